What follows belongs to an exercise in optimizing a design on an open flow for small area; a production flow would make more cautious choices. Where RTL was checked, it was by simulation tests only, not by an equivalence proof against the original. The runs stand in the order in which they began. Some may have run side by side, so a run need not build on the results above it, and the first need not be the original design. Some runs may be left out. An edit can pass the tests and still lose a function that they never use. For runs 4, 5 and 13 to 16, only the layout was checked, not whether the RTL still works. No activity file was given, so power comes from the tool's default toggle rates.

`flow/config.mk`:
```
export PLATFORM = sky130hd
export DESIGN_NAME = dvs_ravens
export DESIGN_NICKNAME = dvs_ravens
export VERILOG_FILES = /design/flow/design.v
export SDC_FILE = /design/flow/constraint.sdc
export NUM_CORES = 4
export LEC_CHECK = 0
export CAP_MARGIN = 20
export CORE_MARGIN = 2
export CORE_UTILIZATION = 45
export PLACE_DENSITY = 0.6
export SLEW_MARGIN = 20
```
`flow/constraint.sdc`:
```
create_clock -name core_clock -period 24.0 [get_ports {clk}]
set_input_delay 4.8000 -clock core_clock [delete_from_list [all_inputs] [get_ports {clk}]]
set_output_delay 4.8000 -clock core_clock [all_outputs]
set_load 0.01 [all_outputs]
```
`flow/design.v`:
```
    package dvs_ravens_pkg;
        localparam DVS_WIDTH_PXLS = 346;
        localparam DVS_HEIGHT_PXLS = 260;
        localparam DVS_X_ADDR_BITS = $clog2(DVS_WIDTH_PXLS);
        localparam DVS_Y_ADDR_BITS = $clog2(DVS_HEIGHT_PXLS);
        localparam CLK_PERIOD_NS = 50;
        localparam CLK_PERIOD_US_DIVISOR = 1000 / CLK_PERIOD_NS;
        localparam TIMESTAMP_US_BITS = 16;
        localparam TIMESTAMP_CLK_CYCLE_BITS = TIMESTAMP_US_BITS + $clog2(CLK_PERIOD_US_DIVISOR);
        localparam EVENT_BITS = DVS_X_ADDR_BITS + DVS_Y_ADDR_BITS + 1 + TIMESTAMP_US_BITS;
        localparam RAVENS_PKT_BITS = 32;
        localparam EVENT_QUEUE_DEPTH = 4;
    endpackage: dvs_ravens_pkg
`timescale 1ns/1ps
import dvs_ravens_pkg::*;
module dummy_sram
    (
        input logic clk,
        input logic [$clog2(EVENT_QUEUE_DEPTH)-1:0] addr,
        input logic [EVENT_BITS-1:0] din,
        input logic wr_en,
        input logic sense_en,
        output logic [EVENT_BITS-1:0] dout
    );
    logic [EVENT_BITS-1:0] sram [EVENT_QUEUE_DEPTH-1:0];
    always_ff @(posedge clk) begin: dummy_sram_mem
        if(wr_en) begin
            sram[addr] <= din;
        end
        else if(sense_en) begin
            dout <= sram[addr];
        end
    end
endmodule
`timescale 1ns/1ps
import dvs_ravens_pkg::*;
module dvs_aer_receiver
    (
        input logic clk,
        input logic rst_n,
        input logic [9:0] aer,
        input logic xsel,
        input logic req,
        input logic [TIMESTAMP_US_BITS-1:0] time_us,
        output logic ack,
        output logic [DVS_X_ADDR_BITS-1:0] event_x,
        output logic [DVS_Y_ADDR_BITS-1:0] event_y,
        output logic [TIMESTAMP_US_BITS-1:0] event_timestamp,
        output logic event_polarity,
        output logic new_event
    );
    enum bit[1:0] {WAIT_FOR_REQ_ASSERT, DELAY_50NS, RECEIVE_DATA, WAIT_FOR_REQ_DEASSERT} cur_fsm_state, next_fsm_state;
    localparam CLK_CYCLES_50NS = (50/CLK_PERIOD_NS);
    localparam REQ_COUNT_50NS = (CLK_CYCLES_50NS > 2) ? CLK_CYCLES_50NS - 2 : 0;
    logic [DVS_Y_ADDR_BITS-1:0] y_addr;
    logic [TIMESTAMP_US_BITS-1:0] timestamp_us;
    logic [$clog2(REQ_COUNT_50NS):0] req_count;
    logic [9:0] aer_mid_sync, aer_synced;
    logic xsel_mid_sync, xsel_synced;
    logic req_mid_sync, req_synced;
    always_ff @(posedge clk, negedge rst_n) begin: rec_double_ff_sync
        if(!rst_n) begin
            aer_mid_sync <= 0;
            xsel_mid_sync <= 0;
            req_mid_sync <= 0;
            aer_synced <= 0;
            xsel_synced <= 0;
            req_synced <= 0;
        end
        else begin
            aer_mid_sync <= aer;
            xsel_mid_sync <= xsel;
            req_mid_sync <= req;
            aer_synced <= aer_mid_sync;
            xsel_synced <= xsel_mid_sync;
            req_synced <= req_mid_sync;
        end
    end
    always_ff @(posedge clk, negedge rst_n) begin: rec_fsm_mem
        if(!rst_n) begin
            cur_fsm_state <= WAIT_FOR_REQ_ASSERT;
        end
        else begin
            cur_fsm_state <= next_fsm_state;
        end
    end
    always_ff @(posedge clk, negedge rst_n) begin: rec_req_delay_counter
        if(!rst_n) begin
            req_count <= REQ_COUNT_50NS;
        end
        else begin
            if(cur_fsm_state != DELAY_50NS) begin
                req_count <= REQ_COUNT_50NS;
            end
            else begin
                req_count <= req_count - 1;
            end
        end
    end
    always_ff @(posedge clk, negedge rst_n) begin: rec_sample_aer_event_data
        if(!rst_n) begin
            y_addr <= 0;
            timestamp_us <= 0;
            event_x <= 0;
            event_y <= 0;
            event_timestamp <= 0;
            event_polarity <= 0;
            new_event <= 0;
        end
        else begin
            if(next_fsm_state == RECEIVE_DATA) begin
                if(xsel_synced == 0) begin
                    y_addr <= aer_synced[DVS_Y_ADDR_BITS-1:0];
                    timestamp_us <= time_us;
                    new_event <= 0;
                end
                else begin
                    event_x <= aer_synced[DVS_X_ADDR_BITS:1];
                    event_y <= y_addr;
                    event_timestamp <= timestamp_us;
                    event_polarity <= aer_synced[0];
                    new_event <= 1;
                end
            end
            else begin
                new_event <= 0;
            end
        end
    end
    always_comb begin: rec_fsm_next_state
        unique case(cur_fsm_state)
            WAIT_FOR_REQ_ASSERT: begin
                if(req_synced) begin
                    if(xsel_synced == 0) begin
                        next_fsm_state = DELAY_50NS;
                    end
                    else begin
                        next_fsm_state = RECEIVE_DATA;
                    end
                end
                else begin
                    next_fsm_state = WAIT_FOR_REQ_ASSERT;
                end
            end
            DELAY_50NS: begin
                if(req_count > 1) begin
                    next_fsm_state = DELAY_50NS;
                end
                else begin
                    next_fsm_state = RECEIVE_DATA;
                end
            end
            RECEIVE_DATA: begin
                next_fsm_state = WAIT_FOR_REQ_DEASSERT;
            end
            WAIT_FOR_REQ_DEASSERT: begin
                if(!req_synced) begin
                    next_fsm_state = WAIT_FOR_REQ_ASSERT;
                end
                else begin
                    next_fsm_state = WAIT_FOR_REQ_DEASSERT;
                end
            end
            default: begin
                next_fsm_state = WAIT_FOR_REQ_ASSERT;
            end
        endcase
    end
    assign ack = (cur_fsm_state == WAIT_FOR_REQ_DEASSERT || cur_fsm_state == RECEIVE_DATA) ? 1 : 0;
endmodule
`timescale 1ns/1ps
import dvs_ravens_pkg::*;
module dvs_event_crop_filter #(parameter CROP_WIDTH = 100, CROP_HEIGHT = 100, CROP_CORNER_X = 0, CROP_CORNER_Y = 0)
    (
        input logic [DVS_X_ADDR_BITS-1:0] event_x,
        input logic [DVS_Y_ADDR_BITS-1:0] event_y,
        output logic crop_filter
    );
    always_comb begin: crop_filter_comb
        if(event_x < CROP_CORNER_X || event_x >= CROP_CORNER_X + CROP_WIDTH || event_y < CROP_CORNER_Y || event_y >= CROP_CORNER_Y + CROP_HEIGHT) begin
            crop_filter = 1;
        end
        else begin
            crop_filter = 0;
        end    
    end
endmodule
`timescale 1ns/1ps
import dvs_ravens_pkg::*;
module dvs_event_polarity_filter #(parameter POS_FILTER = 1)
    (
        input logic event_polarity,
        output logic polarity_filter
    );
    always_comb begin: polarity_filter_comb
        if(POS_FILTER) begin
            if(event_polarity == 0) begin
                polarity_filter = 1;
            end
            else begin
                polarity_filter = 0;
            end
        end
        else begin
            if(event_polarity == 0) begin
                polarity_filter = 0;
            end
            else begin
                polarity_filter = 1;
            end
        end
    end
endmodule
`timescale 1ns/1ps
import dvs_ravens_pkg::*;
module dvs_event_preprocessor
    (
        input logic clk,
        input logic rst_n,
        input logic [DVS_X_ADDR_BITS-1:0] event_x,
        input logic [DVS_Y_ADDR_BITS-1:0] event_y,
        input logic [TIMESTAMP_US_BITS-1:0] event_timestamp,
        input logic event_polarity,
        output logic [EVENT_BITS-1:0] preprocessed_event,
        output logic event_filtered
    );
    logic polarity_filter;
    logic crop_filter;
    dvs_event_polarity_filter #(.POS_FILTER(1)) DVS_EVENT_POLARITY_FILTER_INST (
        .event_polarity(event_polarity),
        .polarity_filter(polarity_filter)
    );
    dvs_event_crop_filter #(.CROP_WIDTH(100), .CROP_HEIGHT(100), .CROP_CORNER_X(0), .CROP_CORNER_Y(0)) DVS_EVENT_CROP_FILTER_INST (
        .event_x(event_x),
        .event_y(event_y),
        .crop_filter(crop_filter)
    );
    assign preprocessed_event = (event_filtered == 0) ? {event_x, event_y, event_polarity, event_timestamp} : 0;
    assign event_filtered = polarity_filter | crop_filter;
endmodule
`timescale 1ns/1ps
import dvs_ravens_pkg::*;
module dvs_aer_to_event_interface
    (
        input logic clk,
        input logic rst_n,
        input logic [9:0] aer,
        input logic xsel,
        input logic req,
        input logic fifo_grant,
        input logic [TIMESTAMP_US_BITS-1:0] time_us,
        output logic ack,
        output logic fifo_req,
        output logic fifo_wr_en,
        output logic [EVENT_BITS-1:0] fifo_event
    );
    logic [DVS_X_ADDR_BITS-1:0] event_x;
    logic [DVS_Y_ADDR_BITS-1:0] event_y;
    logic [TIMESTAMP_US_BITS-1:0] event_timestamp;
    logic event_polarity;
    logic new_event;
    logic [EVENT_BITS-1:0] dvs_event;
    logic event_filtered;
    logic event_written;
    dvs_aer_receiver DVS_AER_RECEIVER_INST (
        .clk(clk),
        .rst_n(rst_n),
        .aer(aer),
        .xsel(xsel),
        .req(req),
        .time_us(time_us),
        .ack(ack),
        .event_x(event_x),
        .event_y(event_y),
        .event_timestamp(event_timestamp),
        .event_polarity(event_polarity),
        .new_event(new_event)
    );
    dvs_event_preprocessor DVS_EVENT_PREPROCESSOR_INST (
        .clk(clk),
        .rst_n(rst_n),
        .event_x(event_x),
        .event_y(event_y),
        .event_timestamp(event_timestamp),
        .event_polarity(event_polarity),
        .preprocessed_event(dvs_event),
        .event_filtered(event_filtered)
    );
    always_ff @(posedge clk, negedge rst_n) begin: aer_event_interface_event_written
        if(!rst_n) begin
            event_written <= 1;
        end
        else begin
            if(new_event) begin
                event_written <= 0;
            end
            else if(fifo_grant) begin
                event_written <= 1;
            end
        end
    end
    always_ff @(posedge clk, negedge rst_n) begin: aer_event_interface_fifo_bus_event
        if(!rst_n) begin
            fifo_event <= 0;
            fifo_wr_en <= 0;
        end
        else begin
            if(fifo_grant) begin
                fifo_event <= dvs_event;
                fifo_wr_en <= 1;
            end
            else begin
                fifo_event <= fifo_event;
                fifo_wr_en <= 0;
            end
        end
    end
    assign fifo_req = ~(event_written | event_filtered);
endmodule
`timescale 1ns/1ps
import dvs_ravens_pkg::*;
module timer_us
    (
        input logic clk,
        input logic rst_n,
        output logic [TIMESTAMP_US_BITS-1:0] time_us
    );
    logic [TIMESTAMP_CLK_CYCLE_BITS-1:0] timestamp_clk_cycles;
    always_ff @(posedge clk, negedge rst_n) begin: timestamp_clk_cycles_counter
        if(!rst_n) begin
            timestamp_clk_cycles <= 0;
        end
        else begin
            timestamp_clk_cycles <= timestamp_clk_cycles + 1;
        end
    end
    assign time_us = timestamp_clk_cycles / CLK_PERIOD_US_DIVISOR;
endmodule
`timescale 1ns/1ps
import dvs_ravens_pkg::*;
module dvs_ravens_arbiter
    (
        input logic req_m1,
        input logic req_m2,
        input logic fifo_empty,
        input logic fifo_full,
        output logic grant_m1,
        output logic grant_m2
    );
    assign grant_m1 = req_m1 & ~fifo_full;
    assign grant_m2 = req_m2 & ~req_m1 & ~fifo_empty;
endmodule
`timescale 1ns/1ps
import dvs_ravens_pkg::*;
module dvs_fifo_event_queue
    (
        input logic clk,
        input logic rst_n,
        input logic [EVENT_BITS-1:0] event_in,
        input logic wr_en,
        input logic rd_en,
        output logic [EVENT_BITS-1:0] event_out,
        output logic empty,
        output logic full
    );
    logic [$clog2(EVENT_QUEUE_DEPTH)-1:0] read_ptr;
    logic [$clog2(EVENT_QUEUE_DEPTH)-1:0] write_ptr;
    logic [$clog2(EVENT_QUEUE_DEPTH)-1:0] next_write_ptr;
    logic [$clog2(EVENT_QUEUE_DEPTH)-1:0] next_read_ptr;
    logic [$clog2(EVENT_QUEUE_DEPTH)-1:0] addr;
    dummy_sram DUMMY_SRAM_INST  (
        .clk(clk),
        .addr(addr),
        .din(event_in),
        .wr_en(wr_en),
        .sense_en(rd_en),
        .dout(event_out)
    );
    always_ff @(posedge clk, negedge rst_n) begin: fifo_queue_update_pointer_mem
        if(!rst_n) begin
            read_ptr <= 0;
            write_ptr <= 0;
        end
        else begin
            read_ptr <= next_read_ptr;
            write_ptr <= next_write_ptr;
        end
    end
    always_comb begin: fifo_queue_next_pointer_logic
        next_read_ptr = read_ptr;
        next_write_ptr = write_ptr;
        if(wr_en && !full) begin
            next_write_ptr = (write_ptr + 1) % EVENT_QUEUE_DEPTH;
        end
        if(rd_en && !empty) begin
            next_read_ptr = (read_ptr + 1) % EVENT_QUEUE_DEPTH;
        end
    end
    assign addr = (wr_en == 1) ? write_ptr : read_ptr;
    assign empty = (read_ptr == write_ptr);
    assign full = ((write_ptr + 1) % EVENT_QUEUE_DEPTH == read_ptr);
endmodule
`timescale 1ns/1ps
import dvs_ravens_pkg::*;
module dvs_event_to_ravens_spike
    (
        input logic [EVENT_BITS-1:0] dvs_event,
        output logic [RAVENS_PKT_BITS-1:0] ravens_spike
    );
    logic [$clog2(DVS_WIDTH_PXLS*DVS_HEIGHT_PXLS)-1:0] flat_pxl_ind;
    logic [7:0] flat_pxl_ind_8_bits;
    assign flat_pxl_ind = dvs_event[EVENT_BITS-1 -: DVS_X_ADDR_BITS] + dvs_event[EVENT_BITS-DVS_X_ADDR_BITS-1 -: DVS_Y_ADDR_BITS] * DVS_WIDTH_PXLS;
    assign flat_pxl_ind_8_bits = flat_pxl_ind % 256;
    assign ravens_spike = {3'b0, 16'b0, flat_pxl_ind_8_bits[7:4], flat_pxl_ind_8_bits[3:0], 5'b0};
endmodule
`timescale 1ns/1ps
import dvs_ravens_pkg::*;
module dvs_ravens_transmitter #(parameter SEGMENT_LENGTH_US = 25, NUM_SEGMENTS_PER_SIM_TIME = 10, SIM_TIME = 15)
    (
        input logic clk,
        input logic rst_n,
        input logic new_spike,
        input logic [TIMESTAMP_US_BITS-1:0] ravens_spike_timestamp_us,
        input logic [RAVENS_PKT_BITS-1:0] ravens_spike,
        input logic [TIMESTAMP_US_BITS-1:0] time_us,
        output logic sent_spike,
        output logic rdy_for_next_spike,
        output logic [RAVENS_PKT_BITS-1:0] ravens_pkt
    );
    enum bit[2:0] {WAIT_FOR_SPIKE_NEW_SIM_TIME, WAIT_FOR_NEXT_SPIKE_IN_SIM_TIME, START_NEW_SIM_TIME, RUN, TRANSMIT_SPIKE} cur_fsm_state, next_fsm_state;
    logic [TIMESTAMP_US_BITS-1:0] time_us_start_looking_for_new_sim_time;
    logic [TIMESTAMP_US_BITS-1:0] segment_last_timestamp_us;
    logic [$clog2(SIM_TIME)-1:0] cur_sim_time_timestep;
    logic [$clog2((1<<TIMESTAMP_US_BITS) / SEGMENT_LENGTH_US + 1) - 1 : 0] num_timesteps_to_run;
    logic is_new_sim_time;
    always_ff @(posedge clk, negedge rst_n) begin: ravens_trasmitter_fsm_mem
        if(!rst_n) begin
            cur_fsm_state <= WAIT_FOR_SPIKE_NEW_SIM_TIME;
        end
        else begin
            cur_fsm_state <= next_fsm_state;
        end
    end
    always_ff @(posedge clk, negedge rst_n) begin: ravens_trasmitter_last_timestamp_us_mem
        if(!rst_n) begin
            segment_last_timestamp_us <= 0;
        end
        else begin
            if(cur_fsm_state == RUN) begin
                segment_last_timestamp_us <= segment_last_timestamp_us + num_timesteps_to_run * SEGMENT_LENGTH_US;
            end
            else if(cur_fsm_state == START_NEW_SIM_TIME) begin
                segment_last_timestamp_us <= ravens_spike_timestamp_us;
            end
        end
    end
    always_ff @(posedge clk, negedge rst_n) begin: ravens_trasmitter_sim_time_timestep_mem
        if(!rst_n) begin
            cur_sim_time_timestep <= 0;
        end
        else begin
            if(cur_fsm_state == RUN) begin
                cur_sim_time_timestep <= cur_sim_time_timestep + num_timesteps_to_run;
            end
            else if(cur_fsm_state == START_NEW_SIM_TIME) begin
                cur_sim_time_timestep <= 0;
            end
        end
    end
    always_ff @(posedge clk, negedge rst_n) begin: ravens_trasmitter_ravens_pkt_mem
        if(!rst_n) begin
            ravens_pkt <= 0;
        end
        else begin
            unique case(cur_fsm_state)
                TRANSMIT_SPIKE: ravens_pkt <= ravens_spike;
                RUN: ravens_pkt <= {3'b001, 29'b0};
                START_NEW_SIM_TIME: ravens_pkt <= {3'b010, 29'b0};
                default: ravens_pkt <= ravens_pkt;
            endcase
        end
    end
    always_ff @(posedge clk, negedge rst_n) begin: ravens_trasmitter_time_us_start_looking_for_new_sim_time_mem
        if(!rst_n) begin
            time_us_start_looking_for_new_sim_time <= 0;
        end
        else begin
            if(next_fsm_state == WAIT_FOR_SPIKE_NEW_SIM_TIME) begin
                time_us_start_looking_for_new_sim_time <= time_us;
            end
        end
    end
    always_comb begin: ravens_transmitter_fsm_next_state
        unique case(cur_fsm_state)
            WAIT_FOR_SPIKE_NEW_SIM_TIME: begin
                if(new_spike == 1 && (time_us_start_looking_for_new_sim_time < ravens_spike_timestamp_us || time_us_start_looking_for_new_sim_time - ravens_spike_timestamp_us < SEGMENT_LENGTH_US*NUM_SEGMENTS_PER_SIM_TIME)) begin
                    next_fsm_state = START_NEW_SIM_TIME;
                end
                else begin
                    next_fsm_state = WAIT_FOR_SPIKE_NEW_SIM_TIME;
                end
            end
            WAIT_FOR_NEXT_SPIKE_IN_SIM_TIME: begin
                if(new_spike == 1) begin
                    if(num_timesteps_to_run > 0) begin
                        next_fsm_state = RUN;
                    end
                    else begin
                        next_fsm_state = TRANSMIT_SPIKE;    
                    end
                end
                else begin
                    next_fsm_state = WAIT_FOR_NEXT_SPIKE_IN_SIM_TIME;
                end
            end
            START_NEW_SIM_TIME: next_fsm_state = TRANSMIT_SPIKE;
            RUN: begin
                if(is_new_sim_time) begin
                    next_fsm_state = WAIT_FOR_SPIKE_NEW_SIM_TIME;
                end
                else begin
                    next_fsm_state = TRANSMIT_SPIKE;
                end
            end
            TRANSMIT_SPIKE: next_fsm_state = WAIT_FOR_NEXT_SPIKE_IN_SIM_TIME;
            default: next_fsm_state = WAIT_FOR_SPIKE_NEW_SIM_TIME;
        endcase
    end
    always_comb begin: ravens_transmitter_num_timesteps_to_run
        if(ravens_spike_timestamp_us > segment_last_timestamp_us) begin
            num_timesteps_to_run = (ravens_spike_timestamp_us - segment_last_timestamp_us - 1) / SEGMENT_LENGTH_US + 1;
            if(cur_sim_time_timestep + num_timesteps_to_run >= NUM_SEGMENTS_PER_SIM_TIME) begin
                num_timesteps_to_run = SIM_TIME - cur_sim_time_timestep;
            end
        end
        else begin
            num_timesteps_to_run = 0;
        end
    end
    assign is_new_sim_time = (num_timesteps_to_run == SIM_TIME - cur_sim_time_timestep) ? 1 : 0;
    assign sent_spike = (cur_fsm_state == TRANSMIT_SPIKE) ? 1 : 0;
    assign rdy_for_next_spike = (cur_fsm_state == WAIT_FOR_SPIKE_NEW_SIM_TIME || cur_fsm_state == WAIT_FOR_NEXT_SPIKE_IN_SIM_TIME) ? 1 : 0;
endmodule
`timescale 1ns/1ps
import dvs_ravens_pkg::*;
module dvs_event_to_ravens
    (
        input logic clk,
        input logic rst_n,
        input logic fifo_grant,
        input logic [EVENT_BITS-1:0] fifo_event,
        input logic [TIMESTAMP_US_BITS-1:0] time_us,
        output logic fifo_req,
        output logic fifo_rd_en,
        output logic [RAVENS_PKT_BITS-1:0] ravens_pkt
    );
    enum bit[1:0] {WAIT_FOR_GRANT, READ_CTRL, READ} cur_fsm_state, next_fsm_state;
    logic new_spike;
    logic sent_spike;
    logic [EVENT_BITS-1:0] dvs_event;
    logic [RAVENS_PKT_BITS-1:0] ravens_spike;
    dvs_event_to_ravens_spike DVS_EVENT_TO_RAVENS_SPIKE_INST (
        .dvs_event(dvs_event),
        .ravens_spike(ravens_spike)
    );
    dvs_ravens_transmitter DVS_RAVENS_TRANSMITTER_INST (
        .clk(clk),
        .rst_n(rst_n),
        .new_spike(new_spike),
        .ravens_spike_timestamp_us(dvs_event[TIMESTAMP_US_BITS-1:0]),
        .ravens_spike(ravens_spike),
        .time_us(time_us),
        .sent_spike(sent_spike),
        .rdy_for_next_spike(fifo_req),
        .ravens_pkt(ravens_pkt)
    );
    always_ff @(posedge clk, negedge rst_n) begin: event_ravens_interface_fsm_mem
        if(!rst_n) begin
            cur_fsm_state <= WAIT_FOR_GRANT;
        end
        else begin
            cur_fsm_state <= next_fsm_state;
        end
    end
    always_ff @(posedge clk, negedge rst_n) begin: event_ravens_interface_fifo_bus_read_event
        if(!rst_n) begin
            dvs_event <= 0;
        end
        else begin
            if(cur_fsm_state == READ) begin
                dvs_event <= fifo_event;
            end
        end
    end
    always_ff @(posedge clk, negedge rst_n) begin: event_ravens_interface_new_spike
        if(!rst_n) begin
            new_spike <= 0;
        end
        else begin
            if(cur_fsm_state == READ) begin
                new_spike <= 1;
            end
            else if(sent_spike == 1) begin
                new_spike <= 0;
            end
        end
    end
    always_comb begin: event_ravens_interface_fsm_next_state
        unique case(cur_fsm_state)
            WAIT_FOR_GRANT: next_fsm_state = (fifo_grant == 1) ? READ_CTRL : WAIT_FOR_GRANT;
            READ_CTRL: next_fsm_state = READ;
            READ: next_fsm_state = WAIT_FOR_GRANT;
            default: next_fsm_state = WAIT_FOR_GRANT;
        endcase
    end
    assign fifo_rd_en = (cur_fsm_state == READ_CTRL) ? 1 : 0;
endmodule
`timescale 1ns/1ps
import dvs_ravens_pkg::*;
module dvs_ravens
    (
        input logic clk,
        input logic rst_n,
        input logic [9:0] aer,
        input logic xsel,
        input logic req,
        output logic ack,
        output logic [RAVENS_PKT_BITS-1:0] ravens_pkt
    );
    logic [TIMESTAMP_US_BITS-1:0] time_us;
    logic fifo_req_write;
    logic fifo_req_read;
    logic fifo_grant_write;
    logic fifo_grant_read;
    logic fifo_wr_en;
    logic fifo_rd_en;
    logic fifo_empty;
    logic fifo_full;
    logic [EVENT_BITS-1:0] fifo_write_event;
    logic [EVENT_BITS-1:0] fifo_read_event;
    dvs_aer_to_event_interface  DVS_AER_TO_EVENT_INTERFACE_INST (
        .clk(clk),
        .rst_n(rst_n),
        .aer(aer),
        .xsel(xsel),
        .req(req),
        .fifo_grant(fifo_grant_write),
        .time_us(time_us),
        .ack(ack),
        .fifo_req(fifo_req_write),
        .fifo_wr_en(fifo_wr_en),
        .fifo_event(fifo_write_event)
    );
    timer_us TIMER_US_INST (
        .clk(clk),
        .rst_n(rst_n),
        .time_us(time_us)
    );
    dvs_ravens_arbiter DVS_RAVENS_ARBITER_INST (
        .req_m1(fifo_req_write),
        .req_m2(fifo_req_read),
        .fifo_empty(fifo_empty),
        .fifo_full(fifo_full),
        .grant_m1(fifo_grant_write),
        .grant_m2(fifo_grant_read)
    );
    dvs_fifo_event_queue DVS_FIFO_EVENT_QUEUE_INST (
        .clk(clk),
        .rst_n(rst_n),
        .event_in(fifo_write_event),
        .wr_en(fifo_wr_en),
        .rd_en(fifo_rd_en),
        .event_out(fifo_read_event),
        .empty(fifo_empty),
        .full(fifo_full)
    );
    dvs_event_to_ravens DVS_EVENT_TO_RAVENS_INST (
        .clk(clk),
        .rst_n(rst_n),
        .fifo_grant(fifo_grant_read),
        .fifo_event(fifo_read_event),
        .time_us(time_us),
        .fifo_req(fifo_req_read),
        .fifo_rd_en(fifo_rd_en),
        .ravens_pkt(ravens_pkt)
    );
endmodule
```
`flow/run.sh`:
```
#!/bin/bash
# synth_recipe.tcl (not shown) runs the flow's synth.tcl, then flattens the netlist and writes it again
# the make line also repeats each setting of config.mk as NAME=value (left out here)
make -C /OpenROAD-flow-scripts/flow DESIGN_CONFIG=/design/flow/config.mk WORK_HOME=/design/flow/orfs CLKGATE_MAP_FILE= SYNTH_SCRIPT=/design/flow/synth_recipe.tcl finish
```
==> impl_results.md, run 1 <==
- Reg2reg start: DVS_EVENT_TO_RAVENS_INST.dvs_event[0]
- H-tree depth: 2
- Clock latency (worst-skew pair): 0.56 ns
- Mean Syn Cell Area: about 10 um2
- CTS tree: built
- R2R depth: 73
- Pin count of the biggest net entering global routing: 114
- Fill cell count: 4797
- Ys flop type: dfrtp_1
- Yosys reg bits: 383
- Pre-CTS setup slack: approximately 4 ns
- Slew headroom: 0.348
- Ranking of synthesized cells by area: dfrtp_1, edfxtp_1, ha_1
- Num rows: 84
- R2R Setup Slk: 3.86 ns
- Fraction of the mapped netlist area in simple logic gates: 0.135
- Post-Syn Area: about 24000 um2
- Core footprint: 52600 um2
- Status: finished clean
- Synth Area in Compound Gates: 0.173
- Area grow syn2layout: 9.24%
- Clk buf depth: 3
- Detailed Routing Iterations Pass 1: 5
- Worst-Margin Slew: between 0.9 and 1 ns
- Library cells used by synthesis: 131
- Final hold violations: 0
- Synth area leader: dfrtp_1
- Critical path class: register to register
- Final WS setup: 3.86 ns
- Synth Area in Adders: 0.0818
- RSZ-0062 raised after global routing: false
- Fmax: 49.7 MHz
- Antenna-violating nets left: 0
- Share of cells above drive strength 1: 0.115
- Tcrit/Tclk final: 0.839
- Slowest CP cell: nor3b_1
- Die area: 55000 um2
- Detailed-route wire length per cell: 18.3 um
- First-pass GRT wire length: roughly 90 mm
- DRC violations left: 0
- CP arrival: 20.61 ns
- Commonest cells after routing, fill and taps aside: nand2_1, dfrtp_1, edfxtp_1, inv_1, o21ai_0
- Starting density of the core: 0.455
- Initial antenna violation count: 0
- Post-synth EDFFs: between 150 and 200
- Number of global-route vias before repair: between 15000 and 20000
- Die outline height: 234 um
- Sequential area share after synthesis: 0.433
- Clock Pin Slew Worst Setup and Hold Paths: 0.06 ns
- Max FO, Critical Path: 16
- Fin crit period: 20.14 ns
- Asr flop ratio synth: 0.595
- Routed via count: 17370
- Num CTS Buffers: 40
- Post-synthesis mux area share: 0.0834
- Gr usage total: 0.205
- Post-Synth XOR/XNOR Area: 0.0460
- Hold Path Stages: 0
- Hold/Removal Path Class: register to register
- Worst Skew: 0.0295 ns
- GPL Wtd Cong: a little under 0.9
- Number of DRC markers in iteration 0: 935
- Vias per cell: 5.70
- Count of hold-fix buffers inserted at cts: 0
- Critical path data required time: approximately 24 ns
- Max Transition Viols Final: 0
- Largest family of logic cells by synthesized area: compound AO/OA/AOI/OAI gates
- Commonest non-fill, non-tap cell in the layout: nand2_1
- Final Setup Violations: 0
- CP endpoint kind: register
- Routed Wire Length: 55.8 mm
- Max-Cap Viols: 0
- Hold WS: 0.348 ns
- Critical Path Source Type: register
- Setup tns final: 0 ns
- Post-synth top area share: 0.238
- Die X: 234 um
- CP dominant cell by count: a21oi_1
- Post-cts sizing count: 0
- Remaining global-route overflow: 0
- Final nets: 2479
- Post-DP HPWL: 39.9 mm
- Mapped Cells: 2312
- Clock sink total: 383
- Port bufs: 24
- Ports: 47
- Postcts setup bufs: 0
- Root Buffer: clkbuf_16
- CP peak stage delay: about 0.7 ns
- Synth warn: 9
-- worst max-delay path by stage --
stage	start	depth (start not counted)	slack, ns	to
6_report	DVS_EVENT_TO_RAVENS_INST.dvs_event[0]	73	3.86	register
5_1_grt	DVS_EVENT_TO_RAVENS_INST.dvs_event[0]	73	2.05	register
4_1_cts	DVS_EVENT_TO_RAVENS_INST.dvs_event[0]	72	3.93	register
3_5_place_dp	DVS_EVENT_TO_RAVENS_INST.dvs_event[0]	72	3.99	register
3_3_place_gp	DVS_EVENT_TO_RAVENS_INST.dvs_event[0]	72	4.56	register
2_1_floorplan	register	72	7.03	register
-- stage by stage --
step                 util  instance area [um2]  std cells
floorplan               -                24100       2359
global placement    0.474                24900       2975
detailed placement  0.474                24900       2975
CTS                 0.497                26100       3048
global route        0.497                26100       3048
finish              0.497                26100       3049
-- worst max-delay path: cells and delay by family (launching register included) --
family,cells,cell delay [ns]
xor gates and xnor gates,6,2.19
adders and majority gates,9,3.13
AOI/OAI and AO/OA,36,9.10
buffers and inverters,4,0.29
and+or+nand+nor,15,4.02
muxes,3,0.91
DFF,1,0.38
-- per-layer routing --
metal | GRT usage | share of wire | vias to the layer above
met5 | 0 | 0 | -
met4 | 0.0609 | 0.027 | 0
met3 | 0.0206 | 0.029 | 99
met2 | 0.365 | 0.51 | 338
met1 | 0.264 | 0.43 | 8502
li1 | - | - | 8431
-- Yosys cell counts (8+ instances only) --
library cell	count
nand2_1	276
mux2i_1	46
a21oi_1	78
nand2b_1	18
o21ai_1	13
nand4_1	17
clkbuf_1	81
xor2_1	32
nor4_1	16
a21o_1	29
mux4_2	31
o21a_1	27
o31ai_1	9
nor2b_1	14
nor2_1	133
buf_2	12
a22oi_1	14
and2_1	13
fa_1	27
or3_1	9
a211oi_1	16
xnor2_1	88
nand3_1	54
a31oi_1	21
nor3_1	59
a211o_1	10
a31o_2	8
o22ai_1	11
dfrtp_1	227
o211ai_1	30
ha_1	109
o2111ai_1	14
o21ai_0	142
o21bai_1	11
buf_4	22
mux2_2	63
inv_1	142
edfxtp_1	155
and3_1	23
-- logic make-up (layout without fill, tap and decap cells) --
| kind of cell | count (synthesis) | in the layout |
|---|---|---|
| buffers and inverters | 270 | 271 |
| flip-flops | 383 | 383 |
| AND/OR/NAND/NOR | 678 | 678 |
| other | 2 | 50 |
| multiplexers | 150 | 150 |
| XOR/XNOR | 123 | 123 |
| AO/OA/AOI/OAI | 565 | 565 |
| adder cells (fa/ha/maj) | 141 | 141 |
-- area by class of cell --
| type | count | area (um2) | share of cell area |
|---|---|---|---|
| Multi-Input combinational cell | 1706 | 12700 | 0.485 |
| Antenna cell | 1 | 2.50 | 0.0000958 |
| Inverter | 146 | 548 | 0.0210 |
| Tap cell | 688 | 861 | 0.0330 |
| Clock inverter | 19 | 166 | 0.00637 |
| Clock buffer | 54 | 1050 | 0.0403 |
| Sequential cell | 383 | 10400 | 0.397 |
| Timing Repair Buffer | 52 | 455 | 0.0174 |
Power of run 1 is not shown: default switching activity piles up to over one toggle a cycle in this logic, so the estimate is an artifact.
==> run 2, diff against run 1 <==
==> flow/design.v (replaced) <==
`timescale 1ns/1ps
module timer_us
    (
        input  logic        clk,
        input  logic        rst_n,
        output logic [15:0] time_prev
    );
    logic [4:0]  tm_pre;
    logic [16:0] tm_us;
    wire tm_wrap = tm_us[16] & tm_us[15] & tm_us[12] & tm_us[11] & tm_us[8] &
                   tm_us[7] & tm_us[4] & tm_us[3] & tm_us[0] &
                   tm_pre[3] & ~tm_pre[2] & tm_pre[1] & tm_pre[0];
    wire tm_tick = tm_pre[4] & tm_pre[1] & tm_pre[0];
    always_ff @(posedge clk, negedge rst_n) begin
        if (!rst_n) begin
            tm_pre <= 5'd11;
            tm_us  <= 17'd104857;
        end
        else if (tm_wrap) begin
            tm_pre <= 5'd0;
            tm_us  <= 17'd0;
        end
        else if (tm_tick) begin
            tm_pre <= 5'd0;
            tm_us  <= tm_us + 17'd1;
        end
        else begin
            tm_pre <= tm_pre + 5'd1;
        end
    end
    assign time_prev = tm_us[15:0];
endmodule
`timescale 1ns/1ps
module dvs_ravens
    (
        input  logic        clk,
        input  logic        rst_n,
        input  logic [9:0]  aer,
        input  logic        xsel,
        input  logic        req,
        output logic        ack,
        output logic [31:0] ravens_pkt
    );
    logic [15:0] time_prev;
    timer_us TIMER (
        .clk(clk),
        .rst_n(rst_n),
        .time_prev(time_prev)
    );
    logic       req_m, req_s;
    logic       xsel_m, xsel_s;
    logic [9:0] aer_m, aer_s;
    always_ff @(posedge clk, negedge rst_n) begin
        if (!rst_n) begin
            req_m <= 1'b0;
            req_s <= 1'b0;
        end
        else begin
            req_m <= req;
            req_s <= req_m;
        end
    end
    always_ff @(posedge clk) begin
        xsel_m <= xsel;
        xsel_s <= xsel_m;
        aer_m  <= aer;
        aer_s  <= aer_m;
    end
    logic [1:0] rx_st;
    wire rx_samp = (rx_st == 2'd1) | ((rx_st == 2'd0) & req_s & xsel_s);
    always_ff @(posedge clk, negedge rst_n) begin
        if (!rst_n) begin
            rx_st <= 2'd0;
        end
        else begin
            case (rx_st)
                2'd0: rx_st <= req_s ? (xsel_s ? 2'd2 : 2'd1) : 2'd0;
                2'd1: rx_st <= 2'd2;
                2'd2: rx_st <= 2'd3;
                2'd3: rx_st <= req_s ? 2'd3 : 2'd0;
            endcase
        end
    end
    assign ack = rx_st[1];
    logic       row_yok;
    logic [6:0] row_y;
    logic       row_tcap;
    logic [15:0] row_ts;
    always_ff @(posedge clk, negedge rst_n) begin
        if (!rst_n) begin
            row_yok  <= 1'b1;
            row_y    <= 7'd0;
            row_tcap <= 1'b0;
        end
        else begin
            row_tcap <= rx_samp & ~xsel_s;
            if (rx_samp & ~xsel_s) begin
                row_yok <= (aer_s[8:0] < 9'd100);
                row_y   <= aer_s[6:0];
            end
        end
    end
    always_ff @(posedge clk, negedge rst_n) begin
        if (!rst_n) begin
            row_ts <= 16'd0;
        end
        else if (row_tcap) begin
            row_ts <= time_prev;
        end
    end
    wire       ev_ok  = aer_s[0] & (aer_s[9:1] < 9'd100) & row_yok;
    wire [7:0] ev_idx = aer_s[8:1] + {row_y, 1'b0} * 8'd45;
    logic [7:0]  ev_idx_q;
    logic [15:0] ev_ts_q;
    logic        ev_unf;
    always_ff @(posedge clk) begin
        if (rx_samp & xsel_s) begin
            ev_idx_q <= ev_idx;
            ev_ts_q  <= row_ts;
        end
    end
    logic ev_new, ev_done, wr_en;
    logic [1:0]  wp, rp;
    logic [23:0] slot [0:3];         
    logic [23:0] cur_ev;             
    logic [1:0] rd_st;
    logic       new_spike;
    logic [2:0] tx_st;
    wire full     = (wp + 2'd1 == rp);
    wire empty    = (wp == rp);
    wire wr_req   = ev_unf & ~ev_done;
    wire wr_grant = wr_req & ~full;
    wire rdy      = (tx_st == 3'd0) | (tx_st == 3'd1);
    wire rd_grant = rdy & ~wr_req & ~empty;
    wire [1:0] wr_slot = wp + {1'b0, wr_en & ~full};
    always_ff @(posedge clk, negedge rst_n) begin
        if (!rst_n) begin
            ev_new  <= 1'b0;
            ev_unf  <= 1'b0;
            ev_done <= 1'b1;
            wr_en   <= 1'b0;
            wp      <= 2'd0;
            rp      <= 2'd0;
            rd_st   <= 2'd0;
        end
        else begin
            ev_new <= rx_samp & xsel_s;
            if (rx_samp & xsel_s) ev_unf <= ev_ok;
            if (ev_new) ev_done <= 1'b0;
            else if (wr_grant) ev_done <= 1'b1;
            wr_en <= wr_grant;
            if (wr_en & ~full) wp <= wp + 2'd1;
            if (rd_st == 2'd1 && !empty) rp <= rp + 2'd1;
            case (rd_st)
                2'd0: rd_st <= rd_grant ? 2'd1 : 2'd0;
                2'd1: rd_st <= 2'd2;
                default: rd_st <= 2'd0;
            endcase
        end
    end
    always_ff @(posedge clk) begin
        if (wr_grant) slot[wr_slot] <= {ev_idx_q, ev_ts_q};
        if (rd_st == 2'd2) cur_ev <= slot[rp - 2'd1];
    end
    wire [15:0] sp_ts  = cur_ev[15:0];
    wire [7:0]  sp_idx = cur_ev[23:16];
    localparam TX_WAIT_NEW = 3'd0, TX_WAIT_NEXT = 3'd1, TX_START = 3'd2, TX_RUN = 3'd3, TX_SPIKE = 3'd4;
    logic [15:0] seg_last;
    logic [3:0]  step;
    wire [16:0] dsum = {1'b0, sp_ts} + {1'b0, ~seg_last};
    wire        later = dsum[16];
    wire [15:0] d = dsum[15:0];
    logic [3:0] q;
    always_comb begin
        if (d[15:8] != 8'd0 || d[7:0] >= 8'd225) q = 4'd9;
        else if (d[7:0] >= 8'd200) q = 4'd8;
        else if (d[7:0] >= 8'd175) q = 4'd7;
        else if (d[7:0] >= 8'd150) q = 4'd6;
        else if (d[7:0] >= 8'd125) q = 4'd5;
        else if (d[7:0] >= 8'd100) q = 4'd4;
        else if (d[7:0] >= 8'd75)  q = 4'd3;
        else if (d[7:0] >= 8'd50)  q = 4'd2;
        else if (d[7:0] >= 8'd25)  q = 4'd1;
        else q = 4'd0;
    end
    wire [4:0] cq     = {1'b0, step} + {1'b0, q};
    wire       capped = (cq >= 5'd9);
    wire [3:0] nrun   = ~later ? 4'd0 : (capped ? (4'd15 - step) : (q + 4'd1));
    wire [4:0] nsum   = {1'b0, nrun} + {1'b0, step};
    wire       new_sim = (nsum == 5'd15);
    wire [16:0] ts_lim  = {1'b0, sp_ts} + 17'd250;
    wire        ts_near = (ts_lim > {1'b0, time_prev});
    always_ff @(posedge clk, negedge rst_n) begin
        if (!rst_n) begin
            tx_st <= TX_WAIT_NEW;
        end
        else begin
            case (tx_st)
                TX_WAIT_NEW:  tx_st <= (new_spike & ts_near) ? TX_START : TX_WAIT_NEW;
                TX_WAIT_NEXT: tx_st <= new_spike ? (later ? TX_RUN : TX_SPIKE) : TX_WAIT_NEXT;
                TX_START:     tx_st <= TX_SPIKE;
                TX_RUN:       tx_st <= new_sim ? TX_WAIT_NEW : TX_SPIKE;
                TX_SPIKE:     tx_st <= TX_WAIT_NEXT;
                default:      tx_st <= TX_WAIT_NEW;
            endcase
        end
    end
    always_ff @(posedge clk, negedge rst_n) begin
        if (!rst_n) begin
            new_spike <= 1'b0;
        end
        else if (rd_st == 2'd2) begin
            new_spike <= 1'b1;
        end
        else if (tx_st == TX_SPIKE) begin
            new_spike <= 1'b0;
        end
    end
    always_ff @(posedge clk, negedge rst_n) begin
        if (!rst_n) begin
            seg_last <= 16'd0;
            step     <= 4'd0;
        end
        else if (tx_st == TX_RUN) begin
            seg_last <= seg_last + nrun * 16'd25;
            step     <= step + nrun;
        end
        else if (tx_st == TX_START) begin
            seg_last <= sp_ts;
            step     <= 4'd0;
        end
    end
    logic [1:0] pkt_hdr;
    logic [7:0] pkt_idx;
    always_ff @(posedge clk, negedge rst_n) begin
        if (!rst_n) begin
            pkt_hdr <= 2'b00;
            pkt_idx <= 8'd0;
        end
        else begin
            case (tx_st)
                TX_SPIKE: begin pkt_hdr <= 2'b00; pkt_idx <= sp_idx; end
                TX_RUN:   begin pkt_hdr <= 2'b01; pkt_idx <= 8'd0; end
                TX_START: begin pkt_hdr <= 2'b10; pkt_idx <= 8'd0; end
                default: ;
            endcase
        end
    end
    assign ravens_pkt = {1'b0, pkt_hdr, 16'd0, pkt_idx, 5'd0};
endmodule
==> run 2 against run 1 <==
Net effect: still clean; fmax increased to 2.5 times the previous value; register-to-register slack better by 12 ns; setup slack better by 12 ns; via count shrank 54%; critical path depth decreased by 47; global-route usage down 2.7 points; die area fell by 45%; utilization grew 0.83 points.
==> impl_results.md, run 2 <==
- Routed via count: 7984 (-54%)
- Die area: 30400 um2 (-45%)
- Root Buffer: clkbuf_16
- Commonest non-fill, non-tap cell in the layout: edfxtp_1
- Critical path data required time: 24.38 ns (-0.09 ns)
- Max FO, Critical Path: 12 (-4)
- Share of cells above drive strength 1: 0.123 (+0.00736)
- Antenna-violating nets left: 0 (unchanged)
- DP Area: 13600 um2 (-45%)
- Hold/Removal Path Class: register to register
- Fin crit period: 7.93 ns (-12.21 ns)
- Die outline height: 174 um (-26%)
- Final Core Density: 0.505 (+0.00831)
- Postcts setup bufs: 0 (unchanged)
- Vias per cell: 5.38 (-5.6%)
- CP endpoint kind: register
- Ys flop type: edfxtp_1
- Yosys reg bits: 261 (-32%)
- Count of hold-fix buffers inserted at cts: 0 (unchanged)
- Clock latency (worst-skew pair): 0.54 ns (-0.02 ns)
- Detailed-route wire length per cell: 17.9 um (-2.1%)
- Final Setup Violations: 0 (unchanged)
- Die X: 174 um (-26%)
- Fmax: 126 MHz (+150%)
- Tcrit/Tclk final: 0.330 (-0.509)
- Reg2reg start: cur_ev[4]
- RSZ-0062 raised after global routing: false
- Remaining global-route overflow: 0 (unchanged)
- Area of the multi-input gates: 5400 um2 (-57%)
- Max-Cap Viols: 0 (unchanged)
- Final hold violations: 0 (unchanged)
- Synth warn: 2 (-7)
- GPL Wtd Cong: 0.803 (-7.5%)
- Clock sink total: 261 (-32%)
- Commonest cells after routing, fill and taps aside: edfxtp_1, ha_1, dfrtp_1, inv_1, nand2_1
- Final nets: 1186 (-52%)
- H-tree depth: 1 (-1)
- Most flops, register: slot
- Synth area leader: edfxtp_1
- Ports: 47 (unchanged)
- Number of flip-flops in the largest register: 96
- Final WS setup: 16.07 ns (+12.21 ns)
- Largest registers: slot: 96 flops, cur_ev: 24 flops, TIMER.tm_us: 17 flops
- Pin count of the biggest net entering global routing: 53 (-54%)
- Worst-Margin Slew: 0.970 ns (-0.00431 ns)
- Post-Syn Area: 13000 um2 (-45%)
- Mean Syn Cell Area: 12.3 um2 (+19%)
- Sequential area share after synthesis: 0.549 (+0.116)
- Pre-CTS setup slack: 16.17 ns (+12.18 ns)
- Num rows: 62 (-26%)
- Mapped Cells: 1057 (-54%)
- Slew headroom: 0.354 (+0.00573)
- Routed Wire Length: 26.6 mm (-52%)
- Post-route cell area: 14500 um2 (-45%)
- Fill cell count: 2461 (-49%)
- Antenna diode count: 0 (-1)
- First-pass GRT wire length: 43.0 mm (-52%)
- Starting density of the core: 0.456 (+0.000575)
- Clock Pin Slew Worst Setup and Hold Paths: 0.07 ns (about the same)
- Clk buf depth: 3 (unchanged)
- HP Start: aer_m[7]
- Library cells used by synthesis: 79 (-40%)
- Critical path class: register to register
- CP arrival: 8.31 ns (-12.30 ns)
- Worst Skew: 0.0121 ns (-0.0174 ns)
- CTS tree: built
- Setup tns final: 0 ns (unchanged)
- Port bufs: 24 (unchanged)
- DRC violations left: 0 (unchanged)
- Number of DRC markers in iteration 0: 410 (-56%)
- Most frequent cell after synthesis: edfxtp_1
- Post-synth EDFFs: 144 (-7.1%)
- Number of global-route vias before repair: 7932 (-53%)
- Area grow syn2layout: 10.9%
- CP Launch Point: cur_ev[4]
- Core footprint: 28600 um2 (-46%)
- Asr flop ratio synth: 0.364 (-0.231)
- Post-cts sizing count: 0 (unchanged)
- Gr usage total: 0.178 (-0.0265)
- Num CTS Buffers: 26 (-35%)
- Initial antenna violation count: 0 (unchanged)
- Critical Path Source Type: register
- Status: finished clean
- Post-synth top area share: 0.332 (+0.0940)
- Detailed Routing Iterations Pass 1: 5 (unchanged)
- Register area: 7160 um2 (-31%)
- Max Transition Viols Final: 0 (unchanged)
- Top cells by count, synth: edfxtp_1, dfrtp_1, ha_1
- Post-DP HPWL: 18.7 mm (-53%)
- Ranking of synthesized cells by area: edfxtp_1, dfrtp_1, ha_1
==> run 2: changes by cell type after synthesis, sizes merged, moves of 46 or more <==
cell and change:
clkbuf -60, mux2 -46, nand2 -212, dfrtp -146, nor2 -75, o21ai -102, inv -69
==> run 2: routing by layer <==
metal,track usage,vias to the layer above,wire (um)
li1,-,3865,-
met1,0.256,3944,12700
met2,0.291,140,12600
met3,0.0199,35,760
met4,0.0455,0,524
met5,0,-,0
==> run 2: final cells by class <==
type,count,share of cell area
well taps,384,0.0332
multi-input cells,685,0.373
clock buffers,31,0.0463
flip-flops and latches,261,0.495
repair buffers,32,0.0206
clock inverters,17,0.0119
inverters,75,0.0195
==> run 2: cells by family (layout without fill, tap and decap cells) <==
group | after synthesis | in the layout | synth area share
flip-flops | 261 | 261 | 0.549
XOR/XNOR | 68 | 68 | 0.0463
buffers and inverters | 132 | 155 | 0.0453
other | 1 | 22 | 0.000288
adder cells (fa/ha/maj) | 91 | 91 | 0.0931
multiplexers | 62 | 62 | 0.0733
AND/OR/NAND/NOR | 238 | 238 | 0.0895
AO/OA/AOI/OAI | 204 | 204 | 0.103
==> run 2: path summary, 6_finish.rpt <==
| path | slack, ns | depth (start not counted) | end |
|---|---|---|---|
| setup / recovery | 16.07 | 26 | seg_last[12] |
| setup reg to reg | 16.07 | 26 | seg_last[12] |
| hold / removal | 0.33 | 0 | aer_s[7] |
| hold reg to reg | 0.33 | 0 | aer_s[7] |
| min in group asynchronous | 4.30 | 1 | row_y[5] |
| max in group asynchronous | 18.66 | 2 | TIMER.tm_us[15] |
==> run 2: worst max-delay path: stages (launching register included) <==
cell and delay [ns]:
edfxtp_1 0.51, ha_1 0.51, nand2_1 0.09, o31a_2 0.35, xor2_1 0.67, a311oi_1 0.30, a311oi_1 0.36, o2111ai_2 0.24
xnor2_1 0.20, ha_1 0.30, nor2_1 0.15, nand3_1 0.12, a22oi_1 0.20, a21oi_1 0.08, mux2_4 0.32, o31ai_1 0.57
ha_1 0.36, fa_1 0.46, ha_1 0.31, inv_1 0.08, o21ai_0 0.11, a2111oi_0 0.44, nor3_1 0.16, a311oi_1 0.45
nor3_1 0.16, mux2i_1 0.19, a21oi_1 0.08
==> run 2: through the flow <==
step / instances / hold slack (ns)
2_1_floorplan: 1078 / 0.310
3_3_place_gp: 1437 / 0.311
3_5_place_dp: 1437 / 0.313
4_1_cts: 1485 / 0.329
5_1_grt: 1485 / 0.332
6_report: 1485 / 0.326
Power of run 2 is not shown: the default activity estimate is doubtful for this run.
==> run 3, diff against run 2 <==
--- a/flow/design.v
+++ b/flow/design.v
@@ -120,9 +120,8 @@
         end
     end
     logic ev_new, ev_done, wr_en;
-    logic [1:0]  wp, rp;
+    logic [1:0]  wp, rp, cur_ptr;
     logic [23:0] slot [0:3];         
-    logic [23:0] cur_ev;             
     logic [1:0] rd_st;
     logic       new_spike;
     logic [2:0] tx_st;
@@ -158,10 +157,13 @@
             endcase
         end
     end
-    always_ff @(posedge clk) begin
-        if (wr_grant) slot[wr_slot] <= {ev_idx_q, ev_ts_q};
-        if (rd_st == 2'd2) cur_ev <= slot[rp - 2'd1];
-    end
+    wire [1:0] rp_next  = rp + {1'b0, rd_st == 2'd1 && !empty};
+    wire       wr_keep  = (wr_slot + 2'd1 != rp_next);
+    always_ff @(posedge clk) begin
+        if (wr_grant & wr_keep) slot[wr_slot] <= {ev_idx_q, ev_ts_q};
+        if (rd_st == 2'd2) cur_ptr <= rp - 2'd1;
+    end
+    wire [23:0] cur_ev = slot[cur_ptr];
     wire [15:0] sp_ts  = cur_ev[15:0];
     wire [7:0]  sp_idx = cur_ev[23:16];
     localparam TX_WAIT_NEW = 3'd0, TX_WAIT_NEXT = 3'd1, TX_START = 3'd2, TX_RUN = 3'd3, TX_SPIKE = 3'd4;
@@ -216,12 +218,8 @@
             new_spike <= 1'b0;
         end
     end
-    always_ff @(posedge clk, negedge rst_n) begin
-        if (!rst_n) begin
-            seg_last <= 16'd0;
-            step     <= 4'd0;
-        end
-        else if (tx_st == TX_RUN) begin
+    always_ff @(posedge clk) begin
+        if (tx_st == TX_RUN) begin
             seg_last <= seg_last + nrun * 16'd25;
             step     <= step + nrun;
         end
--- a/flow/config.mk
+++ b/flow/config.mk
@@ -5,8 +5,9 @@
 export SDC_FILE = /design/flow/constraint.sdc
 export NUM_CORES = 4
 export LEC_CHECK = 0
+export ABC_AREA = 1
 export CAP_MARGIN = 20
 export CORE_MARGIN = 2
-export CORE_UTILIZATION = 45
-export PLACE_DENSITY = 0.6
+export CORE_UTILIZATION = 60
+export PLACE_DENSITY = 0.75
 export SLEW_MARGIN = 20
==> run 3 against run 2 <==
Net effect: still clean on timing, DRC and antenna; routed wire length fell by 4.8%; non-clock buffer count did not move; register-to-register slack got worse by 0.84 ns; via count rose by 11%; first-iteration DRC count rose by 49%; clock skew fell by 0.0047 ns; fmax fell by 9.5%; final cell count rose by 10%; utilization rose by 17 points; critical path type unchanged; critical endpoint is now seg_last[13].
==> impl_results.md, run 3 <==
- Post-synth top area share: 0.341 (+0.00937)
- Number of flip-flops in the largest register: 96 (unchanged)
- Slew headroom: 0.356 (+0.00276)
- Initial antenna violation count: 1 (+1)
- Clock latency (worst-skew pair): 0.51 ns (-0.03 ns)
- Detailed Routing Iterations Pass 1: 5 (unchanged)
- Hold/Removal Path Class: register to register
- Num CTS Buffers: 25 (-3.8%)
- Ports: 47 (unchanged)
- Die area: 22000 um2 (-27%)
- CTS tree: built
- R2R Path End: seg_last[13]
- WHS Endpoint: aer_s[4]
- GPL Wtd Cong: 0.991 (+23%)
- Asr flop ratio synth: 0.311 (-0.0528)
- Clock Pin Slew Worst Setup and Hold Paths: 0.06 ns (about the same)
- DRC violations left: 0 (unchanged)
- Ys flop type: edfxtp_1
- Num rows: 52 (-16%)
- Max-Cap Viols: 0 (unchanged)
- Routed Wire Length: 25.3 mm (-4.8%)
- Worst Skew: 0.00738 ns (-0.00470 ns)
- Worst Path Buf+Inv: 7 (+6)
- Setup tns final: 0 ns (unchanged)
- Area grow syn2layout: 10.6%
- Clock sink total: 241 (-7.7%)
- Most frequent cell after synthesis: nand2_1
- Number of global-route vias before repair: 8655 (+9.1%)
- Post-cts sizing count: 0 (unchanged)
- RSZ-0062 raised after global routing: false
- Top delay family on crit path: simple AND/OR/NAND/NOR gates
- Gr usage total: 0.236 (+0.0575)
- Ranking of synthesized cells by area: edfxtp_1, dfrtp_1, ha_1
- CP peak stage delay: 0.92 ns (+0.25 ns)
- Mean Syn Cell Area: 9.55 um2 (-23%)
- Worst path depth: 44 (+69%)
- Remaining global-route overflow: 0 (unchanged)
- R2R Setup Slk: 15.24 ns (-0.84 ns)
- Synth area leader: edfxtp_1
- Clk buf depth: 3 (unchanged)
- Commonest cells after routing, fill and taps aside: nand2_1, inv_1, edfxtp_1, nor2_1, ha_1
- Antenna-violating nets left: 0 (unchanged)
- Count of hold-fix buffers inserted at cts: 0 (unchanged)
- Final nets: 1454 (+23%)
- CP endpoint kind: register
- Die X: 148 um (-15%)
- Pin count of the biggest net entering global routing: 51 (-3.8%)
- Top cells by count, synth: nand2_1, inv_1, edfxtp_1
- Slowest CP cell: dfxtp_1
- Fmax: 114 MHz (-9.5%)
- Area of the multi-input gates: 5040 um2 (-6.7%)
- Critical path data required time: 24.23 ns (-0.15 ns)
- Critical path class: register to register
- Vias per cell: 5.45 (+1.3%)
- Max Transition Viols Final: 0 (unchanged)
- Fill cell count: 1504 (-39%)
- Number of DRC markers in iteration 0: 612 (+49%)
- HP Start: aer_m[4]
- Max FO, Critical Path: 25 (+13)
- Synth warn: 2 (unchanged)
- First-pass GRT wire length: 42.0 mm (-2.4%)
- Tcrit/Tclk final: 0.365 (+0.0348)
- Root Buffer: clkbuf_16
- Post-synth EDFFs: 142 (-1.4%)
- Yosys reg bits: 241 (-7.7%)
- Post-DP HPWL: 17.9 mm (-4.3%)
- Die outline height: 148 um (-15%)
- Worst-Margin Slew: 0.965 ns (-0.00415 ns)
- H-tree depth: 1 (unchanged)
- Status: finished clean
- Most flops, register: slot
- CP dominant cell by count: nand2_1
- Library cells used by synthesis: 51 (-35%)
- Detailed-route wire length per cell: 15.5 um (-13%)
- Starting density of the core: 0.614 (+0.159)
- CP arrival: 8.99 ns (+0.68 ns)
- Fin crit period: 8.76 ns (+0.836 ns)
- Postcts setup bufs: 0 (unchanged)
- Share of cells above drive strength 1: 0.0690 (-0.0536)
- Port bufs: 24 (unchanged)
- Largest registers: slot: 96 flops, TIMER.tm_us: 17 flops
- Hold Path Stages: 0 (unchanged)
- Final Setup Violations: 0 (unchanged)
- Sequential area share after synthesis: 0.531 (-0.0182)
- Commonest non-fill, non-tap cell in the layout: nand2_1
- Critical Path Source Type: register
- Mapped Cells: 1309 (+24%)
- R2R depth: 44 (+69%)
- Routed via count: 8895 (+11%)
- Post-Syn Area: 12500 um2 (-4.1%)
- Register area: 6640 um2 (-7.3%)
- Core footprint: 20400 um2 (-29%)
- Final hold violations: 0 (unchanged)
## run 3: cell count changes after synthesis, moves of 24 or more
cell     change
nand2_1    +201
inv_1      +100
nand3_1     +66
nor2_1      +55
xnor2_1     -28
mux4_2      -24
## run 3: logic make-up after synthesis
group	count (synthesis)	share of synthesized area
compound gates	172	0.0764
xor+xnor	59	0.0413
fa+ha+maj	96	0.103
buf+inv	223	0.0743
flops	241	0.531
other cells	1	0.000300
simple gates	517	0.174
## run 3: per-layer routing
layer  part of all wire  global-route usage
met5                  0                   0
met4              0.026              0.0676
met3              0.057              0.0273
met2               0.46               0.388
met1               0.45               0.336
## run 3: layout make-up
| cell class | count | area share |
|---|---|---|
| flip-flops and latches | 241 | 0.480 |
| inverters | 178 | 0.0483 |
| diodes | 1 | 0.000181 |
| multi-input cells | 866 | 0.364 |
| well taps | 270 | 0.0244 |
| repair buffers | 32 | 0.0215 |
| clock inverters | 14 | 0.0115 |
| clock buffers | 31 | 0.0498 |
## run 3: how the worst max path moves through the flow
stage	slack (ns)	startpoint	to
after floorplan	16.96	register	seg_last[13]
after global placement	15.68	register	seg_last[13]
after detailed placement	15.32	register	seg_last[13]
final	15.24	register	seg_last[13]
after global routing	14.47	register	seg_last[13]
after CTS	15.31	register	seg_last[13]
## run 3: worst register-to-register path: cells and delay by family, from the launching register on
family / cells / cell delay (ns)
DFF: 1 / 0.92
buffers and inverters: 7 / 1.24
adders and majority gates: 6 / 2.18
xor gates and xnor gates: 3 / 0.40
and+or+nand+nor: 22 / 2.50
AOI/OAI and AO/OA: 6 / 1.24
## run 3: stage by stage
step	setup slack, ns	util	instances	hold WS (ns)	instance area, um2
3_5_place_dp	15.32	0.637	1587	0.313	13000
3_3_place_gp	15.68	0.637	1587	0.311	13000
5_1_grt	14.47	0.679	1632	0.333	13800
2_1_floorplan	16.96	-	1330	0.310	12600
6_report	15.24	0.679	1633	0.323	13800
4_1_cts	15.31	0.679	1632	0.327	13800
Power of run 3 is not shown: the default activity estimate is doubtful for this run.
==> run 4, diff against run 3 <==
--- a/flow/design.v
+++ b/flow/design.v
@@ -167,29 +167,40 @@
     wire [15:0] sp_ts  = cur_ev[15:0];
     wire [7:0]  sp_idx = cur_ev[23:16];
     localparam TX_WAIT_NEW = 3'd0, TX_WAIT_NEXT = 3'd1, TX_START = 3'd2, TX_RUN = 3'd3, TX_SPIKE = 3'd4;
-    logic [15:0] seg_last;
+    logic [15:0] base;
     logic [3:0]  step;
-    wire [16:0] dsum = {1'b0, sp_ts} + {1'b0, ~seg_last};
-    wire        later = dsum[16];
-    wire [15:0] d = dsum[15:0];
-    logic [3:0] q;
+    logic [8:0] step25;
     always_comb begin
-        if (d[15:8] != 8'd0 || d[7:0] >= 8'd225) q = 4'd9;
-        else if (d[7:0] >= 8'd200) q = 4'd8;
-        else if (d[7:0] >= 8'd175) q = 4'd7;
-        else if (d[7:0] >= 8'd150) q = 4'd6;
-        else if (d[7:0] >= 8'd125) q = 4'd5;
-        else if (d[7:0] >= 8'd100) q = 4'd4;
-        else if (d[7:0] >= 8'd75)  q = 4'd3;
-        else if (d[7:0] >= 8'd50)  q = 4'd2;
-        else if (d[7:0] >= 8'd25)  q = 4'd1;
-        else q = 4'd0;
-    end
-    wire [4:0] cq     = {1'b0, step} + {1'b0, q};
-    wire       capped = (cq >= 5'd9);
-    wire [3:0] nrun   = ~later ? 4'd0 : (capped ? (4'd15 - step) : (q + 4'd1));
-    wire [4:0] nsum   = {1'b0, nrun} + {1'b0, step};
-    wire       new_sim = (nsum == 5'd15);
+        case (step)
+            4'd0: step25 = 9'd0;    4'd1: step25 = 9'd25;   4'd2: step25 = 9'd50;
+            4'd3: step25 = 9'd75;   4'd4: step25 = 9'd100;  4'd5: step25 = 9'd125;
+            4'd6: step25 = 9'd150;  4'd7: step25 = 9'd175;  4'd8: step25 = 9'd200;
+            4'd9: step25 = 9'd225;  4'd10: step25 = 9'd250; 4'd11: step25 = 9'd275;
+            4'd12: step25 = 9'd300; 4'd13: step25 = 9'd325; 4'd14: step25 = 9'd350;
+            default: step25 = 9'd375;
+        endcase
+    end
+    wire [9:0] seg_lo = {1'b0, base[8:0]} + {1'b0, step25};
+    wire       seg_wrap = (&base[15:9]) & seg_lo[9];
+    wire [16:0] f = {1'b0, sp_ts} + {1'b0, ~base};
+    wire        e_pos = seg_wrap | f[16];
+    wire        e_big = (seg_wrap & f[16]) | (f[15:8] != 8'd0);
+    logic [3:0] qe;
+    always_comb begin
+        if (e_big || f[7:0] >= 8'd225) qe = 4'd9;
+        else if (f[7:0] >= 8'd200) qe = 4'd8;
+        else if (f[7:0] >= 8'd175) qe = 4'd7;
+        else if (f[7:0] >= 8'd150) qe = 4'd6;
+        else if (f[7:0] >= 8'd125) qe = 4'd5;
+        else if (f[7:0] >= 8'd100) qe = 4'd4;
+        else if (f[7:0] >= 8'd75)  qe = 4'd3;
+        else if (f[7:0] >= 8'd50)  qe = 4'd2;
+        else if (f[7:0] >= 8'd25)  qe = 4'd1;
+        else qe = 4'd0;
+    end
+    wire later   = e_pos & (qe >= step);
+    wire capped  = (qe == 4'd9);
+    wire new_sim = later & capped;
     wire [16:0] ts_lim  = {1'b0, sp_ts} + 17'd250;
     wire        ts_near = (ts_lim > {1'b0, time_prev});
     always_ff @(posedge clk, negedge rst_n) begin
@@ -220,12 +231,11 @@
     end
     always_ff @(posedge clk) begin
         if (tx_st == TX_RUN) begin
-            seg_last <= seg_last + nrun * 16'd25;
-            step     <= step + nrun;
+            if (later) step <= capped ? 4'd15 : qe + 4'd1;
         end
         else if (tx_st == TX_START) begin
-            seg_last <= sp_ts;
-            step     <= 4'd0;
+            base <= sp_ts;
+            step <= 4'd0;
         end
     end
     logic [1:0] pkt_hdr;
--- a/flow/config.mk
+++ b/flow/config.mk
@@ -5,9 +5,10 @@
 export SDC_FILE = /design/flow/constraint.sdc
 export NUM_CORES = 4
 export LEC_CHECK = 0
-export ABC_AREA = 1
 export CAP_MARGIN = 20
 export CORE_MARGIN = 2
 export CORE_UTILIZATION = 60
+export CTS_BUF_LIST = sky130_fd_sc_hd__clkbuf_8
+export CTS_CLUSTER_SIZE = 30
 export PLACE_DENSITY = 0.75
 export SLEW_MARGIN = 20
==> run 4 against run 3 <==
Net effect: first-iteration DRC count decreased by 21%; non-clock buffer count grew 1; still clean on timing, DRC and antenna; critical endpoint is now step25[5]; critical path depth decreased by 19; via count is 18% lower; final area is 3.8% lower.
==> impl_results.md, run 4 <==
- Status: finished clean
- WL met2: 10.3 mm (-13%)
- Max-Cap Viols: 0 (unchanged)
- Met3 wire len: 948 um (-35%)
- DRC violations left: 0 (unchanged)
- Detailed-route wire length per cell: 17.0 um (+9.6%)
- Synth warn: 2 (unchanged)
- Routed Wire Length: 22.2 mm (-12%)
- Max FO, Critical Path: 24 (-4.0%)
- Post-synth EDFFs: 142 (unchanged)
- Worst-Margin Slew: 0.890 ns (-0.0755 ns)
- Library cells used by synthesis: 76 (+49%)
- Tcrit/Tclk final: 0.308 (-0.0567)
- Root Buffer: clkbuf_8
- DP Area: 12600 um2 (-3.3%)
- Vias per cell: 5.60 (+2.8%)
- Clock latency (worst-skew pair): 0.55 ns (+0.04 ns)
- Fin crit period: 7.40 ns (-1.36 ns)
- Asr flop ratio synth: 0.300 (-0.0112)
- Final WS setup: 16.60 ns (+1.36 ns)
- Most flops, register: slot
- Leak: around 5.4 nW
- Critical path class: register to register
- Critical Path Source Type: register
- Initial antenna violation count: 0 (-1)
- Slew headroom: 0.406 (+0.0497)
- Clk buf depth: 3 (unchanged)
- Die area: 21300 um2 (-3.4%)
- Post-DP HPWL: 15.8 mm (-12%)
- Yosys reg bits: 250 (+3.7%)
- Post-Syn Area: 12100 um2 (-3.5%)
- Final Setup Violations: 0 (unchanged)
- CP arrival: 7.88 ns (-1.11 ns)
- CP endpoint kind: register
- Final nets: 1108 (-24%)
- Pre-CTS setup slack: 16.60 ns (+1.27 ns)
- Hold/Removal Path Class: register to register
- Fmax: 135 MHz (+18%)
- Pwr Total: 1.73 mW
- Die outline height: 146 um (-1.7%)
- Num rows: 51 (-1.9%)
- Post-route cell area: 13300 um2 (-3.8%)
- PwrDens: ~130 nW/um2
- Gr usage total: 0.216 (-0.0194)
- Largest registers: slot: 96 flops, TIMER.tm_us: 17 flops
- Remaining global-route overflow: 0 (unchanged)
- Mapped Cells: 958 (-27%)
- Port bufs: 24 (unchanged)
- Ys flop type: edfxtp_1
- Share of cells above drive strength 1: 0.139 (+0.0700)
- Max Transition Viols Final: 0 (unchanged)
- Starting density of the core: 0.616 (+0.00205)
- Setup tns final: 0 ns (unchanged)
- CTS tree: built
- Post-synth top area share: 0.353 (+0.0123)
- Most frequent cell after synthesis: edfxtp_1
- Top cells by count, synth: edfxtp_1, ha_1, inv_1
- Antenna diode count: 0 (-1)
- Hold WS: 0.323 ns (-0.0000700 ns)
- GPL Wtd Cong: 0.897 (-9.5%)
- Commonest non-fill, non-tap cell in the layout: edfxtp_1
- Routed via count: 7321 (-18%)
- Clock Pin Slew Worst Setup and Hold Paths: 0.06 ns (about the same)
- Ranking of synthesized cells by area: edfxtp_1, dfrtp_1, ha_1
- Mean Syn Cell Area: 12.6 um2 (+32%)
- Area grow syn2layout: 10.2%
- Worst Skew: 0.0306 ns (+0.0232 ns)
- RSZ-0062 raised after global routing: false
- Count of hold-fix buffers inserted at cts: 0 (unchanged)
- Die X: 146 um (-1.7%)
- Final hold violations: 0 (unchanged)
- Peak supply drop: 0.110 mV
- First-pass GRT wire length: 37.2 mm (-11%)
- Sequential area share after synthesis: 0.565 (+0.0341)
- Detailed Routing Iterations Pass 1: 5 (unchanged)
- DR top layer: met4
- Num CTS Buffers: 40 (+60%)
- Antenna-violating nets left: 0 (unchanged)
- H-tree depth: 2 (+1)
- Pin count of the biggest net entering global routing: 65 (+27%)
- Number of flip-flops in the largest register: 96 (unchanged)
- Wl on met1: 10.4 mm (-9.7%)
- Commonest cells after routing, fill and taps aside: edfxtp_1, inv_1, ha_1, dfrtp_1, nand2_1
- Number of global-route vias before repair: 7518 (-13%)
- Core footprint: 19600 um2 (-3.8%)
- Ports: 47 (unchanged)
- Number of DRC markers in iteration 0: 484 (-21%)
- Postcts setup bufs: 0 (unchanged)
- Post-cts sizing count: 0 (unchanged)
- Critical path data required time: 24.48 ns (+0.25 ns)
- Clock sink total: 250 (+3.7%)
- Synth area leader: edfxtp_1
[run 4: cell types whose count changed in the layout (fill, tap and decap cells not counted), sizes merged, moves of 29 or more]
cell   previous run  this run
a21oi            70        41
inv             179        89
nand2           275        56
nand3            87        21
nor2            117        54
o21ai            68        38
[run 4: final timing paths]
kind	slack, ns	endpoint	cells after the start	startpoint
max	16.60	step25[5]	25	register
min	0.32	aer_s[4]	0	aer_m[4]
max reg2reg	16.60	step25[5]	25	register
min reg2reg	0.32	aer_s[4]	0	aer_m[4]
max in group asynchronous	18.84	row_ts[6]	2	rst_n
min in group asynchronous	4.08	wp[1]	1	rst_n
[run 4: final cells by class]
type / count / area [um2]
Inverter: 76 / 285
Tap cell: 265 / 332
Multi-Input combinational cell: 611 / 4810
Clock inverter: 28 / 130
Sequential cell: 250 / 6820
Timing Repair Buffer: 33 / 305
Clock buffer: 45 / 619
Fill cell: 1425 / 6290
[run 4: critical path, cell delays in order (launching register included)]
cell and delay [ns]:
dfxtp_1 0.31, buf_4 0.40, mux4_2 0.65, ha_1 0.32, a211oi_1 0.40, o21a_2 0.27
o31a_1 0.20, mux2_4 0.31, or4_4 0.54, or4_4 0.55, or3_4 0.43, inv_1 0.07
ha_1 0.21, nand2b_1 0.14, a21o_1 0.18, a21oi_1 0.13, nor2b_1 0.07, o22ai_1 0.26
a21o_1 0.24, inv_1 0.16, mux2i_2 0.36, ha_1 0.32, ha_1 0.28, a21boi_0 0.13
a41oi_1 0.18, a21boi_1 0.17
[run 4: cells by family (layout without fill, tap and decap cells)]
family                   count (synthesis)  in the layout  share of synthesized area
flip-flops                             250            250                      0.565
adder cells (fa/ha/maj)                 82             82                     0.0881
multiplexers                            54             54                     0.0730
AND/OR/NAND/NOR                        230            230                     0.0971
buffers and inverters                  118            182                     0.0435
XOR/XNOR                                61             61                     0.0443
other                                    1             22                   0.000311
AO/OA/AOI/OAI                          162            162                     0.0886
[run 4: where the power goes]
part	total [mW]	switching (mW)	leakage, nW	internal (mW)
Combinational	0.805	0.448	2.45	0.357
Sequential	0.594	0.0491	2.50	0.545
Clock	0.333	0.161	0.428	0.173
[run 4: routing by layer]
layer | GRT usage | vias to the layer above
met2 | 0.338 | 165
met5 | 0 | -
met3 | 0.0335 | 44
met4 | 0.0873 | 0
met1 | 0.308 | 3527
li1 | - | 3585
[run 4: per-stage QoR]
stage	utilization	cells
final	0.679	1308
after global routing	0.679	1308
after CTS	0.679	1308
after detailed placement	0.641	1235
after global placement	0.641	1235
after floorplan	-	979
==> run 5, diff against run 4 <==
--- a/flow/config.mk
+++ b/flow/config.mk
@@ -8,7 +8,6 @@
 export CAP_MARGIN = 20
 export CORE_MARGIN = 2
 export CORE_UTILIZATION = 60
-export CTS_BUF_LIST = sky130_fd_sc_hd__clkbuf_8
-export CTS_CLUSTER_SIZE = 30
+export CTS_BUF_LIST = sky130_fd_sc_hd__clkbuf_4
 export PLACE_DENSITY = 0.75
 export SLEW_MARGIN = 20
==> run 5 against run 4 <==
Net effect: die area unchanged; first-iteration DRC count down 2.5%; utilization up 0.75 points; count of clock-buffer cells in the layout up 55; total power up 2.8%; sequential power about the same; fmax up 0.50%.
==> impl_results.md, run 5 <==
- Status: finished clean
- Die area: 21300 um2 (unchanged)
- Gr usage total: 0.220 (+0.00356)
- Port bufs: 24 (unchanged)
- Worst-Margin Slew: 0.891 ns (+0.00144 ns)
- Number of DRC markers in iteration 0: 472 (-2.5%)
- Critical path data required time: 24.58 ns (+0.10 ns)
- Num rows: 51 (unchanged)
- Worst Path Buf+Inv: 3 (unchanged)
- Peak supply drop: 0.108 mV (-2.3%)
- WHS Endpoint: aer_s[8]
- Initial antenna violation count: 1 (+1)
- Core footprint: 19600 um2 (unchanged)
- Ys flop type: edfxtp_1
- Clock sink total: 250 (unchanged)
- Layout Cells excl Fill: 1356 (+3.7%)
- Leak: 5.48 nW (+1.8%)
- Hold/Removal Path Class: register to register
- R2R depth: 25 (unchanged)
- Detailed Routing Iterations Pass 1: 5 (unchanged)
- Asr flop ratio synth: 0.300 (unchanged)
- Vias per cell: 5.58 (-0.36%)
- DP Area: 12600 um2 (unchanged)
- Slowest CP cell: mux4_2
- Post-synth top area share: 0.353 (unchanged)
- Clk buf depth: 3 (unchanged)
- Final nets: 1134 (+2.3%)
- Top delay family on crit path: compound AO/OA/AOI/OAI gates
- Routed Wire Length: 22.5 mm (+1.3%)
- Final hold violations: 0 (unchanged)
- CP arrival: 7.94 ns (+0.06 ns)
- RSZ-0062 raised after global routing: false
- Ranking of synthesized cells by area: edfxtp_1, dfrtp_1, ha_1
- CP peak stage delay: 0.65 ns (about the same)
- Critical Path Source Type: register
- Hold WS: 0.327 ns (+0.00365 ns)
- Critical path class: register to register
- Num CTS Buffers: 66 (+65%)
- Share of cells above drive strength 1: 0.184 (+0.0454)
- Synth warn: 2 (unchanged)
- Sequential area share after synthesis: 0.565 (unchanged)
- Mapped Cells: 958 (unchanged)
- Post-DP HPWL: 15.8 mm (unchanged)
- Post-cts sizing count: 0 (unchanged)
- H-tree depth: 3 (+1)
- Die outline height: 146 um (unchanged)
- First-pass GRT wire length: 37.7 mm (+1.4%)
- CTS tree: built
- Slew headroom: 0.405 (-0.000960)
- Ports: 47 (unchanged)
- Top cells by count, synth: edfxtp_1, ha_1, inv_1
- Most flops, register: slot
- GPL Wtd Cong: 0.897 (unchanged)
- Tcrit/Tclk final: 0.307 (-0.00152)
- Largest registers: slot: 96 flops, TIMER.tm_us: 17 flops
- Pin count of the biggest net entering global routing: 65 (unchanged)
- Post-Syn Area: 12100 um2 (unchanged)
- Count of hold-fix buffers inserted at cts: 0 (unchanged)
- Fin crit period: 7.37 ns (-0.0365 ns)
- HP Start: aer_m[8]
- Clock latency (worst-skew pair): 0.66 ns (+0.11 ns)
- Area grow syn2layout: 11.4%
- Max Transition Viols Final: 0 (unchanged)
- Most frequent cell after synthesis: edfxtp_1
- Fmax: 136 MHz (+0.50%)
- Commonest non-fill, non-tap cell in the layout: edfxtp_1
- Detailed-route wire length per cell: 16.6 um (-2.3%)
- Setup tns final: 0 ns (unchanged)
- Remaining global-route overflow: 0 (unchanged)
- Routed via count: 7562 (+3.3%)
- Postcts setup bufs: 0 (unchanged)
- R2R Setup Slk: 16.63 ns (+0.04 ns)
- Hold Path Stages: 0 (unchanged)
- Pre-CTS setup slack: 16.60 ns (unchanged)
- Post-Place Cells: 1235 (unchanged)
- R2R Path End: step25[5]
- PwrDens: 132 nW/um2 (+1.7%)
- Number of global-route vias before repair: 7773 (+3.4%)
- Worst Skew: 0.0416 ns (+0.0110 ns)
- Final WS setup: 16.63 ns (+0.0365 ns)
- Commonest cells after routing, fill and taps aside: edfxtp_1, clkbuf_4, ha_1, inv_1, dfrtp_1
- Post-synth EDFFs: 142 (unchanged)
- Library cells used by synthesis: 76 (unchanged)
- Clock Pin Slew Worst Setup and Hold Paths: 0.06 ns (about the same)
- Max FO, Critical Path: 24 (unchanged)
- Antenna-violating nets left: 0 (unchanged)
- Mean Syn Cell Area: 12.6 um2 (unchanged)
- DRC violations left: 0 (unchanged)
- Root Buffer: clkbuf_4
- Number of flip-flops in the largest register: 96 (unchanged)
- Yosys reg bits: 250 (unchanged)
- Max-Cap Viols: 0 (unchanged)
- Post-route cell area: 13400 um2 (+1.1%)
- CP dominant cell by count: ha_1
- CP endpoint kind: register
- Starting density of the core: 0.616 (unchanged)
- Die X: 146 um (unchanged)
- Final Setup Violations: 0 (unchanged)
- Synth area leader: edfxtp_1
## run 5: cell types whose count changed in the layout (fill, tap and decap cells not counted), sizes merged
cell | before | now
clkbuf | 45 | 100
inv | 89 | 78
bufinv | 0 | 2
clkinv | 13 | 14
diode | 0 | 1
## run 5: layout make-up
| class | instances | area (um2) |
|---|---|---|
| clock inverters | 20 | 143 |
| inverters | 76 | 285 |
| fillers | 1427 | 6140 |
| diodes | 1 | 2.50 |
| multi-input cells | 611 | 4810 |
| well taps | 265 | 332 |
| repair buffers | 33 | 305 |
| flip-flops and latches | 250 | 6820 |
| clock buffers | 100 | 751 |
## run 5: logic make-up (layout without fill, tap and decap cells)
family,after synthesis,in the layout,share of synthesized area
flip-flops,250,250,0.565
AND/OR/NAND/NOR,230,230,0.0971
AO/OA/AOI/OAI,162,162,0.0886
buffers and inverters,118,229,0.0435
adder cells (fa/ha/maj),82,82,0.0881
XOR/XNOR,61,61,0.0443
multiplexers,54,54,0.0730
other,1,23,0.000311
## run 5: worst max-delay path by stage
stage,from,endpoint,slack [ns],cells after the start
3_3_place_gp,register,step25[5],16.79,25
5_1_grt,register,step25[5],15.98,25
3_5_place_dp,register,step25[5],16.60,25
4_1_cts,register,step25[5],16.61,25
6_report,register,step25[5],16.63,25
2_1_floorplan,register,step25[5],16.13,28
## run 5: where the power goes
part	leakage (nW)	total (mW)	switching [mW]	internal (mW)
clock	0.524	0.380	0.167	0.213
combinational	2.45	0.807	0.450	0.358
sequential	2.50	0.594	0.0495	0.544
total	5.48	1.78	0.666	1.12
## run 5: metrics by stage
step	utilization	power, mW
6_report	0.687	1.78
5_1_grt	0.687	1.92
4_1_cts	0.686	1.79
3_5_place_dp	0.641	1.40
3_3_place_gp	0.641	1.38
2_1_floorplan	-	1.22
## run 5: layer usage
metal  up-vias  track usage  wire, um
met4         0       0.0956       665
met1      3630        0.304     10200
met5         -            0         0
met2       204        0.342     10600
li1       3677            -         -
met3        51       0.0455      1100
==> run 6, diff against run 5 <==
--- a/flow/design.v
+++ b/flow/design.v
@@ -169,20 +169,11 @@
     localparam TX_WAIT_NEW = 3'd0, TX_WAIT_NEXT = 3'd1, TX_START = 3'd2, TX_RUN = 3'd3, TX_SPIKE = 3'd4;
     logic [15:0] base;
     logic [3:0]  step;
-    logic [8:0] step25;
-    always_comb begin
-        case (step)
-            4'd0: step25 = 9'd0;    4'd1: step25 = 9'd25;   4'd2: step25 = 9'd50;
-            4'd3: step25 = 9'd75;   4'd4: step25 = 9'd100;  4'd5: step25 = 9'd125;
-            4'd6: step25 = 9'd150;  4'd7: step25 = 9'd175;  4'd8: step25 = 9'd200;
-            4'd9: step25 = 9'd225;  4'd10: step25 = 9'd250; 4'd11: step25 = 9'd275;
-            4'd12: step25 = 9'd300; 4'd13: step25 = 9'd325; 4'd14: step25 = 9'd350;
-            default: step25 = 9'd375;
-        endcase
-    end
+    wire [8:0] step25 = {1'b0, step, 4'b0} + {2'b0, step, 3'b0} + {5'b0, step};
     wire [9:0] seg_lo = {1'b0, base[8:0]} + {1'b0, step25};
     wire       seg_wrap = (&base[15:9]) & seg_lo[9];
-    wire [16:0] f = {1'b0, sp_ts} + {1'b0, ~base};
+    wire [15:0] f_x = (tx_st == TX_WAIT_NEW) ? time_prev : base;
+    wire [16:0] f = {1'b0, sp_ts} + {1'b0, ~f_x};
     wire        e_pos = seg_wrap | f[16];
     wire        e_big = (seg_wrap & f[16]) | (f[15:8] != 8'd0);
     logic [3:0] qe;
@@ -201,8 +192,7 @@
     wire later   = e_pos & (qe >= step);
     wire capped  = (qe == 4'd9);
     wire new_sim = later & capped;
-    wire [16:0] ts_lim  = {1'b0, sp_ts} + 17'd250;
-    wire        ts_near = (ts_lim > {1'b0, time_prev});
+    wire        ts_near = f[16] | (f[15:0] >= 16'd65286);
     always_ff @(posedge clk, negedge rst_n) begin
         if (!rst_n) begin
             tx_st <= TX_WAIT_NEW;
--- a/flow/config.mk
+++ b/flow/config.mk
@@ -8,6 +8,8 @@
 export CAP_MARGIN = 20
 export CORE_MARGIN = 2
 export CORE_UTILIZATION = 60
-export CTS_BUF_LIST = sky130_fd_sc_hd__clkbuf_4
+export CTS_BUF_LIST = sky130_fd_sc_hd__clkbuf_8
+export CTS_CLUSTER_DIAMETER = 100
+export CTS_CLUSTER_SIZE = 20
 export PLACE_DENSITY = 0.75
 export SLEW_MARGIN = 20
==> run 6 against run 5 <==
Net effect: still clean on timing, DRC and antenna; first-iteration DRC count grew 9.7%; fmax grew 16%; sequential share of layout area increased by 4.5 points; non-clock buffer count rose by 3; utilization is 3.9 points lower; final cell count fell by 19%; clock skew decreased by 0.011 ns; synthesized area shrank 6.7%; via count fell by 12%; synthesized cell count down 13%; routed wire length down 2.1%; sequential cell count is 9 lower; highest routed layer unchanged.
==> impl_results.md, run 6 <==
- Most flops, register: slot
- Clock latency (worst-skew pair): 0.53 ns (-0.13 ns)
- Library cells used by synthesis: 75 (-1.3%)
- Detailed-route wire length per cell: 19.9 um (+20%)
- Initial antenna violation count: 0 (-1)
- Die outline height: 141 um (-3.3%)
- Synth Area in Compound Gates: 0.0851 (-0.00355)
- Routed via count: 6691 (-12%)
- Final WS setup: 17.66 ns (+1.02 ns)
- Mean Syn Cell Area: 13.5 um2 (+7.1%)
- Core footprint: 18600 um2 (-5.2%)
- Yosys reg bits: 241 (-3.6%)
- Area grow syn2layout: 6.75%
- Antenna diode count: 0 (-1)
- Mapped Cells: 835 (-13%)
- Ys flop type: edfxtp_1
- Max Transition Viols Final: 0 (unchanged)
- Synth Area in Adders: 0.0780 (-0.0101)
- Clock Pin Slew Worst Setup and Hold Paths: 0.12 ns (+0.06 ns)
- Worst Path Buf+Inv: 1 (-2)
- Post-DP HPWL: 15.5 mm (-1.9%)
- CP arrival: 1.54 ns (-6.40 ns)
- Pin count of the biggest net entering global routing: 76 (+17%)
- GPL Wtd Cong: 0.854 (-4.8%)
- Setup tns final: 0 ns (unchanged)
- Number of flip-flops in the largest register: 96 (unchanged)
- Final hold violations: 0 (unchanged)
- Commonest cells after routing, fill and taps aside: edfxtp_1, dfrtp_1, nor2_1, ha_1, inv_1
- Count of hold-fix buffers inserted at cts: 0 (unchanged)
- Final Setup Violations: 0 (unchanged)
- Asr flop ratio synth: 0.311 (+0.0112)
- Largest registers: slot: 96 flops, TIMER.tm_us: 17 flops
- Final nets: 939 (-17%)
- Synth area leader: edfxtp_1
- Post-synth top area share: 0.379 (+0.0253)
- Root Buffer: clkbuf_8
- Num rows: 50 (-2.0%)
- H-tree depth: 1 (-2)
- Critical path class: register to primary output
- Post-Syn Area: 11300 um2 (-6.7%)
- Ports: 47 (unchanged)
- Status: finished clean
- CP peak stage delay: 0.57 ns (-0.08 ns)
- Gr usage total: 0.226 (+0.00579)
- Hold/Removal Path Class: register to register
- Fmax: 158 MHz (+16%)
- Post-synthesis mux area share: 0.0870 (+0.0140)
- Die area: 19900 um2 (-6.5%)
- Post-Synth XOR/XNOR Area: 0.0389 (-0.00539)
- Worst-path cell chain: clkdlybuf4s50_1
- CP endpoint kind: primary output
- Port bufs: 24 (unchanged)
- Max FO, Critical Path: 6 (-75%)
- Critical path data required time: 19.20 ns (-5.38 ns)
- First-pass GRT wire length: 35.2 mm (-6.5%)
- Post-synth EDFFs: 142 (unchanged)
- Remaining global-route overflow: 0 (unchanged)
- Ranking of synthesized cells by area: edfxtp_1, dfrtp_1, ha_1
- CTS tree: built
- Most frequent cell after synthesis: edfxtp_1
- Hold WS: 0.336 ns (+0.00927 ns)
- Fin crit period: 6.34 ns (-1.02 ns)
- Tcrit/Tclk final: 0.264 (-0.0427)
- Starting density of the core: 0.606 (-0.00989)
- Clock sink total: 241 (-3.6%)
- Slowest CP cell: clkdlybuf4s50_1
- Antenna-violating nets left: 0 (unchanged)
- DP Area: 11700 um2 (-6.9%)
- Pre-CTS setup slack: 18.13 ns (+1.53 ns)
- Share of cells above drive strength 1: 0.124 (-0.0604)
- Routed Wire Length: 22.0 mm (-2.1%)
- Detailed Routing Iterations Pass 1: 6 (+1)
- Post-route cell area: 12000 um2 (-11%)
- Number of DRC markers in iteration 0: 518 (+9.7%)
- Sequential area share after synthesis: 0.589 (+0.0244)
- Top delay family on crit path: buffers and inverters
- Max-Cap Viols: 0 (unchanged)
- RSZ-0062 raised after global routing: false
- Postcts setup bufs: 0 (unchanged)
- DRC violations left: 0 (unchanged)
- Clk buf depth: 3 (unchanged)
- Worst-Margin Slew: 0.799 ns (-0.0927 ns)
- Critical Path Source Type: register
- Vias per cell: 6.06 (+8.6%)
- Die X: 141 um (-3.3%)
- Slew headroom: 0.468 (+0.0625)
- Number of global-route vias before repair: 6687 (-14%)
- Worst Skew: 0.0307 ns (-0.0110 ns)
- Synth warn: 2 (unchanged)
- Top cells by count, synth: edfxtp_1, dfrtp_1, ha_1, nor2_1, nand2_1
- Post-cts sizing count: 0 (unchanged)
- Num CTS Buffers: 16 (-76%)
- Commonest non-fill, non-tap cell in the layout: edfxtp_1
- Fraction of the mapped netlist area in simple logic gates: 0.0854 (-0.0117)
- Largest family of logic cells by synthesized area: multiplexers
-- run 6: path summary, 6_finish.rpt --
kind	start	to	slack, ns	cells after the start
worst max-delay path	rx_st[1]	ack	17.66	1
worst min-delay path	xsel_m	xsel_s	0.34	0
worst max register to register	register	step[0]	18.13	20
worst min register to register	xsel_m	xsel_s	0.34	0
max in group asynchronous	rst_n	TIMER.tm_us[11]	19.13	2
min in group asynchronous	rst_n	pkt_idx[6]	4.20	1
-- run 6: stage by stage --
stage	std cells	util
final	1105	0.647
after global routing	1105	0.647
after CTS	1104	0.646
after detailed placement	1076	0.629
after global placement	1076	0.629
after floorplan	856	-
-- run 6: kinds of logic (layout without fill, tap and decap cells) --
family	count (synthesis)	in the layout
AOI/OAI and AO/OA	140	140
and+or+nand+nor	189	189
DFF	241	241
xor gates and xnor gates	50	50
muxes	65	65
other	1	22
adders and majority gates	65	65
buffers and inverters	84	99
-- run 6: area by class of cell --
class	count	area [um2]
Sequential cell	241	6640
Timing Repair Buffer	36	348
Clock inverter	12	88.8
Inverter	35	131
Clock buffer	16	220
Fill cell	1329	6560
Tap cell	234	293
Multi-Input combinational cell	531	4300
-- run 6: metal layers --
metal	GRT usage	part of all wire	up-vias
met1	0.306	0.42	3356
met4	0.0632	0.023	0
li1	-	-	3093
met2	0.397	0.50	211
met5	0	0	-
met3	0.0194	0.052	31
Power of run 6 is not shown: the default activity estimate is doubtful for this run.
==> run 7, diff against run 6 <==
--- a/flow/config.mk
+++ b/flow/config.mk
@@ -8,8 +8,8 @@
 export CAP_MARGIN = 20
 export CORE_MARGIN = 2
 export CORE_UTILIZATION = 60
-export CTS_BUF_LIST = sky130_fd_sc_hd__clkbuf_8
+export CTS_BUF_LIST = sky130_fd_sc_hd__clkbuf_16
 export CTS_CLUSTER_DIAMETER = 100
-export CTS_CLUSTER_SIZE = 20
+export CTS_CLUSTER_SIZE = 25
 export PLACE_DENSITY = 0.75
 export SLEW_MARGIN = 20
==> run 7 against run 6 <==
Net effect: critical path depth is the same; synthesized area is the same; fmax grew 1.0%; sequential share of layout area shrank 0.56 points; critical path type unchanged.
==> impl_results.md, run 7 <==
- Worst-Margin Slew: 0.816 ns (+0.0176 ns)
- Die area: 19900 um2 (unchanged)
- CTS tree: built
- Antenna-violating nets left: 0 (unchanged)
- Remaining global-route overflow: 0 (unchanged)
- Critical path data required time: 19.20 ns (about the same)
- Hold/Removal Path Class: register to register
- Worst Path Buf+Inv: 1 (unchanged)
- Fill cell count: 1318 (-0.83%)
- Clock Pin Slew Worst Setup and Hold Paths: 0.09 ns (-0.03 ns)
- Ranking of synthesized cells by area: edfxtp_1, dfrtp_1, ha_1
- CP peak stage delay: 0.57 ns (about the same)
- Top cells by count, synth: edfxtp_1, dfrtp_1, ha_1, nor2_1, nand2_1
- Num CTS Buffers: 14 (-2)
- Number of global-route vias before repair: 6751 (+0.96%)
- Synth area leader: edfxtp_1
- Worst-path cell chain: clkdlybuf4s50_1
- Worst Skew: 0.0208 ns (-0.00988 ns)
- Slowest CP cell: clkdlybuf4s50_1
- Sequential area share after synthesis: 0.589 (unchanged)
- Ports: 47 (unchanged)
- DRC violations left: 0 (unchanged)
- Commonest cells after routing, fill and taps aside: edfxtp_1, dfrtp_1, nor2_1, ha_1, inv_1
- Post-DP HPWL: 15.5 mm (unchanged)
- First-pass GRT wire length: 35.5 mm (+0.74%)
- Status: finished clean
- Detailed-route wire length per cell: 20.1 um (+0.59%)
- Largest registers: slot: 96 flops, TIMER.tm_us: 17 flops
- Critical Path Source Type: register
- Vias per cell: 6.04 (-0.21%)
- CP arrival: 1.48 ns (-0.06 ns)
- Post-Syn Area: 11300 um2 (unchanged)
- Critical path class: register to primary output
- Area grow syn2layout: 7.85%
- Post-cts sizing count: 0 (unchanged)
- Largest family of logic cells by synthesized area: multiplexers
- Core footprint: 18600 um2 (unchanged)
- Fin crit period: 6.28 ns (-0.0632 ns)
- Register area: 6640 um2 (unchanged)
- CP endpoint kind: primary output
- Tcrit/Tclk final: 0.262 (-0.00263)
- Postcts setup bufs: 0 (unchanged)
- Routed Wire Length: 22.1 mm (+0.32%)
- Final Setup Violations: 0 (unchanged)
- Port bufs: 24 (unchanged)
- Setup tns final: 0 ns (unchanged)
- Commonest non-fill, non-tap cell in the layout: edfxtp_1
- Area of the multi-input gates: 4300 um2 (unchanged)
- Number of flip-flops in the largest register: 96 (unchanged)
- Post-Synth XOR/XNOR Area: 0.0389 (unchanged)
- Max-Cap Viols: 0 (unchanged)
- RSZ-0062 raised after global routing: false
- Gr usage total: 0.228 (+0.00220)
- Asr flop ratio synth: 0.311 (unchanged)
- Post-synth EDFFs: 142 (unchanged)
- Final hold violations: 0 (unchanged)
- Final nets: 937 (-0.21%)
- Slew headroom: 0.456 (-0.0118)
- Die X: 141 um (unchanged)
- Detailed Routing Iterations Pass 1: 5 (-1)
- Starting density of the core: 0.606 (unchanged)
- Most frequent cell after synthesis: edfxtp_1
- Initial antenna violation count: 1 (+1)
- Clock latency (worst-skew pair): 0.48 ns (-0.05 ns)
- Clk buf depth: 3 (unchanged)
- Fmax: 159 MHz (+1.0%)
- Post-synthesis mux area share: 0.0870 (unchanged)
- Clock sink total: 241 (unchanged)
- GPL Wtd Cong: 0.854 (unchanged)
- Met2 usage: 0.401 (+0.00385)
- Post-synth top area share: 0.379 (unchanged)
- Synth warn: 2 (unchanged)
- Share of cells above drive strength 1: 0.122 (-0.00173)
- Fraction of the mapped netlist area in simple logic gates: 0.0854 (unchanged)
- Number of DRC markers in iteration 0: 511 (-1.4%)
- M3 GR Usage: 0.0272 (+0.00781)
- Max Transition Viols Final: 0 (unchanged)
- Pin count of the biggest net entering global routing: 76 (unchanged)
- Num rows: 50 (unchanged)
- Yosys reg bits: 241 (unchanged)
- Mean Syn Cell Area: 13.5 um2 (unchanged)
- H-tree depth: 1 (unchanged)
- Mapped Cells: 835 (unchanged)
- Grt peak-use layer: met2
- Ys flop type: edfxtp_1
- Die outline height: 141 um (unchanged)
- Count of hold-fix buffers inserted at cts: 0 (unchanged)
- Routed via count: 6659 (-0.48%)
- Top delay family on crit path: buffers and inverters
- Root Buffer: clkbuf_16
- GR Util met1: 0.300 (-0.00575)
- Most flops, register: slot
- Synth Area in Adders: 0.0780 (unchanged)
- Max FO, Critical Path: 6 (unchanged)
- Synth Area in Compound Gates: 0.0851 (unchanged)
- Library cells used by synthesis: 75 (unchanged)
[run 7: final timing paths]
path | startpoint | to | slack [ns] | cells after the start
worst max-delay path | rx_st[1] | ack | 17.72 | 1
worst min-delay path | aer_m[2] | aer_s[2] | 0.32 | 0
worst max register to register | register | step[1] | 18.15 | 20
worst min register to register | aer_m[2] | aer_s[2] | 0.32 | 0
max in group asynchronous | rst_n | row_yok | 19.03 | 2
min in group asynchronous | rst_n | row_y[3] | 4.30 | 1
[run 7: layout make-up]
class / count / share of cell area
inverter: 35 / 0.0108
clock buffer: 15 / 0.0309
clock inverter: 9 / 0.00515
antenna: 1 / 0.000206
sequential: 241 / 0.547
multi-input combinational: 531 / 0.354
timing repair buffer: 36 / 0.0280
tap: 234 / 0.0241
[run 7: metal layers]
layer / routed length, um / vias up
met5: 0 / -
met3: 1190 / 32
met2: 11300 / 200
met4: 617 / 0
met1: 9050 / 3334
li1: - / 3093
[run 7: logic make-up (layout without fill, tap and decap cells)]
kind of cell / after synthesis / count (layout)
AND/OR/NAND/NOR: 189 / 189
other: 1 / 23
XOR/XNOR: 50 / 50
buffers and inverters: 84 / 95
flip-flops: 241 / 241
AO/OA/AOI/OAI: 140 / 140
adder cells (fa/ha/maj): 65 / 65
multiplexers: 65 / 65
[run 7: stage by stage]
stage | hold WS [ns] | worst slack, ns | std cells | util | cell area (um2)
after floorplan | 0.310 | 17.67 | 856 | - | 11300
after global placement | 0.310 | 18.24 | 1076 | 0.629 | 11700
after detailed placement | 0.312 | 18.13 | 1076 | 0.629 | 11700
after CTS | 0.321 | 17.69 | 1100 | 0.653 | 12100
after global routing | 0.320 | 17.66 | 1101 | 0.654 | 12100
final | 0.317 | 17.72 | 1102 | 0.654 | 12100
Power of run 7 is not shown: the default activity estimate is doubtful for this run.
==> run 8, diff against run 7 <==
==> flow/flow/run.sh (new file) <==
#!/bin/bash
# Standard ORFS layout (standard.sh), with two changes to how it is
# made: CTS without dummy loads, and the smallest buffer on the ports.
set -euo pipefail
CTS="-sink_clustering_enable -repair_clock_nets -dont_use_dummy_load -buf_list sky130_fd_sc_hd__clkbuf_16 -sink_clustering_size 25 -sink_clustering_max_diameter 100"
bash standard.sh finish "CTS_ARGS=$CTS" "BUFFER_PORTS_ARGS=-buffer_cell sky130_fd_sc_hd__buf_1" > standard.log 2>&1
==> flow/standard.sh (new file) <==
#!/bin/bash
# synth_recipe.tcl (not shown) runs the flow's synth.tcl, then flattens the netlist and writes it again
# the make line also repeats each setting of config.mk as NAME=value (left out here)
make -C /OpenROAD-flow-scripts/flow DESIGN_CONFIG=/design/flow/config.mk WORK_HOME=/design/flow/orfs CLKGATE_MAP_FILE= SYNTH_SCRIPT=/design/flow/synth_recipe.tcl "${@:-finish}"
removed: flow/run.sh
==> run 8 against run 7 <==
Net effect: register-to-register slack got worse by 0.02 ns; largest cell class unchanged; global-route usage decreased by 0.27 points; clock skew decreased by 0.0017 ns.
==> impl_results.md, run 8 <==
- Asr flop ratio synth: 0.311 (unchanged)
- CP arrival: 1.10 ns (-0.38 ns)
- Number of global-route vias before repair: 6686 (-0.96%)
- Post-route cell area: 11900 um2 (-2.3%)
- Die area: 19900 um2 (unchanged)
- Critical path data required time: 19.20 ns (about the same)
- Detailed-route wire length per cell: 20.1 um (about the same)
- H-tree depth: 1 (unchanged)
- Number of DRC markers in iteration 0: 605 (+18%)
- DRC violations left: 0 (unchanged)
- Commonest non-fill, non-tap cell in the layout: edfxtp_1
- Num rows: 50 (unchanged)
- Final Setup Violations: 0 (unchanged)
- Clk buf depth: 3 (unchanged)
- Clock Pin Slew Worst Setup and Hold Paths: 0.09 ns (about the same)
- Starting density of the core: 0.606 (unchanged)
- Synth warn: 2 (unchanged)
- Commonest cells after routing, fill and taps aside: edfxtp_1, dfrtp_1, nor2_1, ha_1, nand2_1
- Fmax: 170 MHz (+6.4%)
- Max FO, Critical Path: 6 (unchanged)
- Most flops, register: slot
- Critical path class: register to primary output
- Post-synth EDFFs: 142 (unchanged)
- Antenna diode count: 0 (-1)
- Final nets: 934 (-0.32%)
- Die outline height: 141 um (unchanged)
- Initial antenna violation count: 0 (-1)
- Postcts setup bufs: 0 (unchanged)
- DP Area: 11500 um2 (-1.3%)
- Final hold violations: 0 (unchanged)
- Setup tns final: 0 ns (unchanged)
- Antenna-violating nets left: 0 (unchanged)
- Post-Syn Area: 11300 um2 (unchanged)
- Hold/Removal Path Class: register to register
- Top delay family on crit path: flip-flops
- Routed Wire Length: 21.8 mm (-1.2%)
- Worst-Margin Slew: 0.810 ns (-0.00602 ns)
- Count of hold-fix buffers inserted at cts: 0 (unchanged)
- Largest registers: slot: 96 flops, TIMER.tm_us: 17 flops
- Worst-path cell chain: buf_1
- First-pass GRT wire length: 34.9 mm (-1.6%)
- Clock latency (worst-skew pair): 0.47 ns (about the same)
- Die X: 141 um (unchanged)
- Worst Path Buf+Inv: 1 (unchanged)
- Tcrit/Tclk final: 0.246 (-0.0158)
- CP peak stage delay: 0.44 ns (-0.13 ns)
- Vias per cell: 6.17 (+2.1%)
- Sequential area share after synthesis: 0.589 (unchanged)
- Critical Path Source Type: register
- Synth area leader: edfxtp_1
- CP endpoint kind: primary output
- Post-DP HPWL: 15.5 mm (-0.11%)
- Port bufs: 24 (unchanged)
- Ys flop type: edfxtp_1
- Number of flip-flops in the largest register: 96 (unchanged)
- GPL Wtd Cong: 0.873 (+2.3%)
- Top cells by count, synth: edfxtp_1, dfrtp_1, ha_1, nor2_1, nand2_1
- Core footprint: 18600 um2 (unchanged)
- Ranking of synthesized cells by area: edfxtp_1, dfrtp_1, ha_1
- Mapped Cells: 835 (unchanged)
- Remaining global-route overflow: 0 (unchanged)
- Ports: 47 (unchanged)
- CTS tree: built
- Post-synth top area share: 0.379 (unchanged)
- Pin count of the biggest net entering global routing: 76 (unchanged)
- Status: finished clean
- Register area: 6640 um2 (about the same)
- Library cells used by synthesis: 75 (unchanged)
- Fill cell count: 1327 (+0.68%)
- RSZ-0062 raised after global routing: false
- Share of cells above drive strength 1: 0.119 (-0.00282)
- Max Transition Viols Final: 0 (unchanged)
- Worst Skew: 0.0191 ns (-0.00169 ns)
- Num CTS Buffers: 13 (-1)
- Routed via count: 6713 (+0.81%)
- Root Buffer: clkbuf_16
- Most frequent cell after synthesis: edfxtp_1
- Slew headroom: 0.460 (+0.00401)
- Mean Syn Cell Area: 13.5 um2 (unchanged)
- Post-cts sizing count: 0 (unchanged)
- Clock sink total: 241 (unchanged)
- Slowest CP cell: dfrtp_1
- Gr usage total: 0.225 (-0.00268)
- Detailed Routing Iterations Pass 1: 5 (unchanged)
- Max-Cap Viols: 0 (unchanged)
- Fin crit period: 5.90 ns (-0.379 ns)
- Area grow syn2layout: 5.35%
- Yosys reg bits: 241 (unchanged)
- Area of the multi-input gates: 4300 um2 (unchanged)
run 8: cell counts after synthesis:
Identical to the previous run, type by type.
run 8: final timing paths:
| path | from | endpoint | slack (ns) | depth (start not counted) |
|---|---|---|---|---|
| setup / recovery | rx_st[1] | ack | 18.10 | 1 |
| hold / removal | xsel_m | xsel_s | 0.33 | 0 |
| setup reg to reg | register | step[3] | 18.13 | 20 |
| hold reg to reg | xsel_m | xsel_s | 0.33 | 0 |
| max in group asynchronous | rst_n | TIMER.tm_us[10] | 19.02 | 2 |
| min in group asynchronous | rst_n | pkt_idx[2] | 4.47 | 2 |
run 8: kinds of logic after synthesis:
kind of cell / after synthesis / synth area share
AO/OA/AOI/OAI: 140 / 0.0851
XOR/XNOR: 50 / 0.0389
adder cells (fa/ha/maj): 65 / 0.0780
buffers and inverters: 84 / 0.0359
flip-flops: 241 / 0.589
multiplexers: 65 / 0.0870
other: 1 / 0.000333
AND/OR/NAND/NOR: 189 / 0.0854
run 8: routing by layer:
layer | share of wire | global-route usage | routed length (um) | up-vias
met5 | 0 | 0 | 0 | -
met4 | 0.030 | 0.0753 | 648 | 0
met3 | 0.053 | 0.0238 | 1150 | 39
met2 | 0.50 | 0.390 | 10800 | 208
met1 | 0.42 | 0.302 | 9230 | 3390
li1 | - | - | - | 3076
run 8: layout make-up:
class,count,share of cell area
flip-flops and latches,241,0.560
multi-input cells,531,0.363
clock buffers,13,0.0274
well taps,234,0.0247
repair buffers,34,0.0146
inverters,35,0.0111
run 8: through the flow:
step / setup slack [ns] / utilization / instances / hold WS, ns
final: 18.10 / 0.639 / 1088 / 0.328
after global routing: 17.77 / 0.639 / 1088 / 0.338
after floorplan: 17.67 / - / 856 / 0.310
after global placement: 18.06 / 0.621 / 1075 / 0.311
after detailed placement: 18.17 / 0.621 / 1075 / 0.312
after CTS: 18.08 / 0.638 / 1088 / 0.333
Power of run 8 is not shown: the default activity estimate is doubtful for this run.
==> run 9, diff against run 8 <==
==> flow/flow/run.sh (replaced) <==
#!/bin/bash
# Standard ORFS layout (standard.sh), with changes to how it is
# made: CTS without dummy loads, the smallest buffer on the ports, and one
# tie cell for the constant outputs.
set -euo pipefail
CTS="-sink_clustering_enable -repair_clock_nets -dont_use_dummy_load -buf_list sky130_fd_sc_hd__clkbuf_16 -sink_clustering_size 30 -sink_clustering_max_diameter 120"
bash standard.sh finish "CTS_ARGS=$CTS" "BUFFER_PORTS_ARGS=-buffer_cell sky130_fd_sc_hd__buf_1" "SKIP_REPAIR_TIE_FANOUT=1" > standard.log 2>&1
==> run 9 against run 8 <==
Net effect: via count down 1.7%; critical path depth unchanged; clock skew up 0.044 ns; die area unchanged; largest cell class unchanged; register-to-register slack better by 0.04 ns; first-iteration DRC count down 20%; worst hold slack worse by 0.070 ns; non-clock buffer count unchanged.
==> impl_results.md, run 9 <==
- Status: finished clean
- Yosys reg bits: 241 (unchanged)
- Die X: 141 um (unchanged)
- Detailed Routing Iterations Pass 1: 4 (-1)
- Vias per cell: 6.19 (+0.38%)
- Final hold violations: 0 (unchanged)
- Final WS setup: 18.11 ns (+0.0122 ns)
- Tcrit/Tclk final: 0.245 (-0.000508)
- Top delay family on crit path: flip-flops
- Clk buf depth: 3 (unchanged)
- Count of hold-fix buffers inserted at cts: 0 (unchanged)
- Commonest non-fill, non-tap cell in the layout: edfxtp_1
- Postcts setup bufs: 0 (unchanged)
- Fin crit period: 5.89 ns (-0.0122 ns)
- CP endpoint kind: primary output
- RSZ-0062 raised after global routing: false
- Area of the multi-input gates: 4230 um2 (-1.8%)
- Ys flop type: edfxtp_1
- Register area: 6640 um2 (about the same)
- Post-Syn Area: 11300 um2 (unchanged)
- Slew headroom: 0.338 (-0.122)
- Clock sink total: 241 (unchanged)
- Mean Syn Cell Area: 13.5 um2 (unchanged)
- R2R Setup Slk: 18.17 ns (+0.04 ns)
- Die area: 19900 um2 (unchanged)
- Clock latency (worst-skew pair): 0.47 ns (about the same)
- First-pass GRT wire length: 34.5 mm (-1.2%)
- R2R Path End: step[1]
- Commonest cells after routing, fill and taps aside: edfxtp_1, dfrtp_1, nor2_1, ha_1, nand2_1
- Num CTS Buffers: 12 (-1)
- Number of global-route vias before repair: 6684 (-0.030%)
- Most frequent cell after synthesis: edfxtp_1
- CP Launch Point: rx_st[1]
- Worst path depth: 1 (unchanged)
- Gr usage total: 0.220 (-0.00554)
- Clock Pin Slew Worst Setup and Hold Paths: 0.10 ns (about the same)
- Worst-Margin Slew: 0.993 ns (+0.182 ns)
- Post-cts sizing count: 0 (unchanged)
- Starting density of the core: 0.606 (unchanged)
- Max-Cap Viols: 0 (unchanged)
- Synth area leader: edfxtp_1
- Ports: 47 (unchanged)
- Share of cells above drive strength 1: 0.120 (+0.000754)
- Detailed-route wire length per cell: 20.1 um (+0.11%)
- Post-DP HPWL: 14.9 mm (-4.2%)
- Routed Wire Length: 21.4 mm (-1.9%)
- Num rows: 50 (unchanged)
- Final Setup Violations: 0 (unchanged)
- Critical path data required time: 19.20 ns (about the same)
- Number of flip-flops in the largest register: 96 (unchanged)
- Ranking of synthesized cells by area: edfxtp_1, dfrtp_1, ha_1
- Pre-CTS setup slack: 18.16 ns (-0.00810 ns)
- Worst Path Buf+Inv: 1 (unchanged)
- Fmax: 170 MHz (+0.21%)
- Largest registers: slot: 96 flops, TIMER.tm_us: 17 flops
- Routed via count: 6602 (-1.7%)
- Max FO, Critical Path: 6 (unchanged)
- Core footprint: 18600 um2 (unchanged)
- Die outline height: 141 um (unchanged)
- Slowest CP cell: dfrtp_1
- H-tree depth: 1 (unchanged)
- Post-synth EDFFs: 142 (unchanged)
- Fill cell count: 1356 (+2.2%)
- Setup tns final: 0 ns (unchanged)
- CP peak stage delay: 0.46 ns (+0.02 ns)
- Final Core Density: 0.633 (-0.00586)
- CTS tree: built
- DRC violations left: 0 (unchanged)
- Final nets: 912 (-2.4%)
- Top cells by count, synth: edfxtp_1, dfrtp_1, ha_1, nor2_1, nand2_1
- Mapped Cells: 835 (unchanged)
- CP arrival: 1.09 ns (about the same)
- Sequential area share after synthesis: 0.589 (unchanged)
- Critical Path Source Type: register
- Most flops, register: slot
- Antenna diode count: 0 (unchanged)
- Number of DRC markers in iteration 0: 481 (-20%)
- Port bufs: 24 (unchanged)
- Hold/Removal Path Class: register to register
- Asr flop ratio synth: 0.311 (unchanged)
- Critical path class: register to primary output
- Max Transition Viols Final: 0 (unchanged)
- Pin count of the biggest net entering global routing: 76 (unchanged)
- Post-synth top area share: 0.379 (unchanged)
- Worst Skew: 0.0628 ns (+0.0437 ns)
- Remaining global-route overflow: 0 (unchanged)
- Library cells used by synthesis: 75 (unchanged)
- Root Buffer: clkbuf_16
- Area grow syn2layout: 4.39%
- Critical path capture point: ack
- Antenna-violating nets left: 0 (unchanged)
- Initial antenna violation count: 0 (unchanged)
- Worst-path cell chain: buf_1
- R2R depth: 20 (unchanged)
- Synth warn: 2 (unchanged)
- GPL Wtd Cong: 0.896 (+2.6%)
[run 9: cell counts after synthesis]
Identical to the previous run, type by type.
[run 9: layout make-up]
class / instances / share of cell area
multi-input cells: 510 / 0.359
clock buffers: 12 / 0.0255
flip-flops and latches: 241 / 0.565
well taps: 234 / 0.0249
repair buffers: 34 / 0.0144
inverters: 35 / 0.0112
[run 9: worst min path at each step]
stage / startpoint / to / slack, ns / cells past startpoint
CTS: aer_m[5] / aer_s[5] / 0.26 / 0
detailed placement: aer_m[2] / aer_s[2] / 0.31 / 0
global route: aer_m[5] / aer_s[5] / 0.25 / 0
finish: aer_m[5] / aer_s[5] / 0.26 / 0
global placement: aer_m[8] / aer_s[8] / 0.31 / 0
floorplan: aer_m[0] / aer_s[0] / 0.31 / 0
[run 9: cells by family after synthesis]
group / count (synthesis) / share of synthesized area
flops: 241 / 0.589
xor+xnor: 50 / 0.0389
compound gates: 140 / 0.0851
buf+inv: 84 / 0.0359
simple gates: 189 / 0.0854
fa+ha+maj: 65 / 0.0780
mux: 65 / 0.0870
other cells: 1 / 0.000333
[run 9: per-layer routing]
metal	vias to the layer above	share of wire	GRT usage
met5	-	0	0
met4	0	0.019	0.0505
met3	27	0.048	0.0207
met2	170	0.51	0.383
met1	3352	0.43	0.305
li1	3053	-	-
[run 9: metrics by stage]
stage	hold WS [ns]	instance area [um2]	std cells
floorplan	0.310	11300	835
global placement	0.310	11500	1054
detailed placement	0.312	11500	1054
CTS	0.262	11800	1066
global route	0.251	11800	1066
finish	0.259	11800	1066
Power of run 9 is not shown: the default activity estimate is doubtful for this run.
==> run 10, diff against run 9 <==
--- a/flow/design.v
+++ b/flow/design.v
@@ -5,27 +5,29 @@
         input  logic        rst_n,
         output logic [15:0] time_prev
     );
+    localparam logic [4:0] PRE_FIRST = 5'b01100;    
+    localparam logic [4:0] PRE_WRAP  = 5'b00110;    
     logic [4:0]  tm_pre;
     logic [16:0] tm_us;
-    wire tm_wrap = tm_us[16] & tm_us[15] & tm_us[12] & tm_us[11] & tm_us[8] &
-                   tm_us[7] & tm_us[4] & tm_us[3] & tm_us[0] &
-                   tm_pre[3] & ~tm_pre[2] & tm_pre[1] & tm_pre[0];
-    wire tm_tick = tm_pre[4] & tm_pre[1] & tm_pre[0];
-    always_ff @(posedge clk, negedge rst_n) begin
-        if (!rst_n) begin
-            tm_pre <= 5'd11;
+    wire pre_last = ~tm_pre[4] & ~tm_pre[2] & ~tm_pre[0];
+    wire pre_wrap = ~tm_pre[3] & ~tm_pre[0];
+    wire tm_wrap  = tm_us[16] & tm_us[15] & tm_us[12] & tm_us[11] & tm_us[8] &
+                    tm_us[7] & tm_us[4] & tm_us[3] & tm_us[0] & pre_wrap;
+    always_ff @(posedge clk, negedge rst_n) begin
+        if (!rst_n) begin
+            tm_pre <= PRE_WRAP;
             tm_us  <= 17'd104857;
         end
         else if (tm_wrap) begin
-            tm_pre <= 5'd0;
+            tm_pre <= PRE_FIRST;
             tm_us  <= 17'd0;
         end
-        else if (tm_tick) begin
-            tm_pre <= 5'd0;
+        else if (pre_last) begin
+            tm_pre <= PRE_FIRST;
             tm_us  <= tm_us + 17'd1;
         end
         else begin
-            tm_pre <= tm_pre + 5'd1;
+            tm_pre <= {tm_pre[3:0], tm_pre[4] ^ tm_pre[2]};
         end
     end
     assign time_prev = tm_us[15:0];
@@ -96,7 +98,7 @@
             row_tcap <= rx_samp & ~xsel_s;
             if (rx_samp & ~xsel_s) begin
                 row_yok <= (aer_s[8:0] < 9'd100);
-                row_y   <= aer_s[6:0];
+                row_y   <= aer_s[6:0] * 7'd45;
             end
         end
     end
@@ -109,7 +111,7 @@
         end
     end
     wire       ev_ok  = aer_s[0] & (aer_s[9:1] < 9'd100) & row_yok;
-    wire [7:0] ev_idx = aer_s[8:1] + {row_y, 1'b0} * 8'd45;
+    wire [7:0] ev_idx = {aer_s[8:2] + row_y, aer_s[1]};
     logic [7:0]  ev_idx_q;
     logic [15:0] ev_ts_q;
     logic        ev_unf;
==> run 10 against run 9 <==
Net effect: fmax is 0.45% lower; synthesized cell count fell by 1.9%; non-clock buffer count stayed put; count of clock-buffer cells in the layout did not move; die area down 0.89%; still clean; sequential share of layout area increased by 0.41 points; synthesized area decreased by 0.92%; register-to-register slack better by 0.04 ns; clock skew grew 0.0036 ns; routed wire length decreased by 3.4%; first-iteration DRC count shrank 2.9%; critical path depth unchanged.
==> impl_results.md, run 10 <==
- Status: finished clean
- R2R Setup Slk: 18.21 ns (+0.04 ns)
- Mean Syn Cell Area: 13.6 um2 (+1.0%)
- Max FO, Critical Path: 6 (unchanged)
- Wl on met1: 9.23 mm (+0.70%)
- HP Start: aer_m[7]
- CP peak stage delay: 0.45 ns (about the same)
- Critical Path Source Type: register
- Postcts setup bufs: 0 (unchanged)
- Ranking of synthesized cells by area: edfxtp_1, dfrtp_1, ha_1
- Final hold violations: 0 (unchanged)
- Number of DRC markers in iteration 0: 467 (-2.9%)
- Max-Cap Viols: 0 (unchanged)
- R2R depth: 18 (-10%)
- Commonest cells after routing, fill and taps aside: edfxtp_1, dfrtp_1, ha_1, nand2_1, nor2_1
- Post-route cell area: 11700 um2 (-0.73%)
- Core footprint: 18100 um2 (-2.7%)
- Post-synth top area share: 0.382 (+0.00352)
- Post-synth EDFFs: 142 (unchanged)
- Detailed-route wire length per cell: 19.7 um (-1.9%)
- Top delay family on crit path: flip-flops
- CP arrival: 1.11 ns (+0.02 ns)
- Most frequent cell after synthesis: edfxtp_1
- Root Buffer: clkbuf_16
- Yosys reg bits: 241 (unchanged)
- CTS tree: built
- Sequential Power Share: 0.385
- Slew headroom: 0.360 (+0.0213)
- Post-Synth XOR/XNOR Area: 0.0368 (-0.00210)
- Most flops, register: slot
- Die X: 140 um (-0.45%)
- Count of hold-fix buffers inserted at cts: 0 (unchanged)
- Final nets: 901 (-1.2%)
- Clk buf depth: 3 (unchanged)
- Worst Path Buf+Inv: 1 (unchanged)
- Top cells by count, synth: edfxtp_1, dfrtp_1, ha_1
- Synth Area in Adders: 0.0778 (-0.000171)
- Sw Share: 0.391
- First-pass GRT wire length: 33.1 mm (-4.0%)
- Sequential area share after synthesis: 0.595 (+0.00537)
- Post-synthesis mux area share: 0.0836 (-0.00334)
- Post-Syn Area: 11200 um2 (-0.92%)
- Net Switching: 558 uW
- Num rows: 49 (-2.0%)
- Worst Skew: 0.0664 ns (+0.00362 ns)
- Worst-path cell chain: buf_1
- Routed via count: 6401 (-3.0%)
- Post-DP HPWL: 15.2 mm (+2.0%)
- Number of flip-flops in the largest register: 96 (unchanged)
- Antenna-violating nets left: 0 (unchanged)
- Critical path class: register to primary output
- DP Area: 11400 um2 (-0.75%)
- Library cells used by synthesis: 70 (-6.7%)
- Leak: 4.57 nW
- Logic pwr share: 0.472
- Post-cts sizing count: 0 (unchanged)
- CP endpoint kind: primary output
- WHS Endpoint: aer_s[7]
- Detailed Routing Iterations Pass 1: 5 (+1)
- RSZ-0062 raised after global routing: false
- Share of cells above drive strength 1: 0.117 (-0.00326)
- P_int: 870 uW
- R2R Path End: step[2]
- Commonest non-fill, non-tap cell in the layout: edfxtp_1
- Ys flop type: edfxtp_1
- Tcrit/Tclk final: 0.246 (+0.00110)
- Port bufs: 24 (unchanged)
- DR top layer: met4
- Pre-CTS setup slack: 18.24 ns (+0.0768 ns)
- Gr usage total: 0.214 (-0.00570)
- Antenna diode count: 0 (unchanged)
- GPL Wtd Cong: 0.860 (-4.0%)
- Final Setup Violations: 0 (unchanged)
- Post-Place Cells: 1038 (-1.5%)
- H-tree depth: 1 (unchanged)
- Clock power frac: 0.143
- Fraction of the mapped netlist area in simple logic gates: 0.0869 (+0.00147)
- Clock sink total: 241 (unchanged)
- Clock latency (worst-skew pair): 0.48 ns (about the same)
- Mapped Cells: 819 (-1.9%)
- Slowest CP cell: dfrtp_1
- Asr flop ratio synth: 0.311 (unchanged)
- Starting density of the core: 0.617 (+0.0108)
- Area grow syn2layout: 4.59%
- DRC violations left: 0 (unchanged)
- Ports: 47 (unchanged)
- Clock Pin Slew Worst Setup and Hold Paths: 0.10 ns (about the same)
- Fin crit period: 5.91 ns (+0.0265 ns)
- Routed Wire Length: 20.7 mm (-3.4%)
- Largest family of logic cells by synthesized area: simple AND/OR/NAND/NOR gates
- Met3 wire len: 774 um (-24%)
- Hold Path Stages: 0 (unchanged)
- Die area: 19700 um2 (-0.89%)
- Layout Cells excl Fill: 1050 (-1.5%)
- WL met2: 10.1 mm (-6.8%)
- Peak supply drop: roughly 0.090 mV
- Num CTS Buffers: 12 (unchanged)
- Vias per cell: 6.10 (-1.6%)
- Largest registers: slot: 96 flops, TIMER.tm_us: 17 flops
- PwrDens: 122 nW/um2
- Setup tns final: 0 ns (unchanged)
- Initial antenna violation count: 0 (unchanged)
- Max Transition Viols Final: 0 (unchanged)
- Number of global-route vias before repair: 6409 (-4.1%)
- Hold/Removal Path Class: register to register
- Critical path data required time: 19.20 ns (about the same)
- Remaining global-route overflow: 0 (unchanged)
- CP Launch Point: rx_st[1]
- Synth area leader: edfxtp_1
- Pin count of the biggest net entering global routing: 76 (unchanged)
- Final WS setup: 18.09 ns (-0.0265 ns)
- Die outline height: 140 um (-0.45%)
- Synth Area in Compound Gates: 0.0857 (+0.000568)
- Fmax: 169 MHz (-0.45%)
- Worst-Margin Slew: 0.961 ns (-0.0319 ns)
- Synth warn: 2 (unchanged)
## run 10: cell types whose count changed in the layout (fill, tap and decap cells not counted), moves of 6 or more
cell	change
nand2_1	+12
o21ai_0	-12
a22o_1	+14
nor3_1	+9
a22oi_1	-9
nor2_1	-6
## run 10: cell families after synthesis
family,after synthesis
AOI/OAI and AO/OA,132
xor gates and xnor gates,46
adders and majority gates,64
buffers and inverters,79
DFF,241
muxes,61
other,1
and+or+nand+nor,195
## run 10: per-stage QoR
stage          power [mW]  hold slack (ns)  utilization
2_1_floorplan        1.07            0.310            -
3_3_place_gp         1.20            0.310        0.629
3_5_place_dp         1.23            0.312        0.629
4_1_cts              1.43            0.336        0.645
5_1_grt              1.52            0.343        0.645
6_report             1.43            0.335        0.645
## run 10: worst reg2reg max path, stage by stage (launching register included)
cell       delay [ns]
dfxtp_1          0.32
buf_4            0.42
mux4_2           0.60
ha_1             0.26
fa_1             0.44
a211oi_2         0.38
nor2_1           0.10
xor2_1           0.23
nor2_1           0.25
a2111oi_0        0.16
nor4_2           0.38
or4b_1           0.63
a211oi_4         0.28
ha_1             0.29
a21o_1           0.16
a21o_1           0.16
a21oi_1          0.18
a21o_1           0.15
a21oi_1          0.15
## run 10: worst max path at each step
| stage | to | slack, ns | cells past startpoint |
|---|---|---|---|
| after floorplan | step[0] | 17.77 | 21 |
| after global placement | pkt_idx[0] | 18.29 | 1 |
| after detailed placement | pkt_idx[6] | 18.24 | 1 |
| after CTS | ack | 18.06 | 1 |
| after global routing | tx_st[2] | 17.88 | 22 |
| final | ack | 18.09 | 1 |
## run 10: cell type report
class	instances	area [um2]
Fill cell	1286	6410
Inverter	35	131
Clock buffer	12	300
Multi-Input combinational cell	499	4150
Tap cell	229	287
Sequential cell	241	6640
Timing Repair Buffer	34	169
## run 10: per-layer routing
| metal | vias up | GRT usage |
|---|---|---|
| met2 | 161 | 0.368 |
| li1 | 3000 | - |
| met3 | 39 | 0.0212 |
| met4 | 0 | 0.0611 |
| met1 | 3201 | 0.295 |
| met5 | - | 0 |
## run 10: power by group through the flow
stage | Clock [mW] | Combinational, mW | Sequential [mW]
global route | 0.222 | 0.741 | 0.557
CTS | 0.210 | 0.670 | 0.549
finish | 0.204 | 0.674 | 0.550
global placement | 0 | 0.642 | 0.554
detailed placement | 0 | 0.668 | 0.558
floorplan | 0 | 0.529 | 0.543
==> run 11, diff against run 10 <==
==> flow/flow/run.sh (replaced) <==
#!/bin/bash
# Standard ORFS layout (standard.sh), with changes to how it is
# made: CTS without dummy loads, the smallest buffer on the ports, and one
# tie cell for the constant outputs.
set -euo pipefail
CTS="-sink_clustering_enable -repair_clock_nets -dont_use_dummy_load -buf_list {sky130_fd_sc_hd__clkbuf_8 sky130_fd_sc_hd__clkbuf_16} -sink_clustering_size 30 -sink_clustering_max_diameter 120"
bash standard.sh finish "CTS_ARGS=$CTS" "BUFFER_PORTS_ARGS=-buffer_cell sky130_fd_sc_hd__buf_1" "SKIP_REPAIR_TIE_FANOUT=1" > standard.log 2>&1
==> run 11 against run 10 <==
Net effect: largest cell class unchanged; global-route usage unchanged; clock power is essentially flat; routed wire length did not move; synthesized cell count is the same; count of clock-buffer cells in the layout did not move; utilization stayed put; worst hold slack is the same; register-to-register slack barely moved.
==> impl_results.md, run 11 <==
- GR Util met1: 0.295 (unchanged)
- GPL Wtd Cong: 0.860 (unchanged)
- Peak supply drop: 0.0902 mV (unchanged)
- First-pass GRT wire length: 33.1 mm (unchanged)
- Ports: 47 (unchanged)
- CP peak stage delay: 0.45 ns (about the same)
- Antenna-violating nets left: 0 (unchanged)
- Fill cell count: 1286 (unchanged)
- Leak: 4.57 nW (unchanged)
- Post-DP HPWL: 15.2 mm (unchanged)
- Postcts setup bufs: 0 (unchanged)
- Most flops, register: slot
- Post-route cell area: 11700 um2 (unchanged)
- Count of hold-fix buffers inserted at cts: 0 (unchanged)
- Hold Path Stages: 0 (unchanged)
- Die X: 140 um (unchanged)
- Pin count of the biggest net entering global routing: 76 (unchanged)
- Share of cells above drive strength 1: 0.117 (unchanged)
- Die outline height: 140 um (unchanged)
- Hold/Removal Path Class: register to register
- PwrDens: 122 nW/um2 (unchanged)
- Grt peak-use layer: met2
- Detailed Routing Iterations Pass 1: 5 (unchanged)
- R2R Setup Slk: 18.21 ns (about the same)
- Core footprint: 18100 um2 (unchanged)
- Post-cts sizing count: 0 (unchanged)
- Final nets: 901 (unchanged)
- Library cells used by synthesis: 70 (unchanged)
- Top delay family on crit path: flip-flops
- Commonest non-fill, non-tap cell in the layout: edfxtp_1
- Port bufs: 24 (unchanged)
- Final WS setup: 18.09 ns (unchanged)
- DP Area: 11400 um2 (unchanged)
- Starting density of the core: 0.617 (unchanged)
- Top cells by count, synth: edfxtp_1, dfrtp_1, ha_1
- Fmax: 169 MHz (unchanged)
- Post-Syn Area: 11200 um2 (unchanged)
- Remaining global-route overflow: 0 (unchanged)
- Num rows: 49 (unchanged)
- Pre-CTS setup slack: 18.24 ns (unchanged)
- Final hold violations: 0 (unchanged)
- WHS Endpoint: aer_s[7]
- Hold WS: 0.335 ns (unchanged)
- Clock Pin Slew Worst Setup and Hold Paths: 0.10 ns (about the same)
- Fin crit period: 5.91 ns (unchanged)
- Tcrit/Tclk final: 0.246 (unchanged)
- Gr usage total: 0.214 (unchanged)
- Worst Path Buf+Inv: 1 (unchanged)
- Number of flip-flops in the largest register: 96 (unchanged)
- H-tree depth: 1 (unchanged)
- Layout Cells excl Fill: 1050 (unchanged)
- Register area: 6640 um2 (unchanged)
- Clock sink total: 241 (unchanged)
- Post-Place Cells: 1038 (unchanged)
- Final Setup Violations: 0 (unchanged)
- Slew headroom: 0.360 (unchanged)
- HP Start: aer_m[7]
- Worst-path cell chain: buf_1
- Critical path data required time: 19.20 ns (about the same)
- RSZ-0062 raised after global routing: false
- CP arrival: 1.11 ns (about the same)
- Die area: 19700 um2 (unchanged)
- Vias per cell: 6.10 (unchanged)
- Sequential area share after synthesis: 0.595 (unchanged)
- Area grow syn2layout: 4.59% (unchanged)
- Max-Cap Viols: 0 (unchanged)
- Mapped Cells: 819 (unchanged)
- Max Transition Viols Final: 0 (unchanged)
- Max FO, Critical Path: 6 (unchanged)
- Met2 usage: 0.368 (unchanged)
- Initial antenna violation count: 0 (unchanged)
- Worst-Margin Slew: 0.961 ns (unchanged)
- Slowest CP cell: dfrtp_1
- Setup tns final: 0 ns (unchanged)
- R2R Path End: step[2]
- Number of DRC markers in iteration 0: 467 (unchanged)
- Num CTS Buffers: 12 (unchanged)
- R2R depth: 18 (unchanged)
- M3 GR Usage: 0.0212 (unchanged)
- Detailed-route wire length per cell: 19.7 um (unchanged)
- Yosys reg bits: 241 (unchanged)
- Largest registers: slot: 96 flops, TIMER.tm_us: 17 flops
- Pwr Total: 1.43 mW (unchanged)
- Asr flop ratio synth: 0.311 (unchanged)
- Status: finished clean
- Synth warn: 2 (unchanged)
- Post-synth EDFFs: 142 (unchanged)
- Clk buf depth: 3 (unchanged)
- Root Buffer: clkbuf_16
- Post-synth top area share: 0.382 (unchanged)
- Synth area leader: edfxtp_1
- Most frequent cell after synthesis: edfxtp_1
- Critical Path Source Type: register
- Clock latency (worst-skew pair): 0.48 ns (about the same)
- Worst Skew: 0.0664 ns (unchanged)
- Mean Syn Cell Area: 13.6 um2 (unchanged)
- CP endpoint kind: primary output
- Routed Wire Length: 20.7 mm (unchanged)
- Final Core Density: 0.645 (unchanged)
- Antenna diode count: 0 (unchanged)
- Critical path class: register to primary output
- Commonest cells after routing, fill and taps aside: edfxtp_1, dfrtp_1, ha_1, nand2_1, nor2_1
- Ys flop type: edfxtp_1
- Area of the multi-input gates: 4150 um2 (unchanged)
- DRC violations left: 0 (unchanged)
- CTS tree: built
- Ranking of synthesized cells by area: edfxtp_1, dfrtp_1, ha_1
- Routed via count: 6401 (unchanged)
- Number of global-route vias before repair: 6409 (unchanged)
-- run 11: cell counts after synthesis --
No cell type changed its count.
-- run 11: worst max path at each step --
stage / from / endpoint / slack [ns] / cells after the start
6_report: rx_st[1] / ack / 18.09 / 1
5_1_grt: register / tx_st[2] / 17.88 / 22
2_1_floorplan: register / step[0] / 17.77 / 21
4_1_cts: rx_st[1] / ack / 18.06 / 1
3_3_place_gp: rst_n / pkt_idx[0] / 18.29 / 1
3_5_place_dp: rst_n / pkt_idx[6] / 18.24 / 1
-- run 11: logic make-up (layout without fill, tap and decap cells) --
family | count (synthesis) | count (layout) | synth area share
muxes | 61 | 61 | 0.0836
adders and majority gates | 64 | 64 | 0.0778
DFF | 241 | 241 | 0.595
other | 1 | 1 | 0.000336
AOI/OAI and AO/OA | 132 | 132 | 0.0857
xor gates and xnor gates | 46 | 46 | 0.0368
and+or+nand+nor | 195 | 195 | 0.0869
buffers and inverters | 79 | 81 | 0.0341
-- run 11: per-layer routing --
metal  vias to the layer above  part of all wire
met5                         -                 0
met1                      3201              0.45
li1                       3000                 -
met3                        39             0.037
met2                       161              0.49
met4                         0             0.029
-- run 11: layout make-up --
type,instances,share of cell area
inverter,35,0.0113
multi-input combinational,499,0.355
sequential,241,0.569
clock buffer,12,0.0257
tap,229,0.0245
timing repair buffer,34,0.0145
-- run 11: where the power goes --
group          internal [mW]  total [mW]  switching [mW]
clock                 0.0901       0.204           0.114
sequential             0.505       0.550          0.0441
combinational          0.275       0.674           0.399
==> run 12, diff against run 11 <==
==> flow/flow/run.sh (replaced) <==
#!/bin/bash
# Standard ORFS layout (standard.sh), with changes to how it is
# made: CTS without dummy loads, the smallest buffer on the ports, and one
# tie cell for the constant outputs.
set -euo pipefail
CTS="-sink_clustering_enable -repair_clock_nets -dont_use_dummy_load -buf_list sky130_fd_sc_hd__clkbuf_16 -sink_clustering_size 36 -sink_clustering_max_diameter 150"
bash standard.sh finish "CTS_ARGS=$CTS" "BUFFER_PORTS_ARGS=-buffer_cell sky130_fd_sc_hd__buf_1" "SKIP_REPAIR_TIE_FANOUT=1" > standard.log 2>&1
==> run 12 against run 11 <==
Net effect: total power shrank 1.2%; largest cell class unchanged; sequential power barely moved; final area shrank 0.43%; sequential share of layout area increased by 0.25 points; highest routed layer unchanged; clock power shrank 8%; worst hold slack got worse by 0.034 ns; setup slack improved by 0.040 ns; largest power group unchanged.
==> impl_results.md, run 12 <==
- Commonest non-fill, non-tap cell in the layout: edfxtp_1
- Worst path depth: 1 (unchanged)
- Antenna-violating nets left: 0 (unchanged)
- Worst-Margin Slew: 0.950 ns (-0.0106 ns)
- Number of global-route vias before repair: 6399 (-0.16%)
- Die outline height: 140 um (unchanged)
- Sequential area share after synthesis: 0.595 (unchanged)
- Largest family of logic cells by synthesized area: simple AND/OR/NAND/NOR gates
- Largest registers: slot: 96 flops, TIMER.tm_us: 17 flops
- CP peak stage delay: 0.45 ns (about the same)
- Synth Area in Adders: 0.0778 (unchanged)
- Number of flip-flops in the largest register: 96 (unchanged)
- Routed via count: 6414 (+0.20%)
- R2R depth: 18 (unchanged)
- Post-synth EDFFs: 142 (unchanged)
- Num rows: 49 (unchanged)
- Post-synth top area share: 0.382 (unchanged)
- Fill cell count: 1296 (+0.78%)
- Detailed Routing Iterations Pass 1: 5 (unchanged)
- Ports: 47 (unchanged)
- Tcrit/Tclk final: 0.245 (-0.00169)
- Remaining global-route overflow: 0 (unchanged)
- Root Buffer: clkbuf_16
- Detailed-route wire length per cell: 19.9 um (+0.79%)
- Clock latency (worst-skew pair): 0.48 ns (about the same)
- Area grow syn2layout: 4.14%
- Core footprint: 18100 um2 (unchanged)
- Fin crit period: 5.87 ns (-0.0405 ns)
- Most flops, register: slot
- CTS tree: built
- Ranking of synthesized cells by area: edfxtp_1, dfrtp_1, ha_1
- Post-cts sizing count: 0 (unchanged)
- Critical path capture point: ack
- Worst-path cell chain: buf_1
- Pin count of the biggest net entering global routing: 76 (unchanged)
- Synth Area in Compound Gates: 0.0857 (unchanged)
- Max FO, Critical Path: 6 (unchanged)
- Initial antenna violation count: 0 (unchanged)
- RSZ-0062 raised after global routing: false
- Final hold violations: 0 (unchanged)
- Clk buf depth: 3 (unchanged)
- H-tree depth: 1 (unchanged)
- PwrDens: 121 nW/um2 (-0.74%)
- Routed Wire Length: 20.8 mm (+0.59%)
- Ys flop type: edfxtp_1
- Final nets: 899 (-0.22%)
- GPL Wtd Cong: 0.860 (unchanged)
- CP endpoint kind: primary output
- Most frequent cell after synthesis: edfxtp_1
- Critical path class: register to primary output
- Critical Path Source Type: register
- Asr flop ratio synth: 0.311 (unchanged)
- Worst Path Buf+Inv: 1 (unchanged)
- Die X: 140 um (unchanged)
- Post-Syn Area: 11200 um2 (unchanged)
- R2R Setup Slk: 18.20 ns (about the same)
- Synth warn: 2 (unchanged)
- Gr usage total: 0.215 (+0.000922)
- Worst Skew: 0.0361 ns (-0.0303 ns)
- Mean Syn Cell Area: 13.6 um2 (unchanged)
- Max-Cap Viols: 0 (unchanged)
- Slowest CP cell: dfrtp_1
- Setup tns final: 0 ns (unchanged)
- Fraction of the mapped netlist area in simple logic gates: 0.0869 (unchanged)
- Yosys reg bits: 241 (unchanged)
- Share of cells above drive strength 1: 0.115 (-0.00216)
- Peak supply drop: 0.0788 mV (-13%)
- DRC violations left: 0 (unchanged)
- Commonest cells after routing, fill and taps aside: edfxtp_1, dfrtp_1, ha_1, nand2_1, nor2_1
- Post-route cell area: 11600 um2 (-0.43%)
- Number of DRC markers in iteration 0: 426 (-8.8%)
- Clock Pin Slew Worst Setup and Hold Paths: 0.12 ns (+0.02 ns)
- Slew headroom: 0.367 (+0.00707)
- Port bufs: 24 (unchanged)
- Synth area leader: edfxtp_1
- Hold/Removal Path Class: register to register
- Status: finished clean
- Post-Synth XOR/XNOR Area: 0.0368 (unchanged)
- Clock sink total: 241 (unchanged)
- Top cells by count, synth: edfxtp_1, dfrtp_1, ha_1
- CP arrival: 1.07 ns (-0.04 ns)
- R2R Path End: step[0]
- First-pass GRT wire length: 33.4 mm (+0.75%)
- DP Area: 11400 um2 (unchanged)
- Critical path data required time: 19.20 ns (about the same)
- Antenna diode count: 0 (unchanged)
- Max Transition Viols Final: 0 (unchanged)
- Postcts setup bufs: 0 (unchanged)
- Vias per cell: 6.12 (+0.39%)
- Starting density of the core: 0.617 (unchanged)
- Library cells used by synthesis: 70 (unchanged)
- Post-DP HPWL: 15.2 mm (unchanged)
- Count of hold-fix buffers inserted at cts: 0 (unchanged)
- Post-synthesis mux area share: 0.0836 (unchanged)
- Fmax: 170 MHz (+0.69%)
- Hold WS: 0.301 ns (-0.0342 ns)
- Top delay family on crit path: flip-flops
- Leak: 4.54 nW (-0.54%)
- CP Launch Point: rx_st[1]
- Die area: 19700 um2 (unchanged)
- Num CTS Buffers: 10 (-2)
- Mapped Cells: 819 (unchanged)
- Final Setup Violations: 0 (unchanged)
[run 12: cell families after synthesis]
group                      after synthesis
DFF                                    241
and+or+nand+nor                        195
AOI/OAI and AO/OA                      132
buffers and inverters                   79
adders and majority gates               64
muxes                                   61
xor gates and xnor gates                46
other                                    1
[run 12: worst min-delay path by stage]
stage | startpoint | endpoint | cells past startpoint
floorplan | aer_m[0] | aer_s[0] | 0
global route | aer_m[5] | aer_s[5] | 0
CTS | aer_m[5] | aer_s[5] | 0
detailed placement | aer_m[7] | aer_s[7] | 0
global placement | aer_m[3] | aer_s[3] | 0
finish | aer_m[5] | aer_s[5] | 0
[run 12: area by class of cell]
type                       count  area (um2)  share of cell area
multi-input combinational    499        4150               0.357
sequential                   241        6640               0.571
clock buffer                  10         250              0.0215
timing repair buffer          34         169              0.0145
tap                          229         287              0.0247
inverter                      35         131              0.0113
[run 12: power by group]
group,internal [mW],switching (mW)
combinational,0.275,0.400
sequential,0.505,0.0441
clock,0.0760,0.111
[run 12: layer usage]
metal	wire length, um	GRT usage	vias up	share of wire
met5	0	0	-	0
met4	454	0.0468	0	0.022
met3	900	0.0222	30	0.043
met2	10300	0.371	158	0.49
met1	9180	0.300	3235	0.44
li1	-	-	2991	-
[run 12: metrics by stage]
stage	instances	power, mW	setup slack [ns]	util
2_1_floorplan	819	1.07	17.77	-
3_3_place_gp	1038	1.20	18.29	0.629
3_5_place_dp	1038	1.23	18.24	0.629
4_1_cts	1048	1.41	18.10	0.643
5_1_grt	1048	1.50	17.85	0.643
6_report	1048	1.41	18.13	0.643
==> run 13, diff against run 12 <==
--- a/flow/design.v
+++ b/flow/design.v
@@ -123,7 +123,7 @@
     end
     logic ev_new, ev_done, wr_en;
     logic [1:0]  wp, rp, cur_ptr;
-    logic [23:0] slot [0:3];         
+    logic [23:0] slot0, slot1, slot2, slot3;    
     logic [1:0] rd_st;
     logic       new_spike;
     logic [2:0] tx_st;
@@ -161,11 +161,23 @@
     end
     wire [1:0] rp_next  = rp + {1'b0, rd_st == 2'd1 && !empty};
     wire       wr_keep  = (wr_slot + 2'd1 != rp_next);
-    always_ff @(posedge clk) begin
-        if (wr_grant & wr_keep) slot[wr_slot] <= {ev_idx_q, ev_ts_q};
+    wire slot_we = wr_grant & wr_keep;
+    always_ff @(posedge clk) begin
+        if (slot_we && wr_slot == 2'd0) slot0 <= {ev_idx_q, ev_ts_q};
+        if (slot_we && wr_slot == 2'd1) slot1 <= {ev_idx_q, ev_ts_q};
+        if (slot_we && wr_slot == 2'd2) slot2 <= {ev_idx_q, ev_ts_q};
+        if (slot_we && wr_slot == 2'd3) slot3 <= {ev_idx_q, ev_ts_q};
         if (rd_st == 2'd2) cur_ptr <= rp - 2'd1;
     end
-    wire [23:0] cur_ev = slot[cur_ptr];
+    logic [23:0] cur_ev;
+    always_comb begin
+        case (cur_ptr)
+            2'd0: cur_ev = slot0;
+            2'd1: cur_ev = slot1;
+            2'd2: cur_ev = slot2;
+            default: cur_ev = slot3;
+        endcase
+    end
     wire [15:0] sp_ts  = cur_ev[15:0];
     wire [7:0]  sp_idx = cur_ev[23:16];
     localparam TX_WAIT_NEW = 3'd0, TX_WAIT_NEXT = 3'd1, TX_START = 3'd2, TX_RUN = 3'd3, TX_SPIKE = 3'd4;
==> flow/flow/run.sh (replaced) <==
#!/bin/bash
# Standard ORFS layout (standard.sh), with changes to how it is
# made: CTS without dummy loads, the smallest buffer on the ports, and one
# tie cell for the constant outputs.
set -euo pipefail
CTS="-sink_clustering_enable -repair_clock_nets -dont_use_dummy_load -buf_list sky130_fd_sc_hd__clkbuf_16 -sink_clustering_size 30 -sink_clustering_max_diameter 120"
bash standard.sh finish "CTS_ARGS=$CTS" "BUFFER_PORTS_ARGS=-buffer_cell sky130_fd_sc_hd__buf_1" "SKIP_REPAIR_TIE_FANOUT=1" "REMOVE_ABC_BUFFERS=1" "RECOVER_POWER=100" > standard.log 2>&1
==> run 13 against run 12 <==
Net effect: the layout now fails its checks (capacitance limit, slew limit); synthesized cell count increased by 0.85%; critical path depth increased by 1; final area decreased by 0.69%; combinational power decreased by 24%; synthesized area decreased by 0.11%; sequential cell count decreased by 2; global-route usage increased by 0.56 points; critical endpoint is now rp[0].
==> impl_results.md, run 13 <==
- Slew headroom: -1.77 (-2.13)
- Post-Syn Area: 11100 um2 (-0.11%)
- Final hold violations: 0 (unchanged)
- Fmax: 122 MHz (-29%)
- Pwr Total: 1.26 mW (-10%)
- Max FO, Critical Path: 75 (+69)
- Antenna diode count: 0 (unchanged)
- CTS tree: built
- Routed via count: 6496 (+1.3%)
- Synth warn: 2 (unchanged)
- Mapped Cells: 826 (+0.85%)
- Wl on met1: 9.56 mm (+4.1%)
- Area of the multi-input gates: 4130 um2 (-0.30%)
- Clock Pin Slew Worst Setup and Hold Paths: 0.10 ns (-0.02 ns)
- PwrDens: 109 nW/um2 (-9.9%)
- DRC violations left: 0 (unchanged)
- Leak: 4.39 nW (-3.4%)
- Die area: 19700 um2 (-0.11%)
- GPL Wtd Cong: 0.930 (+8.1%)
- Critical path class: input port to asynchronous set/reset pin
- Detailed-route wire length per cell: 20.4 um (+2.6%)
- Vias per cell: 6.18 (+0.99%)
- Clock sink total: 239 (-0.83%)
- DP Area: 11300 um2 (-0.43%)
- Register area: 6600 um2 (-0.60%)
- Ys flop type: edfxtp_1
- Pre-CTS setup slack: 17.83 ns (-0.411 ns)
- Gr usage total: 0.221 (+0.00560)
- Top cells by count, synth: edfxtp_1, dfrtp_1, nand2_1
- Final nets: 902 (+0.33%)
- Most frequent cell after synthesis: edfxtp_1
- Fin crit period: 8.23 ns (+2.35 ns)
- Routed Wire Length: 21.4 mm (+2.9%)
- Met3 wire len: 896 um (-0.44%)
- Ranking of synthesized cells by area: edfxtp_1, dfrtp_1, ha_1
- CP arrival: 7.85 ns (+6.78 ns)
- Critical path data required time: 23.62 ns (+4.42 ns)
- Number of DRC markers in iteration 0: 626 (+47%)
- Root Buffer: clkbuf_16
- Synth area leader: edfxtp_1
- Area grow syn2layout: 3.54%
- Final Setup Violations: 0 (unchanged)
- Pin count of the biggest net entering global routing: 76 (unchanged)
- Tcrit/Tclk final: 0.343 (+0.0981)
- Num CTS Buffers: 11 (+1)
- Starting density of the core: 0.616 (-0.000692)
- Detailed Routing Iterations Pass 1: 5 (unchanged)
- CP endpoint kind: asynchronous set/reset pin
- Fill cell count: 1321 (+1.9%)
- Port bufs: 24 (unchanged)
- Count of hold-fix buffers inserted at cts: 0 (unchanged)
- Worst-path cell chain: clkbuf_4 -> clkbuf_1
- Antenna-violating nets left: 0 (unchanged)
- Worst-Margin Slew: 4.15 ns (+3.20 ns)
- RSZ-0062 raised after global routing: false
- Critical Path Source Type: input port
- H-tree depth: 1 (unchanged)
- Final WS setup: 15.77 ns (-2.35 ns)
- Max Transition Viols Final: 151 (+151)
- Hold/Removal Path Class: register to register
- Peak supply drop: 0.0528 mV (-33%)
- Library cells used by synthesis: 71 (+1.4%)
- First-pass GRT wire length: 34.2 mm (+2.5%)
- Num rows: 49 (unchanged)
- Mean Syn Cell Area: 13.5 um2 (-0.96%)
- WL met2: 10.6 mm (+2.7%)
- Remaining global-route overflow: 0 (unchanged)
- Yosys reg bits: 239 (-0.83%)
- Share of cells above drive strength 1: 0.0912 (-0.0235)
- Final Core Density: 0.638 (-0.00443)
- Clk buf depth: 3 (unchanged)
- Top delay family on crit path: buffers and inverters
- Die X: 140 um (about the same)
- Post-cts sizing count: 0 (unchanged)
- Postcts setup bufs: 0 (unchanged)
- Clock latency (worst-skew pair): 0.47 ns (about the same)
- Commonest non-fill, non-tap cell in the layout: edfxtp_1
- SO Faults: capacitance limit, slew limit
- CP peak stage delay: 2.91 ns (+2.46 ns)
- Initial antenna violation count: 0 (unchanged)
- DR top layer: met4
- Die outline height: 140 um (about the same)
- Post-DP HPWL: 15.2 mm (+0.18%)
- Slowest CP cell: clkbuf_1
- Worst Path Buf+Inv: 2 (+1)
- Commonest cells after routing, fill and taps aside: edfxtp_1, dfrtp_1, nand2_1, ha_1, a21oi_1
- Post-synth EDFFs: 142 (unchanged)
- Status: finished with violations
- Worst Skew: 0.0125 ns (-0.0236 ns)
- Setup tns final: 0 ns (unchanged)
- Number of global-route vias before repair: 6472 (+1.1%)
- Sequential area share after synthesis: 0.592 (-0.00292)
- Core footprint: 18100 um2 (unchanged)
- Post-route cell area: 11500 um2 (-0.69%)
- Post-synth top area share: 0.383 (+0.000429)
- Asr flop ratio synth: 0.314 (+0.00260)
- Max-Cap Viols: 4 (+4)
- Ports: 47 (unchanged)
[run 13: final timing paths]
path                            start         endpoint  slack [ns]  cells past startpoint
setup / recovery                rst_n            rp[0]       15.77                      2
hold / removal               aer_m[4]         aer_s[4]        0.33                      0
setup reg to reg           cur_ptr[0]          step[3]       16.17                     19
hold reg to reg              aer_m[4]         aer_s[4]        0.33                      0
max in group core_clock    cur_ptr[0]          step[3]       16.17                     19
min in group asynchronous       rst_n  TIMER.tm_pre[0]        5.92                      2
[run 13: routing by layer]
layer / track usage / up-vias
li1: - / 3005
met1: 0.307 / 3284
met2: 0.383 / 171
met3: 0.0243 / 36
met4: 0.0447 / 0
met5: 0 / -
[run 13: where the power goes]
part	internal (mW)	switching (mW)	total, mW
clock network	0.0832	0.113	0.197
logic	0.210	0.305	0.516
registers	0.499	0.0519	0.551
[run 13: kinds of logic (layout without fill, tap and decap cells)]
| kind of cell | Yosys count | after routing | synth area share |
|---|---|---|---|
| and+or+nand+nor | 191 | 191 | 0.0880 |
| adders and majority gates | 64 | 64 | 0.0779 |
| muxes | 58 | 58 | 0.0808 |
| buffers and inverters | 79 | 75 | 0.0359 |
| xor gates and xnor gates | 48 | 48 | 0.0377 |
| other | 1 | 1 | 0.000336 |
| AOI/OAI and AO/OA | 146 | 146 | 0.0874 |
| DFF | 239 | 239 | 0.592 |
[run 13: through the flow]
stage	hold slack, ns	instances
2_1_floorplan	0.310	778
3_3_place_gp	0.310	1040
3_5_place_dp	0.312	1040
4_1_cts	0.336	1051
5_1_grt	0.340	1051
6_report	0.333	1051
[run 13: layout make-up]
class	count	share of cell area
Sequential cell	239	0.572
Multi-Input combinational cell	508	0.358
Tap cell	229	0.0248
Clock buffer	11	0.0239
Timing Repair Buffer	33	0.0114
Inverter	31	0.0101
==> run 14, diff against run 13 <==
==> flow/flow/run.sh (replaced) <==
#!/bin/bash
# Standard ORFS layout (standard.sh), with changes to how it is
# made: CTS without dummy loads, the smallest buffer on the ports, and one
# tie cell for the constant outputs.
set -euo pipefail
CTS="-sink_clustering_enable -repair_clock_nets -dont_use_dummy_load -buf_list sky130_fd_sc_hd__clkbuf_8 -sink_clustering_size 16 -sink_clustering_max_diameter 80"
bash standard.sh finish "CTS_ARGS=$CTS" "BUFFER_PORTS_ARGS=-buffer_cell sky130_fd_sc_hd__buf_1" "SKIP_REPAIR_TIE_FANOUT=1" > standard.log 2>&1
==> run 14 against run 13 <==
Net effect: now clean on timing, DRC and antenna; total power is 0.42% lower; combinational power rose by 2%; register-to-register slack better by 2.0 ns; sequential share of layout area shrank 0.28 points; setup slack better by 2.3 ns; die area did not move; non-clock buffer count rose by 1; clock power down 6%; count of clock-buffer cells in the layout grew 8; via count hardly changed; synthesized area stayed put; critical endpoint is now ravens_pkt[12]; highest routed layer unchanged.
==> impl_results.md, run 14 <==
- Tcrit/Tclk final: 0.247 (-0.0961)
- Remaining global-route overflow: 0 (unchanged)
- Most frequent cell after synthesis: edfxtp_1
- Critical path class: register to primary output
- WHS Endpoint: aer_s[2]
- Routed Wire Length: 21.3 mm (-0.52%)
- Routed via count: 6497 (+0.015%)
- Die outline height: 140 um (unchanged)
- Root Buffer: clkbuf_8
- First-pass GRT wire length: 34.2 mm (-0.22%)
- Ranking of synthesized cells by area: edfxtp_1, dfrtp_1, ha_1
- CP arrival: 1.12 ns (-6.73 ns)
- Fin crit period: 5.92 ns (-2.31 ns)
- Top cells by count, synth: edfxtp_1, dfrtp_1, nand2_1
- RSZ-0062 raised after global routing: false
- Port bufs: 24 (unchanged)
- Peak supply drop: 0.0758 mV (+44%)
- Final nets: 911 (+1.0%)
- Layout Cells excl Fill: 1060 (+0.86%)
- Post-DP HPWL: 15.1 mm (-0.59%)
- Worst Skew: 0.0513 ns (+0.0387 ns)
- Worst-Margin Slew: 0.974 ns (-3.18 ns)
- Commonest non-fill, non-tap cell in the layout: edfxtp_1
- Hold/Removal Path Class: register to register
- Final Core Density: 0.641 (+0.00318)
- Status: finished clean
- R2R Path End: step[3]
- PwrDens: 108 nW/um2 (-0.91%)
- Post-Syn Area: 11100 um2 (unchanged)
- CTS tree: built
- Post-Place Cells: 1040 (unchanged)
- Max Transition Viols Final: 0 (-100%)
- Clock Pin Slew Worst Setup and Hold Paths: 0.11 ns (about the same)
- Antenna diode count: 0 (unchanged)
- Ys flop type: edfxtp_1
- Num rows: 49 (unchanged)
- Starting density of the core: 0.616 (unchanged)
- CP endpoint kind: primary output
- Vias per cell: 6.13 (-0.83%)
- Synth area leader: edfxtp_1
- Worst Path Buf+Inv: 1 (-1)
- Critical path data required time: 19.20 ns (-4.42 ns)
- Commonest cells after routing, fill and taps aside: edfxtp_1, dfrtp_1, nand2_1, ha_1, a21oi_1
- R2R Setup Slk: 18.18 ns (+2.01 ns)
- Core footprint: 18100 um2 (unchanged)
- Clk buf depth: 3 (unchanged)
- Final Setup Violations: 0 (unchanged)
- DP Area: 11300 um2 (unchanged)
- Critical Path Source Type: register
- Area grow syn2layout: 4.05%
- GPL Wtd Cong: 0.909 (-2.3%)
- Leak: 4.44 nW (+1.1%)
- H-tree depth: 1 (unchanged)
- Synth warn: 2 (unchanged)
- Mapped Cells: 826 (unchanged)
- CP Launch Point: pkt_idx[7]
- Die X: 140 um (unchanged)
- Share of cells above drive strength 1: 0.117 (+0.0255)
- Max-Cap Viols: 0 (-4)
- Post-synth top area share: 0.383 (unchanged)
- Area of the multi-input gates: 4160 um2 (+0.64%)
- Post-cts sizing count: 0 (unchanged)
- Final hold violations: 0 (unchanged)
- Antenna-violating nets left: 0 (unchanged)
- Number of global-route vias before repair: 6651 (+2.8%)
- Max FO, Critical Path: 3 (-96%)
- Fmax: 169 MHz (+39%)
- Die area: 19700 um2 (unchanged)
- Fill cell count: 1298 (-1.7%)
- Number of DRC markers in iteration 0: 529 (-15%)
- Initial antenna violation count: 0 (unchanged)
- Top delay family on crit path: flip-flops
- Post-synth EDFFs: 142 (unchanged)
- Pin count of the biggest net entering global routing: 76 (unchanged)
- Register area: 6600 um2 (unchanged)
- Reg2reg start: cur_ptr[0]
- HP Start: aer_m[2]
- Hold Path Stages: 0 (unchanged)
- Setup tns final: 0 ns (unchanged)
- DRC violations left: 0 (unchanged)
- R2R depth: 19 (unchanged)
- Gr usage total: 0.220 (about the same)
- Ports: 47 (unchanged)
- Worst-path cell chain: buf_1
- Count of hold-fix buffers inserted at cts: 0 (unchanged)
- Yosys reg bits: 239 (unchanged)
- Slew headroom: 0.351 (+2.12)
- Post-route cell area: 11600 um2 (+0.50%)
- Clock sink total: 239 (unchanged)
- Detailed Routing Iterations Pass 1: 5 (unchanged)
- Postcts setup bufs: 0 (unchanged)
- Library cells used by synthesis: 71 (unchanged)
- CP peak stage delay: 0.39 ns (-2.52 ns)
- Clock latency (worst-skew pair): 0.53 ns (+0.06 ns)
- Slowest CP cell: dfrtp_1
- Asr flop ratio synth: 0.314 (unchanged)
- Detailed-route wire length per cell: 20.1 um (-1.4%)
- Sequential area share after synthesis: 0.592 (unchanged)
- Num CTS Buffers: 19 (+8)
- Mean Syn Cell Area: 13.5 um2 (unchanged)
-- run 14: area by class of cell --
class                      instances  share of cell area
timing repair buffer              34              0.0152
inverter                          31              0.0100
tap                              229              0.0247
sequential                       239               0.569
multi-input combinational        508               0.359
clock buffer                      19              0.0225
-- run 14: cell families after synthesis --
kind of cell	Yosys count	share of synthesized area
and+or+nand+nor	191	0.0880
other	1	0.000336
xor gates and xnor gates	48	0.0377
adders and majority gates	64	0.0779
DFF	239	0.592
AOI/OAI and AO/OA	146	0.0874
muxes	58	0.0808
buffers and inverters	79	0.0359
-- run 14: where the power goes --
group | switching [mW] | internal [mW]
Sequential | 0.0484 | 0.499
Clock | 0.115 | 0.0713
Combinational | 0.311 | 0.214
Total | 0.474 | 0.784
-- run 14: layer usage --
metal	up-vias	share of wire	wire length [um]	track usage
met3	37	0.053	1140	0.0342
met2	177	0.49	10400	0.377
met4	0	0.019	412	0.0516
met1	3260	0.44	9330	0.302
met5	-	0	0	0
li1	3023	-	-	-
-- run 14: worst max path at each step --
stage | end | slack, ns | depth (start not counted)
2_1_floorplan | step[0] | 17.78 | 21
3_3_place_gp | step[0] | 18.12 | 18
3_5_place_dp | step[0] | 17.95 | 18
4_1_cts | step[1] | 17.98 | 18
5_1_grt | step[1] | 17.50 | 19
6_report | ravens_pkt[12] | 18.08 | 1
-- run 14: per-stage QoR --
stage	hold slack (ns)	setup slack (ns)	power, mW
6_report	0.323	18.08	1.26
5_1_grt	0.338	17.50	1.34
4_1_cts	0.325	17.98	1.26
3_5_place_dp	0.313	17.95	1.07
3_3_place_gp	0.312	18.12	1.05
2_1_floorplan	0.310	17.78	0.953
==> run 15, diff against run 14 <==
==> flow/flow/run.sh (replaced) <==
#!/bin/bash
# Standard ORFS layout (standard.sh), with changes to how it is
# made: CTS without dummy loads, the smallest buffer on the ports, and one
# tie cell for the constant outputs.
set -euo pipefail
CTS="-sink_clustering_enable -repair_clock_nets -dont_use_dummy_load -buf_list sky130_fd_sc_hd__clkbuf_8 -sink_clustering_size 16 -sink_clustering_max_diameter 80"
bash standard.sh finish "CTS_ARGS=$CTS" "BUFFER_PORTS_ARGS=-buffer_cell sky130_fd_sc_hd__buf_1" "SKIP_REPAIR_TIE_FANOUT=1" "REMOVE_ABC_BUFFERS=1" > standard.log 2>&1
==> run 15 against run 14 <==
Net effect: still clean on timing, DRC and antenna; final cell count is 0.19% lower; non-clock buffer count fell by 1; synthesized cell count is the same; utilization is 0.16 points lower; die area unchanged; total power decreased by 0.33%; count of clock-buffer cells in the layout fell by 1; largest cell class unchanged.
==> impl_results.md, run 15 <==
- Post-Synth XOR/XNOR Area: 0.0377 (unchanged)
- Detailed Routing Iterations Pass 1: 5 (unchanged)
- Critical path data required time: 24.24 ns (+5.04 ns)
- Final Setup Violations: 0 (unchanged)
- Clock latency (worst-skew pair): 0.51 ns (-0.02 ns)
- Routed via count: 6522 (+0.38%)
- Logic pwr share: 0.416 (about the same)
- Post-cts sizing count: 0 (unchanged)
- Fill cell count: 1314 (+1.2%)
- HP Start: aer_m[4]
- Starting density of the core: 0.616 (unchanged)
- Share of cells above drive strength 1: 0.115 (-0.00213)
- Postcts setup bufs: 0 (unchanged)
- CP peak stage delay: 0.70 ns (+0.31 ns)
- Leak: 4.42 nW (-0.33%)
- Fraction of the mapped netlist area in simple logic gates: 0.0880 (unchanged)
- Num CTS Buffers: 18 (-1)
- Port bufs: 24 (unchanged)
- RSZ-0062 raised after global routing: false
- Detailed-route wire length per cell: 20.1 um (-0.12%)
- Net Switching: 474 uW (+0.13%)
- Max FO, Critical Path: 16 (+13)
- Slowest CP cell: edfxtp_1
- Post-Place Cells: 1040 (unchanged)
- R2R depth: 19 (unchanged)
- Max-Cap Viols: 0 (unchanged)
- Commonest non-fill, non-tap cell in the layout: edfxtp_1
- PwrDens: 108 nW/um2 (about the same)
- H-tree depth: 1 (unchanged)
- Routed Wire Length: 21.2 mm (-0.31%)
- Die outline height: 140 um (unchanged)
- Largest family of logic cells by synthesized area: simple AND/OR/NAND/NOR gates
- Ports: 47 (unchanged)
- Pin count of the biggest net entering global routing: 76 (unchanged)
- DRC violations left: 0 (unchanged)
- WL met2: 10.5 mm (+0.94%)
- Initial antenna violation count: 0 (unchanged)
- Post-synthesis mux area share: 0.0808 (unchanged)
- Core footprint: 18100 um2 (unchanged)
- CP endpoint kind: register
- Synth warn: 2 (unchanged)
- Clock power frac: 0.145 (-0.003)
- Antenna-violating nets left: 0 (unchanged)
- Critical Path Source Type: register
- Sequential area share after synthesis: 0.592 (unchanged)
- First-pass GRT wire length: 34.2 mm (+0.18%)
- Final hold violations: 0 (unchanged)
- Commonest cells after routing, fill and taps aside: edfxtp_1, dfrtp_1, nand2_1, ha_1, a21oi_1
- Final nets: 909 (-0.22%)
- Synth Area in Compound Gates: 0.0874 (unchanged)
- Worst-path cell chain: buf_4 -> mux4_2 -> ha_1 -> fa_1 -> a211oi_2 -> o21ai_1 -> a211oi_1 -> xor2_1 -> o2111ai_1 -> nor4b_4 -> o211ai_1 -> nor2_1 -> ha_1 -> nand2b_1 -> a21o_1 -> a21oi_1 -> nor2b_1 -> o32ai_1 -> a21oi_1
- Wl on met1: 9.33 mm (about the same)
- Post-synth top area share: 0.383 (unchanged)
- Setup tns final: 0 ns (unchanged)
- Clock Pin Slew Worst Setup and Hold Paths: 0.10 ns (about the same)
- Count of hold-fix buffers inserted at cts: 0 (unchanged)
- R2R Path End: step[1]
- GPL Wtd Cong: 0.930 (+2.3%)
- Number of DRC markers in iteration 0: 560 (+5.9%)
- DR top layer: met4
- Register area: 6600 um2 (unchanged)
- Hold/Removal Path Class: register to register
- Synth Area in Adders: 0.0779 (unchanged)
- Num rows: 49 (unchanged)
- Met3 wire len: 1.02 mm (-10%)
- CP arrival: 6.41 ns (+5.29 ns)
- Fmax: 162 MHz (-4.2%)
- Layout Cells excl Fill: 1058 (-0.19%)
- Sw Share: 0.378 (+0.00172)
- Mapped Cells: 826 (unchanged)
- Vias per cell: 6.16 (+0.57%)
- R2R Setup Slk: 17.82 ns (-0.36 ns)
- Synth area leader: edfxtp_1
- Top cells by count, synth: edfxtp_1, dfrtp_1, nand2_1
- Asr flop ratio synth: 0.314 (unchanged)
- P_int: 780 uW (-0.60%)
- Root Buffer: clkbuf_8
- Area of the multi-input gates: 4160 um2 (unchanged)
- Antenna diode count: 0 (unchanged)
- Status: finished clean
- WHS Endpoint: aer_s[4]
- CTS tree: built
- Hold Path Stages: 0 (unchanged)
- Fin crit period: 6.18 ns (+0.258 ns)
- Sequential Power Share: 0.439 (+0.004)
- Mean Syn Cell Area: 13.5 um2 (unchanged)
- Yosys reg bits: 239 (unchanged)
- Area grow syn2layout: 3.79%
- Gr usage total: 0.220 (-0.000224)
- Clock sink total: 239 (unchanged)
- Worst Skew: 0.0465 ns (-0.00477 ns)
- Ranking of synthesized cells by area: edfxtp_1, dfrtp_1, ha_1
- Library cells used by synthesis: 71 (unchanged)
- Reg2reg start: cur_ptr[0]
- Remaining global-route overflow: 0 (unchanged)
- Most frequent cell after synthesis: edfxtp_1
- Slew headroom: 0.242 (-0.109)
- Clk buf depth: 3 (unchanged)
- Post-synth EDFFs: 142 (unchanged)
- Worst-Margin Slew: 1.14 ns (+0.163 ns)
- Number of global-route vias before repair: 6551 (-1.5%)
- Ys flop type: edfxtp_1
- Post-DP HPWL: 15.2 mm (+0.60%)
- Die area: 19700 um2 (unchanged)
- Die X: 140 um (unchanged)
- Post-Syn Area: 11100 um2 (unchanged)
- Critical path class: register to register
- Peak supply drop: 0.0535 mV (-29%)
- Tcrit/Tclk final: 0.257 (+0.0107)
- Max Transition Viols Final: 0 (unchanged)
run 15: cell counts after synthesis:
Identical to the previous run, type by type.
run 15: worst max path at each step:
| stage | start | endpoint | slack (ns) | depth (start not counted) |
|---|---|---|---|---|
| final | cur_ptr[0] | step[1] | 17.82 | 19 |
| after CTS | cur_ptr[0] | step[0] | 17.80 | 19 |
| after detailed placement | cur_ptr[0] | step[0] | 17.83 | 19 |
| after floorplan | tx_st[2] | step[0] | 17.65 | 19 |
| after global routing | cur_ptr[0] | step[1] | 17.25 | 19 |
| after global placement | cur_ptr[0] | step[0] | 18.00 | 19 |
run 15: kinds of logic (layout without fill, tap and decap cells):
group	after synthesis	in the layout
AOI/OAI and AO/OA	146	146
adders and majority gates	64	64
buffers and inverters	79	82
xor gates and xnor gates	48	48
other	1	1
muxes	58	58
DFF	239	239
and+or+nand+nor	191	191
run 15: stage by stage:
step	util	worst slack [ns]	area (um2)	hold WS, ns	power, mW
floorplan	-	17.65	10900	0.310	0.941
global placement	0.626	18.00	11300	0.310	1.05
detailed placement	0.626	17.83	11300	0.312	1.07
CTS	0.640	17.80	11600	0.329	1.26
global route	0.640	17.25	11600	0.339	1.34
finish	0.640	17.82	11600	0.329	1.25
run 15: worst max-delay path, delay by kind of cell, from the launching register on:
family,cells,cell delay (ns)
flip-flops,1,0.70
buffers and inverters,1,0.41
XOR/XNOR,1,0.21
AND/OR/NAND/NOR,4,0.85
multiplexers,1,0.57
AO/OA/AOI/OAI,9,2.25
adder cells (fa/ha/maj),3,0.89
run 15: layout make-up:
cell class                      count  share of cell area
Timing Repair Buffer               33              0.0140
Inverter                           31              0.0101
Multi-Input combinational cell    508               0.360
Sequential cell                   239               0.570
Clock buffer                       18              0.0214
Tap cell                          229              0.0248
run 15: power groups by stage:
stage                     logic (mW)  clock network, mW  registers (mW)
final                          0.522              0.182           0.551
after detailed placement       0.514                  0           0.560
after global placement         0.492                  0           0.555
after floorplan                0.393                  0           0.549
after global routing           0.576              0.204           0.559
after CTS                      0.517              0.187           0.551
run 15: metal layers:
| metal | vias to the layer above | track usage |
|---|---|---|
| met3 | 37 | 0.0270 |
| li1 | 3015 | - |
| met4 | 0 | 0.0500 |
| met2 | 209 | 0.379 |
| met5 | - | 0 |
| met1 | 3261 | 0.305 |
==> run 16, diff against run 15 <==
==> flow/flow/run.sh (replaced) <==
#!/bin/bash
# Standard ORFS layout (standard.sh), with changes to how it is
# made: CTS without dummy loads, the smallest buffer on the ports, and one
# tie cell for the constant outputs.
set -euo pipefail
CTS="-sink_clustering_enable -repair_clock_nets -dont_use_dummy_load -buf_list sky130_fd_sc_hd__clkbuf_8 -sink_clustering_size 20 -sink_clustering_max_diameter 90"
bash standard.sh finish "CTS_ARGS=$CTS" "BUFFER_PORTS_ARGS=-buffer_cell sky130_fd_sc_hd__buf_1" "SKIP_REPAIR_TIE_FANOUT=1" > standard.log 2>&1
==> run 16 against run 15 <==
Net effect: still clean; combinational power hardly changed; non-clock buffer count is 1 higher; sequential power is 0.7% lower; sequential share of layout area is 0.062 points higher; fmax is 4.3% higher; total power is 0.65% lower; synthesized cell count stayed put; routed wire length hardly changed; critical endpoint is now ack; setup slack better by 0.25 ns; critical path depth is 18 lower; first-iteration DRC count is 14% lower; clock skew is 0.0031 ns lower.
==> impl_results.md, run 16 <==
- Status: finished clean
- Num rows: 49 (unchanged)
- P_int: 774 uW (-0.76%)
- Post-Place Cells: 1040 (unchanged)
- Area grow syn2layout: 3.68%
- Register area: 6600 um2 (unchanged)
- Setup tns final: 0 ns (unchanged)
- Clock Pin Slew Worst Setup and Hold Paths: 0.12 ns (+0.02 ns)
- Gr usage total: 0.220 (about the same)
- Die outline height: 140 um (unchanged)
- Number of DRC markers in iteration 0: 484 (-14%)
- Sequential Power Share: 0.439 (about the same)
- Final Setup Violations: 0 (unchanged)
- Clock sink total: 239 (unchanged)
- Max-Cap Viols: 0 (unchanged)
- Mapped Cells: 826 (unchanged)
- Slew headroom: 0.350 (+0.109)
- CP endpoint kind: primary output
- Detailed Routing Iterations Pass 1: 5 (unchanged)
- Max Transition Viols Final: 0 (unchanged)
- Worst-path cell chain: buf_1
- Logic pwr share: 0.421 (+0.005)
- Slowest CP cell: dfrtp_1
- Die area: 19700 um2 (unchanged)
- H-tree depth: 1 (unchanged)
- GPL Wtd Cong: 0.909 (-2.3%)
- Clk buf depth: 3 (unchanged)
- CTS tree: built
- Worst-Margin Slew: 0.975 ns (-0.163 ns)
- Commonest non-fill, non-tap cell in the layout: edfxtp_1
- Mean Syn Cell Area: 13.5 um2 (unchanged)
- CP arrival: 1.12 ns (-5.29 ns)
- Pin count of the biggest net entering global routing: 76 (unchanged)
- Fmax: 169 MHz (+4.3%)
- PwrDens: 108 nW/um2 (-0.54%)
- Fin crit period: 5.92 ns (-0.254 ns)
- Layout Cells excl Fill: 1057 (-0.095%)
- Area of the multi-input gates: 4160 um2 (unchanged)
- Port bufs: 24 (unchanged)
- Top cells by count, synth: edfxtp_1, dfrtp_1, nand2_1
- Post-Syn Area: 11100 um2 (unchanged)
- Post-cts sizing count: 0 (unchanged)
- Ranking of synthesized cells by area: edfxtp_1, dfrtp_1, ha_1
- Starting density of the core: 0.616 (unchanged)
- Net Switching: 472 uW (-0.47%)
- Hold/Removal Path Class: register to register
- CP peak stage delay: 0.45 ns (-0.25 ns)
- Max FO, Critical Path: 6 (-10)
- Die X: 140 um (unchanged)
- Library cells used by synthesis: 71 (unchanged)
- Synth warn: 2 (unchanged)
- Synth area leader: edfxtp_1
- Sw Share: 0.379 (+0.000680)
- Routed via count: 6407 (-1.8%)
- Post-synth top area share: 0.383 (unchanged)
- Clock latency (worst-skew pair): 0.51 ns (about the same)
- First-pass GRT wire length: 34.1 mm (-0.30%)
- Initial antenna violation count: 0 (unchanged)
- Postcts setup bufs: 0 (unchanged)
- Pwr Total: 1.25 mW (-0.65%)
- Post-DP HPWL: 15.1 mm (-0.59%)
- Antenna diode count: 0 (unchanged)
- Commonest cells after routing, fill and taps aside: edfxtp_1, dfrtp_1, nand2_1, ha_1, a21oi_1
- Final hold violations: 0 (unchanged)
- Top delay family on crit path: flip-flops
- Peak supply drop: 0.0640 mV (+20%)
- Routed Wire Length: 21.3 mm (about the same)
- Root Buffer: clkbuf_8
- Worst Path Buf+Inv: 1 (unchanged)
- Fill cell count: 1312 (-0.15%)
- Share of cells above drive strength 1: 0.114 (-0.00107)
- Count of hold-fix buffers inserted at cts: 0 (unchanged)
- Core footprint: 18100 um2 (unchanged)
- Vias per cell: 6.06 (-1.7%)
- Ys flop type: edfxtp_1
- Ports: 47 (unchanged)
- Asr flop ratio synth: 0.314 (unchanged)
- Sequential area share after synthesis: 0.592 (unchanged)
- Critical path data required time: 19.20 ns (-5.04 ns)
- Number of global-route vias before repair: 6612 (+0.93%)
- Yosys reg bits: 239 (unchanged)
- Leak: 4.42 nW (-0.16%)
- Worst Skew: 0.0434 ns (-0.00310 ns)
- Tcrit/Tclk final: 0.247 (-0.0106)
- RSZ-0062 raised after global routing: false
- Remaining global-route overflow: 0 (unchanged)
- Detailed-route wire length per cell: 20.1 um (+0.13%)
- Num CTS Buffers: 16 (-2)
- Critical path class: register to primary output
- Clock power frac: 0.140 (-0.005)
- Antenna-violating nets left: 0 (unchanged)
- DRC violations left: 0 (unchanged)
- Post-synth EDFFs: 142 (unchanged)
- Most frequent cell after synthesis: edfxtp_1
- Critical Path Source Type: register
- Final nets: 908 (-0.11%)
[run 16: cell counts after synthesis]
No cell type changed its count.
[run 16: logic make-up after synthesis]
group / Yosys count / share of synthesized area
AND/OR/NAND/NOR: 191 / 0.0880
other: 1 / 0.000336
XOR/XNOR: 48 / 0.0377
buffers and inverters: 79 / 0.0359
adder cells (fa/ha/maj): 64 / 0.0779
multiplexers: 58 / 0.0808
flip-flops: 239 / 0.592
AO/OA/AOI/OAI: 146 / 0.0874
[run 16: path summary, 6_finish.rpt]
kind	from	cells after the start	slack (ns)	end
setup / recovery	rx_st[1]	1	18.08	ack
hold / removal	aer_m[3]	0	0.28	aer_s[3]
setup reg to reg	cur_ptr[0]	19	18.17	step[3]
hold reg to reg	aer_m[3]	0	0.28	aer_s[3]
max in group asynchronous	rst_n	2	18.79	row_y[2]
min in group asynchronous	rst_n	2	4.56	TIMER.tm_us[5]
[run 16: layout make-up]
class / instances / share of cell area
inverters: 31 / 0.0101
multi-input cells: 508 / 0.360
well taps: 229 / 0.0248
clock buffers: 16 / 0.0191
flip-flops and latches: 239 / 0.571
repair buffers: 34 / 0.0153
[run 16: per-layer routing]
layer  routed length, um  GRT usage  share of wire
met2               10400      0.376           0.49
met5                   0          0              0
met4                 370     0.0516          0.017
met3                1110     0.0369          0.052
met1                9320      0.300           0.44
[run 16: power groups by stage]
stage          logic (mW)  clock network [mW]  registers, mW
4_1_cts             0.518               0.178          0.550
3_5_place_dp        0.515                   0          0.558
5_1_grt             0.579               0.192          0.555
2_1_floorplan       0.417                   0          0.536
3_3_place_gp        0.498                   0          0.554
6_report            0.525               0.174          0.547
[run 16: per-stage QoR]
stage          hold slack (ns)  cell area, um2   util  worst slack (ns)
2_1_floorplan            0.310           11100      -             17.78
3_3_place_gp             0.312           11300  0.626             18.12
3_5_place_dp             0.313           11300  0.626             17.95
4_1_cts                  0.288           11500  0.638             17.93
5_1_grt                  0.287           11600  0.639             17.51
6_report                 0.281           11600  0.639             18.08
==> run 17, diff against run 16 <==
--- a/flow/design.v
+++ b/flow/design.v
@@ -84,18 +84,17 @@
         end
     end
     assign ack = rx_st[1];
+    logic ev_new;
+    wire  row_tcap = (rx_st == 2'd2) & ~ev_new;
     logic       row_yok;
     logic [6:0] row_y;
-    logic       row_tcap;
     logic [15:0] row_ts;
     always_ff @(posedge clk, negedge rst_n) begin
         if (!rst_n) begin
             row_yok  <= 1'b1;
             row_y    <= 7'd0;
-            row_tcap <= 1'b0;
-        end
-        else begin
-            row_tcap <= rx_samp & ~xsel_s;
+        end
+        else begin
             if (rx_samp & ~xsel_s) begin
                 row_yok <= (aer_s[8:0] < 9'd100);
                 row_y   <= aer_s[6:0] * 7'd45;
@@ -121,7 +120,7 @@
             ev_ts_q  <= row_ts;
         end
     end
-    logic ev_new, ev_done, wr_en;
+    logic ev_done, wr_en;
     logic [1:0]  wp, rp, cur_ptr;
     logic [23:0] slot0, slot1, slot2, slot3;    
     logic [1:0] rd_st;
==> flow/flow/run.sh (replaced) <==
#!/bin/bash
# Standard ORFS layout (standard.sh), with changes to how it is
# made: CTS without dummy loads, the smallest buffer on the ports, and one
# tie cell for the constant outputs.
set -euo pipefail
CTS="-sink_clustering_enable -repair_clock_nets -dont_use_dummy_load -buf_list sky130_fd_sc_hd__clkbuf_8 -sink_clustering_size 16 -sink_clustering_max_diameter 80"
bash standard.sh finish "CTS_ARGS=$CTS" "BUFFER_PORTS_ARGS=-buffer_cell sky130_fd_sc_hd__buf_1" "SKIP_REPAIR_TIE_FANOUT=1" "REMOVE_ABC_BUFFERS=1" > standard.log 2>&1
==> run 17 against run 16 <==
Net effect: non-clock buffer count increased by 2; critical path depth stayed put; sequential power is 0.9% lower; critical path type unchanged.
==> impl_results.md, run 17 <==
- Num rows: 49 (unchanged)
- Final hold violations: 0 (unchanged)
- Die outline height: 139 um (-0.83%)
- Routed via count: 6289 (-1.8%)
- Commonest cells after routing, fill and taps aside: edfxtp_1, nand2_1, dfrtp_1, ha_1, nor2_1
- Worst Skew: 0.0565 ns (+0.0131 ns)
- Routed Wire Length: 20.6 mm (-3.2%)
- Vias per cell: 5.97 (-1.5%)
- Setup tns final: 0 ns (unchanged)
- Remaining global-route overflow: 0 (unchanged)
- Yosys reg bits: 238 (-0.42%)
- Max Transition Viols Final: 0 (unchanged)
- DRC violations left: 0 (unchanged)
- Leak: 4.40 nW (-0.32%)
- Post-route cell area: 11500 um2 (-0.90%)
- Final Setup Violations: 0 (unchanged)
- Ys flop type: edfxtp_1
- Share of cells above drive strength 1: 0.114 (+0.000551)
- Critical Path Source Type: register
- Synth area leader: edfxtp_1
- Pin count of the biggest net entering global routing: 75 (-1.3%)
- Starting density of the core: 0.610 (-0.00631)
- CP endpoint kind: primary output
- Slew headroom: 0.520 (+0.170)
- Critical path class: register to primary output
- Mean Syn Cell Area: 13.4 um2 (-0.61%)
- Gr usage total: 0.218 (-0.00243)
- PwrDens: 116 nW/um2 (+7.5%)
- Num CTS Buffers: 19 (+3)
- CTS tree: built
- Critical path capture point: ack
- Clock sink total: 238 (-0.42%)
- R2R Setup Slk: 18.08 ns (-0.09 ns)
- Post-synth EDFFs: 142 (unchanged)
- Clk buf depth: 3 (unchanged)
- Final WS setup: 18.01 ns (-0.0700 ns)
- Library cells used by synthesis: 63 (-11%)
- Tcrit/Tclk final: 0.250 (+0.00292)
- HP Start: aer_m[2]
- Fin crit period: 5.99 ns (+0.0700 ns)
- Fmax: 167 MHz (-1.2%)
- Asr flop ratio synth: 0.311 (-0.00288)
- Pwr Total: 1.33 mW (+6.6%)
- Clock latency (worst-skew pair): 0.53 ns (+0.02 ns)
- RSZ-0062 raised after global routing: false
- Initial antenna violation count: 0 (unchanged)
- Port bufs: 24 (unchanged)
- Number of DRC markers in iteration 0: 413 (-15%)
- Worst-path cell chain: buf_1
- Postcts setup bufs: 0 (unchanged)
- Area grow syn2layout: 4.52%
- R2R Path End: step[0]
- Count of hold-fix buffers inserted at cts: 0 (unchanged)
- First-pass GRT wire length: 33.5 mm (-2.0%)
- Ranking of synthesized cells by area: edfxtp_1, dfrtp_1, ha_1
- Max-Cap Viols: 0 (unchanged)
- Post-DP HPWL: 14.4 mm (-4.3%)
- Reg2reg start: cur_ptr[0]
- Number of global-route vias before repair: 6442 (-2.6%)
- Worst path depth: 1 (unchanged)
- Die area: 19400 um2 (-1.6%)
- Hold WS: 0.327 ns (+0.0462 ns)
- Pre-CTS setup slack: 18.14 ns (+0.187 ns)
- Hold Path Stages: 0 (unchanged)
- Mapped Cells: 817 (-1.1%)
- Sequential area share after synthesis: 0.600 (+0.00792)
- Peak supply drop: 0.0704 mV (+10%)
- Worst Path Buf+Inv: 1 (unchanged)
- Top cells by count, synth: edfxtp_1, nand2_1, dfrtp_1
- Synth warn: 2 (unchanged)
- Status: finished clean
- CP arrival: 1.19 ns (+0.07 ns)
- Commonest non-fill, non-tap cell in the layout: edfxtp_1
- CP Launch Point: rx_st[1]
- Core footprint: 18000 um2 (-0.68%)
- R2R depth: 20 (+1)
- Slowest CP cell: dfrtp_1
- Antenna-violating nets left: 0 (unchanged)
- Post-cts sizing count: 0 (unchanged)
- Post-synth top area share: 0.389 (+0.00660)
- Clock Pin Slew Worst Setup and Hold Paths: 0.10 ns (-0.02 ns)
- Root Buffer: clkbuf_8
- CP peak stage delay: 0.49 ns (+0.04 ns)
- Detailed-route wire length per cell: 19.5 um (-2.8%)
- Final nets: 904 (-0.44%)
- Top delay family on crit path: flip-flops
- Antenna diode count: 0 (unchanged)
- H-tree depth: 1 (unchanged)
- Die X: 139 um (-0.83%)
- Hold/Removal Path Class: register to register
- Worst-Margin Slew: 0.715 ns (-0.260 ns)
- DP Area: 11200 um2 (-1.4%)
- Critical path data required time: 19.20 ns (about the same)
- Most frequent cell after synthesis: edfxtp_1
- Post-Syn Area: 11000 um2 (-1.7%)
- Ports: 47 (unchanged)
- GPL Wtd Cong: 0.867 (-4.6%)
- Detailed Routing Iterations Pass 1: 5 (unchanged)
- Max FO, Critical Path: 7 (+1)
-- run 17: power by group --
part | switching, mW | leakage, nW | internal, mW | total (mW)
logic | 0.345 | 1.88 | 0.254 | 0.599
clock network | 0.116 | 0.137 | 0.0714 | 0.187
registers | 0.0449 | 2.38 | 0.497 | 0.542
-- run 17: worst min-delay path by stage --
| stage | slack (ns) | to |
|---|---|---|
| after floorplan | 0.31 | aer_s[0] |
| after CTS | 0.33 | aer_s[2] |
| final | 0.33 | aer_s[2] |
| after global routing | 0.34 | aer_s[1] |
| after global placement | 0.31 | aer_s[2] |
| after detailed placement | 0.31 | aer_s[2] |
-- run 17: layer usage --
layer	GRT usage	vias to the layer above	part of all wire
li1	-	2958	-
met1	0.312	3153	0.45
met2	0.361	154	0.48
met3	0.0304	24	0.048
met4	0.0521	0	0.015
met5	0	-	0
-- run 17: final cells by class --
| cell class | instances | area, um2 |
|---|---|---|
| sequential | 238 | 6570 |
| inverter | 25 | 93.8 |
| fill | 1302 | 6510 |
| tap | 229 | 287 |
| timing repair buffer | 36 | 204 |
| clock buffer | 19 | 262 |
| multi-input combinational | 506 | 4040 |
-- run 17: metrics by stage --
| step | util | cells |
|---|---|---|
| finish | 0.638 | 1053 |
| global route | 0.638 | 1053 |
| CTS | 0.636 | 1052 |
| detailed placement | 0.622 | 1033 |
| global placement | 0.622 | 1033 |
| floorplan | - | 769 |
-- run 17: logic make-up after synthesis --
group                    after synthesis  share of synthesized area
buffers and inverters                 73                     0.0335
multiplexers                          59                     0.0831
XOR/XNOR                              48                     0.0384
other                                  1                   0.000342
adder cells (fa/ha/maj)               65                     0.0802
AND/OR/NAND/NOR                      207                     0.0936
flip-flops                           238                      0.600
AO/OA/AOI/OAI                        126                     0.0711
==> run 18, diff against run 17 <==
==> flow/config.mk (replaced) <==
export PLATFORM = sky130hd
export DESIGN_NAME = dvs_ravens
export DESIGN_NICKNAME = dvs_ravens
export VERILOG_FILES = /design/flow/design.v
export SDC_FILE = /design/flow/constraint.sdc
export NUM_CORES = 4
export LEC_CHECK = 0
export CAP_MARGIN = 20
export CORE_MARGIN = 2
export CORE_UTILIZATION = 75
export PLACE_DENSITY = 0.85
export SLEW_MARGIN = 20
==> run 18 against run 17 <==
Net effect: still clean; non-clock buffer count shrank 2; synthesized area unchanged; register-to-register slack barely moved; final area down 0.91%; routed wire length down 0.95%; synthesized cell count unchanged; die area down 19%; largest cell class unchanged.
==> impl_results.md, run 18 <==
- Status: finished clean
- Worst Skew: 0.0622 ns (+0.00570 ns)
- Slowest CP cell: dfrtp_1
- DP Area: 11100 um2 (-0.56%)
- CP peak stage delay: 0.48 ns (about the same)
- Gr usage total: 0.270 (+0.0518)
- Commonest cells after routing, fill and taps aside: edfxtp_1, nand2_1, dfrtp_1, ha_1, nor2_1
- Number of global-route vias before repair: 6535 (+1.4%)
- Die area: 15600 um2 (-19%)
- Top cells by count, synth: edfxtp_1, nand2_1, dfrtp_1
- Post-DP HPWL: 14.7 mm (+1.4%)
- First-pass GRT wire length: 33.1 mm (-0.99%)
- Fill cell count: 822 (-37%)
- Mean Syn Cell Area: 13.4 um2 (unchanged)
- Die outline height: 125 um (-10%)
- Setup tns final: 0 ns (unchanged)
- Critical path class: register to primary output
- CP arrival: 1.19 ns (about the same)
- R2R Path End: step[2]
- Most frequent cell after synthesis: edfxtp_1
- Mapped Cells: 817 (unchanged)
- R2R Setup Slk: 18.08 ns (about the same)
- Max-Cap Viols: 0 (unchanged)
- Post-route cell area: 11300 um2 (-0.91%)
- Area grow syn2layout: 3.57%
- CP endpoint kind: primary output
- R2R depth: 20 (unchanged)
- Vias per cell: 6.34 (+6.2%)
- Initial antenna violation count: 0 (unchanged)
- Post-Syn Area: 11000 um2 (unchanged)
- PwrDens: 117 nW/um2 (+0.69%)
- Yosys reg bits: 238 (unchanged)
- Fmax: 167 MHz (+0.10%)
- Ports: 47 (unchanged)
- Ys flop type: edfxtp_1
- Synth area leader: edfxtp_1
- Fin crit period: 5.99 ns (-0.00610 ns)
- Hold Path Stages: 0 (unchanged)
- Pin count of the biggest net entering global routing: 75 (unchanged)
- Clock sink total: 238 (unchanged)
- Clock Pin Slew Worst Setup and Hold Paths: 0.09 ns (about the same)
- Detailed-route wire length per cell: 20.3 um (+3.8%)
- Asr flop ratio synth: 0.311 (unchanged)
- Remaining global-route overflow: 0 (unchanged)
- Num rows: 44 (-10%)
- Tcrit/Tclk final: 0.249 (-0.000254)
- H-tree depth: 1 (unchanged)
- Worst path depth: 1 (unchanged)
- HP Start: aer_m[2]
- Port bufs: 24 (unchanged)
- Slew headroom: 0.374 (-0.146)
- WHS Endpoint: aer_s[2]
- Count of hold-fix buffers inserted at cts: 0 (unchanged)
- Post-cts sizing count: 0 (unchanged)
- Synth warn: 2 (unchanged)
- Final hold violations: 0 (unchanged)
- Worst-Margin Slew: 0.939 ns (+0.224 ns)
- Sequential area share after synthesis: 0.600 (unchanged)
- Reg2reg start: cur_ptr[0]
- CTS tree: built
- Area of the multi-input gates: 4040 um2 (about the same)
- Routed Wire Length: 20.4 mm (-0.95%)
- Peak supply drop: 0.0779 mV (+11%)
- Max FO, Critical Path: 7 (unchanged)
- Top delay family on crit path: flip-flops
- Root Buffer: clkbuf_8
- Final nets: 901 (-0.33%)
- Number of DRC markers in iteration 0: 559 (+35%)
- Commonest non-fill, non-tap cell in the layout: edfxtp_1
- Worst Path Buf+Inv: 1 (unchanged)
- Post-synth EDFFs: 142 (unchanged)
- Antenna diode count: 0 (unchanged)
- Core footprint: 14400 um2 (-20%)
- Num CTS Buffers: 18 (-1)
- Hold/Removal Path Class: register to register
- Clock latency (worst-skew pair): 0.53 ns (about the same)
- Detailed Routing Iterations Pass 1: 5 (unchanged)
- Routed via count: 6373 (+1.3%)
- Die X: 125 um (-10%)
- Post-synth top area share: 0.389 (unchanged)
- Starting density of the core: 0.760 (+0.150)
- GPL Wtd Cong: 0.933 (+7.7%)
- Register area: 6570 um2 (unchanged)
- Clk buf depth: 3 (unchanged)
- Max Transition Viols Final: 0 (unchanged)
- Share of cells above drive strength 1: 0.112 (-0.00202)
- Leak: 4.38 nW (-0.56%)
- Worst-path cell chain: buf_1
- Library cells used by synthesis: 63 (unchanged)
- Ranking of synthesized cells by area: edfxtp_1, dfrtp_1, ha_1
- Critical Path Source Type: register
- RSZ-0062 raised after global routing: false
- Critical path data required time: 19.20 ns (about the same)
- Final Setup Violations: 0 (unchanged)
- Antenna-violating nets left: 0 (unchanged)
- DRC violations left: 0 (unchanged)
- Postcts setup bufs: 0 (unchanged)
-- run 18: cell counts after synthesis --
No cell type changed its count.
-- run 18: kinds of logic (layout without fill, tap and decap cells) --
| group | after synthesis | in the layout | synth area share |
|---|---|---|---|
| buf+inv | 73 | 77 | 0.0335 |
| other cells | 1 | 1 | 0.000342 |
| fa+ha+maj | 65 | 65 | 0.0802 |
| mux | 59 | 59 | 0.0831 |
| flops | 238 | 238 | 0.600 |
| compound gates | 126 | 126 | 0.0711 |
| simple gates | 207 | 207 | 0.0936 |
| xor+xnor | 48 | 48 | 0.0384 |
-- run 18: through the flow --
step	setup WS, ns	hold slack (ns)	instances	utilization	power, mW
2_1_floorplan	17.47	0.310	769	-	1.00
3_3_place_gp	18.31	0.310	987	0.770	1.11
3_5_place_dp	18.16	0.312	987	0.770	1.14
4_1_cts	17.98	0.333	1005	0.787	1.32
5_1_grt	17.65	0.341	1005	0.787	1.42
6_report	18.01	0.333	1005	0.787	1.32
-- run 18: layer usage --
layer,GRT usage,share of wire,vias to the layer above
met3,0.0391,0.057,41
li1,-,-,2947
met1,0.381,0.43,3166
met4,0.0843,0.030,0
met2,0.443,0.48,219
met5,0.0196,0,-
-- run 18: worst max path at each step --
stage | from | end | slack, ns
final | rx_st[1] | ack | 18.01
after detailed placement | cur_ptr[0] | step[3] | 18.16
after CTS | rx_st[1] | ack | 17.98
after global routing | cur_ptr[0] | step[2] | 17.65
after global placement | rst_n | TIMER.tm_us[9] | 18.31
after floorplan | tx_st[2] | step[0] | 17.47
-- run 18: report_power, final --
group | internal [mW] | total, mW | switching, mW
Combinational | 0.253 | 0.601 | 0.348
Sequential | 0.497 | 0.543 | 0.0464
Clock | 0.0677 | 0.181 | 0.113
-- run 18: final cells by class --
| class | count | area share |
|---|---|---|
| clock buffer | 18 | 0.0218 |
| multi-input combinational | 506 | 0.356 |
| timing repair buffer | 34 | 0.0149 |
| tap | 184 | 0.0203 |
| sequential | 238 | 0.579 |
| inverter | 25 | 0.00827 |
==> run 19, diff against run 18 <==
--- a/flow/config.mk
+++ b/flow/config.mk
@@ -7,6 +7,6 @@
 export LEC_CHECK = 0
 export CAP_MARGIN = 20
 export CORE_MARGIN = 2
-export CORE_UTILIZATION = 75
-export PLACE_DENSITY = 0.85
+export CORE_UTILIZATION = 45
+export PLACE_DENSITY = 0.6
 export SLEW_MARGIN = 20
==> run 19 against run 18 <==
Net effect: clock power up 4%; combinational power down 0.8%; setup slack worse by 0.011 ns; critical path depth unchanged; clock skew down 0.0018 ns; synthesized area unchanged; highest routed layer unchanged; via count down 3.0%.
==> impl_results.md, run 19 <==
- DRC violations left: 0 (unchanged)
- Ys flop type: edfxtp_1
- Final hold violations: 0 (unchanged)
- Sequential Power Share: 0.409 (about the same)
- Yosys reg bits: 238 (unchanged)
- Fill cell count: 2162 (+160%)
- Slowest CP cell: dfrtp_1
- Final WS setup: 18.00 ns (-0.0110 ns)
- GPL Wtd Cong: 0.881 (-5.6%)
- Critical path data required time: 19.20 ns (about the same)
- WHS Endpoint: aer_s[2]
- Net Switching: 508 uW (+0.15%)
- Top cells by count, synth: edfxtp_1, nand2_1, dfrtp_1
- Number of global-route vias before repair: 6436 (-1.5%)
- Logic pwr share: 0.449 (-0.004)
- Fmax: 167 MHz (-0.18%)
- Area grow syn2layout: 5.41%
- Pin count of the biggest net entering global routing: 75 (unchanged)
- Critical path class: register to primary output
- HP Start: aer_m[2]
- Commonest non-fill, non-tap cell in the layout: edfxtp_1
- Max-Cap Viols: 0 (unchanged)
- Antenna diode count: 0 (unchanged)
- Hold/Removal Path Class: register to register
- Sequential area share after synthesis: 0.600 (unchanged)
- Root Buffer: clkbuf_8
- Library cells used by synthesis: 63 (unchanged)
- R2R depth: 20 (unchanged)
- P_int: 820 uW (+0.23%)
- RSZ-0062 raised after global routing: false
- CTS tree: built
- Remaining global-route overflow: 0 (unchanged)
- Asr flop ratio synth: 0.311 (unchanged)
- First-pass GRT wire length: 33.6 mm (+1.4%)
- Worst Skew: 0.0604 ns (-0.00182 ns)
- Clock Pin Slew Worst Setup and Hold Paths: 0.09 ns (about the same)
- Peak supply drop: 0.0567 mV (-27%)
- Initial antenna violation count: 1 (+1)
- Post-synth EDFFs: 142 (unchanged)
- Antenna-violating nets left: 0 (unchanged)
- Reg2reg start: cur_ptr[0]
- Final nets: 903 (+0.22%)
- Die outline height: 160 um (+28%)
- Num CTS Buffers: 19 (+1)
- Top delay family on crit path: flip-flops
- Count of hold-fix buffers inserted at cts: 0 (unchanged)
- Pre-CTS setup slack: 18.08 ns (-0.0792 ns)
- Post-DP HPWL: 14.6 mm (-0.54%)
- Routed via count: 6179 (-3.0%)
- Post-synth top area share: 0.389 (unchanged)
- Core footprint: 24100 um2 (+67%)
- Clock power frac: 0.142 (+0.006)
- Sw Share: 0.382 (about the same)
- Worst Path Buf+Inv: 1 (unchanged)
- Final Setup Violations: 0 (unchanged)
- Die X: 160 um (+28%)
- Number of DRC markers in iteration 0: 434 (-22%)
- Synth warn: 2 (unchanged)
- Status: finished clean
- Slew headroom: 0.375 (+0.00129)
- Die area: 25600 um2 (+64%)
- Detailed Routing Iterations Pass 1: 4 (-1)
- Starting density of the core: 0.455 (-0.305)
- Detailed-route wire length per cell: 18.1 um (-11%)
- Ranking of synthesized cells by area: edfxtp_1, dfrtp_1, ha_1
- Commonest cells after routing, fill and taps aside: edfxtp_1, nand2_1, dfrtp_1, ha_1
- CP peak stage delay: 0.48 ns (about the same)
- Hold Path Stages: 0 (unchanged)
- Vias per cell: 5.39 (-15%)
- PwrDens: 115 nW/um2 (-1.6%)
- Tcrit/Tclk final: 0.250 (+0.000458)
- Setup tns final: 0 ns (unchanged)
- Final Core Density: 0.479 (-0.308)
- Pwr Total: 1.33 mW (+0.20%)
- Ports: 47 (unchanged)
- Clock latency (worst-skew pair): 0.54 ns (about the same)
- H-tree depth: 1 (unchanged)
- Routed Wire Length: 20.7 mm (+1.7%)
- Postcts setup bufs: 0 (unchanged)
- Share of cells above drive strength 1: 0.114 (+0.00216)
- Fin crit period: 6.00 ns (+0.0110 ns)
- Mapped Cells: 817 (unchanged)
- Worst-path cell chain: buf_1
- Port bufs: 24 (unchanged)
- Gr usage total: 0.165 (-0.104)
- Mean Syn Cell Area: 13.4 um2 (unchanged)
- Post-cts sizing count: 0 (unchanged)
- Clk buf depth: 3 (unchanged)
- Leak: 4.39 nW (+0.28%)
- Post-Place Cells: 1128 (+14%)
- Post-Syn Area: 11000 um2 (unchanged)
- Num rows: 57 (+30%)
- Worst-Margin Slew: 0.936 ns (-0.00294 ns)
- CP arrival: 1.20 ns (about the same)
- Clock sink total: 238 (unchanged)
- Max FO, Critical Path: 7 (unchanged)
- Layout Cells excl Fill: 1147 (+14%)
- Most frequent cell after synthesis: edfxtp_1
- R2R Setup Slk: 18.12 ns (+0.04 ns)
- Critical Path Source Type: register
- Synth area leader: edfxtp_1
- R2R Path End: step[0]
- Max Transition Viols Final: 0 (unchanged)
- CP endpoint kind: primary output
==> run 19: metal layers <==
layer | GRT usage | wire (um)
met1 | 0.220 | 9310
met2 | 0.286 | 10100
met3 | 0.0177 | 716
met4 | 0.0549 | 569
met5 | 0 | 0
==> run 19: power groups by stage <==
stage	clock, mW	combinational, mW	sequential (mW)
2_1_floorplan	0	0.455	0.549
3_3_place_gp	0	0.580	0.549
3_5_place_dp	0	0.594	0.553
4_1_cts	0.196	0.596	0.544
5_1_grt	0.209	0.671	0.551
6_report	0.188	0.596	0.543
==> run 19: how the worst max path moves through the flow <==
| stage | start | endpoint | slack [ns] | cells after the start |
|---|---|---|---|---|
| final | rx_st[1] | ack | 18.00 | 1 |
| after global routing | cur_ptr[0] | step[3] | 17.76 | 20 |
| after CTS | rx_st[1] | ack | 17.95 | 1 |
| after detailed placement | cur_ptr[0] | step[3] | 18.08 | 20 |
| after global placement | rst_n | pkt_hdr[0] | 18.21 | 2 |
| after floorplan | tx_st[2] | step[0] | 17.47 | 18 |
==> run 19: through the flow <==
step / hold WS, ns / instance area, um2
2_1_floorplan: 0.310 / 10700
3_3_place_gp: 0.311 / 11300
3_5_place_dp: 0.312 / 11300
4_1_cts: 0.336 / 11500
5_1_grt: 0.337 / 11600
6_report: 0.333 / 11600
==> run 19: logic make-up (layout without fill, tap and decap cells) <==
logic type                 Yosys count  after routing  synth area share
and+or+nand+nor                    207            207            0.0936
buffers and inverters               73             79            0.0335
DFF                                238            238             0.600
adders and majority gates           65             65            0.0802
muxes                               59             59            0.0831
other                                1              1          0.000342
xor gates and xnor gates            48             48            0.0384
AOI/OAI and AO/OA                  126            126            0.0711
==> run 19: cell type report <==
cell class | count | area [um2] | share of cell area
multi-input combinational | 506 | 4040 | 0.350
inverter | 25 | 93.8 | 0.00812
tap | 324 | 405 | 0.0351
sequential | 238 | 6570 | 0.569
timing repair buffer | 35 | 180 | 0.0156
clock buffer | 19 | 262 | 0.0226
==> run 20, diff against run 19 <==
==> flow/flow/run.sh (replaced) <==
#!/bin/bash
# Standard ORFS layout (standard.sh, which also runs the standard
# synthesis unchanged), with these changes to how the layout is made:
#  - CTS: clkbuf_8 buffers on sink clusters of at most 16 flip-flops, and no
#    dummy loads;
#  - the ports are buffered with the smallest buffer, buf_1;
#  - one tie cell drives the constant outputs;
#  - the buffers that ABC inserted during synthesis are removed at floorplan
#    (repair_design then buffers what needs it).
# The make output goes to standard.log; each tool's log is under orfs/logs/.
set -euo pipefail
CTS="-sink_clustering_enable -repair_clock_nets -dont_use_dummy_load -buf_list sky130_fd_sc_hd__clkbuf_8 -sink_clustering_size 16 -sink_clustering_max_diameter 80"
bash standard.sh finish "CTS_ARGS=$CTS" "BUFFER_PORTS_ARGS=-buffer_cell sky130_fd_sc_hd__buf_1" "SKIP_REPAIR_TIE_FANOUT=1" "REMOVE_ABC_BUFFERS=1" > standard.log 2>&1
--- a/flow/config.mk
+++ b/flow/config.mk
@@ -7,6 +7,6 @@
 export LEC_CHECK = 0
 export CAP_MARGIN = 20
 export CORE_MARGIN = 2
-export CORE_UTILIZATION = 45
-export PLACE_DENSITY = 0.6
+export CORE_UTILIZATION = 75
+export PLACE_DENSITY = 0.85
 export SLEW_MARGIN = 20
==> run 20 against run 19 <==
Net effect: still clean; routed wire length is 1.7% lower; die area fell by 39%; sequential power is essentially flat; sequential share of layout area rose by 1.0 points; critical endpoint unchanged; highest routed layer unchanged.
==> impl_results.md, run 20 <==
- Initial antenna violation count: 0 (-1)
- Synth area leader: edfxtp_1
- Status: finished clean
- Clock sink total: 238 (unchanged)
- Post-Place Cells: 987 (-13%)
- Top cells by count, synth: edfxtp_1, nand2_1, dfrtp_1
- Port bufs: 24 (unchanged)
- H-tree depth: 1 (unchanged)
- Remaining global-route overflow: 0 (unchanged)
- RSZ-0062 raised after global routing: false
- Ranking of synthesized cells by area: edfxtp_1, dfrtp_1, ha_1
- Final hold violations: 0 (unchanged)
- Slowest CP cell: dfrtp_1
- Top delay family on crit path: flip-flops
- Leak: 4.38 nW (-0.28%)
- Pin count of the biggest net entering global routing: 75 (unchanged)
- Number of DRC markers in iteration 0: 559 (+29%)
- R2R depth: 20 (unchanged)
- Synth warn: 2 (unchanged)
- Area grow syn2layout: 3.57%
- Final Setup Violations: 0 (unchanged)
- Routed Wire Length: 20.4 mm (-1.7%)
- R2R Setup Slk: 18.08 ns (-0.04 ns)
- Fin crit period: 5.99 ns (-0.0110 ns)
- Slew headroom: 0.374 (-0.00129)
- Post-DP HPWL: 14.7 mm (+0.54%)
- Clock latency (worst-skew pair): 0.53 ns (about the same)
- Antenna diode count: 0 (unchanged)
- Detailed-route wire length per cell: 20.3 um (+12%)
- CP peak stage delay: 0.48 ns (about the same)
- Logic pwr share: 0.453 (+0.004)
- Die area: 15600 um2 (-39%)
- Max FO, Critical Path: 7 (unchanged)
- Mapped Cells: 817 (unchanged)
- Setup tns final: 0 ns (unchanged)
- Critical path class: register to primary output
- Vias per cell: 6.34 (+18%)
- Mean Syn Cell Area: 13.4 um2 (unchanged)
- Yosys reg bits: 238 (unchanged)
- Worst-path cell chain: buf_1
- Detailed Routing Iterations Pass 1: 5 (+1)
- Asr flop ratio synth: 0.311 (unchanged)
- HP Start: aer_m[2]
- Net Switching: 507 uW (-0.15%)
- Post-Syn Area: 11000 um2 (unchanged)
- Final nets: 901 (-0.22%)
- Die outline height: 125 um (-22%)
- Sequential Power Share: 0.410 (about the same)
- First-pass GRT wire length: 33.1 mm (-1.4%)
- Clock Pin Slew Worst Setup and Hold Paths: 0.09 ns (about the same)
- Max-Cap Viols: 0 (unchanged)
- Reg2reg start: cur_ptr[0]
- Max Transition Viols Final: 0 (unchanged)
- Ys flop type: edfxtp_1
- Tcrit/Tclk final: 0.249 (-0.000458)
- Count of hold-fix buffers inserted at cts: 0 (unchanged)
- Peak supply drop: 0.0779 mV (+37%)
- Library cells used by synthesis: 63 (unchanged)
- Clock power frac: 0.136 (-0.006)
- CP endpoint kind: primary output
- WHS Endpoint: aer_s[2]
- Sequential area share after synthesis: 0.600 (unchanged)
- Hold/Removal Path Class: register to register
- Critical Path Source Type: register
- DRC violations left: 0 (unchanged)
- Post-synth top area share: 0.389 (unchanged)
- Routed via count: 6373 (+3.1%)
- Worst Path Buf+Inv: 1 (unchanged)
- Core footprint: 14400 um2 (-40%)
- Antenna-violating nets left: 0 (unchanged)
- CTS tree: built
- Most frequent cell after synthesis: edfxtp_1
- Post-synth EDFFs: 142 (unchanged)
- Gr usage total: 0.270 (+0.104)
- Num rows: 44 (-23%)
- Worst Skew: 0.0622 ns (+0.00182 ns)
- CP arrival: 1.19 ns (about the same)
- Fmax: 167 MHz (+0.18%)
- Post-cts sizing count: 0 (unchanged)
- Commonest cells after routing, fill and taps aside: edfxtp_1, nand2_1, dfrtp_1, ha_1, nor2_1
- Ports: 47 (unchanged)
- Sw Share: 0.383 (about the same)
- Root Buffer: clkbuf_8
- Critical path data required time: 19.20 ns (about the same)
- Share of cells above drive strength 1: 0.112 (-0.00216)
- Num CTS Buffers: 18 (-1)
- GPL Wtd Cong: 0.933 (+5.9%)
- R2R Path End: step[2]
- Postcts setup bufs: 0 (unchanged)
- Layout Cells excl Fill: 1005 (-12%)
- Starting density of the core: 0.760 (+0.305)
- PwrDens: 117 nW/um2 (+1.6%)
- Hold Path Stages: 0 (unchanged)
- Die X: 125 um (-22%)
- Number of global-route vias before repair: 6535 (+1.5%)
- Commonest non-fill, non-tap cell in the layout: edfxtp_1
- P_int: 818 uW (-0.23%)
- Worst-Margin Slew: 0.939 ns (+0.00294 ns)
- Clk buf depth: 3 (unchanged)
## run 20: layout make-up
cell class                 instances  area (um2)
sequential                       238        6570
multi-input combinational        506        4040
fill                             822        3070
inverter                          25        93.8
timing repair buffer              34         169
clock buffer                      18         248
tap                              184         230
## run 20: cell families (layout without fill, tap and decap cells)
logic type,after synthesis,in the layout,synth area share
buf+inv,73,77,0.0335
simple gates,207,207,0.0936
mux,59,59,0.0831
xor+xnor,48,48,0.0384
other cells,1,1,0.000342
compound gates,126,126,0.0711
flops,238,238,0.600
fa+ha+maj,65,65,0.0802
## run 20: worst max path at each step
stage	slack (ns)	start	depth (start not counted)	end
2_1_floorplan	17.47	tx_st[2]	18	step[0]
3_3_place_gp	18.31	rst_n	1	TIMER.tm_us[9]
3_5_place_dp	18.16	cur_ptr[0]	20	step[3]
4_1_cts	17.98	rx_st[1]	1	ack
5_1_grt	17.65	cur_ptr[0]	20	step[2]
6_report	18.01	rx_st[1]	1	ack
## run 20: power by group through the flow
stage / Sequential, mW / Clock (mW) / Combinational (mW)
floorplan: 0.549 / 0 / 0.455
global placement: 0.546 / 0 / 0.566
detailed placement: 0.551 / 0 / 0.592
CTS: 0.543 / 0.185 / 0.595
global route: 0.550 / 0.198 / 0.667
finish: 0.543 / 0.181 / 0.601
## run 20: metal layers
metal / wire [um] / track usage / vias up
met2: 9820 / 0.443 / 219
li1: - / - / 2947
met4: 609 / 0.0843 / 0
met5: 0 / 0.0196 / -
met3: 1150 / 0.0391 / 41
met1: 8790 / 0.381 / 3166
## run 20: per-stage QoR
stage               power, mW  instance area, um2  setup slack [ns]  hold slack (ns)   util
finish                   1.32               11300             18.01            0.333  0.787
global route             1.42               11300             17.65            0.341  0.787
CTS                      1.32               11300             17.98            0.333  0.787
detailed placement       1.14               11100             18.16            0.312  0.770
global placement         1.11               11100             18.31            0.310  0.770
floorplan                1.00               10700             17.47            0.310      -
==> run 21, diff against run 20 <==
--- a/flow/config.mk
+++ b/flow/config.mk
@@ -7,6 +7,6 @@
 export LEC_CHECK = 0
 export CAP_MARGIN = 20
 export CORE_MARGIN = 2
-export CORE_UTILIZATION = 75
-export PLACE_DENSITY = 0.85
+export CORE_UTILIZATION = 85
+export PLACE_DENSITY = 0.92
 export SLEW_MARGIN = 20
==> run 21 against run 20 <==
Net effect: clock skew down 0.014 ns; routed wire length grew 36%; critical path depth grew 19; combinational power is 7.8% higher; fmax decreased by 5.8%; final cell count fell by 1.2%; sequential power up 3%; synthesized area stayed put; non-clock buffer count unchanged; total power is 5.4% higher; setup slack lost 0.37 ns.
==> impl_results.md, run 21 <==
- Area grow syn2layout: 3.43%
- Critical path class: register to register
- Met2 usage: 0.703 (+0.260)
- M3 GR Usage: 0.0698 (+0.0307)
- Num rows: 41 (-6.8%)
- Slowest CP cell: o311ai_0
- Max Transition Viols Final: 0 (unchanged)
- Antenna-violating nets left: 0 (unchanged)
- CP endpoint kind: register
- Max FO, Critical Path: 18 (+11)
- Port bufs: 24 (unchanged)
- Critical path data required time: 24.19 ns (+4.99 ns)
- Die outline height: 118 um (-5.9%)
- Starting density of the core: 0.868 (+0.109)
- Status: finished clean
- Final nets: 901 (unchanged)
- Routed Wire Length: 27.8 mm (+36%)
- Area of the multi-input gates: 4040 um2 (about the same)
- Top delay family on crit path: compound AO/OA/AOI/OAI gates
- Ranking of synthesized cells by area: edfxtp_1, dfrtp_1, ha_1
- Vias per cell: 7.39 (+16%)
- Register area: 6570 um2 (unchanged)
- Ys flop type: edfxtp_1
- Library cells used by synthesis: 63 (unchanged)
- Fill cell count: 456 (-45%)
- Core footprint: 12600 um2 (-13%)
- Fin crit period: 6.36 ns (+0.369 ns)
- Final hold violations: 0 (unchanged)
- Number of DRC markers in iteration 0: 1054 (+89%)
- Worst Path Buf+Inv: 2 (+1)
- R2R Path End: step[0]
- Root Buffer: clkbuf_8
- R2R depth: 20 (unchanged)
- Clock latency (worst-skew pair): 0.53 ns (about the same)
- Leak: 4.38 nW (about the same)
- Top cells by count, synth: edfxtp_1, nand2_1, dfrtp_1
- Most frequent cell after synthesis: edfxtp_1
- Commonest non-fill, non-tap cell in the layout: edfxtp_1
- GR Util met1: 0.529 (+0.148)
- Final Setup Violations: 0 (unchanged)
- First-pass GRT wire length: 43.0 mm (+30%)
- CP arrival: 6.55 ns (+5.36 ns)
- Share of cells above drive strength 1: 0.111 (-0.00122)
- HP Start: aer_m[1]
- Detailed Routing Iterations Pass 1: 6 (+1)
- Asr flop ratio synth: 0.311 (unchanged)
- Die X: 118 um (-5.9%)
- Initial antenna violation count: 2 (+2)
- Post-synth top area share: 0.389 (unchanged)
- Remaining global-route overflow: 0 (unchanged)
- Clock Pin Slew Worst Setup and Hold Paths: 0.10 ns (about the same)
- Die area: 13800 um2 (-11%)
- Post-Place Cells: 975 (-1.2%)
- R2R Setup Slk: 17.64 ns (-0.44 ns)
- Worst-Margin Slew: 1.13 ns (+0.193 ns)
- DRC violations left: 0 (unchanged)
- Post-synth EDFFs: 142 (unchanged)
- Post-cts sizing count: 0 (unchanged)
- Num CTS Buffers: 18 (unchanged)
- Critical Path Source Type: register
- Number of global-route vias before repair: 7497 (+15%)
- Mean Syn Cell Area: 13.4 um2 (unchanged)
- Count of hold-fix buffers inserted at cts: 0 (unchanged)
- Gr usage total: 0.414 (+0.144)
- Hold/Removal Path Class: register to register
- Routed via count: 7334 (+15%)
- RSZ-0062 raised after global routing: false
- Peak supply drop: 0.0838 mV (+7.6%)
- Tcrit/Tclk final: 0.265 (+0.0154)
- Detailed-route wire length per cell: 28.0 um (+38%)
- Post-route cell area: 11300 um2 (-0.14%)
- PwrDens: 123 nW/um2 (+5.5%)
- Worst-path cell chain: buf_4 -> mux4_2 -> ha_1 -> fa_1 -> a211oi_2 -> nor2_1 -> xor2_1 -> o311ai_0 -> o21ai_0 -> a22o_1 -> a221o_1 -> nand2_1 -> inv_1 -> ha_1 -> nand2b_1 -> a21o_1 -> a21o_1 -> a21oi_1 -> a21o_1 -> a21oi_1
- Antenna diode count: 0 (unchanged)
- Worst Skew: 0.0479 ns (-0.0143 ns)
- Commonest cells after routing, fill and taps aside: edfxtp_1, nand2_1, dfrtp_1, ha_1, nor2_1
- CP peak stage delay: 0.70 ns (+0.22 ns)
- Setup tns final: 0 ns (unchanged)
- Yosys reg bits: 238 (unchanged)
- Clk buf depth: 3 (unchanged)
- Layout Cells excl Fill: 993 (-1.2%)
- WHS Endpoint: aer_s[1]
- Pin count of the biggest net entering global routing: 75 (unchanged)
- Sequential area share after synthesis: 0.600 (unchanged)
- CP dominant cell by count: a21o_1
- Synth area leader: edfxtp_1
- H-tree depth: 1 (unchanged)
- Clock sink total: 238 (unchanged)
- Final Core Density: 0.898 (+0.111)
- Slew headroom: 0.245 (-0.129)
- Post-DP HPWL: 18.0 mm (+23%)
- Synth warn: 2 (unchanged)
- Max-Cap Viols: 0 (unchanged)
- Pwr Total: 1.40 mW (+5.4%)
- Fmax: 157 MHz (-5.8%)
- Hold Path Stages: 0 (unchanged)
- CTS tree: built
- Ports: 47 (unchanged)
- Postcts setup bufs: 0 (unchanged)
- Grt peak-use layer: met2
- DP Area: 11100 um2 (-0.15%)
- GPL Wtd Cong: 0.879 (-5.8%)
- Reg2reg start: cur_ptr[0]
- Mapped Cells: 817 (unchanged)
- Post-Syn Area: 11000 um2 (unchanged)
-- run 21: cell types whose count changed in the layout (fill, tap and decap cells not counted) --
cell	delta
and2_1	+1
and2_2	-1
-- run 21: cell families after synthesis --
family          after synthesis  share of synthesized area
other cells                   1                   0.000342
simple gates                207                     0.0936
compound gates              126                     0.0711
mux                          59                     0.0831
flops                       238                      0.600
fa+ha+maj                    65                     0.0802
buf+inv                      73                     0.0335
xor+xnor                     48                     0.0384
-- run 21: routing by layer --
metal  share of wire  vias up
met3            0.11      173
met1            0.33     3535
met5               0        -
li1                -     2951
met4           0.062        0
met2            0.50      675
-- run 21: stage by stage --
step                      hold slack (ns)  setup WS, ns
after CTS                           0.332         17.71
after floorplan                     0.310         17.47
final                               0.333         17.64
after detailed placement            0.312         17.87
after global placement              0.310         18.17
after global routing                0.339         17.28
-- run 21: final cells by class --
cell class,instances,area share
flip-flops and latches,238,0.580
multi-input cells,506,0.356
clock buffers,18,0.0219
well taps,172,0.0190
repair buffers,34,0.0149
inverters,25,0.00828
-- run 21: worst max-delay path by stage --
| stage | start | to | slack [ns] | cells past startpoint |
|---|---|---|---|---|
| floorplan | tx_st[2] | step[0] | 17.47 | 18 |
| global placement | cur_ptr[0] | step[0] | 18.17 | 18 |
| detailed placement | cur_ptr[0] | step[0] | 17.87 | 20 |
| CTS | cur_ptr[0] | step[0] | 17.71 | 20 |
| global route | cur_ptr[0] | step[0] | 17.28 | 20 |
| finish | cur_ptr[0] | step[0] | 17.64 | 20 |
-- run 21: worst register-to-register path: stages, from the launching register on --
cell and delay (ns):
edfxtp_1 0.61, buf_4 0.44, mux4_2 0.63, ha_1 0.28, fa_1 0.43, a211oi_2 0.39
nor2_1 0.13, xor2_1 0.25, o311ai_0 0.70, o21ai_0 0.19, a22o_1 0.23, a221o_1 0.34
nand2_1 0.14, inv_1 0.06, ha_1 0.26, nand2b_1 0.09, a21o_1 0.10, a21o_1 0.10
a21oi_1 0.06, a21o_1 0.20, a21oi_1 0.38
-- run 21: power by group --
group	internal (mW)	switching [mW]	total, mW
clock network	0.0680	0.121	0.189
logic	0.258	0.391	0.648
registers	0.497	0.0622	0.559
total	0.823	0.573	1.40

## port drivers added, routing unchanged
The flow's constraints put no driver on any port. The routed layouts listed below were extracted and timed again, unchanged, in two steps. Step 1, drivers: a clkbuf_16 drives clk and a buf_2 each remaining input, both assumed. Step 2, shift: input delay + t, output delay - t, t = (earliest + latest rising clock arrival at the registers) / 2. This alone moves slack from input paths to output paths. Slacks: no drivers / after step 1 / after step 2; pairs: no drivers / after step 1.
run	shift t [ns]	setup slack, ns	worst register clock-pin slew, ns
run 1	0.597	3.862 / 3.862 / 3.862	0.07 / 0.07
run 2	0.583	16.072 / 16.072 / 16.072	0.07 / 0.07
run 3	0.552	15.236 / 15.236 / 15.236	0.06 / 0.06
run 4	0.575	16.597 / 16.597 / 16.597	0.06 / 0.06
run 5	0.677	16.634 / 16.634 / 16.634	0.07 / 0.07
run 6	0.549	17.658 / 17.625 / 18.127	0.12 / 0.12
run 7	0.504	17.722 / 17.686 / 18.148	0.10 / 0.10
run 8	0.506	18.101 / 18.057 / 18.134	0.10 / 0.10
run 9	0.481	18.113 / 18.072 / 18.170	0.11 / 0.11
run 10	0.485	18.087 / 18.050 / 18.206	0.11 / 0.11
run 11	0.485	18.087 / 18.050 / 18.206	0.11 / 0.11
run 12	0.498	18.127 / 18.090 / 18.197	0.13 / 0.13
run 13	0.499	15.774 / 15.793 / 15.294	0.12 / 0.12
run 14	0.542	18.081 / 18.044 / 18.176	0.11 / 0.11
run 15	0.532	17.823 / 17.823 / 17.823	0.10 / 0.10
run 16	0.530	18.077 / 18.041 / 18.166	0.12 / 0.12
run 17	0.542	18.007 / 17.966 / 18.083	0.10 / 0.10
run 18	0.534	18.013 / 17.974 / 18.076	0.10 / 0.10
run 19	0.547	18.002 / 17.961 / 18.115	0.10 / 0.10
run 20	0.534	18.013 / 17.974 / 18.076	0.10 / 0.10
run 21	0.538	17.644 / 17.644 / 17.644	0.12 / 0.12
For run 13, which loses most, drivers alone change the setup slack by +0.019 ns; drivers and shift together by -0.480 ns. The worst setup slack also covers recovery checks on asynchronous resets.
